This is an optimization exercise on Yosys and OpenROAD, whose aim is small area, not a production implementation.
Where RTL was checked, it was by simulation tests only, not by an equivalence proof against the original.
The runs stand in the order in which they began. Some may have run side by side, so a run need not build on the results above it, and the first need not be the original design.
The series may have gaps, and a smaller design here may also do less where the tests do not look.
Only the layout flow was run in runs 1 and 3; the RTL was not checked for function there.
Power figures rest on the tool's default switching activity, not on a simulated workload.

## design/flow/config.mk

```make
export PLATFORM = sky130hd
export DESIGN_NAME = VGA_Display
export DESIGN_NICKNAME = VGA_Display
export VERILOG_FILES = /design/flow/design.v
export SDC_FILE = /design/flow/constraint.sdc
export NUM_CORES = 4
export LEC_CHECK = 0
export CAP_MARGIN = 20
export CORE_MARGIN = 2
export CORE_UTILIZATION = 40
export SLEW_MARGIN = 20
```

## design/flow/constraint.sdc

```tcl
create_clock -name core_clock -period 10.0 [get_ports {clk}]
set_input_delay 2.0000 -clock core_clock [delete_from_list [all_inputs] [get_ports {clk}]]
set_output_delay 2.0000 -clock core_clock [all_outputs]
set_load 0.01 [all_outputs]
```

## design/flow/design.v

```verilog
`timescale 1ns / 1ps
module Sync_Controller(
    input clk,
    input rst,
    output vga_out_hsync,
    output vga_out_vsync,
    output [9:0] X_Pixel,
    output [9:0] Y_Pixel,
	 output active
    );
localparam HActive = 10'd630;
localparam HBack = 10'd48;		 
localparam HFront = 10'd16;
localparam HSync = 10'd96;		 
localparam VActive = 10'd480;
localparam VBack = 10'd31;
localparam VFront = 10'd11;
localparam VSync = 10'd2;		 
reg [9:0] Count_X;
reg [9:0] Count_Y;
wire H_MAX = (Count_X == (HActive + HBack + HFront + HSync - 1'b1) );
wire V_MAX = (Count_Y == (VActive + VBack + VFront + VSync - 1'b1) );
always @ (posedge clk or posedge rst)	begin
	if (rst)
		Count_X <= 10'b0; 
	else if (H_MAX)
		Count_X <= 10'b0;
	else
		Count_X <= Count_X + 1'b1;
end
always @ (posedge clk or posedge rst) begin
	if (rst)
		Count_Y <= 10'b0;
	else if (V_MAX && H_MAX)
		Count_Y <= 10'b0;
	else if (H_MAX)
		Count_Y <= Count_Y + 1'b1;
	else
		Count_Y <= Count_Y; 
end
assign vga_out_hsync = ~(Count_X < HActive + HFront + HSync && Count_X >= HActive + HFront);
assign vga_out_vsync = ~(Count_Y <= (VActive + VFront + VSync) && Count_Y >= (VActive + VFront) );
assign X_Pixel = Count_X;
assign Y_Pixel = Count_Y;
wire ActiveH = (Count_X < HActive);
wire ActiveV = (Count_Y < VActive);
assign active = ActiveH && ActiveV;
endmodule
`timescale 1ns / 1ps
module blocks_generator(
	 input clk,
	 input rst,
	 input [24:0] collision_ball,
	 output [9:0] b1,
	 output [9:0] b2,
	 output [9:0] b3,
	 output [9:0] b4,
	 output [9:0] b5,
	 output [9:0] b6,
	 output [9:0] b7,
	 output [9:0] b8,
	 output [9:0] b9,
	 output [9:0] b10,
	 output [9:0] b11,
	 output [9:0] b12,
	 output [9:0] b13,
	 output [9:0] b14,
	 output [9:0] b15,
	 output [9:0] b16,
	 output [9:0] b17,
	 output [9:0] b18,
	 output [9:0] b19,
	 output [9:0] b20,
	 output [9:0] r1,
	 output [9:0] r2,
	 output [9:0] r3,
	 output [9:0] r4,
	 output [9:0] r5,
	 output [9:0] G1_Y,
	 output [9:0] G2_Y,
	 output [9:0] G3_Y,
	 output [9:0] G4_Y,
	 output [9:0] G5_Y,
	 output [9:0] G6_Y,
	 output [9:0] block_width,
	 output [9:0] rock_width,
	 output [9:0] rock2_width
    );
assign b1 = (collision_ball[0]) ? 10'd640 : 10'd30;
assign b2 = (collision_ball[1]) ? 10'd640 : 10'd100;
assign b3 = (collision_ball[2]) ? 10'd640 : 10'd30;
assign b4 = (collision_ball[3]) ? 10'd640 : 10'd100;
assign b5 = (collision_ball[4]) ? 10'd640 : 10'd30;
assign b6 = (collision_ball[5]) ? 10'd640 : 10'd100;
assign b7 = (collision_ball[6]) ? 10'd640 : 10'd30;
assign b8 = (collision_ball[7]) ? 10'd640 : 10'd100;
assign b9 = (collision_ball[8]) ? 10'd640 : 10'd220;
assign b10 = (collision_ball[9]) ? 10'd640 : 10'd305;
assign b11 = (collision_ball[10]) ? 10'd640 : 10'd220;
assign b12 = (collision_ball[11]) ? 10'd640 : 10'd305;
assign b13 = (collision_ball[12]) ? 10'd640 : 10'd450;	
assign b14 = (collision_ball[13]) ? 10'd640 : 10'd520;
assign b15 = (collision_ball[14]) ? 10'd640 : 10'd450;
assign b16 = (collision_ball[15]) ? 10'd640 : 10'd520;
assign b17 = (collision_ball[16]) ? 10'd640 : 10'd450;
assign b18 = (collision_ball[17]) ? 10'd640 : 10'd520;
assign b19 = (collision_ball[18]) ? 10'd640 : 10'd450;
assign b20 = (collision_ball[19]) ? 10'd640 : 10'd520;
assign r1 = (collision_ball[20]) ? 10'd640 : 10'd170;
assign r2 = (collision_ball[21]) ? 10'd640 : 10'd400;
assign r3 = (collision_ball[22]) ? 10'd640 : 10'd220;
assign r4 = (collision_ball[23]) ? 10'd640 : 10'd170;
assign r5 = (collision_ball[24]) ? 10'd640 : 10'd400;
assign G1_Y = 10'd40;
assign G2_Y = 10'd100;
assign G3_Y = 10'd130;
assign G4_Y = 10'd180;
assign G5_Y = 10'd230;
assign G6_Y = 10'd290;
assign block_width = 10'd60;
assign rock_width = 10'd30;
assign rock2_width = 10'd170;
endmodule
`timescale 1ns / 1ps
module BCD7segment(
    input [3:0] IN,
    output reg [6:0] OUT
    );
always @ (IN)
begin
	case (IN)
0: OUT = 7'b0000001;
1: OUT = 7'b1001111;
2: OUT = 7'b0010010;
3: OUT = 7'b0000110;
4: OUT = 7'b1001100;
5: OUT = 7'b0100100;
6: OUT = 7'b0100000;
7: OUT = 7'b0001111;
8: OUT = 7'b0000000;
9: OUT = 7'b0000100;
10: OUT = 7'b0001000;
11: OUT = 7'b0000000;
12: OUT = 7'b0110001;
13: OUT = 7'b0000001;
14: OUT = 7'b0110000;
15: OUT = 7'b0111000;
endcase
end
endmodule
`timescale 1ns / 1ps
module moduloNcounter(
	 input clk,
	 input tick,
    input rst,
    output [3:0] Q,
    input EN,
    input [4:0] N
    );
reg [3:0] Q1;
always @ (posedge clk or posedge rst)
begin
if (rst)
	Q1 <= 4'b0;
else if (!tick)
	Q1 <= Q1;
else if( (Q1 == N) & EN)
	Q1 <= 4'b0;
else if(EN)
		Q1 <= Q1+1'b1;
else
		Q1 <= Q1;
end
assign Q = Q1;
endmodule
`timescale 1ns / 1ps
module Counter(
	 input clk,
	 input Score,
	 input rst,
    output [3:0] out0,
    output [3:0] out1
    );
reg Score_d;
always @ (posedge clk or posedge rst)
if (rst)
	Score_d <= 1'b0;
else
	Score_d <= Score;
wire fall = Score_d & ~Score;
moduloNcounter first(.clk(clk), .tick(fall), .rst(rst), .Q(out0), .EN(1'b1), .N(5'd9));
moduloNcounter second(.clk(clk), .tick(fall), .rst(rst), .Q(out1), .EN(out0 == 4'd9), .N(5'd9));
endmodule
`timescale 1ns / 1ps
module CounterSequence(
	 input clk,
	 input Score_update,			 
    input rst,
    output reg [3:0] Q,
    input EN,
    input [4:0] N
    );
always @ (posedge clk or posedge rst)
begin
if (rst)
	Q <= 0;
else if (!Score_update)
	Q <= Q;
else if(Q == N & EN)
	Q <= 0;
else
	if(EN)
		Q<= Q+1'b1;
	else
		Q <= Q;
end
endmodule
`timescale 1ns / 1ps
module ScoreCounter(
    input clk,
    input tick,				 
	 input Score_P1_update,
	 input Score_P2_update,
    input rst,
    output reg [6:0] OUT,
    output reg [3:0] EN
    );
wire [3:0] out0, out2;
wire [3:0] out1, out3;
wire [6:0] bcd0, bcd1, bcd2, bcd3;
wire [3:0] sel_MUX;
Counter	P1(.clk(clk), .Score(Score_P1_update), .rst(rst), .out0(out0), .out1(out1));
Counter	P2(.clk(clk), .Score(Score_P2_update), .rst(rst), .out0(out2), .out1(out3));
BCD7segment		BCD0(out0, bcd0);
BCD7segment		BCD1(out1, bcd1);
BCD7segment		BCD2(out2, bcd2);
BCD7segment		BCD3(out3, bcd3);
CounterSequence cont(.clk(clk), .Score_update(tick),.rst(rst), .Q(sel_MUX), .EN(1'b1), .N(5'd3));
always @ (posedge clk or posedge rst)		 
begin
	if (rst)
		EN <= 4'b1111;
	else if (tick)
	case(sel_MUX)
	0: EN <= 4'b0111;
	1: EN <= 4'b1011;
	2: EN <= 4'b1101;
	3: EN <= 4'b1110;
	default: EN <= EN;
	endcase
end
always @ (posedge clk or posedge rst)		 
begin
	if (rst)
		OUT <= 7'b1111111;
	else if (tick)
	case(sel_MUX)
	0: OUT <= bcd3;
	1: OUT <= bcd2;
	2: OUT <= bcd1;
	3: OUT <= bcd0;
	default: OUT <= OUT;
	endcase
end
endmodule
`timescale 1ns / 1ps
module Game_Clock_Divider(
    input clk,
    input rst,
    input fast,				 
    output out_clk
    );
reg [31:0] counter;
wire [31:0] limit = fast ? 32'd63 : 32'd33750;
always @ (posedge clk or posedge rst)
if (rst)
	counter <= 32'd0;
else if (counter >= limit)
	counter <= 32'd0;
else
	counter <= counter + 1;
assign out_clk = (counter >= limit);
endmodule
`timescale 1ns / 1ps
module paddle_clock(
    input clk,
    input rst,
    input fast,				 
    output out_clk
    );
reg [31:0] counter;
wire [31:0] limit = fast ? 32'd79 : 32'd43750;
always @ (posedge clk or posedge rst)
if (rst)
	counter <= 32'd0;
else if (counter >= limit)
	counter <= 32'd0;
else
	counter <= counter + 1;
assign out_clk = (counter >= limit);
endmodule
`timescale 1ns / 1ps
module Paddle(
    input clk,
    input rst,
    input en,					 
    input [1:0] controls,		 
	 input [6:0] paddle_width,
    output reg [9:0] paddle_x
    );
always @ (posedge clk or posedge rst)
if (rst)
	paddle_x <= 10'd295;  
else if (!en)
	paddle_x <= paddle_x;
else if((controls == 2'd1) && (paddle_x - paddle_width > 20))
	paddle_x <= paddle_x - 2'b10;		 
else if ((controls == 2'd2) && (paddle_x + paddle_width < 610))
	paddle_x <= paddle_x + 2'b10;
else
	paddle_x <= paddle_x;
endmodule
`timescale 1ns / 1ps
module Ball(
    input clk,
    input rst,
    input en,				 
    output [9:0] ball_x,
    output [9:0] ball_y,
    input [3:0] collision	 
    );
reg [9:0] Vx, Vy;
reg [9:0] Bx, By;
always @ (posedge clk or posedge rst)
	if(rst)	begin
		Bx <= 10'd295;
		By <= 10'd240;
		Vx <= 10'd1;
		Vy <= 10'b1111111111;
	end
	else if (!en) begin
		Bx <= Bx;
		By <= By;
	end
	else if (collision == 4'd0)	begin
		Bx <= 10'd295;
		By <= 10'd240;
		Vx <= 10'd1;
		Vy <= 10'b1111111111;
	end
	else if(collision == 4'd1) begin	 
		Vy <= 10'd2;
		if(Vx == 10'd2 || Vx == 10'd3)
			Vx <= 10'd2;
		else
			Vx <= 10'b1111111110;
	end
	else if (collision == 4'd2) begin 
		Vy <= 10'd1;
		if(Vx == 10'd2 || Vx == 10'd3)
			Vx <= 10'd3;
		else
			Vx <= 10'b1111111101;
	end
	else if (collision == 4'd3) begin	 
		Vy <= 10'b1111111110;
		if(Vx == 10'd2 || Vx == 10'd3)
			Vx <= 10'd2;
		else
			Vx <=10'b1111111110;
	end	
	else if (collision == 4'd4) begin	 
		Vy <= 10'b1111111111;
		if(Vx == 10'd2 || Vx == 10'd3)
			Vx <=10'd3;
		else
			Vx <= 10'b1111111101;
	end
	else if (collision == 4'd5) 	 
		if (Vx == 10'b1111111101)
			Vx <= 10'd3;
		else
			Vx <= 10'd2;
	else if (collision == 4'd6)	 
		if(Vx == 10'd3)
			Vx <= 10'b1111111101;
		else
			Vx <= 10'b1111111110;
	else if (collision == 4'd7)begin
		Bx <= Bx + Vx;
		By <= By + Vy;
	end
	else begin
		Bx <= Bx;
		By <= By;
	end
assign ball_x = Bx;
assign ball_y = By;
endmodule
`timescale 1ns / 1ps
module ClkDiv_66_67kHz(
    CLK,
    RST,
    CLKOUT,
    RISE,
    FALL
    );
	input CLK;
	input RST;
	output CLKOUT;
	output RISE;
	output FALL;
	reg CLKOUT;
	parameter cntEndVal = 10'd187;
	reg [9:0] clkCount;
	assign RISE = (clkCount == cntEndVal) & ~CLKOUT;
	assign FALL = (clkCount == cntEndVal) & CLKOUT;
	always @(posedge CLK or posedge RST) begin
			if(RST == 1'b1) begin
					CLKOUT <= 1'b0;
					clkCount <= 10'b0000000000;
			end
			else begin
					if(clkCount == cntEndVal) begin
							CLKOUT <= ~CLKOUT;
							clkCount <= 10'b0000000000;
					end
					else begin
							clkCount <= clkCount + 1'b1;
					end
			end
	end
endmodule
`timescale 1ns / 1ps
module ClkDiv_5Hz(
    CLK,
    RST,
    CLKOUT
    );
	input CLK;
	input RST;
	output CLKOUT;
	reg CLKOUT;
	parameter cntEndVal = 24'd49999;
	reg [23:0] clkCount;
	always @(posedge CLK or posedge RST) begin
			if(RST == 1'b1) begin
					CLKOUT <= 1'b0;
					clkCount <= 24'h000000;
			end
			else begin
					if(clkCount == cntEndVal) begin
							CLKOUT <= ~CLKOUT;
							clkCount <= 24'h000000;
					end
					else begin
							clkCount <= clkCount + 1'b1;
					end
			end
	end
endmodule
`timescale 1ns / 1ps
module spiCtrl(
			CLK,
			FALL,
			RST,
			sndRec,
			BUSY,
			DIN,
			RxData,
			SS,
			getByte,
			sndData,
			DOUT
    );
			input CLK;
			input FALL;						 
			input RST;						 
			input sndRec;					 
			input BUSY;						 
			input [7:0] DIN;				 
			input [7:0] RxData;			 
			output SS;						 
			output getByte;				 
			output [7:0] sndData;		 
			output [39:0] DOUT;			 
			reg SS;
			reg getByte;
			reg [7:0] sndData;
			reg [39:0] DOUT;
			parameter [2:0] Idle = 3'd0,
								 Init = 3'd1,
								 Wait = 3'd2,
								 Check = 3'd3,
								 Done = 3'd4;
			reg [2:0] pState;
			reg [2:0] byteCnt;					 
			parameter byteEndVal = 3'd5;				 
			reg [39:0] tmpSR;		 
	always @(posedge CLK or posedge RST) begin
			if(RST == 1'b1) begin
					SS <= 1'b1;
					getByte <= 1'b0;
					sndData <= 8'h00;
					tmpSR <= 40'h0000000000;
					DOUT <= 40'h0000000000;
					byteCnt <= 3'd0;
					pState <= Idle;
			end
			else if(FALL) begin
					case(pState)
								Idle : begin
										SS <= 1'b1;								 
										getByte <= 1'b0;						 
										sndData <= 8'h00;						 
										tmpSR <= 40'h0000000000;			 
										DOUT <= DOUT;							 
										byteCnt <= 3'd0;						 
										if(sndRec == 1'b1) begin
											pState <= Init;
										end
										else begin
											pState <= Idle;
										end
								end
								Init : begin
										SS <= 1'b0;								 
										getByte <= 1'b1;						 
										sndData <= DIN;						 
										tmpSR <= tmpSR;						 
										DOUT <= DOUT;							 
										if(BUSY == 1'b1) begin
												pState <= Wait;
												byteCnt <= byteCnt + 1'b1;	 
										end
										else begin
												pState <= Init;
										end
								end
								Wait : begin
										SS <= 1'b0;								 
										getByte <= 1'b0;						 
										sndData <= sndData;					 
										tmpSR <= tmpSR;						 
										DOUT <= DOUT;							 
										byteCnt <= byteCnt;					 
										if(BUSY == 1'b0) begin
												pState <= Check;
										end
										else begin
												pState <= Wait;
										end
								end
								Check : begin
										SS <= 1'b0;								 
										getByte <= 1'b0;						 
										sndData <= sndData;					 
										tmpSR <= {tmpSR[31:0], RxData};	 
										DOUT <= DOUT;							 
										byteCnt <= byteCnt;					 
										if(byteCnt == 3'd5) begin
												pState <= Done;
										end
										else begin
												pState <= Init;
										end
								end
								Done : begin
										SS <= 1'b1;							 
										getByte <= 1'b0;					 
										sndData <= 8'h00;					 
										tmpSR <= tmpSR;					 
										DOUT[39:0] <= tmpSR[39:0];		 
										byteCnt <= byteCnt;				 
										if(sndRec == 1'b0) begin
												pState <= Idle;
										end
										else begin
												pState <= Done;
										end
								end
								default : pState <= Idle;
						endcase
			end
	end
endmodule
`timescale 1ns / 1ps
module spiMode0(
    CLK,
    SCK,
    RISE,
    FALL,
    RST,
    sndRec,
    DIN,
    MISO,
    MOSI,
    SCLK,
	 BUSY,
    DOUT
    );
			input CLK;
			input SCK;						 
			input RISE;						 
			input FALL;						 
			input RST;						 
			input sndRec;					 
			input [7:0] DIN;				 
			input MISO;						 
			output MOSI;					 
			output SCLK;					 
			output BUSY;					 
			output [7:0] DOUT;			 
			wire MOSI;
			wire SCLK;
			wire [7:0] DOUT;
			reg BUSY;
			parameter [1:0] Idle = 2'd0,
								 Init = 2'd1,
								 RxTx = 2'd2,
								 Done = 2'd3;
			reg [4:0] bitCount;							 
			reg [7:0] rSR;						 
			reg [7:0] wSR;						 
			reg [1:0] pState;					 
			reg CE;										 
			assign SCLK = (CE == 1'b1) ? SCK : 1'b0;
			assign MOSI = wSR[7];
			assign DOUT = rSR;
			always @(posedge CLK or posedge RST) begin
					if(RST == 1'b1) begin
							wSR <= 8'h00;
					end
					else if(FALL) begin
							case(pState)
									Idle : begin
											wSR <= DIN;
									end
									Init : begin
											wSR <= wSR;
									end
									RxTx : begin
											if(CE == 1'b1) begin
													wSR <= {wSR[6:0], 1'b0};
											end
									end
									Done : begin
											wSR <= wSR;
									end
							endcase
					end
			end
			always @(posedge CLK or posedge RST) begin
					if(RST == 1'b1) begin
							rSR <= 8'h00;
					end
					else if(RISE) begin
							case(pState)
									Idle : begin
											rSR <= rSR;
									end
									Init : begin
											rSR <= rSR;
									end
									RxTx : begin
											if(CE == 1'b1) begin
													rSR <= {rSR[6:0], MISO};
											end
									end
									Done : begin
											rSR <= rSR;
									end
							endcase
					end
			end
			always @(posedge CLK or posedge RST) begin
					if(RST == 1'b1) begin
							CE <= 1'b0;				 
							BUSY <= 1'b0;			 
							bitCount <= 4'h0;		 
							pState <= Idle;		 
					end
					else if(FALL) begin
							case (pState)
								Idle : begin
										CE <= 1'b0;				 
										BUSY <= 1'b0;			 
										bitCount <= 4'd0;		 
										if(sndRec == 1'b1) begin
											pState <= Init;
										end
										else begin
											pState <= Idle;
										end
								end
								Init : begin
										BUSY <= 1'b1;			 
										bitCount <= 4'h0;		 
										CE <= 1'b0;				 
										pState <= RxTx;		 
								end
								RxTx : begin
										BUSY <= 1'b1;						 
										bitCount <= bitCount + 1'b1;	 
										if(bitCount >= 4'd8) begin
												CE <= 1'b0;
										end
										else begin
												CE <= 1'b1;
										end
										if(bitCount == 4'd8) begin
												pState <= Done;
										end
										else begin
												pState <= RxTx;
										end
								end
								Done : begin
										CE <= 1'b0;			 
										BUSY <= 1'b1;		 
										bitCount <= 4'd0;	 
										pState <= Idle;
								end
								default : pState <= Idle;
							endcase
					end
			end
endmodule
`timescale 1ns / 1ps
module PmodJSTK(
			CLK,
			RST,
			sndRec,
			DIN,
			MISO,
			SS,
			SCLK,
			MOSI,
			DOUT
    );
			input CLK;						 
			input RST;						 
			input sndRec;					 
			input [7:0] DIN;				 
			input MISO;						 
			output SS;						 
			output SCLK;					 
			output MOSI;					 
			output [39:0] DOUT;			 
			wire SS;
			wire SCLK;
			wire MOSI;
			wire [39:0] DOUT;
			wire getByte;									 
			wire [7:0] sndData;							 
			wire [7:0] RxData;							 
			wire BUSY;										 
			wire iSCLK;
			wire sRise, sFall;										 
			spiCtrl SPI_Ctrl(
					.CLK(CLK),
					.FALL(sFall),
					.RST(RST),
					.sndRec(sndRec),
					.BUSY(BUSY),
					.DIN(DIN),
					.RxData(RxData),
					.SS(SS),
					.getByte(getByte),
					.sndData(sndData),
					.DOUT(DOUT)
			);
			spiMode0 SPI_Int(
					.CLK(CLK),
					.SCK(iSCLK),
					.RISE(sRise),
					.FALL(sFall),
					.RST(RST),
					.sndRec(getByte),
					.DIN(sndData),
					.MISO(MISO),
					.MOSI(MOSI),
					.SCLK(SCLK),
					.BUSY(BUSY),
					.DOUT(RxData)
			);
			ClkDiv_66_67kHz SerialClock(
					.CLK(CLK),
					.RST(RST),
					.CLKOUT(iSCLK),
					.RISE(sRise),
					.FALL(sFall)
			);
endmodule
`timescale 1ns / 1ps
module VGA_Display(input clk, input left, input left_2, input rst, input switch, input AI_switch,
						 output [2:0] R, output [2:0] G, output [1:0] B, output vga_out_vsync, output vga_out_hsync,
						 output reg flag, output [6:0] OUT, output[3:0] EN,
						 input MISO, output SS, output MOSI, output SCLK, 
						 input MISO_P2, output SS_P2, output MOSI_P2, output SCLK_P2 ,output test,
						 input fast);
wire pixel_clk = clk;
wire game_clk;
wire temp_clk;
wire ball_clk = (switch) ? temp_clk : game_clk;
wire [9:0] X_Pixel;
wire [9:0] Y_Pixel;
wire active;
wire [9:0] paddle_x_P1;		 
wire [9:0] paddle_x_P2;
parameter [6:0] paddle_width = 7'd60;
wire [9:0] ball_x;
wire [9:0] ball_y;
wire [5:0] collision_ball;
wire [4:0] ball_size;
assign ball_size = 5'd20;
wire RightBorder = (X_Pixel >= 610 && X_Pixel <= 630);
wire LeftBorder = (X_Pixel >= 0 && X_Pixel <= 20);
wire TopBorder = (Y_Pixel >= 0 && Y_Pixel <= 20);
wire border_Rico = (RightBorder | LeftBorder | TopBorder);
wire border = (RightBorder | LeftBorder);
wire paddle_P1 = ( (X_Pixel <= paddle_x_P1 + paddle_width) && (X_Pixel >= paddle_x_P1 - paddle_width) ) && (Y_Pixel >= 460 && Y_Pixel < 480);
wire paddle_P2 = ( (X_Pixel <= paddle_x_P2 + paddle_width) && (X_Pixel >= paddle_x_P2 - paddle_width) ) && (Y_Pixel >= 0 && Y_Pixel < 20);
wire paddle_P1_left = (X_Pixel >= paddle_x_P1 - paddle_width && X_Pixel <= paddle_x_P1 - paddle_width + 40);
wire paddle_P1_right = (X_Pixel <= paddle_x_P1 + paddle_width && X_Pixel >= paddle_x_P1 + paddle_width - 40);
wire paddle_P2_left = (X_Pixel >= paddle_x_P2 - paddle_width && X_Pixel <= paddle_x_P2 - paddle_width + 40);
wire paddle_P2_right = (X_Pixel <= paddle_x_P2 + paddle_width && X_Pixel >= paddle_x_P2 + paddle_width - 40);
wire ball = (X_Pixel >= ball_x && X_Pixel <= ball_x + ball_size && Y_Pixel >= ball_y && Y_Pixel <= ball_y + ball_size);
wire ball_reset = (ball_y > 530);
wire [9:0] b1;
wire [9:0] b2;
wire [9:0] b3;
wire [9:0] b4;
wire [9:0] b5;
wire [9:0] b6;
wire [9:0] b7;
wire [9:0] b8;
wire [9:0] b9;
wire [9:0] b10;
wire [9:0] b11;
wire [9:0] b12;
wire [9:0] b13;
wire [9:0] b14;
wire [9:0] b15;
wire [9:0] b16;
wire [9:0] b17;
wire [9:0] b18;
wire [9:0] b19;
wire [9:0] b20;
wire [9:0] r1;
wire [9:0] r2;
wire [9:0] r3;
wire [9:0] r4;
wire [9:0] r5;
wire [9:0] G1_Y;
wire [9:0] G2_Y;
wire [9:0] G3_Y;
wire [9:0] G4_Y;
wire [9:0] G5_Y;
wire [9:0] G6_Y;
wire [24:0] collision_blocks;
wire [9:0] block_width;
wire [9:0] rock_width;
wire [9:0] rock2_width;
wire [9:0] s = 10'd30;
wire Block1 = (X_Pixel >= b1 && X_Pixel <= b1 + block_width && Y_Pixel >= G1_Y + 20 - s && Y_Pixel <= G3_Y - 10 - s); 																										
wire Block2 = (X_Pixel >= b2 && X_Pixel <= b2 + block_width && Y_Pixel >= G1_Y + 20 - s && Y_Pixel <= G3_Y - 10 - s);							
wire Block3 = (X_Pixel >= b3 && X_Pixel <= b3 + block_width && Y_Pixel >= G3_Y - s && Y_Pixel <= G3_Y + 50 - s);																		
wire Block4 = (X_Pixel >= b4 && X_Pixel <= b4 + block_width && Y_Pixel >= G3_Y - s && Y_Pixel <= G3_Y + 50 - s);																
wire Block5 = (X_Pixel >= b5 && X_Pixel <= b5 + block_width && Y_Pixel >= G5_Y - s && Y_Pixel <= G6_Y - 10 - s);
wire Block6 = (X_Pixel >= b6 && X_Pixel <= b6 + block_width && Y_Pixel >= G5_Y - s && Y_Pixel <= G6_Y - 10 - s);
wire Block7 = (X_Pixel >= b7 && X_Pixel <= b7 + block_width && Y_Pixel >= G6_Y - s && Y_Pixel <= G6_Y + 50 - s);
wire Block8 = (X_Pixel >= b8 && X_Pixel <= b8 + block_width && Y_Pixel >= G6_Y - s && Y_Pixel <= G6_Y + 50 - s);														
wire Block9 = (X_Pixel >= b9 && X_Pixel <= b10 - 20 && Y_Pixel >= G1_Y + 20 - s && Y_Pixel <= G3_Y - 10 - s);		
wire Block10 = (X_Pixel >= b10 && X_Pixel <= r2 - 20 && Y_Pixel >= G1_Y + 20 - s && Y_Pixel <= G3_Y - 10 - s);		
wire Block11 = (X_Pixel >= b11 && X_Pixel <= b12 - 20 && Y_Pixel >= G3_Y - s && Y_Pixel <= G3_Y + 50 - s);		
wire Block12 = (X_Pixel >= b12 && X_Pixel <= r2 - 20 && Y_Pixel >= G3_Y - s && Y_Pixel <= G3_Y + 50 - s);		
wire Block13 = (X_Pixel >= b13 && X_Pixel <= b14 - 10 && Y_Pixel >= G1_Y + 20 - s && Y_Pixel <= G3_Y - 10 - s);		
wire Block14 = (X_Pixel >= b14 && X_Pixel <= b14 + 60 && Y_Pixel >= G1_Y + 20 - s && Y_Pixel <= G3_Y - 10 - s);		
wire Block15 = (X_Pixel >= b15 && X_Pixel <= b16 - 10 && Y_Pixel >= G3_Y - s && Y_Pixel <= G3_Y + 50 - s);		
wire Block16 = (X_Pixel >= b16 && X_Pixel <= b16 + 60 && Y_Pixel >= G3_Y - s && Y_Pixel <= G3_Y + 50 - s);		
wire Block17 = (X_Pixel >= b17 && X_Pixel <= b18 - 10 && Y_Pixel >= G5_Y - s && Y_Pixel <= G6_Y - 10 - s);		
wire Block18 = (X_Pixel >= b18 && X_Pixel <= b18 + 60 && Y_Pixel >= G5_Y - s && Y_Pixel <= G6_Y - 10 - s);		
wire Block19 = (X_Pixel >= b19 && X_Pixel <= b20 - 10 && Y_Pixel >= G6_Y - s && Y_Pixel <= G6_Y + 50 - s);		
wire Block20 = (X_Pixel >= b20 && X_Pixel <= b20 + 60&& Y_Pixel >= G6_Y - s && Y_Pixel <= G6_Y + 50 - s);		
wire Rock1 = (X_Pixel >= r1 && X_Pixel <= r1 + rock_width && Y_Pixel >= G1_Y + 20 - s && Y_Pixel <= G3_Y + 50 - s);		
wire Rock2 = (X_Pixel >= r2 && X_Pixel <= r2 + rock_width && Y_Pixel >= G1_Y + 20 - s && Y_Pixel <= G3_Y + 50 - s);		
wire Rock4 = (X_Pixel >= r4 && X_Pixel <= r4 + rock_width && Y_Pixel >= G5_Y - s && Y_Pixel <= G5_Y + 110 - s);		
wire Rock5 = (X_Pixel >= r5 && X_Pixel <= r5 + rock_width && Y_Pixel >= G5_Y - s && Y_Pixel <= G5_Y + 110 - s);
wire Rocks = (Rock1 || Rock2 || Rock5 || Rock4);
wire Blocks = (Block1 || Block2 || Block3 || Block4 || Block5 || Block6 || Block7 || 
					Block8 || Block9 || Block10 || Block11 || Block12 || Block13 || Block14 ||
					Block15|| Block16 || Block17 || Block18 || Block19 || Block20);																
wire ball_top = (X_Pixel == ball_x + (ball_size)/2 && Y_Pixel <= ball_y - 8 && Y_Pixel >= ball_y  - 13);
wire ball_bot = (X_Pixel == ball_x + (ball_size)/2 && Y_Pixel >= ball_y + ball_size + 8 && Y_Pixel <= ball_y  + ball_size + 13);
wire ball_right = (X_Pixel >= ball_x + ball_size + 8 && X_Pixel <= ball_x + ball_size + 13 && Y_Pixel == ball_y + (ball_size)/2);
wire ball_left = (X_Pixel <= ball_x - 8 && X_Pixel >= ball_x - 13 && Y_Pixel == ball_y + (ball_size)/2);
wire ball_top_2 = (X_Pixel == ball_x + (ball_size)/2 && Y_Pixel == ball_y - 5);
wire ball_bot_2 = (X_Pixel == ball_x + (ball_size)/2 && Y_Pixel == ball_y + ball_size + 5);
wire ball_right_2 = (X_Pixel == ball_x + ball_size + 5 && Y_Pixel == ball_y + (ball_size)/2);
wire ball_left_2 = (X_Pixel == ball_x - 5 && Y_Pixel == ball_y + (ball_size)/2);
wire ball_all_2 = (ball_top_2 || ball_left_2 || ball_right_2 || ball_bot_2);
wire ball_all = (ball_top || ball_left || ball_right || ball_bot);
wire ANYTHING = (switch) ?  (paddle_P1 || border_Rico || Rocks) : (paddle_P1 || border || paddle_P2);
wire CLK = clk;
wire RST = rst;
wire [7:0] sndData;
wire [7:0] sndData_P2;
wire sndRec;
wire sndRec_P2;
wire [39:0] jstkData;
wire [39:0] jstkData_P2;
wire [9:0] posData;
wire [9:0] posData_P2;
PmodJSTK PmodJSTK_Int(
					.CLK(CLK),
					.RST(RST),
					.sndRec(sndRec),
					.DIN(sndData),
					.MISO(MISO),
					.SS(SS),
					.SCLK(SCLK),
					.MOSI(MOSI),
					.DOUT(jstkData) );
PmodJSTK PmodJSTK_Int2(
					.CLK(CLK),
					.RST(RST),
					.sndRec(sndRec),
					.DIN(sndData_P2),
					.MISO(MISO_P2),
					.SS(SS_P2),
					.SCLK(SCLK_P2),
					.MOSI(MOSI_P2),
					.DOUT(jstkData_P2) );
ClkDiv_5Hz genSndRec(
					.CLK(CLK),
					.RST(RST),
					.CLKOUT(sndRec)
			);
assign posData = {jstkData[25:24], jstkData[39:32]};
assign posData_P2 = {jstkData_P2[25:24], jstkData_P2[39:32]};
assign sndData = {10'b10000010};
assign sndData_P2 = {10'b10000001};
assign test = (posData > 480) && (posData < 490);
ScoreCounter SCounter (clk, ball_clk, (ball_y >= 1'b1 && ball_y <= 2), (ball_y >= 480 && ball_y <= 482), rst, OUT, EN);
Game_Clock_Divider game_divider (clk, rst, fast, game_clk);	 
paddle_clock ball_p (clk, rst, fast, temp_clk);					 
Sync_Controller controller(.clk(pixel_clk), .rst(rst), .vga_out_vsync(vga_out_vsync), .vga_out_hsync(vga_out_hsync), .X_Pixel(X_Pixel), .Y_Pixel(Y_Pixel), .active(active));
wire [1:0] left_P2 = (posData_P2 > 550) ? 2 : (posData_P2 < 400) ? 1 : 0;
wire [1:0] left_ai = (paddle_x_P2 > ball_x && ball_y < 300) ? 1'b1 : (paddle_x_P2 < ball_x && ball_y < 300) ? 2'd2 : 2'd0;
wire [1:0] controls_P1 = (posData > 550) ? 2 : (posData < 400) ? 1 : 0;
wire [1:0] controls_P2 = (AI_switch) ? left_ai : left_P2;
Paddle P1 (clk, rst, game_clk, controls_P1, paddle_width, paddle_x_P1);
Paddle P2 (clk, rst, game_clk, controls_P2, paddle_width, paddle_x_P2);
Ball ball_module (clk, rst, ball_clk, ball_x, ball_y, collision_ball);	 
blocks_generator Blocks_Gen (pixel_clk, rst, collision_blocks, b1, b2, b3, b4, b5, b6, b7, b8, b9, b10, b11, b12, b13, b14, b15, b16, b17, b18, b19, b20,
 r1, r2, r3, r4, r5, G1_Y, G2_Y, G3_Y, G4_Y, G5_Y, G6_Y, block_width, rock_width, rock2_width);
reg [3:0] CBall;
always @ (posedge pixel_clk or posedge rst) begin		 
	if (rst) begin
		CBall <= 4'd7;
		flag <= 0;
		end
	else if(game_clk)begin
		CBall <= 4'd7;
		flag <= 0;
	end
	else if (ANYTHING && ball_top_2 && !flag && !border) begin
		flag <= 1;
		if(paddle_P1_left || paddle_P1_right)
			CBall <= 4'd2;
		else
			CBall <= 4'd1;
		end
	else if (ANYTHING && ball_bot_2 && !flag && !border) begin
		flag <= 1;
		if(paddle_P2_left || paddle_P2_right) 
			CBall <= 4'd4;
		else
			CBall <= 4'd3;
		end
	else if (ANYTHING && ball_left_2 && !flag && !paddle_P1 && !paddle_P2) begin
		CBall <= 4'd5;
		flag <= 1;
		end
	else if (ANYTHING && ball_right_2 && !flag && !paddle_P1 && !paddle_P2) begin
		CBall <= 4'd6;
		flag <= 1;
		end
	else if (ball_reset) begin
		CBall <= 4'd0;
	end	
end
reg [24:0] CBlocks;
reg flag_block;
wire detect = (CBall[0] || CBall[1] || CBall[2] || CBall[3]);
always @ (posedge pixel_clk or posedge rst) begin
	if (rst) begin
		CBlocks <= 20'b0;
		flag_block <= 0;
		end
	else if (ball_all_2 && Block1) 
		CBlocks <= CBlocks | (20'd1);
	else if (ball_all_2 && Block2) 
		CBlocks <= CBlocks | (20'd2);
	else if (ball_all_2 && Block3)
		CBlocks <= CBlocks | (20'd4);
	else if (ball_all_2 && Block4) 
		CBlocks <= CBlocks | (20'd8);
	else if (ball_all_2 && Block5) 
		CBlocks <= CBlocks | (20'd16);
	else if (ball_all_2 && Block6) 
		CBlocks <= CBlocks | (20'd32);
	else if (ball_all_2 && Block7) 
		CBlocks <= CBlocks | (20'd64);
	else if (ball_all_2 && Block8) 
		CBlocks <= CBlocks | (20'd128);
	else if (ball_all_2 && Block9) 
		CBlocks <= CBlocks | (20'd256);
	else if (ball_all_2 && Block10) 
		CBlocks <= CBlocks | (20'd512);
	else if (ball_all_2 && Block11) 
		CBlocks <= CBlocks | (1024);
	else if (ball_all_2 && Block12) 
		CBlocks <= CBlocks | (20'd2048);
	else if (ball_all_2 && Block13) 
		CBlocks <= CBlocks | (20'd4096);
	else if (ball_all_2 && Block14) 
		CBlocks <= CBlocks | (20'd8192);
	else if (ball_all_2 && Block15) 
		CBlocks <= CBlocks | (20'd16384);
	else if (ball_all_2 && Block16) 
		CBlocks <= CBlocks | (20'd32768);
	else if (ball_all_2 && Block17) 
		CBlocks <= CBlocks | (20'd65536);
	else if (ball_all_2 && Block18) 
		CBlocks <= CBlocks | (20'd131072);
	else if (ball_all_2 && Block19) 
		CBlocks <= CBlocks | (20'd262144);
	else if (ball_all_2 && Block20) 
		CBlocks <= CBlocks | (20'd524288);
	else if (ball_reset) begin
		CBlocks <= 20'b0;
		flag_block <= 0;
		end
end
wire pong = border || paddle_P1 || paddle_P2 || ball;
wire ricochet = border_Rico || paddle_P1 || ball || Blocks;
wire R_temp = (switch) ? (ricochet ^ border_Rico ^ Blocks) & active : (pong ^ paddle_P1) & active;
wire B_temp = (switch) ? (ricochet ^ Blocks ^ ball ^ Rocks) & active : (pong ^ paddle_P2 ^ ball) & active;
wire G_temp = (switch) ? (ricochet ^ border_Rico ^ ball ^ Rocks) & active : (pong ^ ball) & active;
assign R = (R_temp) ? 3'b111 : 3'b000;
assign G = (G_temp) ? 3'b111 : 3'b000;
assign B = (B_temp) ? 2'b11 : 2'b00;
assign collision_ball = CBall;
assign collision_blocks = CBlocks;
endmodule
```

## design/flow/run.sh

```bash
#!/bin/bash
# synth_recipe.tcl (not shown) runs the flow's synth.tcl, then flattens the netlist and writes it again
# the make line also repeats each setting of config.mk as NAME=value (left out here)
make -C /OpenROAD-flow-scripts/flow DESIGN_CONFIG=/design/flow/config.mk WORK_HOME=/design/flow/orfs CLKGATE_MAP_FILE= SYNTH_SCRIPT=/design/flow/synth_recipe.tcl finish
```

==> results of run 1 <==
==> layout by cell type, fill, tap and decap left out, types with 20 or more instances in the layout <==
cell type | Yosys | final
a211oi_1 | 22 | 22
a21o_1 | 50 | 50
a21oi_1 | 166 | 166
a22o_1 | 95 | 95
a31oi_1 | 30 | 30
and3_1 | 34 | 34
buf_4 | 10 | 30
clkbuf_16 | 0 | 48
clkdlybuf4s50_1 | 0 | 35
conb_1 | 1 | 30
dfrtp_1 | 362 | 355
dfstp_2 | 37 | 37
ha_1 | 404 | 404
inv_1 | 175 | 174
mux2_2 | 49 | 49
nand2_1 | 240 | 240
nand2b_1 | 39 | 39
nand3_1 | 118 | 118
nand4_1 | 56 | 56
nor2_1 | 234 | 232
nor2b_1 | 50 | 50
nor3_1 | 83 | 83
nor4_1 | 44 | 42
o211ai_1 | 20 | 20
o21ai_0 | 209 | 209
o22ai_1 | 26 | 26
xnor2_1 | 126 | 126
xor2_1 | 84 | 84
==> worst max-delay path: stages, from the launching register on <==
cell	delay, ns
dfrtp_2	0.58
buf_4	0.55
inv_2	0.23
nor3b_1	0.46
o211ai_1	0.16
a21o_1	0.18
o211ai_1	0.12
nand4_1	0.18
or4b_1	0.71
or4_4	0.64
mux2_1	0.33
a21oi_1	0.35
clkdlybuf4s50_1	0.61
==> stage by stage <==
| step | hold WS [ns] | setup WS (ns) | power, mW | util, % |
|---|---|---|---|---|
| after floorplan | 0.443 | 2.66 | 3.98 | - |
| after global placement | 0.463 | 2.96 | 4.51 | 42.3 |
| after detailed placement | 0.464 | 2.98 | 4.54 | 42.3 |
| after CTS | 0.477 | 2.34 | 6.56 | 44.7 |
| after global routing | 0.485 | 2.00 | 7.04 | 44.7 |
| final | 0.477 | 2.29 | 6.50 | 44.7 |
==> final cells by class <==
class	count	area (um^2)
multi-input combinational	2552	18400
sequential	399	10000
timing repair buffer	66	596
inverter	178	672
clock inverter	26	435
tap	959	1200
clock buffer	62	1360
fill	7065	40500
==> state kept, by name, summed over array words and instances, names as in the netlist, 5 cells and up <==
register / cells
game_divider.counter: 32
PmodJSTK_Int.SPI_Int.rSR: 8
controller.Count_Y: 10
P1.paddle_x: 9
Blocks_Gen.collision_ball: 20
ball_module.By: 10
genSndRec.clkCount: 24
P2.paddle_x: 9
PmodJSTK_Int2.SPI_Int.wSR: 8
PmodJSTK_Int2.SPI_Int.bitCount: 5
PmodJSTK_Int.SPI_Int.wSR: 7
PmodJSTK_Int.SPI_Ctrl.tmpSR: 40
PmodJSTK_Int2.SerialClock.clkCount: 10
PmodJSTK_Int.SPI_Ctrl.DOUT: 10
PmodJSTK_Int2.SPI_Int.rSR: 8
PmodJSTK_Int2.SPI_Ctrl.DOUT: 10
PmodJSTK_Int.SPI_Int.bitCount: 5
ball_module.Bx: 10
ball_p.counter: 32
SCounter.OUT: 7
PmodJSTK_Int2.SPI_Ctrl.tmpSR: 40
PmodJSTK_Int.SerialClock.clkCount: 10
controller.Count_X: 10
==> cells by family after synthesis <==
family / count (synthesis) / share of synthesized area (%)
AOI/OAI and AO/OA: 810 / 18.2
buffers and inverters: 326 / 4.38
adders and majority gates: 409 / 17.4
other: 1 / 0.0127
DFF: 399 / 33.9
and+or+nand+nor: 1030 / 17.6
muxes: 63 / 2.42
xor gates and xnor gates: 210 / 6.21
==> metal layers <==
metal	up-vias	GRT usage [%]	wire length [um]
met5	-	0	0
met4	0	4.13	1290
met3	89	2.24	2570
met2	372	29.0	31300
met1	11352	26.4	34800
li1	11776	-	-
==> report_power, final <==
| group | switching, mW | internal [mW] | total, mW |
|---|---|---|---|
| logic | 1.45 | 1.11 | 2.56 |
| registers | 0.252 | 1.73 | 1.98 |
| clock network | 0.733 | 1.22 | 1.96 |
==> cells in the mapped netlist (11+ instances only) <==
cell | number | area, um^2
a31oi_1 | 30 | 188
nor4b_1 | 15 | 131
mux2i_1 | 11 | 110
a21oi_1 | 166 | 831
nor2b_1 | 50 | 313
buf_2 | 12 | 60.1
and2_1 | 19 | 119
and3_1 | 34 | 213
o21ai_0 | 209 | 1050
nand2b_1 | 39 | 244
dfstp_2 | 37 | 972
xor2_1 | 84 | 736
nand4_1 | 56 | 350
o31ai_1 | 15 | 113
o211ai_1 | 20 | 150
xnor2_1 | 126 | 1100
or3_1 | 18 | 113
ha_1 | 404 | 5050
nor4_1 | 44 | 275
a211oi_1 | 22 | 165
or4_1 | 13 | 97.6
nand2_1 | 240 | 901
o22ai_1 | 26 | 163
a2111oi_0 | 14 | 123
nand4b_1 | 15 | 131
a22oi_1 | 17 | 128
nor3_1 | 83 | 415
buf_1 | 15 | 56.3
dfrtp_1 | 362 | 9060
inv_1 | 175 | 657
nor2_1 | 234 | 878
nand3_1 | 118 | 591
o2111ai_1 | 12 | 105
mux2_2 | 49 | 552
a22o_1 | 95 | 832
a21o_1 | 50 | 375
clkbuf_1 | 108 | 405
o21a_1 | 18 | 135
==> final timing paths <==
check | depth (start not counted) | to | slack [ns]
min in group asynchronous | 2 | PmodJSTK_Int.SPI_Ctrl.tmpSR[18] | 1.83
hold / removal | 1 | PmodJSTK_Int.SerialClock.clkCount[9] | 0.48
max in group asynchronous | 4 | ball_module.Vy[8] | 6.54
setup reg to reg | 12 | Blocks_Gen.collision_ball[17] | 5.02
hold reg to reg | 1 | PmodJSTK_Int.SerialClock.clkCount[9] | 0.48
setup / recovery | 12 | G[1] | 2.29
==> results.sh, run 1 <==
export IMPL_status="timing/DRC/antenna clean"
export IMPL_antenna_cells=0
export IMPL_drtPass1Iterations=5
export IMPL_syn_area_um2=29600
export IMPL_synth_warnings=16
export IMPL_dieWidth_um=276
export IMPL_async_flop_share_pct=100
export IMPL_clk_pin_slew_worst_paths_ns=0.06
export IMPL_worstMarginPinSlew_ns=0.970
export IMPL_drive_above_1_share_pct=7.55
export IMPL_drv_cap=0
export IMPL_r2r_start="ball_module.By[3]"
export IMPL_cts_buffers=47
export IMPL_startpoint="controller.Count_X[7]"
export IMPL_cts_tree="done"
export IMPL_synth_cell_types=97
export IMPL_yosys_register_bits=399
export IMPL_hold_start="PmodJSTK_Int.SerialClock.clkCount[9]"
export IMPL_worstPathArrival_ns=5.71
export IMPL_fin_crit_ns=7.71
export IMPL_finalSetupTns_ns=0
export IMPL_power_density_nw_per_um2=198
export IMPL_placed_cells=4154
export IMPL_slew_viol_final=0
export IMPL_grt_first_pass_wirelength_mm=118
export IMPL_grt_ovfl_total=0
export IMPL_final_hold_viol_count=0
export IMPL_worst_hold_path_type="flip-flop to flip-flop"
export IMPL_drt_iter0_drc=1522
export IMPL_finalCritPeriodShare_pct=77.1
export IMPL_rsz0062_at_grt="false"
export IMPL_rows=99
export IMPL_cts_resized=0
export IMPL_syn_to_final_growth_pct=10.5
export IMPL_worstPathMaxFanout=33
export IMPL_grt_pass1_vias=22533
export IMPL_io_pins=38
export IMPL_antenna_found_initial=0
export IMPL_design_area_um2=32700
export IMPL_cts_max_path_buffers=3
export IMPL_cts_max_level=2
export IMPL_detail_route_wl_per_cell_um=16.5
export IMPL_synthFlopType="dfrtp_1"
export IMPL_die_area_um2=76300
export IMPL_critPathLaunchType="flip-flop"
export IMPL_seq_area_frac_synth_pct=33.9
export IMPL_placed_area_um2=30900
export IMPL_grt_use_total_pct=18.2
export IMPL_critical_path_endpoint_type="output pin"
export IMPL_fin_nets=3661
export IMPL_viasPerCell=5.56
export IMPL_syn_area_per_cell_um2=9.12
export IMPL_synth_edf_count=0
export IMPL_core_area_um2=73200
export IMPL_ant_nets=0
export IMPL_routed_wl_mm=70.0
export IMPL_p_leak_nw=14.7
export IMPL_hpwl_mm=48.2
export IMPL_start_util_pct=40.5
export IMPL_port_buffer_count=35
export IMPL_die_h_um=276
export IMPL_relSlewSlack_pct=35.1
export IMPL_critPathRequiredTime_ns=8.00
export IMPL_drcViolationCount=0
export IMPL_skew_ns=0.0205
export IMPL_setup_viol=0
export IMPL_ir_drop_v=0.000150
export IMPL_clkSinkCount=399
export IMPL_vias=23589
export IMPL_cts_hold_buf=0
export IMPL_syn_inst=3248
export IMPL_fin_cells=4242
export IMPL_worstSetupPathType="flip-flop to output pin"
export IMPL_clock_root_buffer="clkbuf_16"
export IMPL_grt_max_degree=163
export IMPL_clkLatencyLatePin_ns=0.60
export IMPL_postCtsSetupRepairBufs=0
export IMPL_clock_fmax_ghz=0.130
export IMPL_routabilityCongestion=0.872
==> inputs of run 2 (changes only) <==
==> design/flow/design.v (replaced) <==
`timescale 1ns / 1ps
module VGA_pixel(
	input [9:0] X, input [9:0] Y,           
	input [9:0] Bx, input [9:0] By,         
	input [8:0] p1h, input [8:0] p2h,       
	input [19:0] CBlocks,                   
	input [2:0] CBall, input flag,
	input switch, input game_clk,
	output R_temp, output G_temp, output B_temp,
	output reg [2:0] CBall_n, output reg flag_n,
	output reg [19:0] CBlocks_n,
	output [1:0] ai_ctl
	);
wire [9:0] paddle_x_P1 = {p1h, 1'b1};
wire [9:0] paddle_x_P2 = {p2h, 1'b1};
wire active = (X < 10'd630) && (Y < 10'd480);
wire [10:0] dP1 = {1'b0, X} - {1'b0, paddle_x_P1};
wire [10:0] dP2 = {1'b0, X} - {1'b0, paddle_x_P2};
wire [10:0] dBX = {1'b0, X} - {1'b0, Bx};
wire [10:0] dBY = {1'b0, Y} - {1'b0, By};
wire signed [10:0] sP1 = dP1, sP2 = dP2, sBX = dBX, sBY = dBY;
wire RightBorder = (X >= 10'd610 && X <= 10'd630);
wire LeftBorder = (X <= 10'd20);
wire TopBorder = (Y <= 10'd20);
wire border_Rico = RightBorder | LeftBorder | TopBorder;
wire border = RightBorder | LeftBorder;
wire paddle_P1 = (sP1 >= -11'sd60) && (sP1 <= 11'sd60) && (Y >= 10'd460 && Y < 10'd480);
wire paddle_P2 = (sP2 >= -11'sd60) && (sP2 <= 11'sd60) && (Y < 10'd20);
wire paddle_P1_left  = (sP1 >= -11'sd60) && (sP1 <= -11'sd20);
wire paddle_P1_right = (sP1 >= 11'sd20) && (sP1 <= 11'sd60);
wire paddle_P2_left  = (sP2 >= -11'sd60) && (sP2 <= -11'sd20);
wire paddle_P2_right = (sP2 >= 11'sd20) && (sP2 <= 11'sd60);
wire ball = (sBX >= 11'sd0) && (sBX <= 11'sd20) && (sBY >= 11'sd0) && (sBY <= 11'sd20);
wire ball_reset = (By > 10'd530);
wire xMid = (sBX == 11'sd10);          
wire yMid = (sBY == 11'sd10);          
wire ball_top_2 = xMid && (sBY == -11'sd5);
wire ball_bot_2 = xMid && (sBY == 11'sd25);
wire ball_right_2 = (sBX == 11'sd25) && yMid;
wire ball_left_2 = (sBX == -11'sd5) && yMid;
wire ball_all_2 = ball_top_2 | ball_left_2 | ball_right_2 | ball_bot_2;
wire yb1 = (Y >= 10'd30) && (Y <= 10'd90);
wire yb3 = (Y >= 10'd100) && (Y <= 10'd150);
wire yb5 = (Y >= 10'd200) && (Y <= 10'd250);
wire yb6 = (Y >= 10'd260) && (Y <= 10'd310);
wire xOff = (X >= 10'd640) && (X <= 10'd700);
wire xA = (X >= 10'd30) && (X <= 10'd90);
wire xB = (X >= 10'd100) && (X <= 10'd160);
wire xC = (X >= 10'd520) && (X <= 10'd580);
wire x220 = (X >= 10'd220), x305 = (X >= 10'd305), x450 = (X >= 10'd450);
wire le285 = (X <= 10'd285), le620 = (X <= 10'd620), le380 = (X <= 10'd380);
wire le510 = (X <= 10'd510), le630 = (X <= 10'd630);
wire [19:0] bx;
assign bx[0]  = ~CBlocks[0] & xA;
assign bx[1]  = ~CBlocks[1] & xB;
assign bx[2]  = ~CBlocks[2] & xA;
assign bx[3]  = ~CBlocks[3] & xB;
assign bx[4]  = ~CBlocks[4] & xA;
assign bx[5]  = ~CBlocks[5] & xB;
assign bx[6]  = ~CBlocks[6] & xA;
assign bx[7]  = ~CBlocks[7] & xB;
assign bx[8]  = ~CBlocks[8] & x220 & (CBlocks[9] ? le620 : le285);
assign bx[9]  = ~CBlocks[9] & x305 & le380;
assign bx[10] = ~CBlocks[10] & x220 & (CBlocks[11] ? le620 : le285);
assign bx[11] = ~CBlocks[11] & x305 & le380;
assign bx[12] = ~CBlocks[12] & x450 & (CBlocks[13] ? le630 : le510);
assign bx[13] = ~CBlocks[13] & xC;
assign bx[14] = ~CBlocks[14] & x450 & (CBlocks[15] ? le630 : le510);
assign bx[15] = ~CBlocks[15] & xC;
assign bx[16] = ~CBlocks[16] & x450 & (CBlocks[17] ? le630 : le510);
assign bx[17] = ~CBlocks[17] & xC;
assign bx[18] = ~CBlocks[18] & x450 & (CBlocks[19] ? le630 : le510);
assign bx[19] = ~CBlocks[19] & xC;
wire [19:0] yb = {yb6, yb6, yb5, yb5, yb3, yb3, yb1, yb1, yb3, yb3, yb1, yb1, yb6, yb6, yb5, yb5, yb3, yb3, yb1, yb1};
wire [19:0] blk = bx & yb;
wire Blocks = |blk;
wire offBlk = xOff & ((yb1 & (CBlocks[0] | CBlocks[1] | CBlocks[13])) |
                      (yb3 & (CBlocks[2] | CBlocks[3] | CBlocks[15])) |
                      (yb5 & (CBlocks[4] | CBlocks[5] | CBlocks[17])) |
                      (yb6 & (CBlocks[6] | CBlocks[7] | CBlocks[19])));
wire Rocks = ((Y >= 10'd30 && Y <= 10'd150) || (Y >= 10'd200 && Y <= 10'd310)) &&
             ((X >= 10'd170 && X <= 10'd200) || (X >= 10'd400 && X <= 10'd430));
wire ANYTHING = switch ? (paddle_P1 | border_Rico | Rocks) : (paddle_P1 | border | paddle_P2);
assign ai_ctl = (By < 10'd300) ? ((paddle_x_P2 > Bx) ? 2'd1 : (paddle_x_P2 < Bx) ? 2'd2 : 2'd0) : 2'd0;
always @(*) begin
	CBall_n = CBall; flag_n = flag;
	if (game_clk) begin CBall_n = 3'd7; flag_n = 1'b0; end
	else if (ANYTHING && ball_top_2 && !flag && !border) begin
		flag_n = 1'b1;
		CBall_n = (paddle_P1_left || paddle_P1_right) ? 3'd2 : 3'd1;
	end
	else if (ANYTHING && ball_bot_2 && !flag && !border) begin
		flag_n = 1'b1;
		CBall_n = (paddle_P2_left || paddle_P2_right) ? 3'd4 : 3'd3;
	end
	else if (ANYTHING && ball_left_2 && !flag && !paddle_P1 && !paddle_P2) begin
		CBall_n = 3'd5; flag_n = 1'b1;
	end
	else if (ANYTHING && ball_right_2 && !flag && !paddle_P1 && !paddle_P2) begin
		CBall_n = 3'd6; flag_n = 1'b1;
	end
	else if (ball_reset) CBall_n = 3'd0;
end
wire [19:0] hit = blk & {20{ball_all_2}};
wire [19:0] first_hit = hit & ~(hit - 1'b1);
always @(*) begin
	CBlocks_n = CBlocks;
	if (ball_all_2 & Blocks) CBlocks_n = CBlocks | first_hit;
	else if (ball_reset & ~(ball_all_2 & offBlk)) CBlocks_n = 20'd0;
end
wire pong = border | paddle_P1 | paddle_P2 | ball;
wire ricochet = border_Rico | paddle_P1 | ball | Blocks;
assign R_temp = switch ? (ricochet ^ border_Rico ^ Blocks) & active : (pong ^ paddle_P1) & active;
assign B_temp = switch ? (ricochet ^ Blocks ^ ball ^ Rocks) & active : (pong ^ paddle_P2 ^ ball) & active;
assign G_temp = switch ? (ricochet ^ border_Rico ^ ball ^ Rocks) & active : (pong ^ ball) & active;
endmodule
`timescale 1ns / 1ps
module VGA_Display(input clk, input left, input left_2, input rst, input switch, input AI_switch,
						 output [2:0] R, output [2:0] G, output [1:0] B, output vga_out_vsync, output vga_out_hsync,
						 output reg flag, output [6:0] OUT, output[3:0] EN,
						 input MISO, output SS, output MOSI, output SCLK,
						 input MISO_P2, output SS_P2, output MOSI_P2, output SCLK_P2 ,output test,
						 input fast);
reg [9:0] X, Y;
wire H_MAX = X[9] & X[8] & X[4] & X[2] & X[0];   
wire V_MAX = Y[9] & Y[3] & Y[1] & Y[0];          
always @(posedge clk or posedge rst)
	if (rst) X <= 10'd0;
	else if (H_MAX) X <= 10'd0;
	else X <= X + 1'b1;
always @(posedge clk or posedge rst)
	if (rst) Y <= 10'd0;
	else if (H_MAX) Y <= V_MAX ? 10'd0 : Y + 1'b1;
assign vga_out_hsync = ~(X >= 10'd646 && X < 10'd742);
assign vga_out_vsync = ~(Y >= 10'd491 && Y <= 10'd493);
wire active = (X < 10'd630) && (Y < 10'd480);
reg [5:0] gl;
reg [9:0] gh;
wire game_clk = fast ? ((|gh) | (&gl))
                     : ((gh == 10'd400) & gl[4] & gl[2] & gl[1]);
always @(posedge clk or posedge rst)
	if (rst) begin gl <= 6'd0; gh <= 10'd0; end
	else if (game_clk) begin gl <= 6'd0; gh <= 10'd0; end
	else begin
		gl <= gl + 1'b1;
		if (&gl) gh <= {gh[8:0], ~(gh[9] ^ gh[6])};
	end
reg [6:0] pl;
reg [8:0] ph;
wire temp_clk = fast ? ((|ph) | (pl[6] & (pl[5] | pl[4] | (&pl[3:0]))))
                     : ((ph == 9'd380) & pl[6] & pl[5] & pl[2] & pl[1]);
always @(posedge clk or posedge rst)
	if (rst) begin pl <= 7'd0; ph <= 9'd0; end
	else if (temp_clk) begin pl <= 7'd0; ph <= 9'd0; end
	else begin
		pl <= pl + 1'b1;
		if (&pl) ph <= {ph[7:0], ~(ph[8] ^ ph[4])};
	end
wire ball_clk = switch ? temp_clk : game_clk;
reg [15:0] rcnt;
reg sndRec;
wire rc_end = (rcnt == 16'd38023);
always @(posedge clk or posedge rst)
	if (rst) begin rcnt <= 16'd0; sndRec <= 1'b0; end
	else if (rc_end) begin rcnt <= 16'd0; sndRec <= ~sndRec; end
	else rcnt <= {rcnt[14:0], ~(rcnt[15] ^ rcnt[14] ^ rcnt[12] ^ rcnt[3])};
reg [7:0] scnt;
reg SCK;
wire sc_end = (scnt == 8'd76);
wire sRise = sc_end & ~SCK;
wire sFall = sc_end & SCK;
always @(posedge clk or posedge rst)
	if (rst) begin scnt <= 8'd0; SCK <= 1'b0; end
	else if (sc_end) begin scnt <= 8'd0; SCK <= ~SCK; end
	else scnt <= {scnt[6:0], ~(scnt[7] ^ scnt[5] ^ scnt[4] ^ scnt[3])};
localparam M_IDLE = 2'd0, M_INIT = 2'd1, M_RXTX = 2'd2, M_DONE = 2'd3;
reg [1:0] mState;
reg [3:0] bitCount;
reg CE, BUSY;
reg mosiL;             
localparam C_IDLE = 3'd0, C_INIT = 3'd1, C_WAIT = 3'd2, C_CHECK = 3'd3, C_DONE = 3'd4;
reg [2:0] cState;
reg [2:0] byteCnt;
reg getByte, SSr, sndNZ;
always @(posedge clk or posedge rst)
	if (rst) begin
		CE <= 1'b0; BUSY <= 1'b0; bitCount <= 4'd0; mState <= M_IDLE; mosiL <= 1'b0;
	end
	else if (sFall) begin
		case (mState)
			M_IDLE: begin
				CE <= 1'b0; BUSY <= 1'b0; bitCount <= 4'd0; mosiL <= sndNZ;
				mState <= getByte ? M_INIT : M_IDLE;
			end
			M_INIT: begin
				BUSY <= 1'b1; bitCount <= 4'd0; CE <= 1'b0; mState <= M_RXTX;
			end
			M_RXTX: begin
				BUSY <= 1'b1; bitCount <= bitCount + 1'b1;
				CE <= (bitCount >= 4'd8) ? 1'b0 : 1'b1;
				mState <= (bitCount == 4'd8) ? M_DONE : M_RXTX;
			end
			M_DONE: begin
				CE <= 1'b0; BUSY <= 1'b1; bitCount <= 4'd0; mState <= M_IDLE; mosiL <= 1'b0;
			end
		endcase
	end
always @(posedge clk or posedge rst)
	if (rst) begin
		SSr <= 1'b1; getByte <= 1'b0; sndNZ <= 1'b0; byteCnt <= 3'd0; cState <= C_IDLE;
	end
	else if (sFall) begin
		case (cState)
			C_IDLE: begin
				SSr <= 1'b1; getByte <= 1'b0; sndNZ <= 1'b0; byteCnt <= 3'd0;
				cState <= sndRec ? C_INIT : C_IDLE;
			end
			C_INIT: begin
				SSr <= 1'b0; getByte <= 1'b1; sndNZ <= 1'b1;
				if (BUSY) begin cState <= C_WAIT; byteCnt <= byteCnt + 1'b1; end
			end
			C_WAIT: begin
				SSr <= 1'b0; getByte <= 1'b0;
				if (!BUSY) cState <= C_CHECK;
			end
			C_CHECK: begin
				SSr <= 1'b0; getByte <= 1'b0;
				cState <= (byteCnt == 3'd5) ? C_DONE : C_INIT;
			end
			C_DONE: begin
				SSr <= 1'b1; getByte <= 1'b0; sndNZ <= 1'b0;
				if (!sndRec) cState <= C_IDLE;
			end
			default: cState <= C_IDLE;
		endcase
	end
assign SS = SSr;
assign SS_P2 = SSr;
assign SCLK = CE & SCK;
assign SCLK_P2 = CE & SCK;
wire m_first = (mState == M_IDLE) | (mState == M_INIT) |
               ((mState == M_RXTX) & (bitCount[3:1] == 3'd0));
wire m_rx = (mState == M_RXTX);
assign MOSI    = mosiL & (m_first | (m_rx & (bitCount == 4'd7)));
assign MOSI_P2 = mosiL & (m_first | (m_rx & (bitCount == 4'd8)));
	function [2:0] jstk1_next;
	  input [3:0] k;    
	  input [2:0] s;
	  input m;
	  begin
	    jstk1_next = 3'd0;
	    case (k)
	      4'd1: case (m)
	          1'b0: jstk1_next = 3'd1;
	          1'b1: jstk1_next = 3'd0;
	          default: jstk1_next = 3'd0;
	        endcase
	      4'd2: case ({s, m})
	          {3'd0, 1'b0}: jstk1_next = 3'd1;
	          {3'd0, 1'b1}: jstk1_next = 3'd3;
	          {3'd1, 1'b0}: jstk1_next = 3'd2;
	          {3'd1, 1'b1}: jstk1_next = 3'd0;
	          default: jstk1_next = 3'd0;
	        endcase
	      4'd3: case ({s, m})
	          {3'd0, 1'b0}: jstk1_next = 3'd0;
	          {3'd0, 1'b1}: jstk1_next = 3'd0;
	          {3'd1, 1'b0}: jstk1_next = 3'd1;
	          {3'd1, 1'b1}: jstk1_next = 3'd4;
	          {3'd2, 1'b0}: jstk1_next = 3'd3;
	          {3'd2, 1'b1}: jstk1_next = 3'd2;
	          {3'd3, 1'b0}: jstk1_next = 3'd4;
	          {3'd3, 1'b1}: jstk1_next = 3'd5;
	          default: jstk1_next = 3'd0;
	        endcase
	      4'd4: case ({s, m})
	          {3'd0, 1'b0}: jstk1_next = 3'd0;
	          {3'd0, 1'b1}: jstk1_next = 3'd0;
	          {3'd1, 1'b0}: jstk1_next = 3'd0;
	          {3'd1, 1'b1}: jstk1_next = 3'd3;
	          {3'd2, 1'b0}: jstk1_next = 3'd1;
	          {3'd2, 1'b1}: jstk1_next = 3'd0;
	          {3'd3, 1'b0}: jstk1_next = 3'd2;
	          {3'd3, 1'b1}: jstk1_next = 3'd2;
	          {3'd4, 1'b0}: jstk1_next = 3'd3;
	          {3'd4, 1'b1}: jstk1_next = 3'd3;
	          {3'd5, 1'b0}: jstk1_next = 3'd4;
	          {3'd5, 1'b1}: jstk1_next = 3'd3;
	          default: jstk1_next = 3'd0;
	        endcase
	      4'd5: case ({s, m})
	          {3'd0, 1'b0}: jstk1_next = 3'd0;
	          {3'd0, 1'b1}: jstk1_next = 3'd0;
	          {3'd1, 1'b0}: jstk1_next = 3'd1;
	          {3'd1, 1'b1}: jstk1_next = 3'd0;
	          {3'd2, 1'b0}: jstk1_next = 3'd2;
	          {3'd2, 1'b1}: jstk1_next = 3'd2;
	          {3'd3, 1'b0}: jstk1_next = 3'd3;
	          {3'd3, 1'b1}: jstk1_next = 3'd3;
	          {3'd4, 1'b0}: jstk1_next = 3'd4;
	          {3'd4, 1'b1}: jstk1_next = 3'd5;
	          default: jstk1_next = 3'd0;
	        endcase
	      4'd6: case ({s, m})
	          {3'd0, 1'b0}: jstk1_next = 3'd0;
	          {3'd0, 1'b1}: jstk1_next = 3'd0;
	          {3'd1, 1'b0}: jstk1_next = 3'd2;
	          {3'd1, 1'b1}: jstk1_next = 3'd1;
	          {3'd2, 1'b0}: jstk1_next = 3'd2;
	          {3'd2, 1'b1}: jstk1_next = 3'd2;
	          {3'd3, 1'b0}: jstk1_next = 3'd3;
	          {3'd3, 1'b1}: jstk1_next = 3'd3;
	          {3'd4, 1'b0}: jstk1_next = 3'd4;
	          {3'd4, 1'b1}: jstk1_next = 3'd6;
	          {3'd5, 1'b0}: jstk1_next = 3'd5;
	          {3'd5, 1'b1}: jstk1_next = 3'd3;
	          default: jstk1_next = 3'd0;
	        endcase
	      4'd7: case ({s, m})
	          {3'd0, 1'b0}: jstk1_next = 3'd0;
	          {3'd0, 1'b1}: jstk1_next = 3'd0;
	          {3'd1, 1'b0}: jstk1_next = 3'd2;
	          {3'd1, 1'b1}: jstk1_next = 3'd1;
	          {3'd2, 1'b0}: jstk1_next = 3'd2;
	          {3'd2, 1'b1}: jstk1_next = 3'd2;
	          {3'd3, 1'b0}: jstk1_next = 3'd3;
	          {3'd3, 1'b1}: jstk1_next = 3'd3;
	          {3'd4, 1'b0}: jstk1_next = 3'd4;
	          {3'd4, 1'b1}: jstk1_next = 3'd5;
	          {3'd5, 1'b0}: jstk1_next = 3'd5;
	          {3'd5, 1'b1}: jstk1_next = 3'd3;
	          {3'd6, 1'b0}: jstk1_next = 3'd5;
	          {3'd6, 1'b1}: jstk1_next = 3'd5;
	          default: jstk1_next = 3'd0;
	        endcase
	      4'd8: case ({s, m})
	          {3'd0, 1'b0}: jstk1_next = 3'd0;
	          {3'd0, 1'b1}: jstk1_next = 3'd0;
	          {3'd1, 1'b0}: jstk1_next = 3'd1;
	          {3'd1, 1'b1}: jstk1_next = 3'd0;
	          {3'd2, 1'b0}: jstk1_next = 3'd1;
	          {3'd2, 1'b1}: jstk1_next = 3'd1;
	          {3'd3, 1'b0}: jstk1_next = 3'd2;
	          {3'd3, 1'b1}: jstk1_next = 3'd2;
	          {3'd4, 1'b0}: jstk1_next = 3'd2;
	          {3'd4, 1'b1}: jstk1_next = 3'd3;
	          {3'd5, 1'b0}: jstk1_next = 3'd3;
	          {3'd5, 1'b1}: jstk1_next = 3'd3;
	          default: jstk1_next = 3'd0;
	        endcase
	      4'd9: case ({s, m})
	          {3'd0, 1'b0}: jstk1_next = 3'd1;
	          {3'd0, 1'b1}: jstk1_next = 3'd0;
	          {3'd1, 1'b0}: jstk1_next = 3'd1;
	          {3'd1, 1'b1}: jstk1_next = 3'd4;
	          {3'd2, 1'b0}: jstk1_next = 3'd2;
	          {3'd2, 1'b1}: jstk1_next = 3'd0;
	          {3'd3, 1'b0}: jstk1_next = 3'd3;
	          {3'd3, 1'b1}: jstk1_next = 3'd0;
	          default: jstk1_next = 3'd0;
	        endcase
	      4'd10: case ({s, m})
	          {3'd0, 1'b0}: jstk1_next = 3'd2;
	          {3'd0, 1'b1}: jstk1_next = 3'd2;
	          {3'd1, 1'b0}: jstk1_next = 3'd1;
	          {3'd1, 1'b1}: jstk1_next = 3'd1;
	          {3'd2, 1'b0}: jstk1_next = 3'd1;
	          {3'd2, 1'b1}: jstk1_next = 3'd0;
	          {3'd3, 1'b0}: jstk1_next = 3'd1;
	          {3'd3, 1'b1}: jstk1_next = 3'd3;
	          {3'd4, 1'b0}: jstk1_next = 3'd0;
	          {3'd4, 1'b1}: jstk1_next = 3'd2;
	          default: jstk1_next = 3'd0;
	        endcase
	      default: jstk1_next = s;
	    endcase
	  end
	endfunction
	function [2:0] jstk2_next;
	  input [3:0] k;    
	  input [2:0] s;
	  input m;
	  begin
	    jstk2_next = 3'd0;
	    case (k)
	      4'd1: case (m)
	          1'b0: jstk2_next = 3'd1;
	          1'b1: jstk2_next = 3'd0;
	          default: jstk2_next = 3'd0;
	        endcase
	      4'd2: case ({s, m})
	          {3'd0, 1'b0}: jstk2_next = 3'd1;
	          {3'd0, 1'b1}: jstk2_next = 3'd3;
	          {3'd1, 1'b0}: jstk2_next = 3'd2;
	          {3'd1, 1'b1}: jstk2_next = 3'd0;
	          default: jstk2_next = 3'd0;
	        endcase
	      4'd3: case ({s, m})
	          {3'd0, 1'b0}: jstk2_next = 3'd0;
	          {3'd0, 1'b1}: jstk2_next = 3'd0;
	          {3'd1, 1'b0}: jstk2_next = 3'd1;
	          {3'd1, 1'b1}: jstk2_next = 3'd4;
	          {3'd2, 1'b0}: jstk2_next = 3'd3;
	          {3'd2, 1'b1}: jstk2_next = 3'd2;
	          {3'd3, 1'b0}: jstk2_next = 3'd4;
	          {3'd3, 1'b1}: jstk2_next = 3'd4;
	          default: jstk2_next = 3'd0;
	        endcase
	      4'd4: case ({s, m})
	          {3'd0, 1'b0}: jstk2_next = 3'd0;
	          {3'd0, 1'b1}: jstk2_next = 3'd0;
	          {3'd1, 1'b0}: jstk2_next = 3'd0;
	          {3'd1, 1'b1}: jstk2_next = 3'd3;
	          {3'd2, 1'b0}: jstk2_next = 3'd1;
	          {3'd2, 1'b1}: jstk2_next = 3'd0;
	          {3'd3, 1'b0}: jstk2_next = 3'd2;
	          {3'd3, 1'b1}: jstk2_next = 3'd2;
	          {3'd4, 1'b0}: jstk2_next = 3'd3;
	          {3'd4, 1'b1}: jstk2_next = 3'd3;
	          default: jstk2_next = 3'd0;
	        endcase
	      4'd5: case ({s, m})
	          {3'd0, 1'b0}: jstk2_next = 3'd0;
	          {3'd0, 1'b1}: jstk2_next = 3'd0;
	          {3'd1, 1'b0}: jstk2_next = 3'd1;
	          {3'd1, 1'b1}: jstk2_next = 3'd0;
	          {3'd2, 1'b0}: jstk2_next = 3'd2;
	          {3'd2, 1'b1}: jstk2_next = 3'd2;
	          {3'd3, 1'b0}: jstk2_next = 3'd3;
	          {3'd3, 1'b1}: jstk2_next = 3'd3;
	          default: jstk2_next = 3'd0;
	        endcase
	      4'd6: case ({s, m})
	          {3'd0, 1'b0}: jstk2_next = 3'd0;
	          {3'd0, 1'b1}: jstk2_next = 3'd0;
	          {3'd1, 1'b0}: jstk2_next = 3'd2;
	          {3'd1, 1'b1}: jstk2_next = 3'd1;
	          {3'd2, 1'b0}: jstk2_next = 3'd2;
	          {3'd2, 1'b1}: jstk2_next = 3'd2;
	          {3'd3, 1'b0}: jstk2_next = 3'd3;
	          {3'd3, 1'b1}: jstk2_next = 3'd3;
	          default: jstk2_next = 3'd0;
	        endcase
	      4'd7: case ({s, m})
	          {3'd0, 1'b0}: jstk2_next = 3'd0;
	          {3'd0, 1'b1}: jstk2_next = 3'd0;
	          {3'd1, 1'b0}: jstk2_next = 3'd2;
	          {3'd1, 1'b1}: jstk2_next = 3'd1;
	          {3'd2, 1'b0}: jstk2_next = 3'd2;
	          {3'd2, 1'b1}: jstk2_next = 3'd2;
	          {3'd3, 1'b0}: jstk2_next = 3'd3;
	          {3'd3, 1'b1}: jstk2_next = 3'd3;
	          default: jstk2_next = 3'd0;
	        endcase
	      4'd8: case ({s, m})
	          {3'd0, 1'b0}: jstk2_next = 3'd0;
	          {3'd0, 1'b1}: jstk2_next = 3'd0;
	          {3'd1, 1'b0}: jstk2_next = 3'd1;
	          {3'd1, 1'b1}: jstk2_next = 3'd0;
	          {3'd2, 1'b0}: jstk2_next = 3'd1;
	          {3'd2, 1'b1}: jstk2_next = 3'd1;
	          {3'd3, 1'b0}: jstk2_next = 3'd2;
	          {3'd3, 1'b1}: jstk2_next = 3'd2;
	          default: jstk2_next = 3'd0;
	        endcase
	      4'd9: case ({s, m})
	          {3'd0, 1'b0}: jstk2_next = 3'd1;
	          {3'd0, 1'b1}: jstk2_next = 3'd0;
	          {3'd1, 1'b0}: jstk2_next = 3'd1;
	          {3'd1, 1'b1}: jstk2_next = 3'd3;
	          {3'd2, 1'b0}: jstk2_next = 3'd2;
	          {3'd2, 1'b1}: jstk2_next = 3'd0;
	          default: jstk2_next = 3'd0;
	        endcase
	      4'd10: case ({s, m})
	          {3'd0, 1'b0}: jstk2_next = 3'd2;
	          {3'd0, 1'b1}: jstk2_next = 3'd2;
	          {3'd1, 1'b0}: jstk2_next = 3'd1;
	          {3'd1, 1'b1}: jstk2_next = 3'd1;
	          {3'd2, 1'b0}: jstk2_next = 3'd1;
	          {3'd2, 1'b1}: jstk2_next = 3'd0;
	          {3'd3, 1'b0}: jstk2_next = 3'd0;
	          {3'd3, 1'b1}: jstk2_next = 3'd2;
	          default: jstk2_next = 3'd0;
	        endcase
	      default: jstk2_next = s;
	    endcase
	  end
	endfunction
wire shiftIn = sRise & m_rx & CE;
wire jUpd = shiftIn & ((byteCnt == 3'd1) | ((byteCnt == 3'd2) & (bitCount[3] | (bitCount == 4'd7))));
wire [3:0] jStep = (byteCnt == 3'd1) ? bitCount : {2'b10, bitCount[3], ~bitCount[3]};    
reg [2:0] j1s, j2s;       
reg [1:0] j1c, j2c;       
always @(posedge clk or posedge rst)
	if (rst) begin j1s <= 3'd0; j2s <= 3'd0; end
	else if (jUpd) begin
		j1s <= jstk1_next(jStep, j1s, MISO);
		j2s <= jstk2_next(jStep, j2s, MISO_P2);
	end
always @(posedge clk or posedge rst)
	if (rst) begin j1c <= 2'd1; j2c <= 2'd1; end
	else if (sFall & (cState == C_DONE)) begin j1c <= j1s[1:0]; j2c <= j2s[1:0]; end
assign test = (j1c == 2'd3);
wire [1:0] controls_P1 = (j1c == 2'd3) ? 2'd0 : j1c;
wire [1:0] left_P2 = j2c;
reg [8:0] p1h, p2h;
reg [9:0] Bx, By;
reg vxOne, vxNeg, vxThree;    
reg vyNeg, vyTwo;             
reg [2:0] CBall;
wire [1:0] ai_ctl;
wire [1:0] controls_P2 = AI_switch ? ai_ctl : left_P2;
always @(posedge clk or posedge rst)
	if (rst) begin p1h <= 9'd147; p2h <= 9'd147; end
	else if (game_clk) begin
		if (controls_P1 == 2'd1 && p1h >= 9'd40) p1h <= p1h - 1'b1;
		else if (controls_P1 == 2'd2 && p1h <= 9'd274) p1h <= p1h + 1'b1;
		if (controls_P2 == 2'd1 && p2h >= 9'd40) p2h <= p2h - 1'b1;
		else if (controls_P2 == 2'd2 && p2h <= 9'd274) p2h <= p2h + 1'b1;
	end
wire vx23 = ~vxOne & ~vxNeg;    
wire [9:0] Vx10 = {{8{vxNeg}}, vxOne ? 2'b01 : (vxNeg ? (vxThree ? 2'b01 : 2'b10) : (vxThree ? 2'b11 : 2'b10))};
wire [9:0] Vy10 = {{8{vyNeg}}, vyTwo | vyNeg, ~vyTwo};
always @(posedge clk or posedge rst)
	if (rst) begin
		Bx <= 10'd295; By <= 10'd240;
		vxOne <= 1'b1; vxNeg <= 1'b0; vxThree <= 1'b0; vyNeg <= 1'b1; vyTwo <= 1'b0;
	end
	else if (ball_clk) begin
		case (CBall)
			3'd0: begin
				Bx <= 10'd295; By <= 10'd240;
				vxOne <= 1'b1; vxNeg <= 1'b0; vxThree <= 1'b0; vyNeg <= 1'b1; vyTwo <= 1'b0;
			end
			3'd1, 3'd2, 3'd3, 3'd4: begin
				vyNeg <= CBall[1] & CBall[0] | CBall[2];
				vyTwo <= CBall[0];
				vxOne <= 1'b0; vxNeg <= ~vx23; vxThree <= ~CBall[0];
			end
			3'd5: begin    
				vxThree <= vxNeg & vxThree; vxNeg <= 1'b0; vxOne <= 1'b0;
			end
			3'd6: begin    
				vxThree <= ~vxNeg & vxThree & ~vxOne; vxNeg <= 1'b1; vxOne <= 1'b0;
			end
			3'd7: begin
				Bx <= Bx + Vx10; By <= By + Vy10;
			end
		endcase
	end
reg [19:0] CBlocks;
wire R_temp, G_temp, B_temp;
wire [2:0] CBall_n;
wire flag_n;
wire [19:0] CBlocks_n;
VGA_pixel pix(.X(X), .Y(Y), .Bx(Bx), .By(By), .p1h(p1h), .p2h(p2h), .CBlocks(CBlocks),
	.CBall(CBall), .flag(flag), .switch(switch), .game_clk(game_clk),
	.R_temp(R_temp), .G_temp(G_temp), .B_temp(B_temp),
	.CBall_n(CBall_n), .flag_n(flag_n), .CBlocks_n(CBlocks_n), .ai_ctl(ai_ctl));
always @(posedge clk or posedge rst)
	if (rst) begin CBall <= 3'd7; flag <= 1'b0; CBlocks <= 20'd0; end
	else begin CBall <= CBall_n; flag <= flag_n; CBlocks <= CBlocks_n; end
assign R = {3{R_temp}};
assign G = {3{G_temp}};
assign B = {2{B_temp}};
wire sc1 = (By >= 10'd1) && (By <= 10'd2);
wire sc2 = (By >= 10'd480) && (By <= 10'd482);
reg sc1_d, sc2_d;
reg [3:0] d0, d1, d2, d3;
wire f1 = sc1_d & ~sc1;
wire f2 = sc2_d & ~sc2;
always @(posedge clk or posedge rst)
	if (rst) begin sc1_d <= 1'b0; sc2_d <= 1'b0; d0 <= 4'd0; d1 <= 4'd0; d2 <= 4'd0; d3 <= 4'd0; end
	else begin
		sc1_d <= sc1; sc2_d <= sc2;
		if (f1) begin
			d0 <= (d0 == 4'd9) ? 4'd0 : d0 + 1'b1;
			if (d0 == 4'd9) d1 <= (d1 == 4'd9) ? 4'd0 : d1 + 1'b1;
		end
		if (f2) begin
			d2 <= (d2 == 4'd9) ? 4'd0 : d2 + 1'b1;
			if (d2 == 4'd9) d3 <= (d3 == 4'd9) ? 4'd0 : d3 + 1'b1;
		end
	end
reg [1:0] shown;
reg [3:0] dsp;
wire [1:0] sel = shown + 1'b1;
always @(posedge clk or posedge rst)
	if (rst) begin shown <= 2'd3; dsp <= 4'd15; end
	else if (ball_clk) begin
		shown <= sel;
		case (sel)
			2'd0: dsp <= d3;
			2'd1: dsp <= d2;
			2'd2: dsp <= d1;
			2'd3: dsp <= d0;
		endcase
	end
wire blank = &dsp;
assign EN = blank ? 4'b1111 : ~(4'b1000 >> shown);
reg [6:0] seg;
always @(*)
	case (dsp)
		4'd0: seg = 7'b0000001;
		4'd1: seg = 7'b1001111;
		4'd2: seg = 7'b0010010;
		4'd3: seg = 7'b0000110;
		4'd4: seg = 7'b1001100;
		4'd5: seg = 7'b0100100;
		4'd6: seg = 7'b0100000;
		4'd7: seg = 7'b0001111;
		4'd8: seg = 7'b0000000;
		4'd9: seg = 7'b0000100;
		default: seg = 7'b1111111;
	endcase
assign OUT = seg;
endmodule
==> run 2 against run 1 <==
Effect of this change:
- worst setup slack better by 0.19 ns
- final cell count shrank 46%
- sequential cell count decreased by 202
- area after synthesis shrank 48%
- highest routed layer unchanged
- utilization fell by 1.2 points
- global-route usage is 0.72 points higher
==> results.sh, run 2 <==
export IMPL_crit_buf_inv=2
export IMPL_holdWs_ns=0.377
export IMPL_layout_commonest_cell="dfrtp_1"
export IMPL_vias=13205
export IMPL_netlist_top_cells_count="dfrtp_1, nor2_1, nand2_1"
export IMPL_routed_wl_mm=37.4
export IMPL_layout_common_cells="dfrtp_1, nor2_1, nand2_1"
export IMPL_crit_cells=13
export IMPL_dieWidth_um=201
export IMPL_crit_family="compound AO/OA/AOI/OAI gates"
export IMPL_ant_nets=0
export IMPL_core_area_um2=38400
export IMPL_io_pins=38
export IMPL_status="timing/DRC/antenna clean"
export IMPL_syn_inst=1800
export IMPL_final_hold_viol_count=0
export IMPL_grt_ovfl_total=0
export IMPL_synth_warnings=2
export IMPL_drtPass1Iterations=5
export IMPL_r2r_start="X[0]"
export IMPL_clock_power_share_pct=21.4
export IMPL_synthFlopType="dfrtp_1"
export IMPL_async_flop_share_pct=100
export IMPL_p_leak_nw=7.30
export IMPL_grt_pass1_vias=12697
export IMPL_grt_max_degree=127
export IMPL_drv_cap=0
export IMPL_fin_crit_ns=7.51
export IMPL_cts_max_level=4
export IMPL_path_cells="inv_1 > fa_1 > nor2b_1 > o21a_1 > o311ai_0 > a311o_1 > nor4_1 > o21ai_0 > a21boi_0 > xnor2_1 > nand3_1 > a31oi_1 > clkdlybuf4s50_1"
export IMPL_cts_hold_buf=0
export IMPL_critPathLaunchType="flip-flop"
export IMPL_p_switching_mw=1.38
export IMPL_p_sw_share_pct=40.9
export IMPL_power_density_nw_per_um2=201
export IMPL_top_regs="CBlocks (20), rcnt (16)"
export IMPL_clock_root_buffer="clkbuf_16"
export IMPL_largest_register="CBlocks"
export IMPL_finalCritPeriodShare_pct=75.1
export IMPL_yosysMostFrequentCell="dfrtp_1"
export IMPL_synth_edf_count=0
export IMPL_worstMarginPinSlew_ns=0.962
export IMPL_yosys_area_top_type="dfrtp_1"
export IMPL_seq_area_frac_synth_pct=32.1
export IMPL_drcViolationCount=0
export IMPL_worst_hold_path_type="flip-flop to flip-flop"
export IMPL_worstPathArrival_ns=5.51
export IMPL_setup_viol=0
export IMPL_relSlewSlack_pct=35.4
export IMPL_finalSetupTns_ns=0
export IMPL_viasPerCell=5.74
export IMPL_critPathSlowestCell="dfrtp_1"
export IMPL_die_area_um2=40300
export IMPL_antenna_found_initial=0
export IMPL_syn_area_um2=15500
export IMPL_rsz0062_at_grt="false"
export IMPL_port_buffer_count=35
export IMPL_clkLatencyLatePin_ns=0.47
export IMPL_skew_ns=0.0173
export IMPL_startpoint="X[1]"
export IMPL_drive_above_1_share_pct=6.62
export IMPL_max_stage_delay_ns=0.77
export IMPL_clock_fmax_ghz=0.133
export IMPL_grt_first_pass_wirelength_mm=63.8
export IMPL_clkSinkCount=197
export IMPL_start_util_pct=40.3
export IMPL_syn_area_per_cell_um2=8.59
export IMPL_cts_tree="done"
export IMPL_die_h_um=201
export IMPL_routabilityCongestion=0.886
export IMPL_detail_route_wl_per_cell_um=16.2
export IMPL_cts_resized=0
export IMPL_worstPathMaxFanout=18
export IMPL_power_frac_seq_pct=32.1
export IMPL_synth_top_area_share_pct=26.9
export IMPL_synth_area_leaders="dfrtp_1, ha_1, dfstp_2"
export IMPL_whs_path_depth=0
export IMPL_combPwrFrac_pct=46.5
export IMPL_critical_path_endpoint_type="output pin"
export IMPL_postCtsSetupRepairBufs=0
export IMPL_largest_reg_flops=20
export IMPL_drt_iter0_drc=813
export IMPL_antenna_cells=0
export IMPL_p_int_mw=1.99
export IMPL_syn_to_final_growth_pct=8.07
export IMPL_fin_nets=1904
export IMPL_cts_buffers=17
export IMPL_worstSetupPathType="flip-flop to output pin"
export IMPL_rows=72
export IMPL_synth_cell_types=100
export IMPL_slew_viol_final=0
export IMPL_clk_pin_slew_worst_paths_ns=0.08
export IMPL_r2r_cells=13
export IMPL_cts_max_path_buffers=2
export IMPL_ir_drop_v=0.000144
export IMPL_fill_cells=3838
export IMPL_critPathRequiredTime_ns=8.00
export IMPL_grt_use_total_pct=18.9
export IMPL_hpwl_mm=27.2
export IMPL_hold_start="scnt[1]"
export IMPL_yosys_register_bits=197
==> run 2: changes by cell type in the layout (fill, tap and decap cells not counted), sizes merged, moves of 56 or more <==
cell | before | now
nand3 | 119 | 51
dfrtp | 362 | 166
o21ai | 215 | 124
nor2 | 234 | 148
a21oi | 166 | 110
ha | 404 | 117
nand2 | 240 | 142
xnor2 | 126 | 55
a22o | 95 | 14
==> run 2: power groups by stage <==
stage          Sequential, mW  Clock, mW  Combinational [mW]
6_report                 1.08      0.721                1.56
5_1_grt                  1.11      0.775                1.77
4_1_cts                  1.08      0.745                1.57
3_5_place_dp             1.10          0                1.56
3_3_place_gp             1.09          0                1.51
2_1_floorplan            1.03          0                1.25
==> run 2: worst paths after layout <==
check	endpoint	slack [ns]
hold reg to reg	scnt[2]	0.38
min in group asynchronous	pl[0]	2.10
setup / recovery	G[1]	2.49
setup reg to reg	CBlocks[8]	5.51
hold / removal	scnt[2]	0.38
max in group asynchronous	CBlocks[15]	6.42
==> run 2: per-layer routing <==
metal	global-route usage (%)	vias up	wire, um
met2	30.9	244	17300
met5	0	-	0
met4	4.74	0	515
met1	26.2	6414	18100
li1	-	6514	-
met3	3.15	33	1440
==> run 2: final cells by class <==
cell class / count / area (um^2) / share of cell area (%)
clock buffer: 19 / 443 / 2.65
clock inverter: 13 / 160 / 0.958
timing repair buffer: 41 / 395 / 2.37
tap: 518 / 648 / 3.88
multi-input combinational: 1393 / 9640 / 57.7
inverter: 120 / 458 / 2.74
sequential: 197 / 4970 / 29.7
==> run 2: per-stage QoR <==
| stage | setup WS (ns) | instance area (um^2) | power (mW) | util [%] | cells |
|---|---|---|---|---|---|
| floorplan | 2.68 | 15500 | 2.28 | - | 1800 |
| global placement | 3.24 | 16100 | 2.60 | 41.9 | 2267 |
| detailed placement | 3.12 | 16100 | 2.65 | 42.0 | 2268 |
| CTS | 2.58 | 16700 | 3.39 | 43.5 | 2300 |
| global route | 2.16 | 16700 | 3.65 | 43.5 | 2301 |
| finish | 2.49 | 16700 | 3.37 | 43.5 | 2301 |
==> run 2: logic make-up after synthesis <==
kind of cell / synth area share, %
mux: 2.76
xor+xnor: 4.93
flops: 32.1
simple gates: 20.1
compound gates: 24.0
fa+ha+maj: 10.5
buf+inv: 5.57
==> inputs of run 3 (changes only) <==
==> design/flow/design.v (replaced) <==
`timescale 1ns / 1ps
module VGA_pixel(
	input [9:0] X, input [9:0] Y,           
	input [9:0] Bx, input [9:0] By,         
	input [8:0] p1h, input [8:0] p2h,       
	input [19:0] CBlocks,                   
	input [2:0] CBall, input flag,
	input switch, input game_clk,
	output R_temp, output G_temp, output B_temp,
	output reg [2:0] CBall_n, output reg flag_n,
	output reg [19:0] CBlocks_n,
	output [1:0] ai_ctl
	);
function [10:0] sub11;
	input [9:0] a, b;
	reg c; integer i;
	begin
		c = 1'b1;
		for (i = 0; i < 10; i = i + 1) begin
			sub11[i] = a[i] ^ ~b[i] ^ c;
			c = (a[i] & ~b[i]) | (a[i] & c) | (~b[i] & c);
		end
		sub11[10] = ~c;
	end
endfunction
function geC;                     
	input [10:0] x, k;
	integer i;
	begin
		geC = 1'b1;
		for (i = 0; i < 11; i = i + 1)
			geC = k[i] ? (x[i] & geC) : (x[i] | geC);
	end
endfunction
function leC;                     
	input [10:0] x, k;
	integer i;
	begin
		leC = 1'b1;
		for (i = 0; i < 11; i = i + 1)
			leC = k[i] ? (~x[i] | leC) : (~x[i] & leC);
	end
endfunction
function inS;                     
	input [10:0] d, lo, hi;
	inS = geC(d ^ 11'h400, lo ^ 11'h400) & leC(d ^ 11'h400, hi ^ 11'h400);
endfunction
wire [9:0] paddle_x_P1 = {p1h, 1'b1};
wire [9:0] paddle_x_P2 = {p2h, 1'b1};
wire active = (leC({1'b0, X}, 11'd629)) && (leC({1'b0, Y}, 11'd479));
wire [10:0] dP1 = sub11(X, paddle_x_P1);
wire [10:0] dP2 = sub11(X, paddle_x_P2);
wire [10:0] dBX = sub11(X, Bx);
wire [10:0] dBY = sub11(Y, By);
wire signed [10:0] sP1 = dP1, sP2 = dP2, sBX = dBX, sBY = dBY;
wire RightBorder = (geC({1'b0, X}, 11'd610) && leC({1'b0, X}, 11'd630));
wire LeftBorder = (leC({1'b0, X}, 11'd20));
wire TopBorder = (leC({1'b0, Y}, 11'd20));
wire border_Rico = RightBorder | LeftBorder | TopBorder;
wire border = RightBorder | LeftBorder;
wire paddle_P1 = inS(dP1, -11'sd60, 11'sd60) && (geC({1'b0, Y}, 11'd460) && leC({1'b0, Y}, 11'd479));
wire paddle_P2 = inS(dP2, -11'sd60, 11'sd60) && (leC({1'b0, Y}, 11'd19));
wire paddle_P1_left  = inS(dP1, -11'sd60, -11'sd20);
wire paddle_P1_right = inS(dP1, 11'sd20, 11'sd60);
wire paddle_P2_left  = inS(dP2, -11'sd60, -11'sd20);
wire paddle_P2_right = inS(dP2, 11'sd20, 11'sd60);
wire ball = inS(dBX, 11'sd0, 11'sd20) && inS(dBY, 11'sd0, 11'sd20);
wire ball_reset = (geC({1'b0, By}, 11'd531));
wire xMid = (sBX == 11'sd10);          
wire yMid = (sBY == 11'sd10);          
wire ball_top_2 = xMid && (sBY == -11'sd5);
wire ball_bot_2 = xMid && (sBY == 11'sd25);
wire ball_right_2 = (sBX == 11'sd25) && yMid;
wire ball_left_2 = (sBX == -11'sd5) && yMid;
wire ball_all_2 = ball_top_2 | ball_left_2 | ball_right_2 | ball_bot_2;
wire yb1 = (geC({1'b0, Y}, 11'd30)) && (leC({1'b0, Y}, 11'd90));
wire yb3 = (geC({1'b0, Y}, 11'd100)) && (leC({1'b0, Y}, 11'd150));
wire yb5 = (geC({1'b0, Y}, 11'd200)) && (leC({1'b0, Y}, 11'd250));
wire yb6 = (geC({1'b0, Y}, 11'd260)) && (leC({1'b0, Y}, 11'd310));
wire xOff = (geC({1'b0, X}, 11'd640)) && (leC({1'b0, X}, 11'd700));
wire xA = (geC({1'b0, X}, 11'd30)) && (leC({1'b0, X}, 11'd90));
wire xB = (geC({1'b0, X}, 11'd100)) && (leC({1'b0, X}, 11'd160));
wire xC = (geC({1'b0, X}, 11'd520)) && (leC({1'b0, X}, 11'd580));
wire x220 = (geC({1'b0, X}, 11'd220)), x305 = (geC({1'b0, X}, 11'd305)), x450 = (geC({1'b0, X}, 11'd450));
wire le285 = (leC({1'b0, X}, 11'd285)), le620 = (leC({1'b0, X}, 11'd620)), le380 = (leC({1'b0, X}, 11'd380));
wire le510 = (leC({1'b0, X}, 11'd510)), le630 = (leC({1'b0, X}, 11'd630));
wire [19:0] bx;
assign bx[0]  = ~CBlocks[0] & xA;
assign bx[1]  = ~CBlocks[1] & xB;
assign bx[2]  = ~CBlocks[2] & xA;
assign bx[3]  = ~CBlocks[3] & xB;
assign bx[4]  = ~CBlocks[4] & xA;
assign bx[5]  = ~CBlocks[5] & xB;
assign bx[6]  = ~CBlocks[6] & xA;
assign bx[7]  = ~CBlocks[7] & xB;
assign bx[8]  = ~CBlocks[8] & x220 & (CBlocks[9] ? le620 : le285);
assign bx[9]  = ~CBlocks[9] & x305 & le380;
assign bx[10] = ~CBlocks[10] & x220 & (CBlocks[11] ? le620 : le285);
assign bx[11] = ~CBlocks[11] & x305 & le380;
assign bx[12] = ~CBlocks[12] & x450 & (CBlocks[13] ? le630 : le510);
assign bx[13] = ~CBlocks[13] & xC;
assign bx[14] = ~CBlocks[14] & x450 & (CBlocks[15] ? le630 : le510);
assign bx[15] = ~CBlocks[15] & xC;
assign bx[16] = ~CBlocks[16] & x450 & (CBlocks[17] ? le630 : le510);
assign bx[17] = ~CBlocks[17] & xC;
assign bx[18] = ~CBlocks[18] & x450 & (CBlocks[19] ? le630 : le510);
assign bx[19] = ~CBlocks[19] & xC;
wire [19:0] yb = {yb6, yb6, yb5, yb5, yb3, yb3, yb1, yb1, yb3, yb3, yb1, yb1, yb6, yb6, yb5, yb5, yb3, yb3, yb1, yb1};
wire [19:0] blk = bx & yb;
wire Blocks = |blk;
wire offBlk = xOff & ((yb1 & (CBlocks[0] | CBlocks[1] | CBlocks[13])) |
                      (yb3 & (CBlocks[2] | CBlocks[3] | CBlocks[15])) |
                      (yb5 & (CBlocks[4] | CBlocks[5] | CBlocks[17])) |
                      (yb6 & (CBlocks[6] | CBlocks[7] | CBlocks[19])));
wire Rocks = ((geC({1'b0, Y}, 11'd30) && leC({1'b0, Y}, 11'd150)) || (geC({1'b0, Y}, 11'd200) && leC({1'b0, Y}, 11'd310))) &&
             ((geC({1'b0, X}, 11'd170) && leC({1'b0, X}, 11'd200)) || (geC({1'b0, X}, 11'd400) && leC({1'b0, X}, 11'd430)));
wire ANYTHING = switch ? (paddle_P1 | border_Rico | Rocks) : (paddle_P1 | border | paddle_P2);
wire [10:0] dPB = sub11(paddle_x_P2, Bx);
assign ai_ctl = leC({1'b0, By}, 11'd299) ? {dPB[10], ~dPB[10] & (|dPB[9:0])} : 2'd0;
always @(*) begin
	CBall_n = CBall; flag_n = flag;
	if (game_clk) begin CBall_n = 3'd7; flag_n = 1'b0; end
	else if (ANYTHING && ball_top_2 && !flag && !border) begin
		flag_n = 1'b1;
		CBall_n = (paddle_P1_left || paddle_P1_right) ? 3'd2 : 3'd1;
	end
	else if (ANYTHING && ball_bot_2 && !flag && !border) begin
		flag_n = 1'b1;
		CBall_n = (paddle_P2_left || paddle_P2_right) ? 3'd4 : 3'd3;
	end
	else if (ANYTHING && ball_left_2 && !flag && !paddle_P1 && !paddle_P2) begin
		CBall_n = 3'd5; flag_n = 1'b1;
	end
	else if (ANYTHING && ball_right_2 && !flag && !paddle_P1 && !paddle_P2) begin
		CBall_n = 3'd6; flag_n = 1'b1;
	end
	else if (ball_reset) CBall_n = 3'd0;
end
wire [19:0] hit = blk & {20{ball_all_2}};
reg [19:0] first_hit;
reg seen;
integer fi;
always @(*) begin
	seen = 1'b0;
	for (fi = 0; fi < 20; fi = fi + 1) begin
		first_hit[fi] = hit[fi] & ~seen;
		seen = seen | hit[fi];
	end
end
always @(*) begin
	CBlocks_n = CBlocks;
	if (ball_all_2 & Blocks) CBlocks_n = CBlocks | first_hit;
	else if (ball_reset & ~(ball_all_2 & offBlk)) CBlocks_n = 20'd0;
end
wire pong = border | paddle_P1 | paddle_P2 | ball;
wire ricochet = border_Rico | paddle_P1 | ball | Blocks;
assign R_temp = switch ? (ricochet ^ border_Rico ^ Blocks) & active : (pong ^ paddle_P1) & active;
assign B_temp = switch ? (ricochet ^ Blocks ^ ball ^ Rocks) & active : (pong ^ paddle_P2 ^ ball) & active;
assign G_temp = switch ? (ricochet ^ border_Rico ^ ball ^ Rocks) & active : (pong ^ ball) & active;
endmodule
`timescale 1ns / 1ps
module jstk1_class(input b2, input [3:0] bc, input [2:0] s, input m, output reg [2:0] n);
wire p = s[2];
wire [1:0] xy = s[1:0];
wire [7:0] c39 = 8'b00100111, c144 = 8'b10010000, c225 = 8'b11100001, c233 = 8'b11101001;
wire [2:0] ix = 3'd0 - bc[2:0];    
reg c;
always @(*)
	case (xy)
		2'd0: c = c39[ix];
		2'd1: c = c144[ix];
		2'd2: c = c225[ix];
		default: c = c233[ix];
	endcase
wire above = m & ~c;
reg [1:0] dcls;
always @(*)
	case (xy)
		2'd0: dcls = above ? 2'd1 : 2'd0;
		2'd1: dcls = above ? 2'd2 : 2'd1;
		2'd2: dcls = (above & (bc != 4'd4)) ? 2'd3 : 2'd2;
		default: dcls = above ? 2'd2 : 2'd3;
	endcase
wire [1:0] cls = p ? ((xy == 2'd0) ? 2'd1 : (xy == 2'd1) ? 2'd2 : 2'd3) : xy;
always @(*) begin
	n = s;
	if (!b2) begin
		if (bc == 4'd1) n = {1'b1, m, 1'b0};
		else if (p & (bc == 4'd2) & (xy == 2'd2)) n = {1'b1, m, ~m};
		else if (p & (bc == 4'd5) & (xy == 2'd2)) n = {1'b1, 1'b1, m};
		else if (p & (m != c)) n = {1'b0, dcls};
	end
	else if (!bc[3]) n = m ? {2'b10, cls != 2'd0} : {1'b0, cls[1] & cls[0], ~cls[1] | cls[0]};
	else n = s[2] ? {1'b0, m | s[0], 1'b0} : (m ? {1'b0, s[1:0]} : 3'b001);
end
endmodule
module jstk2_class(input b2, input [3:0] bc, input [2:0] s, input m, output reg [2:0] n);
wire [7:0] c39 = 8'b00100111, c144 = 8'b10010000;
wire c = s[1] ? c144[4'd8 - bc] : c39[4'd8 - bc];
wire u = s[2], g = s[1], e = s[0];
wire A = ~g | (~e & ~u);
wire B = g | e;
always @(*) begin
  if (!b2) begin
    if (bc == 4'd1) n = {1'b0, m, 1'b1};
    else n = {u | (e & g & m & ~c), g | (e & ~g & m & ~c), e & ~(m ^ c)};
  end else if (!bc[3]) n = {1'b0, m, m ? B : A};
  else n = {1'b0, g & (m | e), ~g & (~m | e)};
end
endmodule
`timescale 1ns / 1ps
module VGA_Display(input clk, input left, input left_2, input rst, input switch, input AI_switch,
						 output [2:0] R, output [2:0] G, output [1:0] B, output vga_out_vsync, output vga_out_hsync,
						 output reg flag, output [6:0] OUT, output[3:0] EN,
						 input MISO, output SS, output MOSI, output SCLK,
						 input MISO_P2, output SS_P2, output MOSI_P2, output SCLK_P2 ,output test,
						 input fast);
function [15:0] inc16;            
	input [15:0] x;
	reg c; integer i;
	begin
		c = 1'b1;
		for (i = 0; i < 16; i = i + 1) begin
			inc16[i] = x[i] ^ c;
			c = x[i] & c;
		end
	end
endfunction
function [9:0] add10;             
	input [9:0] a, b;
	reg c; integer i;
	begin
		c = 1'b0;
		for (i = 0; i < 10; i = i + 1) begin
			add10[i] = a[i] ^ b[i] ^ c;
			c = (a[i] & b[i]) | (a[i] & c) | (b[i] & c);
		end
	end
endfunction
function geC;                     
	input [9:0] x, k;
	integer i;
	begin
		geC = 1'b1;
		for (i = 0; i < 10; i = i + 1)
			geC = k[i] ? (x[i] & geC) : (x[i] | geC);
	end
endfunction
function leC;                     
	input [9:0] x, k;
	integer i;
	begin
		leC = 1'b1;
		for (i = 0; i < 10; i = i + 1)
			leC = k[i] ? (~x[i] | leC) : (~x[i] & leC);
	end
endfunction
reg [9:0] X, Y;
wire H_MAX = X[9] & X[8] & X[4] & X[2] & X[0];   
wire V_MAX = Y[9] & Y[3] & Y[1] & Y[0];          
always @(posedge clk or posedge rst)
	if (rst) X <= 10'd0;
	else if (H_MAX) X <= 10'd0;
	else X <= inc16({6'd0, X});
always @(posedge clk or posedge rst)
	if (rst) Y <= 10'd0;
	else if (H_MAX) Y <= V_MAX ? 10'd0 : inc16({6'd0, Y});
assign vga_out_hsync = ~(geC(X, 10'd646) && leC(X, 10'd741));
assign vga_out_vsync = ~(geC(Y, 10'd491) && leC(Y, 10'd493));
reg [5:0] gl;
reg [9:0] gh;
wire game_clk = fast ? ((|gh) | (&gl))
                     : ((gh == 10'd400) & gl[4] & gl[2] & gl[1]);
always @(posedge clk or posedge rst)
	if (rst) begin gl <= 6'd0; gh <= 10'd0; end
	else if (game_clk) begin gl <= 6'd0; gh <= 10'd0; end
	else begin
		gl <= inc16({10'd0, gl});
		if (&gl) gh <= {gh[8:0], ~(gh[9] ^ gh[6])};
	end
reg [6:0] pl;
reg [8:0] ph;
wire temp_clk = fast ? ((|ph) | (pl[6] & (pl[5] | pl[4] | (&pl[3:0]))))
                     : ((ph == 9'd380) & pl[6] & pl[5] & pl[2] & pl[1]);
always @(posedge clk or posedge rst)
	if (rst) begin pl <= 7'd0; ph <= 9'd0; end
	else if (temp_clk) begin pl <= 7'd0; ph <= 9'd0; end
	else begin
		pl <= inc16({9'd0, pl});
		if (&pl) ph <= {ph[7:0], ~(ph[8] ^ ph[4])};
	end
wire ball_clk = switch ? temp_clk : game_clk;
reg [15:0] rcnt;
reg sndRec;
wire rc_end = (rcnt == 16'd38023);
always @(posedge clk or posedge rst)
	if (rst) begin rcnt <= 16'd0; sndRec <= 1'b0; end
	else if (rc_end) begin rcnt <= 16'd0; sndRec <= ~sndRec; end
	else rcnt <= {rcnt[14:0], ~(rcnt[15] ^ rcnt[14] ^ rcnt[12] ^ rcnt[3])};
reg [7:0] scnt;
reg SCK;
wire sc_end = (scnt == 8'd76);
wire sRise = sc_end & ~SCK;
wire sFall = sc_end & SCK;
always @(posedge clk or posedge rst)
	if (rst) begin scnt <= 8'd0; SCK <= 1'b0; end
	else if (sc_end) begin scnt <= 8'd0; SCK <= ~SCK; end
	else scnt <= {scnt[6:0], ~(scnt[7] ^ scnt[5] ^ scnt[4] ^ scnt[3])};
localparam M_IDLE = 2'd0, M_INIT = 2'd1, M_RXTX = 2'd2, M_DONE = 2'd3;
reg [1:0] mState;
reg [3:0] bitCount;
reg CE, BUSY;
reg mosiL;             
localparam C_IDLE = 3'd0, C_INIT = 3'd1, C_WAIT = 3'd2, C_CHECK = 3'd3, C_DONE = 3'd4;
reg [2:0] cState;
reg [2:0] byteCnt;
reg getByte, SSr, sndNZ;
always @(posedge clk or posedge rst)
	if (rst) begin
		CE <= 1'b0; BUSY <= 1'b0; bitCount <= 4'd0; mState <= M_IDLE; mosiL <= 1'b0;
	end
	else if (sFall) begin
		case (mState)
			M_IDLE: begin
				CE <= 1'b0; BUSY <= 1'b0; bitCount <= 4'd0; mosiL <= sndNZ;
				mState <= getByte ? M_INIT : M_IDLE;
			end
			M_INIT: begin
				BUSY <= 1'b1; bitCount <= 4'd0; CE <= 1'b0; mState <= M_RXTX;
			end
			M_RXTX: begin
				BUSY <= 1'b1; bitCount <= inc16({12'd0, bitCount});
				CE <= (bitCount >= 4'd8) ? 1'b0 : 1'b1;
				mState <= (bitCount == 4'd8) ? M_DONE : M_RXTX;
			end
			M_DONE: begin
				CE <= 1'b0; BUSY <= 1'b1; bitCount <= 4'd0; mState <= M_IDLE; mosiL <= 1'b0;
			end
		endcase
	end
always @(posedge clk or posedge rst)
	if (rst) begin
		SSr <= 1'b1; getByte <= 1'b0; sndNZ <= 1'b0; byteCnt <= 3'd0; cState <= C_IDLE;
	end
	else if (sFall) begin
		case (cState)
			C_IDLE: begin
				SSr <= 1'b1; getByte <= 1'b0; sndNZ <= 1'b0; byteCnt <= 3'd0;
				cState <= sndRec ? C_INIT : C_IDLE;
			end
			C_INIT: begin
				SSr <= 1'b0; getByte <= 1'b1; sndNZ <= 1'b1;
				if (BUSY) begin cState <= C_WAIT; byteCnt <= inc16({13'd0, byteCnt}); end
			end
			C_WAIT: begin
				SSr <= 1'b0; getByte <= 1'b0;
				if (!BUSY) cState <= C_CHECK;
			end
			C_CHECK: begin
				SSr <= 1'b0; getByte <= 1'b0;
				cState <= (byteCnt == 3'd5) ? C_DONE : C_INIT;
			end
			C_DONE: begin
				SSr <= 1'b1; getByte <= 1'b0; sndNZ <= 1'b0;
				if (!sndRec) cState <= C_IDLE;
			end
			default: cState <= C_IDLE;
		endcase
	end
assign SS = SSr;
assign SS_P2 = SSr;
assign SCLK = CE & SCK;
assign SCLK_P2 = CE & SCK;
wire m_first = (mState == M_IDLE) | (mState == M_INIT) |
               ((mState == M_RXTX) & (bitCount[3:1] == 3'd0));
wire m_rx = (mState == M_RXTX);
assign MOSI    = mosiL & (m_first | (m_rx & (bitCount == 4'd7)));
assign MOSI_P2 = mosiL & (m_first | (m_rx & (bitCount == 4'd8)));
wire shiftIn = sRise & m_rx & CE;
wire jUpd = shiftIn & ((byteCnt == 3'd1) | ((byteCnt == 3'd2) & (bitCount[3] | (bitCount == 4'd7))));
reg [2:0] j1s, j2s;       
wire [2:0] j1n, j2n;
jstk1_class jc1(.b2(byteCnt[1]), .bc(bitCount), .s(j1s), .m(MISO), .n(j1n));
jstk2_class jc2(.b2(byteCnt[1]), .bc(bitCount), .s(j2s), .m(MISO_P2), .n(j2n));
reg [1:0] j1c, j2c;       
always @(posedge clk or posedge rst)
	if (rst) begin j1s <= 3'd0; j2s <= 3'd0; end
	else if (jUpd) begin
		j1s <= j1n;
		j2s <= j2n;
	end
always @(posedge clk or posedge rst)
	if (rst) begin j1c <= 2'd1; j2c <= 2'd1; end
	else if (sFall & (cState == C_DONE)) begin j1c <= j1s[1:0]; j2c <= j2s[1:0]; end
assign test = (j1c == 2'd3);
wire [1:0] controls_P1 = (j1c == 2'd3) ? 2'd0 : j1c;
wire [1:0] left_P2 = j2c;
reg [8:0] p1h, p2h;
reg [9:0] Bx, By;
reg vxOne, vxNeg, vxThree;    
reg vyNeg, vyTwo;             
reg [2:0] CBall;
wire [1:0] ai_ctl;
wire [1:0] controls_P2 = AI_switch ? ai_ctl : left_P2;
wire p1mv = controls_P1[0] ? geC({1'b0, p1h}, 10'd40) : (controls_P1[1] & leC({1'b0, p1h}, 10'd274));
wire p2mv = controls_P2[0] ? geC({1'b0, p2h}, 10'd40) : (controls_P2[1] & leC({1'b0, p2h}, 10'd274));
wire [9:0] p1nx = add10({1'b0, p1h}, {{9{controls_P1[0]}}, 1'b1});
wire [9:0] p2nx = add10({1'b0, p2h}, {{9{controls_P2[0]}}, 1'b1});
always @(posedge clk or posedge rst)
	if (rst) begin p1h <= 9'd147; p2h <= 9'd147; end
	else if (game_clk) begin
		if (p1mv) p1h <= p1nx[8:0];
		if (p2mv) p2h <= p2nx[8:0];
	end
wire vx23 = ~vxOne & ~vxNeg;    
wire [9:0] Vx10 = {{8{vxNeg}}, vxOne ? 2'b01 : (vxNeg ? (vxThree ? 2'b01 : 2'b10) : (vxThree ? 2'b11 : 2'b10))};
wire [9:0] Vy10 = {{8{vyNeg}}, vyTwo | vyNeg, ~vyTwo};
always @(posedge clk or posedge rst)
	if (rst) begin
		Bx <= 10'd295; By <= 10'd240;
		vxOne <= 1'b1; vxNeg <= 1'b0; vxThree <= 1'b0; vyNeg <= 1'b1; vyTwo <= 1'b0;
	end
	else if (ball_clk) begin
		case (CBall)
			3'd0: begin
				Bx <= 10'd295; By <= 10'd240;
				vxOne <= 1'b1; vxNeg <= 1'b0; vxThree <= 1'b0; vyNeg <= 1'b1; vyTwo <= 1'b0;
			end
			3'd1, 3'd2, 3'd3, 3'd4: begin
				vyNeg <= CBall[1] & CBall[0] | CBall[2];
				vyTwo <= CBall[0];
				vxOne <= 1'b0; vxNeg <= ~vx23; vxThree <= ~CBall[0];
			end
			3'd5: begin    
				vxThree <= vxNeg & vxThree; vxNeg <= 1'b0; vxOne <= 1'b0;
			end
			3'd6: begin    
				vxThree <= ~vxNeg & vxThree & ~vxOne; vxNeg <= 1'b1; vxOne <= 1'b0;
			end
			3'd7: begin
				Bx <= add10(Bx, Vx10); By <= add10(By, Vy10);
			end
		endcase
	end
reg [19:0] CBlocks;
wire R_temp, G_temp, B_temp;
wire [2:0] CBall_n;
wire flag_n;
wire [19:0] CBlocks_n;
VGA_pixel pix(.X(X), .Y(Y), .Bx(Bx), .By(By), .p1h(p1h), .p2h(p2h), .CBlocks(CBlocks),
	.CBall(CBall), .flag(flag), .switch(switch), .game_clk(game_clk),
	.R_temp(R_temp), .G_temp(G_temp), .B_temp(B_temp),
	.CBall_n(CBall_n), .flag_n(flag_n), .CBlocks_n(CBlocks_n), .ai_ctl(ai_ctl));
always @(posedge clk or posedge rst)
	if (rst) begin CBall <= 3'd7; flag <= 1'b0; CBlocks <= 20'd0; end
	else begin CBall <= CBall_n; flag <= flag_n; CBlocks <= CBlocks_n; end
assign R = {3{R_temp}};
assign G = {3{G_temp}};
assign B = {2{B_temp}};
wire sc1 = geC(By, 10'd1) && leC(By, 10'd2);
wire sc2 = geC(By, 10'd480) && leC(By, 10'd482);
reg sc1_d, sc2_d;
reg [3:0] d0, d1, d2, d3;
wire f1 = sc1_d & ~sc1;
wire f2 = sc2_d & ~sc2;
always @(posedge clk or posedge rst)
	if (rst) begin sc1_d <= 1'b0; sc2_d <= 1'b0; d0 <= 4'd0; d1 <= 4'd0; d2 <= 4'd0; d3 <= 4'd0; end
	else begin
		sc1_d <= sc1; sc2_d <= sc2;
		if (f1) begin
			d0 <= (d0 == 4'd9) ? 4'd0 : inc16({12'd0, d0});
			if (d0 == 4'd9) d1 <= (d1 == 4'd9) ? 4'd0 : inc16({12'd0, d1});
		end
		if (f2) begin
			d2 <= (d2 == 4'd9) ? 4'd0 : inc16({12'd0, d2});
			if (d2 == 4'd9) d3 <= (d3 == 4'd9) ? 4'd0 : inc16({12'd0, d3});
		end
	end
reg [1:0] shown;
reg [3:0] dsp;
wire [1:0] sel = {shown[1] ^ shown[0], ~shown[0]};
always @(posedge clk or posedge rst)
	if (rst) begin shown <= 2'd3; dsp <= 4'd15; end
	else if (ball_clk) begin
		shown <= sel;
		case (sel)
			2'd0: dsp <= d3;
			2'd1: dsp <= d2;
			2'd2: dsp <= d1;
			2'd3: dsp <= d0;
		endcase
	end
wire blank = &dsp;
assign EN = blank ? 4'b1111 : ~(4'b1000 >> shown);
reg [6:0] seg;
always @(*)
	case (dsp)
		4'd0: seg = 7'b0000001;
		4'd1: seg = 7'b1001111;
		4'd2: seg = 7'b0010010;
		4'd3: seg = 7'b0000110;
		4'd4: seg = 7'b1001100;
		4'd5: seg = 7'b0100100;
		4'd6: seg = 7'b0100000;
		4'd7: seg = 7'b0001111;
		4'd8: seg = 7'b0000000;
		4'd9: seg = 7'b0000100;
		default: seg = 7'b1111111;
	endcase
assign OUT = seg;
endmodule
==> run 3 against run 2 <==
Effect of this change:
- still clean on timing, DRC and antenna
- clock skew fell by 0.0054 ns
- non-clock buffer count grew 1
- sequential power about the same
- critical path depth increased by 7
- maximum frequency decreased by 21%
- count of clock-buffer cells in the layout shrank 1
- sequential share of layout area rose by 4.6 points
- sequential cell count is the same
- area after synthesis decreased by 14%
- first-iteration DRC count decreased by 18%
- synthesized cell count is 24% lower
- critical path type unchanged
- critical endpoint is now B[1]
- largest power group is now sequential cells
- highest routed layer unchanged
==> results.sh, run 3 <==
export IMPL_grt_pass1_vias=9548
export IMPL_setup_ws_ns=0.542
export IMPL_seq_area_frac_synth_pct=37.5
export IMPL_netlist_top_cells_count="dfrtp_1, inv_1, nand2_1"
export IMPL_pre_cts_ws_ns=0.926
export IMPL_layout_commonest_cell="dfrtp_1"
export IMPL_synth_top_area_share_pct=31.3
export IMPL_io_pins=38
export IMPL_clkSinkCount=197
export IMPL_max_stage_delay_ns=0.69
export IMPL_relSlewSlack_pct=22.3
export IMPL_rsz0062_at_grt="false"
export IMPL_p_leak_nw=6.22
export IMPL_hpwl_mm=20.2
export IMPL_synth_cell_types=86
export IMPL_syn_area_per_cell_um2=9.65
export IMPL_postCtsSetupRepairBufs=0
export IMPL_antenna_cells=0
export IMPL_skew_ns=0.0119
export IMPL_clock_fmax_ghz=0.106
export IMPL_grt_max_degree=140
export IMPL_synthFlopType="dfrtp_1"
export IMPL_fill_cells=3110
export IMPL_fin_util_pct=44.4
export IMPL_synth_edf_count=0
export IMPL_slew_viol_final=0
export IMPL_whs_path_depth=0
export IMPL_worstPathArrival_ns=7.46
export IMPL_cts_tree="done"
export IMPL_ir_drop_v=0.000172
export IMPL_top_regs="CBlocks (20), rcnt (16)"
export IMPL_setup_viol=0
export IMPL_r2r_start="p2h[0]"
export IMPL_syn_inst=1374
export IMPL_detail_route_wl_per_cell_um=15.5
export IMPL_drv_cap=0
export IMPL_drcViolationCount=0
export IMPL_port_buffer_count=35
export IMPL_finalSetupTns_ns=0
export IMPL_rrSetupSlack_ns=1.75
export IMPL_syn_area_um2=13300
export IMPL_worstMarginPinSlew_ns=1.15
export IMPL_yosys_register_bits=197
export IMPL_vias=9746
export IMPL_cp_common_cell="fa_1"
export IMPL_finalCritPeriodShare_pct=94.6
export IMPL_largest_register="CBlocks"
export IMPL_synth_area_leaders="dfrtp_1, fa_1, ha_1"
export IMPL_fin_crit_ns=9.46
export IMPL_rows=66
export IMPL_layout_common_cells="dfrtp_1, inv_1, nand2_1"
export IMPL_fin_nets=1513
export IMPL_worst_hold_path_type="flip-flop to flip-flop"
export IMPL_critPathRequiredTime_ns=8.00
export IMPL_yosysMostFrequentCell="dfrtp_1"
export IMPL_critical_path_endpoint_type="output pin"
export IMPL_drt_iter0_drc=669
export IMPL_cts_max_level=4
export IMPL_reg2reg_to="p2h[8]"
export IMPL_critPathLaunchType="flip-flop"
export IMPL_cts_resized=0
export IMPL_clkLatencyLatePin_ns=0.46
export IMPL_syn_to_final_growth_pct=9.19
export IMPL_antenna_found_initial=0
export IMPL_viasPerCell=5.37
export IMPL_path_cells="inv_1 > ha_1 > a211oi_1 > fa_1 > inv_1 > fa_1 > fa_1 > fa_1 > fa_1 > fa_1 > fa_1 > fa_1 > and4b_1 > o311ai_0 > a2111oi_4 > nor2_1 > a211oi_1 > o21ai_0 > nor3_1 > clkdlybuf4s50_1"
export IMPL_drtPass1Iterations=5
export IMPL_synth_warnings=4
export IMPL_cts_hold_buf=0
export IMPL_yosys_area_top_type="dfrtp_1"
export IMPL_critPathSlowestCell="a2111oi_4"
export IMPL_core_area_um2=32600
export IMPL_routabilityCongestion=0.830
export IMPL_grt_first_pass_wirelength_mm=48.6
export IMPL_cts_buffers=17
export IMPL_clk_pin_slew_worst_paths_ns=0.08
export IMPL_hold_start="rcnt[5]"
export IMPL_largest_reg_flops=20
export IMPL_die_area_um2=34600
export IMPL_dieWidth_um=186
export IMPL_worstSetupPathType="flip-flop to output pin"
export IMPL_r2r_cells=24
export IMPL_final_hold_viol_count=0
export IMPL_cts_max_path_buffers=2
export IMPL_start_util_pct=40.6
export IMPL_grt_ovfl_total=0
export IMPL_die_h_um=186
export IMPL_crit_buf_inv=3
export IMPL_clock_root_buffer="clkbuf_16"
export IMPL_grt_use_total_pct=17.5
export IMPL_routed_wl_mm=28.2
export IMPL_crit_family="adder cells"
export IMPL_worstPathMaxFanout=8
export IMPL_power_density_nw_per_um2=193
export IMPL_status="timing/DRC/antenna clean"
export IMPL_async_flop_share_pct=100
export IMPL_min_to="rcnt[6]"
export IMPL_crit_cells=20
export IMPL_ant_nets=0
export IMPL_drive_above_1_share_pct=8.08
==> run 3: per-layer routing <==
metal  GRT usage, %  part of all wire, %
met5              0                    0
met3           2.93                  3.3
met4           4.50                  1.3
met1           25.0                   50
met2           27.8                   45
==> run 3: where the power goes <==
group	leakage (nW)	internal [mW]	switching, mW
clock network	0.275	0.332	0.351
logic	3.44	0.456	0.575
registers	2.50	0.936	0.139
total	6.22	1.72	1.07
==> run 3: final cells by class <==
cell class | count | area (um^2) | area share, %
Clock buffer | 18 | 429 | 2.97
Clock inverter | 14 | 141 | 0.977
Inverter | 124 | 473 | 3.27
Sequential cell | 197 | 4970 | 34.3
Tap cell | 442 | 553 | 3.82
Multi-Input combinational cell | 979 | 7510 | 51.9
Timing Repair Buffer | 42 | 403 | 2.78
==> run 3: per-stage QoR <==
step | instance area, um^2 | total power, mW | hold slack, ns | cells
2_1_floorplan | 13300 | 1.83 | 0.410 | 1374
3_3_place_gp | 13900 | 2.08 | 0.358 | 1784
3_5_place_dp | 13900 | 2.12 | 0.357 | 1784
4_1_cts | 14500 | 2.82 | 0.375 | 1816
5_1_grt | 14500 | 3.03 | 0.392 | 1816
6_report | 14500 | 2.79 | 0.372 | 1816
==> run 3: worst reg2reg max path, cell delays in order (launching register included) <==
cell,delay [ns]
dfstp_2,0.52
inv_1,0.14
ha_1,0.26
fa_1,0.38
fa_1,0.41
fa_1,0.41
fa_1,0.39
fa_1,0.39
fa_1,0.39
fa_1,0.39
fa_1,0.49
nand4_1,0.08
nor3_1,0.17
nor2_1,0.07
a31oi_1,0.45
inv_1,0.33
fa_1,0.48
fa_1,0.39
fa_1,0.41
fa_1,0.39
fa_1,0.39
fa_1,0.39
xnor2_1,0.18
nand2_1,0.10
xnor2_1,0.15
==> run 3: how the worst max path moves through the flow <==
stage | startpoint | to
floorplan | p1h[0] | B[0]
global placement | p1h[0] | B[1]
detailed placement | p1h[0] | B[1]
CTS | p1h[0] | B[1]
global route | p1h[0] | B[1]
finish | p1h[0] | B[1]
==> run 3: logic make-up after synthesis <==
family,Yosys count,synth area share (%)
simple gates,461,18.2
compound gates,301,15.1
buf+inv,198,6.09
flops,197,37.5
fa+ha+maj,144,17.7
mux,42,3.45
xor+xnor,31,2.05
==> inputs of run 4 (changes only) <==
--- a/design/flow/design.v
+++ b/design/flow/design.v
@@ -138,19 +138,7 @@
 end
 wire [19:0] hit = blk & {20{ball_all_2}};
-reg [19:0] first_hit;
-reg seen;
-integer fi;
-always @(*) begin
-	seen = 1'b0;
-	for (fi = 0; fi < 20; fi = fi + 1) begin
-		first_hit[fi] = hit[fi] & ~seen;
-		seen = seen | hit[fi];
-	end
-end
-always @(*) begin
-	CBlocks_n = CBlocks;
-	if (ball_all_2 & Blocks) CBlocks_n = CBlocks | first_hit;
-	else if (ball_reset & ~(ball_all_2 & offBlk)) CBlocks_n = 20'd0;
-end
+wire [19:0] first_hit = hit & ~{4'b0, hit[10], hit[10], hit[8], hit[8], 12'b0};
+wire clr = ball_reset & ~(ball_all_2 & (Blocks | offBlk));
+always @(*) CBlocks_n = {20{~clr}} & (CBlocks | first_hit);
 wire pong = border | paddle_P1 | paddle_P2 | ball;
 wire ricochet = border_Rico | paddle_P1 | ball | Blocks;
@@ -310,30 +298,31 @@
 reg [1:0] mState;
 reg [3:0] bitCount;
-reg CE, BUSY;
 reg mosiL;             
+wire CE = (mState == M_RXTX) & (|bitCount);
+wire BUSY = mState[1] | ((mState == M_IDLE) & bitCount[3]);
 localparam C_IDLE = 3'd0, C_INIT = 3'd1, C_WAIT = 3'd2, C_CHECK = 3'd3, C_DONE = 3'd4;
 reg [2:0] cState;
-reg [2:0] byteCnt;
-reg getByte, SSr, sndNZ;
+reg [2:0] byteCnt;     
+reg getByte, SSr;
+wire sndNZ = ~SSr;
 always @(posedge clk or posedge rst)
 	if (rst) begin
-		CE <= 1'b0; BUSY <= 1'b0; bitCount <= 4'd0; mState <= M_IDLE; mosiL <= 1'b0;
+		bitCount <= 4'd0; mState <= M_IDLE; mosiL <= 1'b0;
 	end
 	else if (sFall) begin
 		case (mState)
 			M_IDLE: begin
-				CE <= 1'b0; BUSY <= 1'b0; bitCount <= 4'd0; mosiL <= sndNZ;
+				bitCount <= 4'd0; mosiL <= sndNZ;
 				mState <= getByte ? M_INIT : M_IDLE;
 			end
 			M_INIT: begin
-				BUSY <= 1'b1; bitCount <= 4'd0; CE <= 1'b0; mState <= M_RXTX;
+				bitCount <= 4'd0; mState <= M_RXTX;
 			end
 			M_RXTX: begin
-				BUSY <= 1'b1; bitCount <= inc16({12'd0, bitCount});
-				CE <= (bitCount >= 4'd8) ? 1'b0 : 1'b1;
+				bitCount <= inc16({12'd0, bitCount});
 				mState <= (bitCount == 4'd8) ? M_DONE : M_RXTX;
 			end
 			M_DONE: begin
-				CE <= 1'b0; BUSY <= 1'b1; bitCount <= 4'd0; mState <= M_IDLE; mosiL <= 1'b0;
+				bitCount <= 4'd8; mState <= M_IDLE; mosiL <= 1'b0;
 			end
 		endcase
@@ -341,15 +330,15 @@
 always @(posedge clk or posedge rst)
 	if (rst) begin
-		SSr <= 1'b1; getByte <= 1'b0; sndNZ <= 1'b0; byteCnt <= 3'd0; cState <= C_IDLE;
+		SSr <= 1'b1; getByte <= 1'b0; cState <= C_IDLE;
 	end
 	else if (sFall) begin
 		case (cState)
 			C_IDLE: begin
-				SSr <= 1'b1; getByte <= 1'b0; sndNZ <= 1'b0; byteCnt <= 3'd0;
+				SSr <= 1'b1; getByte <= 1'b0;
 				cState <= sndRec ? C_INIT : C_IDLE;
 			end
 			C_INIT: begin
-				SSr <= 1'b0; getByte <= 1'b1; sndNZ <= 1'b1;
-				if (BUSY) begin cState <= C_WAIT; byteCnt <= inc16({13'd0, byteCnt}); end
+				SSr <= 1'b0; getByte <= 1'b1;
+				if (BUSY) cState <= C_WAIT;
 			end
 			C_WAIT: begin
@@ -362,5 +351,5 @@
 			end
 			C_DONE: begin
-				SSr <= 1'b1; getByte <= 1'b0; sndNZ <= 1'b0;
+				SSr <= 1'b1; getByte <= 1'b0;
 				if (!sndRec) cState <= C_IDLE;
 			end
@@ -368,4 +357,9 @@
 		endcase
 	end
+always @(posedge clk)
+	if (sFall) begin
+		if (cState == C_IDLE) byteCnt <= 3'd0;
+		else if ((cState == C_INIT) & BUSY) byteCnt <= inc16({13'd0, byteCnt});
+	end
 assign SS = SSr;
 assign SS_P2 = SSr;
@@ -384,7 +378,6 @@
 jstk2_class jc2(.b2(byteCnt[1]), .bc(bitCount), .s(j2s), .m(MISO_P2), .n(j2n));
 reg [1:0] j1c, j2c;       
-always @(posedge clk or posedge rst)
-	if (rst) begin j1s <= 3'd0; j2s <= 3'd0; end
-	else if (jUpd) begin
+always @(posedge clk)       
+	if (jUpd) begin
 		j1s <= j1n;
 		j2s <= j2n;
==> design/flow/flow/run.sh (new file) <==
#!/bin/bash
# Layout flow: the standard ORFS flow, with two changes that only affect
# cell choice:
#  - ABC maps the logic with an area-oriented script (flow/abc_area.script)
#    instead of ORFS's delay-oriented one (registers are mapped before ABC
#    and are untouched by it);
#  - the input/output port buffers are buf_1 cells.
# Each tool's output goes to a log file in this folder.
set -euo pipefail
WORK=$(pwd)
rm -rf "$WORK/scripts_local"
cp -r "$FLOW_HOME/scripts" "$WORK/scripts_local"
cp "$WORK/flow/abc_area.script" "$WORK/scripts_local/abc_speed.script"
bash "$WORK/standard.sh" SCRIPTS_DIR="$WORK/scripts_local" \
	BUFFER_PORTS_ARGS="-buffer_cell sky130_fd_sc_hd__buf_1" finish > "$WORK/flow_make.log" 2>&1
==> design/flow/flow/abc_area.script (new file) <==
strash
&get -n
&fraig -x
&put
scorr
dc2
strash
&get -n
&syn2
&dch -f
&nf -R 1000 -p
&put
strash
dch -f
&get -n
&nf -R 1000 -p
&put
==> design/flow/standard.sh (new file) <==
#!/bin/bash
# synth_recipe.tcl (not shown) runs the flow's synth.tcl, then flattens the netlist and writes it again
# the make line also repeats each setting of config.mk as NAME=value (left out here)
make -C /OpenROAD-flow-scripts/flow DESIGN_CONFIG=/design/flow/config.mk WORK_HOME=/design/flow/orfs CLKGATE_MAP_FILE= SYNTH_SCRIPT=/design/flow/synth_recipe.tcl "${@:-finish}"
removed: design/flow/run.sh
==> run 4 against run 3 <==
Effect of this change:
- final cell count shrank 5.7%
- clock power is essentially flat
- via count shrank 4.4%
- critical path type unchanged
- final area shrank 6.0%
- non-clock buffer count grew 1
- die area shrank 6.0%
- area after synthesis shrank 6.1%
- maximum frequency grew 6.0%
- count of clock-buffer cells in the layout grew 1
==> results.sh, run 4 <==
export IMPL_detail_route_wl_per_cell_um=15.4
export IMPL_io_pins=38
export IMPL_yosys_register_bits=194
export IMPL_layout_commonest_cell="dfrtp_1"
export IMPL_drtPass1Iterations=5
export IMPL_synth_warnings=4
export IMPL_worstPathMaxFanout=5
export IMPL_drive_above_1_share_pct=5.55
export IMPL_netlist_top_cells_count="dfrtp_1, nor2_1, clkinv_1"
export IMPL_synth_cell_types=70
export IMPL_synth_edf_count=9
export IMPL_clkLatencyLatePin_ns=0.45
export IMPL_cts_hold_buf=0
export IMPL_seq_area_frac_synth_pct=39.7
export IMPL_routed_wl_mm=26.4
export IMPL_layout_common_cells="dfrtp_1, nor2_1, clkinv_1"
export IMPL_synthFlopType="dfrtp_1"
export IMPL_clock_root_buffer="clkbuf_16"
export IMPL_vias=9314
export IMPL_power_mw=2.67
export IMPL_relSlewSlack_pct=31.0
export IMPL_worstSetupPathType="flip-flop to output pin"
export IMPL_antenna_cells=0
export IMPL_start_util_pct=40.7
export IMPL_rsz0062_at_grt="false"
export IMPL_critical_path_endpoint_type="output pin"
export IMPL_port_buffer_count=35
export IMPL_clk_pin_slew_worst_paths_ns=0.08
export IMPL_skew_ns=0.0140
export IMPL_fin_util_pct=44.5
export IMPL_viasPerCell=5.44
export IMPL_worst_hold_path_type="flip-flop to flip-flop"
export IMPL_yosysMostFrequentCell="dfrtp_1"
export IMPL_syn_to_final_growth_pct=9.35
export IMPL_routabilityCongestion=0.807
export IMPL_clkSinkCount=194
export IMPL_cts_resized=0
export IMPL_yosys_area_top_type="dfrtp_1"
export IMPL_die_area_um2=32500
export IMPL_fin_crit_ns=8.92
export IMPL_cts_tree="done"
export IMPL_drcViolationCount=0
export IMPL_status="timing/DRC/antenna clean"
export IMPL_antenna_found_initial=0
export IMPL_clock_fmax_ghz=0.112
export IMPL_postCtsSetupRepairBufs=0
export IMPL_ir_drop_v=0.000137
export IMPL_drt_iter0_drc=592
export IMPL_dieWidth_um=180
export IMPL_cts_max_level=4
export IMPL_hpwl_mm=19.5
export IMPL_die_h_um=180
export IMPL_synth_area_leaders="dfrtp_1, fa_1, ha_1"
export IMPL_setup_viol=0
export IMPL_grt_ovfl_total=0
export IMPL_syn_inst=1263
export IMPL_syn_area_per_cell_um2=9.86
export IMPL_top_regs="CBlocks (20), rcnt (16)"
export IMPL_finalSetupTns_ns=0
export IMPL_grt_first_pass_wirelength_mm=45.9
export IMPL_power_density_nw_per_um2=196
export IMPL_drv_cap=0
export IMPL_finalCritPeriodShare_pct=89.2
export IMPL_ant_nets=0
export IMPL_fin_nets=1454
export IMPL_worstMarginPinSlew_ns=1.03
export IMPL_p_leak_nw=5.65
export IMPL_cts_buffers=17
export IMPL_rows=64
export IMPL_grt_use_total_pct=17.0
export IMPL_async_flop_share_pct=95.4
export IMPL_synth_top_area_share_pct=31.0
export IMPL_critPathLaunchType="flip-flop"
export IMPL_critPathRequiredTime_ns=8.00
export IMPL_core_area_um2=30600
export IMPL_cts_max_path_buffers=2
export IMPL_grt_pass1_vias=9241
export IMPL_largest_register="CBlocks"
export IMPL_largest_reg_flops=20
export IMPL_worstPathArrival_ns=6.92
export IMPL_grt_max_degree=87
export IMPL_slew_viol_final=0
export IMPL_syn_area_um2=12400
export IMPL_final_hold_viol_count=0
## run 4: power by group
group,total (mW),internal [mW],switching [mW]
clock network,0.681,0.340,0.341
registers,1.06,0.928,0.132
logic,0.924,0.393,0.531
total,2.67,1.66,1.00
## run 4: cell families after synthesis
family | count (synthesis) | synth area share (%)
buf+inv | 136 | 4.40
mux | 39 | 3.30
compound gates | 272 | 13.9
simple gates | 451 | 18.1
xor+xnor | 29 | 2.04
fa+ha+maj | 142 | 18.6
flops | 194 | 39.7
## run 4: final cells by class
class,count,area [um^2]
Fill cell,2939,17000
Multi-Input combinational cell,933,6970
Sequential cell,194,4940
Tap cell,396,495
Clock buffer,19,443
Inverter,114,435
Timing Repair Buffer,43,191
Clock inverter,13,140
## run 4: per-stage QoR
step	hold WS (ns)	instances	instance area [um^2]	setup WS (ns)
after global placement	0.359	1680	13000	1.50
final	0.372	1712	13600	1.08
after detailed placement	0.364	1680	13000	1.41
after global routing	0.394	1712	13600	0.595
after CTS	0.377	1712	13600	1.05
after floorplan	0.410	1263	12400	1.98
## run 4: layer usage
metal / vias to the layer above / routed length (um) / part of all wire, % / global-route usage [%]
met5: - / 0 / 0 / 0
met4: 0 / 343 / 1.3 / 4.39
met3: 20 / 1000 / 3.8 / 3.13
met2: 164 / 12400 / 47 / 27.4
met1: 4600 / 12700 / 48 / 23.7
li1: 4530 / - / - / -
## run 4: worst paths after layout
path / slack, ns / start / endpoint / depth (start not counted)
worst max-delay path: 1.08 / p2h[0] / B[1] / 21
worst min-delay path: 0.37 / rcnt[11] / rcnt[12] / 0
worst max register to register: 1.43 / p2h[0] / p2h[8] / 24
worst min register to register: 0.37 / rcnt[11] / rcnt[12] / 0
max in group asynchronous: 7.24 / rst / d1[3] / 3
min in group asynchronous: 1.60 / rst / mState[0] / 2
## run 4: critical path: stages (launching register included)
cell	delay (ns)
dfstp_2	0.56
clkinv_1	0.20
ha_1	0.25
a211oi_1	0.26
fa_1	0.22
clkinv_1	0.07
fa_1	0.38
fa_1	0.39
fa_1	0.39
fa_1	0.39
fa_1	0.39
fa_1	0.40
fa_1	0.52
nand3_1	0.08
nor4b_1	0.43
o21a_1	0.29
nand2b_1	0.13
or2_0	0.19
nor3b_1	0.21
a211oi_1	0.08
a311oi_1	0.44
buf_1	0.20
==> inputs of run 5 (changes only) <==
==> design/flow/run.sh (new file) <==
#!/bin/bash
# synth_recipe.tcl (not shown) runs the flow's synth.tcl, then flattens the netlist and writes it again
# the make line also repeats each setting of config.mk as NAME=value (left out here)
make -C /OpenROAD-flow-scripts/flow DESIGN_CONFIG=/design/flow/config.mk WORK_HOME=/design/flow/orfs CLKGATE_MAP_FILE= SYNTH_SCRIPT=/design/flow/synth_recipe.tcl finish
--- a/design/flow/config.mk
+++ b/design/flow/config.mk
@@ -9,3 +9,4 @@
 export CORE_MARGIN = 2
 export CORE_UTILIZATION = 40
+export CTS_BUF_LIST = sky130_fd_sc_hd__clkbuf_8
 export SLEW_MARGIN = 20
removed: design/flow/flow/run.sh
removed: design/flow/flow/abc_area.script
removed: design/flow/standard.sh
==> run 5 against run 4 <==
Effect of this change:
- area after synthesis rose by 4.4%
- still clean
- sequential power barely moved
- synthesized cell count rose by 6.2%
- clock skew is 0.0051 ns higher
- global-route usage is 0.53 points higher
- final area is 3.0% higher
- highest routed layer unchanged
- largest cell class unchanged
==> results.sh, run 5 <==
export IMPL_status="timing/DRC/antenna clean"
export IMPL_core_area_um2=31800
export IMPL_skew_ns=0.0191
export IMPL_grt_pass1_vias=9515
export IMPL_grt_use_total_pct=17.5
export IMPL_postCtsSetupRepairBufs=0
export IMPL_drive_above_1_share_pct=8.77
export IMPL_worstPathMaxFanout=9
export IMPL_power_density_nw_per_um2=190
export IMPL_io_pins=38
export IMPL_routed_wl_mm=27.5
export IMPL_synth_warnings=4
export IMPL_synth_simple_area_share_pct=18.4
export IMPL_final_hold_viol_count=0
export IMPL_cts_buffers=17
export IMPL_rrSetupSlack_ns=2.18
export IMPL_drv_cap=0
export IMPL_clk_pin_slew_worst_paths_ns=0.12
export IMPL_drtPass1Iterations=5
export IMPL_drt_iter0_drc=538
export IMPL_drcViolationCount=0
export IMPL_power_mw=2.67
export IMPL_die_h_um=184
export IMPL_cts_max_level=4
export IMPL_clkLatencyLatePin_ns=0.51
export IMPL_hold_start="scnt[1]"
export IMPL_max_stage_delay_ns=0.64
export IMPL_worstPathArrival_ns=7.15
export IMPL_yosys_register_bits=194
export IMPL_layout_commonest_cell="dfrtp_1"
export IMPL_synth_cell_types=86
export IMPL_start_util_pct=40.9
export IMPL_yosys_area_top_type="dfrtp_1"
export IMPL_syn_area_per_cell_um2=9.69
export IMPL_worst_hold_path_type="flip-flop to flip-flop"
export IMPL_syn_area_um2=13000
export IMPL_yosysMostFrequentCell="dfrtp_1"
export IMPL_vias=9486
export IMPL_die_area_um2=33900
export IMPL_syn_inst=1341
export IMPL_ir_drop_v=0.000127
export IMPL_critPathRequiredTime_ns=8.00
export IMPL_synthAdderAreaFrac_pct=17.9
export IMPL_synthFlopType="dfrtp_1"
export IMPL_crit_family="adder cells"
export IMPL_largest_reg_flops=20
export IMPL_dieWidth_um=184
export IMPL_routabilityCongestion=0.864
export IMPL_synth_top_area_share_pct=29.7
export IMPL_cts_hold_buf=0
export IMPL_fin_nets=1484
export IMPL_synth_compound_area_share_pct=14.4
export IMPL_top_regs="CBlocks (20), rcnt (16)"
export IMPL_finalSetupTns_ns=0
export IMPL_ant_nets=0
export IMPL_r2r_cells=27
export IMPL_rsz0062_at_grt="false"
export IMPL_path_cells="inv_1 > ha_1 > inv_1 > fa_1 > inv_1 > fa_1 > inv_1 > fa_1 > fa_1 > fa_1 > fa_1 > fa_1 > fa_1 > fa_1 > nor4b_1 > nand4_1 > and3b_1 > a21o_1 > o21ai_0 > a211oi_1 > clkdlybuf4s50_1"
export IMPL_grt_first_pass_wirelength_mm=48.1
export IMPL_antenna_cells=0
export IMPL_clkSinkCount=194
export IMPL_synth_mux_area_fraction_pct=2.92
export IMPL_cp_common_cell="fa_1"
export IMPL_p_leak_nw=6.06
export IMPL_synth_top_family_by_area="simple AND/OR/NAND/NOR gates"
export IMPL_largest_register="CBlocks"
export IMPL_viasPerCell=5.33
export IMPL_rows=65
export IMPL_relSlewSlack_pct=34.9
export IMPL_seq_area_frac_synth_pct=38.0
export IMPL_netlist_top_cells_count="dfrtp_1, inv_1, nor2_1"
export IMPL_slew_viol_final=0
export IMPL_grt_ovfl_total=0
export IMPL_hpwl_mm=19.5
export IMPL_grt_max_degree=111
export IMPL_detail_route_wl_per_cell_um=15.4
export IMPL_finalCritPeriodShare_pct=91.5
export IMPL_clock_fmax_ghz=0.109
export IMPL_syn_to_final_growth_pct=7.92
export IMPL_clock_root_buffer="clkbuf_8"
export IMPL_synth_edf_count=9
export IMPL_crit_buf_inv=5
export IMPL_layout_common_cells="dfrtp_1, nor2_1, inv_1"
export IMPL_whs_path_depth=0
export IMPL_worstSetupPathType="flip-flop to output pin"
export IMPL_async_flop_share_pct=95.4
export IMPL_synth_area_leaders="dfrtp_1, fa_1, ha_1"
export IMPL_critical_path_endpoint_type="output pin"
export IMPL_multi_input_area_um2=7270
export IMPL_regArea_um2=4940
export IMPL_min_to="scnt[2]"
export IMPL_worstMarginPinSlew_ns=0.977
export IMPL_synth_xor_area_share_pct=2.16
export IMPL_cts_max_path_buffers=2
export IMPL_port_buffer_count=35
export IMPL_reg2reg_to="p2h[8]"
export IMPL_cts_resized=0
export IMPL_critPathSlowestCell="clkdlybuf4s50_1"
export IMPL_critPathLaunchType="flip-flop"
export IMPL_antenna_found_initial=0
export IMPL_cts_tree="done"
export IMPL_fill_cells=3043
export IMPL_setup_viol=0
export IMPL_r2r_start="p2h[0]"
export IMPL_fin_crit_ns=9.15
run 5: cell types whose count changed after synthesis, sizes merged, moves of 9 or more:
cell,change
and2,+9
clkbuf,+48
clkinv,-114
inv,+118
mux2i,-11
nor2,-19
nor2b,-14
nor3,+27
o21ai,+11
or4,-11
run 5: final cells by class:
| cell class | instances | area share, % |
|---|---|---|
| Inverter | 118 | 3.21 |
| Sequential cell | 194 | 35.2 |
| Timing Repair Buffer | 42 | 2.93 |
| Multi-Input combinational cell | 960 | 51.9 |
| Tap cell | 435 | 3.88 |
| Clock inverter | 14 | 1.12 |
| Clock buffer | 18 | 1.77 |
run 5: logic make-up after synthesis:
logic type,Yosys count
simple gates,461
compound gates,289
mux,35
buf+inv,187
flops,194
xor+xnor,32
fa+ha+maj,143
run 5: worst max path at each step:
stage | from | endpoint | slack, ns | cells after the start
6_report | Y[0] | B[1] | 0.85 | 21
5_1_grt | Y[0] | B[1] | 0.48 | 21
4_1_cts | Y[0] | B[1] | 0.78 | 21
3_5_place_dp | Y[0] | B[1] | 1.32 | 21
3_3_place_gp | Y[0] | B[1] | 1.42 | 21
2_1_floorplan | Y[0] | R[0] | 2.37 | 22
run 5: where the power goes:
| part | leakage (nW) | switching (mW) | internal (mW) |
|---|---|---|---|
| clock | 0.210 | 0.328 | 0.217 |
| sequential | 2.41 | 0.144 | 0.932 |
| combinational | 3.44 | 0.593 | 0.456 |
run 5: through the flow:
stage	worst slack [ns]	cell area, um^2	hold slack [ns]	instances	utilization, %
3_3_place_gp	1.42	13600	0.352	1747	42.7
3_5_place_dp	1.32	13600	0.362	1747	42.8
4_1_cts	0.782	14000	0.388	1779	44.0
5_1_grt	0.482	14000	0.411	1781	44.1
2_1_floorplan	2.37	13000	0.410	1341	-
6_report	0.849	14000	0.371	1781	44.1
run 5: per-layer routing:
| layer | vias to the layer above | GRT usage (%) | share of wire [%] |
|---|---|---|---|
| met1 | 4653 | 25.0 | 50 |
| met2 | 166 | 27.2 | 45 |
| met4 | 0 | 5.34 | 1.6 |
| li1 | 4639 | - | - |
| met5 | - | 0 | 0 |
| met3 | 28 | 3.14 | 3.3 |
==> inputs of run 6 (changes only) <==
==> design/flow/flow/run.sh (new file) <==
#!/bin/bash
# Layout flow: the standard ORFS flow, with two changes that only affect
# cell choice:
#  - ABC maps the logic with an area-oriented script (flow/abc_area.script)
#    instead of ORFS's delay-oriented one (registers are mapped before ABC
#    and are untouched by it);
#  - the input/output port buffers are buf_1 cells;
#  - clock tree synthesis uses clkbuf_8 and adds no dummy loads.
# Each tool's output goes to a log file in this folder.
set -euo pipefail
WORK=$(pwd)
rm -rf "$WORK/scripts_local"
cp -r "$FLOW_HOME/scripts" "$WORK/scripts_local"
cp "$WORK/flow/abc_area.script" "$WORK/scripts_local/abc_speed.script"
bash "$WORK/standard.sh" SCRIPTS_DIR="$WORK/scripts_local" \
	BUFFER_PORTS_ARGS="-buffer_cell sky130_fd_sc_hd__buf_1" \
	CTS_ARGS="-sink_clustering_enable -repair_clock_nets -dont_use_dummy_load -buf_list sky130_fd_sc_hd__clkbuf_8 -sink_clustering_size 10" finish > "$WORK/flow_make.log" 2>&1
==> design/flow/flow/abc_area.script (new file) <==
strash
&get -n
&fraig -x
&put
scorr
dc2
strash
&get -n
&syn2
&dch -f
&nf -R 1000 -p
&put
strash
dch -f
&get -n
&nf -R 1000 -p
&put
==> design/flow/standard.sh (new file) <==
#!/bin/bash
# synth_recipe.tcl (not shown) runs the flow's synth.tcl, then flattens the netlist and writes it again
# the make line also repeats each setting of config.mk as NAME=value (left out here)
make -C /OpenROAD-flow-scripts/flow DESIGN_CONFIG=/design/flow/config.mk WORK_HOME=/design/flow/orfs CLKGATE_MAP_FILE= SYNTH_SCRIPT=/design/flow/synth_recipe.tcl "${@:-finish}"
--- a/design/flow/config.mk
+++ b/design/flow/config.mk
@@ -9,4 +9,3 @@
 export CORE_MARGIN = 2
 export CORE_UTILIZATION = 40
-export CTS_BUF_LIST = sky130_fd_sc_hd__clkbuf_8
 export SLEW_MARGIN = 20
removed: design/flow/run.sh
==> run 6 against run 5 <==
Effect of this change:
- clock power shrank 27%
- hold slack got worse by 0.0067 ns
- final cell count is 4.7% lower
- non-clock buffer count up 1
- total power down 11%
- maximum frequency increased by 2.2%
- combinational power fell by 12%
- sequential power about the same
- sequential share of layout area up 2.0 points
- highest routed layer unchanged
- largest power group unchanged
- critical path depth is the same
- sequential cell count unchanged
- utilization is 0.73 points lower
==> results.sh, run 6 <==
export IMPL_status="timing/DRC/antenna clean"
export IMPL_p_switching_uw=912
export IMPL_grt_first_pass_wirelength_mm=45.4
export IMPL_die_area_um2=32500
export IMPL_vias=9250
export IMPL_finalSetupTns_ns=0
export IMPL_port_buffer_count=35
export IMPL_yosys_area_top_type="dfrtp_1"
export IMPL_cts_max_path_buffers=2
export IMPL_drv_cap=0
export IMPL_synthFlopType="dfrtp_1"
export IMPL_drt_iter0_drc=570
export IMPL_io_pins=38
export IMPL_top_regs="CBlocks (20), rcnt (16)"
export IMPL_grt_ovfl_total=0
export IMPL_postCtsSetupRepairBufs=0
export IMPL_crit_cells=21
export IMPL_drcViolationCount=0
export IMPL_power_frac_seq_pct=44.5
export IMPL_synth_cell_types=70
export IMPL_syn_area_per_cell_um2=9.86
export IMPL_ir_drop_v=0.0000963
export IMPL_drtPass1Iterations=5
export IMPL_syn_area_um2=12400
export IMPL_worstSetupPathType="flip-flop to output pin"
export IMPL_worstPathArrival_ns=6.95
export IMPL_startpoint="p2h[0]"
export IMPL_p_int_mw=1.47
export IMPL_whs_path_depth=0
export IMPL_final_hold_viol_count=0
export IMPL_grt_use_total_pct=16.8
export IMPL_pre_cts_ws_ns=1.41
export IMPL_finalCritPeriodShare_pct=89.5
export IMPL_clock_fmax_ghz=0.112
export IMPL_hpwl_mm=19.5
export IMPL_routabilityCongestion=0.807
export IMPL_power_density_nw_per_um2=180
export IMPL_clkLatencyLatePin_ns=0.50
export IMPL_async_flop_share_pct=95.4
export IMPL_critical_path_endpoint_type="output pin"
export IMPL_cts_resized=0
export IMPL_largest_reg_flops=20
export IMPL_fin_nets=1454
export IMPL_p_leak_nw=5.49
export IMPL_synth_area_leaders="dfrtp_1, fa_1, ha_1"
export IMPL_crit_family="adder cells"
export IMPL_layout_commonest_cell="dfrtp_1"
export IMPL_route_met2_wl_mm=12.4
export IMPL_worst_hold_path_type="flip-flop to flip-flop"
export IMPL_antenna_found_initial=0
export IMPL_rows=64
export IMPL_synth_top_area_share_pct=31.0
export IMPL_clk_pin_slew_worst_paths_ns=0.11
export IMPL_cts_buffers=17
export IMPL_cts_max_level=4
export IMPL_setup_ws_ns=1.05
export IMPL_slew_viol_final=0
export IMPL_grt_max_degree=87
export IMPL_netlist_top_cells_count="dfrtp_1, nor2_1, clkinv_1"
export IMPL_ant_nets=0
export IMPL_reg2reg_to="p2h[8]"
export IMPL_fin_crit_ns=8.95
export IMPL_cp_common_cell="fa_1"
export IMPL_die_h_um=180
export IMPL_skew_ns=0.0456
export IMPL_max_stage_delay_ns=0.56
export IMPL_cts_tree="done"
export IMPL_p_sw_share_pct=38.3
export IMPL_clock_power_share_pct=16.8
export IMPL_yosys_register_bits=194
export IMPL_worstMarginPinSlew_ns=1.03
export IMPL_met1Wirelength_mm=12.7
export IMPL_holdWs_ns=0.365
export IMPL_worstPathMaxFanout=5
export IMPL_grt_pass1_vias=9139
export IMPL_setup_viol=0
export IMPL_crit_path_end="B[1]"
export IMPL_syn_to_final_growth_pct=6.54
export IMPL_yosysMostFrequentCell="dfrtp_1"
export IMPL_rrSetupSlack_ns=1.44
export IMPL_critPathRequiredTime_ns=8.00
export IMPL_layout_common_cells="dfrtp_1, nor2_1, clkinv_1"
export IMPL_relSlewSlack_pct=31.4
export IMPL_clock_root_buffer="clkbuf_8"
export IMPL_r2r_cells=24
export IMPL_viasPerCell=5.45
export IMPL_core_area_um2=30600
export IMPL_dieWidth_um=180
export IMPL_seq_area_frac_synth_pct=39.7
export IMPL_critPathLaunchType="flip-flop"
export IMPL_routed_wl_mm=26.2
export IMPL_synth_warnings=4
export IMPL_synth_edf_count=9
export IMPL_start_util_pct=40.7
export IMPL_cts_hold_buf=0
export IMPL_wl_met3_um=982
export IMPL_syn_inst=1263
export IMPL_path_cells="clkinv_1 > ha_1 > a211oi_1 > fa_1 > clkinv_1 > fa_1 > fa_1 > fa_1 > fa_1 > fa_1 > fa_1 > fa_1 > nand3_1 > nor4b_1 > o21a_1 > nand2b_1 > or2_0 > nor3b_1 > a211oi_1 > a311oi_1 > buf_1"
export IMPL_drive_above_1_share_pct=4.53
export IMPL_largest_register="CBlocks"
export IMPL_critPathSlowestCell="dfstp_2"
export IMPL_rsz0062_at_grt="false"
export IMPL_clkSinkCount=194
export IMPL_crit_buf_inv=3
export IMPL_detail_route_wl_per_cell_um=15.5
export IMPL_r2r_start="p2h[0]"
export IMPL_antenna_cells=0
export IMPL_highest_layer="met4"
export IMPL_combPwrFrac_pct=38.7
## run 6: power groups by stage
stage	logic, mW	clock network, mW	registers, mW
2_1_floorplan	0.712	0	1.04
3_3_place_gp	0.889	0	1.08
3_5_place_dp	0.927	0	1.08
4_1_cts	0.934	0.420	1.06
5_1_grt	1.07	0.451	1.09
6_report	0.923	0.399	1.06
## run 6: area by class of cell
class	instances	area (um^2)
fillers	2969	17300
multi-input cells	933	6970
flip-flops and latches	194	4940
well taps	396	495
inverters	114	435
clock buffers	17	234
repair buffers	43	191
## run 6: through the flow
| stage | utilization, % | cell area, um^2 | cells | total power, mW |
|---|---|---|---|---|
| floorplan | - | 12400 | 1263 | 1.75 |
| global placement | 42.6 | 13000 | 1680 | 1.97 |
| detailed placement | 42.6 | 13000 | 1680 | 2.00 |
| CTS | 43.4 | 13300 | 1697 | 2.42 |
| global route | 43.4 | 13300 | 1697 | 2.61 |
| finish | 43.4 | 13300 | 1697 | 2.38 |
## run 6: worst min-delay path by stage
stage | endpoint | from | slack [ns]
detailed placement | scnt[1] | scnt[0] | 0.36
global placement | scnt[1] | scnt[0] | 0.36
floorplan | gl[0] | gl[0] | 0.41
finish | rcnt[12] | rcnt[11] | 0.36
global route | rcnt[12] | rcnt[11] | 0.39
CTS | rcnt[12] | rcnt[11] | 0.37
## run 6: cell families after synthesis
kind of cell	after synthesis	synth area share, %
AO/OA/AOI/OAI	272	13.9
adder cells (fa/ha/maj)	142	18.6
flip-flops	194	39.7
AND/OR/NAND/NOR	451	18.1
buffers and inverters	136	4.40
multiplexers	39	3.30
XOR/XNOR	29	2.04
## run 6: metal layers
metal  global-route usage (%)  vias to the layer above
met5                        0                        -
li1                         -                     4508
met4                     3.81                        0
met2                     27.4                      162
met3                     2.91                       15
met1                     23.5                     4565
==> inputs of run 7 (changes only) <==
--- a/design/flow/flow/run.sh
+++ b/design/flow/flow/run.sh
@@ -15,3 +15,3 @@
 bash "$WORK/standard.sh" SCRIPTS_DIR="$WORK/scripts_local" \
 	BUFFER_PORTS_ARGS="-buffer_cell sky130_fd_sc_hd__buf_1" \
-	CTS_ARGS="-sink_clustering_enable -repair_clock_nets -dont_use_dummy_load -buf_list sky130_fd_sc_hd__clkbuf_8 -sink_clustering_size 10" finish > "$WORK/flow_make.log" 2>&1
+	CTS_ARGS="-sink_clustering_enable -repair_clock_nets -dont_use_dummy_load -buf_list sky130_fd_sc_hd__clkbuf_8" finish > "$WORK/flow_make.log" 2>&1
==> run 7 against run 6 <==
Effect of this change:
- non-clock buffer count did not move
- clock skew did not move
- maximum frequency did not move
- final cell count did not move
- hold slack did not move
- sequential cell count did not move
- total power did not move
- register-to-register slack barely moved
- routed wire length did not move
- worst setup slack did not move
- clock power barely moved
- critical path type unchanged
==> results.sh, run 7 <==
export IMPL_routed_wl_mm=26.2
export IMPL_max_stage_delay_ns=0.56
export IMPL_skew_ns=0.0456
export IMPL_power_frac_seq_pct=44.5
export IMPL_rsz0062_at_grt="false"
export IMPL_drtPass1Iterations=5
export IMPL_drcViolationCount=0
export IMPL_holdWs_ns=0.365
export IMPL_critPathLaunchType="flip-flop"
export IMPL_start_util_pct=40.7
export IMPL_highest_layer="met4"
export IMPL_critical_path_endpoint_type="output pin"
export IMPL_crit_buf_inv=3
export IMPL_wl_met3_um=982
export IMPL_yosysMostFrequentCell="dfrtp_1"
export IMPL_synth_area_leaders="dfrtp_1, fa_1, ha_1"
export IMPL_core_area_um2=30600
export IMPL_clkLatencyLatePin_ns=0.50
export IMPL_largest_reg_flops=20
export IMPL_fin_crit_ns=8.95
export IMPL_relSlewSlack_pct=31.4
export IMPL_yosys_area_top_type="dfrtp_1"
export IMPL_die_area_um2=32500
export IMPL_p_switching_uw=912
export IMPL_syn_inst=1263
export IMPL_worstPathMaxFanout=5
export IMPL_synth_edf_count=9
export IMPL_synth_cell_types=70
export IMPL_cts_hold_buf=0
export IMPL_slew_viol_final=0
export IMPL_syn_area_um2=12400
export IMPL_cts_buffers=17
export IMPL_seq_area_frac_synth_pct=39.7
export IMPL_rrSetupSlack_ns=1.44
export IMPL_rows=64
export IMPL_clkSinkCount=194
export IMPL_clock_fmax_ghz=0.112
export IMPL_clock_power_share_pct=16.8
export IMPL_min_to="rcnt[12]"
export IMPL_synth_top_area_share_pct=31.0
export IMPL_met1Wirelength_mm=12.7
export IMPL_combPwrFrac_pct=38.7
export IMPL_r2r_cells=24
export IMPL_largest_register="CBlocks"
export IMPL_grt_first_pass_wirelength_mm=45.4
export IMPL_cts_tree="done"
export IMPL_r2r_start="p2h[0]"
export IMPL_syn_area_per_cell_um2=9.86
export IMPL_layout_common_cells="dfrtp_1, nor2_1, clkinv_1"
export IMPL_critPathRequiredTime_ns=8.00
export IMPL_drive_above_1_share_pct=4.53
export IMPL_worstPathArrival_ns=6.95
export IMPL_worstSetupPathType="flip-flop to output pin"
export IMPL_worst_hold_path_type="flip-flop to flip-flop"
export IMPL_clk_pin_slew_worst_paths_ns=0.11
export IMPL_detail_route_wl_per_cell_um=15.5
export IMPL_layout_commonest_cell="dfrtp_1"
export IMPL_ir_drop_v=0.0000963
export IMPL_route_met2_wl_mm=12.4
export IMPL_reg2reg_to="p2h[8]"
export IMPL_netlist_top_cells_count="dfrtp_1, nor2_1, clkinv_1"
export IMPL_crit_family="adder cells"
export IMPL_dieWidth_um=180
export IMPL_antenna_found_initial=0
export IMPL_synthFlopType="dfrtp_1"
export IMPL_setup_viol=0
export IMPL_drt_iter0_drc=570
export IMPL_cts_max_path_buffers=2
export IMPL_whs_path_depth=0
export IMPL_routabilityCongestion=0.807
export IMPL_cts_resized=0
export IMPL_grt_ovfl_total=0
export IMPL_syn_to_final_growth_pct=6.54
export IMPL_finalSetupTns_ns=0
export IMPL_status="timing/DRC/antenna clean"
export IMPL_final_hold_viol_count=0
export IMPL_port_buffer_count=35
export IMPL_async_flop_share_pct=95.4
export IMPL_cp_common_cell="fa_1"
export IMPL_grt_use_total_pct=16.8
export IMPL_p_int_mw=1.47
export IMPL_antenna_cells=0
export IMPL_path_cells="clkinv_1 > ha_1 > a211oi_1 > fa_1 > clkinv_1 > fa_1 > fa_1 > fa_1 > fa_1 > fa_1 > fa_1 > fa_1 > nand3_1 > nor4b_1 > o21a_1 > nand2b_1 > or2_0 > nor3b_1 > a211oi_1 > a311oi_1 > buf_1"
export IMPL_yosys_register_bits=194
export IMPL_critPathSlowestCell="dfstp_2"
export IMPL_postCtsSetupRepairBufs=0
export IMPL_top_regs="CBlocks (20), rcnt (16)"
export IMPL_ant_nets=0
export IMPL_worstMarginPinSlew_ns=1.03
export IMPL_io_pins=38
export IMPL_cts_max_level=4
export IMPL_grt_pass1_vias=9139
export IMPL_grt_max_degree=87
export IMPL_clock_root_buffer="clkbuf_8"
export IMPL_power_density_nw_per_um2=180
export IMPL_p_leak_nw=5.49
export IMPL_viasPerCell=5.45
export IMPL_drv_cap=0
export IMPL_hpwl_mm=19.5
export IMPL_finalCritPeriodShare_pct=89.5
export IMPL_p_sw_share_pct=38.3
export IMPL_vias=9250
export IMPL_synth_warnings=4
export IMPL_hold_start="rcnt[11]"
export IMPL_fin_nets=1454
export IMPL_die_h_um=180
-- run 7: worst max-delay path by stage --
| stage | start | to | slack (ns) | cells after the start |
|---|---|---|---|---|
| floorplan | p2h[0] | p2h[8] | 1.98 | 24 |
| global placement | p2h[0] | p2h[8] | 1.50 | 24 |
| detailed placement | p2h[0] | p2h[8] | 1.41 | 24 |
| CTS | p2h[0] | B[1] | 1.03 | 21 |
| global route | p2h[0] | B[1] | 0.57 | 21 |
| finish | p2h[0] | B[1] | 1.05 | 21 |
-- run 7: worst register-to-register path: stages (launching register included) --
cell      delay [ns]
dfstp_2         0.56
clkinv_1        0.20
ha_1            0.28
fa_1            0.38
fa_1            0.39
fa_1            0.39
fa_1            0.38
fa_1            0.39
fa_1            0.39
fa_1            0.39
fa_1            0.43
nand2_1         0.07
nor3_1          0.05
or4b_1          0.47
o21ai_0         0.27
clkinv_1        0.50
fa_1            0.53
fa_1            0.39
fa_1            0.39
fa_1            0.39
fa_1            0.39
fa_1            0.40
xnor2_1         0.16
nand2_1         0.09
xnor2_1         0.17
-- run 7: cell type report --
cell class | instances | area [um^2]
flip-flops and latches | 194 | 4940
inverters | 114 | 435
repair buffers | 43 | 191
well taps | 396 | 495
clock buffers | 17 | 234
fillers | 2969 | 17300
multi-input cells | 933 | 6970
-- run 7: power by group through the flow --
| stage | Clock, mW | Sequential [mW] | Combinational [mW] |
|---|---|---|---|
| floorplan | 0 | 1.04 | 0.712 |
| global placement | 0 | 1.08 | 0.889 |
| detailed placement | 0 | 1.08 | 0.927 |
| CTS | 0.420 | 1.06 | 0.934 |
| global route | 0.451 | 1.09 | 1.07 |
| finish | 0.399 | 1.06 | 0.923 |
-- run 7: cell families after synthesis --
| group | Yosys count | share of synthesized area, % |
|---|---|---|
| and+or+nand+nor | 451 | 18.1 |
| AOI/OAI and AO/OA | 272 | 13.9 |
| DFF | 194 | 39.7 |
| xor gates and xnor gates | 29 | 2.04 |
| muxes | 39 | 3.30 |
| adders and majority gates | 142 | 18.6 |
| buffers and inverters | 136 | 4.40 |
-- run 7: metrics by stage --
stage	area [um^2]	total power, mW	utilization [%]	cells	setup WS [ns]
floorplan	12400	1.75	-	1263	1.98
global placement	13000	1.97	42.6	1680	1.50
detailed placement	13000	2.00	42.6	1680	1.41
CTS	13300	2.42	43.4	1697	1.03
global route	13300	2.61	43.4	1697	0.575
finish	13300	2.38	43.4	1697	1.05
-- run 7: metal layers --
| layer | up-vias | global-route usage (%) |
|---|---|---|
| li1 | 4508 | - |
| met1 | 4565 | 23.5 |
| met2 | 162 | 27.4 |
| met3 | 15 | 2.91 |
| met4 | 0 | 3.81 |
| met5 | - | 0 |
==> inputs of run 8 (changes only) <==
--- a/design/flow/design.v
+++ b/design/flow/design.v
@@ -2,6 +2,6 @@
 module VGA_pixel(
 	input [9:0] X, input [9:0] Y,           
-	input [9:0] Bx, input [9:0] By,         
-	input [8:0] p1h, input [8:0] p2h,       
+	input [9:0] nBx, input [9:0] nBy,       
+	input [8:0] nP1, input [8:0] nP2,       
 	input [19:0] CBlocks,                   
 	input [2:0] CBall, input flag,
@@ -12,14 +12,23 @@
 	output [1:0] ai_ctl
 	);
-function [10:0] sub11;
-	input [9:0] a, b;
+function [10:0] sub11n;
+	input [9:0] a, nb;
 	reg c; integer i;
 	begin
 		c = 1'b1;
 		for (i = 0; i < 10; i = i + 1) begin
-			sub11[i] = a[i] ^ ~b[i] ^ c;
-			c = (a[i] & ~b[i]) | (a[i] & c) | (~b[i] & c);
+			sub11n[i] = a[i] ^ nb[i] ^ c;
+			c = (a[i] & nb[i]) | (a[i] & c) | (nb[i] & c);
 		end
-		sub11[10] = ~c;
+		sub11n[10] = ~c;
+	end
+endfunction
+function ltU;                     
+	input [9:0] a, b;
+	integer i;
+	begin
+		ltU = 1'b0;
+		for (i = 0; i < 10; i = i + 1)
+			ltU = (~a[i] & b[i]) | (~(a[i] ^ b[i]) & ltU);
 	end
 endfunction
@@ -46,11 +55,11 @@
 	inS = geC(d ^ 11'h400, lo ^ 11'h400) & leC(d ^ 11'h400, hi ^ 11'h400);
 endfunction
-wire [9:0] paddle_x_P1 = {p1h, 1'b1};
-wire [9:0] paddle_x_P2 = {p2h, 1'b1};
+wire [9:0] nPx1 = {nP1, 1'b0};          
+wire [9:0] nPx2 = {nP2, 1'b0};
 wire active = (leC({1'b0, X}, 11'd629)) && (leC({1'b0, Y}, 11'd479));
-wire [10:0] dP1 = sub11(X, paddle_x_P1);
-wire [10:0] dP2 = sub11(X, paddle_x_P2);
-wire [10:0] dBX = sub11(X, Bx);
-wire [10:0] dBY = sub11(Y, By);
+wire [10:0] dP1 = sub11n(X, nPx1);
+wire [10:0] dP2 = sub11n(X, nPx2);
+wire [10:0] dBX = sub11n(X, nBx);
+wire [10:0] dBY = sub11n(Y, nBy);
 wire signed [10:0] sP1 = dP1, sP2 = dP2, sBX = dBX, sBY = dBY;
 wire RightBorder = (geC({1'b0, X}, 11'd610) && leC({1'b0, X}, 11'd630));
@@ -66,5 +75,5 @@
 wire paddle_P2_right = inS(dP2, 11'sd20, 11'sd60);
 wire ball = inS(dBX, 11'sd0, 11'sd20) && inS(dBY, 11'sd0, 11'sd20);
-wire ball_reset = (geC({1'b0, By}, 11'd531));
+wire ball_reset = leC({1'b0, nBy}, 11'd492);      
 wire xMid = (sBX == 11'sd10);          
 wire yMid = (sBY == 11'sd10);          
@@ -116,6 +125,5 @@
              ((geC({1'b0, X}, 11'd170) && leC({1'b0, X}, 11'd200)) || (geC({1'b0, X}, 11'd400) && leC({1'b0, X}, 11'd430)));
 wire ANYTHING = switch ? (paddle_P1 | border_Rico | Rocks) : (paddle_P1 | border | paddle_P2);
-wire [10:0] dPB = sub11(paddle_x_P2, Bx);
-assign ai_ctl = leC({1'b0, By}, 11'd299) ? {dPB[10], ~dPB[10] & (|dPB[9:0])} : 2'd0;
+assign ai_ctl = geC({1'b0, nBy}, 11'd724) ? {ltU(nBx, nPx2), ltU(nPx2, nBx)} : 2'd0;
 always @(*) begin
 	CBall_n = CBall; flag_n = flag;
@@ -389,6 +397,6 @@
 wire [1:0] controls_P1 = (j1c == 2'd3) ? 2'd0 : j1c;
 wire [1:0] left_P2 = j2c;
-reg [8:0] p1h, p2h;
-reg [9:0] Bx, By;
+reg [8:0] nP1, nP2;
+reg [9:0] nBx, nBy;
 reg vxOne, vxNeg, vxThree;    
 reg vyNeg, vyTwo;             
@@ -396,20 +404,20 @@
 wire [1:0] ai_ctl;
 wire [1:0] controls_P2 = AI_switch ? ai_ctl : left_P2;
-wire p1mv = controls_P1[0] ? geC({1'b0, p1h}, 10'd40) : (controls_P1[1] & leC({1'b0, p1h}, 10'd274));
-wire p2mv = controls_P2[0] ? geC({1'b0, p2h}, 10'd40) : (controls_P2[1] & leC({1'b0, p2h}, 10'd274));
-wire [9:0] p1nx = add10({1'b0, p1h}, {{9{controls_P1[0]}}, 1'b1});
-wire [9:0] p2nx = add10({1'b0, p2h}, {{9{controls_P2[0]}}, 1'b1});
+wire p1mv = controls_P1[0] ? leC({1'b0, nP1}, 10'd471) : (controls_P1[1] & geC({1'b0, nP1}, 10'd237));
+wire p2mv = controls_P2[0] ? leC({1'b0, nP2}, 10'd471) : (controls_P2[1] & geC({1'b0, nP2}, 10'd237));
+wire [9:0] p1nx = add10({1'b0, nP1}, {{9{~controls_P1[0]}}, 1'b1});
+wire [9:0] p2nx = add10({1'b0, nP2}, {{9{~controls_P2[0]}}, 1'b1});
 always @(posedge clk or posedge rst)
-	if (rst) begin p1h <= 9'd147; p2h <= 9'd147; end
+	if (rst) begin nP1 <= ~9'd147; nP2 <= ~9'd147; end
 	else if (game_clk) begin
-		if (p1mv) p1h <= p1nx[8:0];
-		if (p2mv) p2h <= p2nx[8:0];
+		if (p1mv) nP1 <= p1nx[8:0];
+		if (p2mv) nP2 <= p2nx[8:0];
 	end
 wire vx23 = ~vxOne & ~vxNeg;    
-wire [9:0] Vx10 = {{8{vxNeg}}, vxOne ? 2'b01 : (vxNeg ? (vxThree ? 2'b01 : 2'b10) : (vxThree ? 2'b11 : 2'b10))};
-wire [9:0] Vy10 = {{8{vyNeg}}, vyTwo | vyNeg, ~vyTwo};
+wire [9:0] nVx10 = {{8{~vxNeg}}, vxOne ? 2'b11 : (vxNeg ? (vxThree ? 2'b11 : 2'b10) : (vxThree ? 2'b01 : 2'b10))};
+wire [9:0] nVy10 = {{8{~vyNeg}}, vyTwo | ~vyNeg, ~vyTwo};
 always @(posedge clk or posedge rst)
 	if (rst) begin
-		Bx <= 10'd295; By <= 10'd240;
+		nBx <= ~10'd295; nBy <= ~10'd240;
 		vxOne <= 1'b1; vxNeg <= 1'b0; vxThree <= 1'b0; vyNeg <= 1'b1; vyTwo <= 1'b0;
 	end
@@ -417,5 +425,5 @@
 		case (CBall)
 			3'd0: begin
-				Bx <= 10'd295; By <= 10'd240;
+				nBx <= ~10'd295; nBy <= ~10'd240;
 				vxOne <= 1'b1; vxNeg <= 1'b0; vxThree <= 1'b0; vyNeg <= 1'b1; vyTwo <= 1'b0;
 			end
@@ -432,5 +440,5 @@
 			end
 			3'd7: begin
-				Bx <= add10(Bx, Vx10); By <= add10(By, Vy10);
+				nBx <= add10(nBx, nVx10); nBy <= add10(nBy, nVy10);
 			end
 		endcase
@@ -441,5 +449,5 @@
 wire flag_n;
 wire [19:0] CBlocks_n;
-VGA_pixel pix(.X(X), .Y(Y), .Bx(Bx), .By(By), .p1h(p1h), .p2h(p2h), .CBlocks(CBlocks),
+VGA_pixel pix(.X(X), .Y(Y), .nBx(nBx), .nBy(nBy), .nP1(nP1), .nP2(nP2), .CBlocks(CBlocks),
 	.CBall(CBall), .flag(flag), .switch(switch), .game_clk(game_clk),
 	.R_temp(R_temp), .G_temp(G_temp), .B_temp(B_temp),
@@ -451,6 +459,6 @@
 assign G = {3{G_temp}};
 assign B = {2{B_temp}};
-wire sc1 = geC(By, 10'd1) && leC(By, 10'd2);
-wire sc2 = geC(By, 10'd480) && leC(By, 10'd482);
+wire sc1 = geC(nBy, 10'd1021) && leC(nBy, 10'd1022);    
+wire sc2 = geC(nBy, 10'd541) && leC(nBy, 10'd543);      
 reg sc1_d, sc2_d;
 reg [3:0] d0, d1, d2, d3;
==> design/flow/flow/run.sh (replaced) <==
#!/bin/bash
# Layout flow: the standard ORFS flow, with changes that only affect
# cell choice:
#  - ABC maps the logic with an area-oriented script (flow/abc_area.script)
#    instead of ORFS's delay-oriented one (registers are mapped before ABC
#    and are untouched by it);
#  - adders are left to ABC (no full/half-adder cell extraction before it);
#  - the input/output port buffers are buf_1 cells;
#  - clock tree synthesis uses clkbuf_8 and adds no dummy loads.
# Each tool's output goes to a log file in this folder.
set -euo pipefail
WORK=$(pwd)
rm -rf "$WORK/scripts_local"
cp -r "$FLOW_HOME/scripts" "$WORK/scripts_local"
cp "$WORK/flow/abc_area.script" "$WORK/scripts_local/abc_speed.script"
bash "$WORK/standard.sh" SCRIPTS_DIR="$WORK/scripts_local" ADDER_MAP_FILE= \
	BUFFER_PORTS_ARGS="-buffer_cell sky130_fd_sc_hd__buf_1" \
	CTS_ARGS="-sink_clustering_enable -repair_clock_nets -dont_use_dummy_load -buf_list sky130_fd_sc_hd__clkbuf_8" finish > "$WORK/flow_make.log" 2>&1
==> run 8 against run 7 <==
Effect of this change:
- via count rose by 15%
- combinational power fell by 33%
- routed wire length up 9.9%
- global-route usage is 2.4 points higher
- non-clock buffer count rose by 3
- highest routed layer unchanged
- critical path type unchanged
- largest cell class unchanged
- area after synthesis down 4.9%
- total power decreased by 11%
- final area fell by 4.6%
- synthesized cell count up 14%
- sequential share of layout area rose by 1.8 points
==> results.sh, run 8 <==
export IMPL_yosys_register_bits=194
export IMPL_power_density_nw_per_um2=168
export IMPL_netlist_top_cells_count="nor2_1, nand2_1, dfrtp_1"
export IMPL_clk_pin_slew_worst_paths_ns=0.11
export IMPL_slew_viol_final=0
export IMPL_critPathLaunchType="flip-flop"
export IMPL_core_area_um2=28900
export IMPL_worstMarginPinSlew_ns=0.998
export IMPL_viasPerCell=5.69
export IMPL_grt_first_pass_wirelength_mm=49.0
export IMPL_status="timing/DRC/antenna clean"
export IMPL_grt_use_total_pct=19.2
export IMPL_synth_edf_count=9
export IMPL_relSlewSlack_pct=31.7
export IMPL_io_pins=38
export IMPL_drcViolationCount=0
export IMPL_dieWidth_um=176
export IMPL_rsz0062_at_grt="false"
export IMPL_path_cells="or2_0 > nand2_1 > nand2_1 > a21oi_1 > nor2_1 > a21o_1 > o21ai_0 > a21oi_1 > o21ai_0 > nand2_1 > o21ai_0 > a31oi_1 > maj3_1 > or2_0 > a21oi_1 > a2111oi_0 > clkinv_1 > a221oi_1 > nor2_1 > and2_0 > a21oi_1 > nor2_1 > a311oi_1 > buf_1"
export IMPL_clock_root_buffer="clkbuf_8"
export IMPL_hpwl_mm=20.3
export IMPL_cts_resized=0
export IMPL_ir_drop_v=0.0000930
export IMPL_routabilityCongestion=0.851
export IMPL_critPathSlowestCell="a221oi_1"
export IMPL_finalCritPeriodShare_pct=82.6
export IMPL_critPathRequiredTime_ns=8.00
export IMPL_antenna_found_initial=0
export IMPL_synthFlopType="dfrtp_1"
export IMPL_drv_cap=0
export IMPL_detail_route_wl_per_cell_um=15.5
export IMPL_vias=10600
export IMPL_cts_buffers=17
export IMPL_port_buffer_count=35
export IMPL_syn_area_um2=11800
export IMPL_cts_tree="done"
export IMPL_synth_top_area_share_pct=31.7
export IMPL_drtPass1Iterations=5
export IMPL_synth_warnings=4
export IMPL_cts_hold_buf=0
export IMPL_clock_fmax_ghz=0.121
export IMPL_skew_ns=0.0418
export IMPL_final_hold_viol_count=0
export IMPL_worstPathArrival_ns=6.26
export IMPL_antenna_cells=0
export IMPL_worst_hold_path_type="flip-flop to flip-flop"
export IMPL_grt_ovfl_total=0
export IMPL_max_stage_delay_ns=0.66
export IMPL_yosysMostFrequentCell="nor2_1"
export IMPL_top_regs="CBlocks (20), rcnt (16)"
export IMPL_layout_common_cells="nor2_1, nand2_1, dfrtp_1"
export IMPL_crit_family="compound AO/OA/AOI/OAI gates"
export IMPL_cts_max_path_buffers=2
export IMPL_fin_util_pct=43.7
export IMPL_drt_iter0_drc=784
export IMPL_layout_commonest_cell="nor2_1"
export IMPL_die_area_um2=31000
export IMPL_cts_max_level=4
export IMPL_ant_nets=0
export IMPL_fin_nets=1489
export IMPL_clkLatencyLatePin_ns=0.49
export IMPL_grt_max_degree=107
export IMPL_yosys_area_top_type="dfrtp_1"
export IMPL_p_leak_nw=4.98
export IMPL_finalSetupTns_ns=0
export IMPL_crit_buf_inv=2
export IMPL_start_util_pct=40.9
export IMPL_syn_area_per_cell_um2=8.23
export IMPL_seq_area_frac_synth_pct=41.8
export IMPL_routed_wl_mm=28.8
export IMPL_synth_area_leaders="dfrtp_1, dfstp_2, nor2_1"
export IMPL_grt_pass1_vias=9777
export IMPL_rows=62
export IMPL_cp_common_cell="a21oi_1"
export IMPL_die_h_um=176
export IMPL_fin_crit_ns=8.26
export IMPL_async_flop_share_pct=95.4
export IMPL_synth_cell_types=70
export IMPL_syn_inst=1438
export IMPL_largest_register="CBlocks"
export IMPL_setup_viol=0
export IMPL_syn_to_final_growth_pct=6.96
export IMPL_largest_reg_flops=20
export IMPL_critical_path_endpoint_type="output pin"
export IMPL_worstPathMaxFanout=13
export IMPL_postCtsSetupRepairBufs=0
export IMPL_drive_above_1_share_pct=4.40
export IMPL_worstSetupPathType="flip-flop to output pin"
export IMPL_clkSinkCount=194
run 8: worst reg2reg max path, cell delays in order (launching register included):
cell and delay, ns:
dfrtp_1 0.61, or2_0 0.46, nand2_1 0.10, nand2_1 0.15, a21oi_1 0.11, nor2_1 0.22
a21o_1 0.11, o21ai_0 0.12, a21oi_1 0.23, o21ai_0 0.10, nand2_1 0.18, o21ai_0 0.14
a31oi_1 0.32, maj3_1 0.27, or2_0 0.17, a21oi_1 0.08, a2111oi_0 0.40, clkinv_1 0.27
a221oi_1 0.66, nor2_1 0.16, a311oi_1 0.50, and3_1 0.28, nand2_1 0.10, a221oi_1 0.37
a21oi_1 0.11, a211o_1 0.29
run 8: path summary, 6_finish.rpt:
check                      startpoint        to  slack [ns]  depth (start not counted)
max                              X[1]      R[2]        1.74                         24
min                           rcnt[4]   rcnt[5]        0.39                          0
max reg2reg                      X[1]  CBall[2]        3.42                         25
min reg2reg                   rcnt[4]   rcnt[5]        0.39                          0
max in group asynchronous         rst     d0[1]        7.11                          3
min in group asynchronous         rst     gl[4]        1.67                          2
run 8: cells by family after synthesis:
family                   Yosys count  share of synthesized area (%)
AND/OR/NAND/NOR                  694                           28.5
AO/OA/AOI/OAI                    390                           19.9
flip-flops                       194                           41.8
XOR/XNOR                          74                           5.48
buffers and inverters             62                           2.28
multiplexers                      18                           1.61
adder cells (fa/ha/maj)            6                          0.508
run 8: layout make-up:
type                    instances  area, um^2
multi-input cells            1182        6630
flip-flops and latches        194        4940
inverters                      39         154
well taps                     384         480
clock buffers                  17         234
repair buffers                 46         218
fillers                      2886       16300
run 8: power breakdown:
group / internal, mW / switching [mW] / total [mW] / leakage (nW)
clock: 0.151 / 0.254 / 0.405 / 0.122
sequential: 0.916 / 0.191 / 1.11 / 2.41
combinational: 0.263 / 0.353 / 0.616 / 2.45
run 8: stage by stage:
stage	hold WS [ns]	cell area [um^2]	power, mW	std cells	worst slack, ns
6_report	0.385	12700	2.13	1862	1.74
3_5_place_dp	0.360	12400	1.73	1845	2.32
4_1_cts	0.385	12700	2.15	1862	1.78
3_3_place_gp	0.357	12400	1.72	1845	2.47
5_1_grt	0.396	12700	2.29	1862	0.817
2_1_floorplan	0.429	11800	1.55	1438	2.93
run 8: layer usage:
metal  GRT usage, %  up-vias  share of wire (%)
li1               -     5282                  -
met1           27.3     5071                 49
met2           30.9      223                 46
met3           2.89       24                3.8
met4           4.82        0                1.2
met5              0        -                  0
==> inputs of run 9 (changes only) <==
--- a/design/flow/flow/run.sh
+++ b/design/flow/flow/run.sh
@@ -2,5 +2,6 @@
 # Layout flow: the standard ORFS flow, with changes that only affect
 # cell choice:
-#  - ABC maps the logic with an area-oriented script (flow/abc_area.script)
+#  - ABC restructures the logic for fewer nodes (&deepsyn, 2 minutes) and
+#    maps it with an area-oriented script (flow/abc_area.script)
 #    instead of ORFS's delay-oriented one (registers are mapped before ABC
 #    and are untouched by it);
@@ -16,3 +17,3 @@
 bash "$WORK/standard.sh" SCRIPTS_DIR="$WORK/scripts_local" ADDER_MAP_FILE= \
 	BUFFER_PORTS_ARGS="-buffer_cell sky130_fd_sc_hd__buf_1" \
-	CTS_ARGS="-sink_clustering_enable -repair_clock_nets -dont_use_dummy_load -buf_list sky130_fd_sc_hd__clkbuf_8" finish > "$WORK/flow_make.log" 2>&1
+	CTS_ARGS="-sink_clustering_enable -repair_clock_nets -dont_use_dummy_load -buf_list \"sky130_fd_sc_hd__clkbuf_8 sky130_fd_sc_hd__clkbuf_16\"" finish > "$WORK/flow_make.log" 2>&1
==> design/flow/flow/abc_area.script (replaced) <==
strash
&get -n
&fraig -x
&put
scorr
dc2
strash
&get -n
&deepsyn -T 120
&put
strash
&get -n
&dch -f
&nf -R 1000 -p
&put
==> run 9 against run 8 <==
Effect of this change:
- the flow now stops in clock tree synthesis
- synthesized cell count shrank 11%
- area after synthesis decreased by 5.2%
==> results.sh, run 9 <==
export IMPL_io_pins=38
export IMPL_syn_area_um2=11200
export IMPL_die_h_um=171
export IMPL_dieWidth_um=171
export IMPL_synth_area_leaders="dfrtp_1, dfstp_2, nor2_1"
export IMPL_stop_stage="clock tree synthesis"
export IMPL_yosysMostFrequentCell="nor2_1"
export IMPL_hpwl_mm=18.3
export IMPL_error="[ERROR STA-0564] clock_tree_synthesis positional arguments not supported."
export IMPL_synth_simple_area_share_pct=24.2
export IMPL_placed_area_um2=11800
export IMPL_synth_compound_area_share_pct=20.9
export IMPL_synth_xor_area_share_pct=6.56
export IMPL_port_buffer_count=35
export IMPL_yosys_area_top_type="dfrtp_1"
export IMPL_status="aborted with a tool error"
export IMPL_synthAdderAreaFrac_pct=0
export IMPL_synth_top_family_by_area="simple AND/OR/NAND/NOR gates"
export IMPL_syn_inst=1278
export IMPL_synthFlopType="dfrtp_1"
export IMPL_rows=61
export IMPL_syn_area_per_cell_um2=8.78
export IMPL_routabilityCongestion=0.859
export IMPL_netlist_top_cells_count="nor2_1, dfrtp_1, nand2_1"
export IMPL_start_util_pct=40.5
export IMPL_synth_top_area_share_pct=33.5
export IMPL_seq_area_frac_synth_pct=44.1
export IMPL_synth_edf_count=9
export IMPL_async_flop_share_pct=95.4
export IMPL_synth_warnings=4
export IMPL_pre_cts_ws_ns=3.57
export IMPL_yosys_register_bits=194
export IMPL_synth_cell_types=70
export IMPL_synth_mux_area_fraction_pct=2.05
-- run 9: cell types whose count changed after synthesis, moves of 7 or more --
cell / change
nand2_1: -27
a22o_1: +23
clkinv_1: -7
a311oi_1: -7
xor2_1: +7
nor2_1: -52
nor2b_1: -10
nor3_1: -21
a21oi_1: -39
-- run 9: cell families after synthesis --
group / count (synthesis)
flip-flops: 194
multiplexers: 17
buffers and inverters: 55
AO/OA/AOI/OAI: 374
AND/OR/NAND/NOR: 554
XOR/XNOR: 84
-- run 9: how the worst max path moves through the flow --
stage | from | end | slack (ns) | depth (start not counted)
detailed placement | X[2] | G[2] | 3.57 | 18
global placement | X[2] | G[1] | 3.67 | 18
floorplan | X[4] | G[0] | 4.34 | 18
-- run 9: stage by stage --
| stage | utilization (%) | hold WS [ns] | cells |
|---|---|---|---|
| 3_5_place_dp | 42.4 | 0.364 | 1674 |
| 3_3_place_gp | 42.4 | 0.359 | 1674 |
| 2_1_floorplan | - | 0.423 | 1278 |
-- run 9: power groups by stage --
| stage | sequential [mW] | combinational (mW) | clock, mW |
|---|---|---|---|
| 2_1_floorplan | 0.995 | 0.369 | 0 |
| 3_3_place_gp | 1.03 | 0.453 | 0 |
| 3_5_place_dp | 1.04 | 0.464 | 0 |
==> inputs of run 10 (changes only) <==
--- a/design/flow/flow/run.sh
+++ b/design/flow/flow/run.sh
@@ -17,3 +17,3 @@
 bash "$WORK/standard.sh" SCRIPTS_DIR="$WORK/scripts_local" ADDER_MAP_FILE= \
 	BUFFER_PORTS_ARGS="-buffer_cell sky130_fd_sc_hd__buf_1" \
-	CTS_ARGS="-sink_clustering_enable -repair_clock_nets -dont_use_dummy_load -buf_list \"sky130_fd_sc_hd__clkbuf_8 sky130_fd_sc_hd__clkbuf_16\"" finish > "$WORK/flow_make.log" 2>&1
+	CTS_ARGS="-sink_clustering_enable -repair_clock_nets -dont_use_dummy_load -buf_list {sky130_fd_sc_hd__clkbuf_8 sky130_fd_sc_hd__clkbuf_16}" finish > "$WORK/flow_make.log" 2>&1
==> run 10 against run 9 <==
Effect of this change:
- the run now finishes clean
- synthesized cell count is the same
- area after synthesis unchanged
==> results.sh, run 10 <==
export IMPL_cts_tree="done"
export IMPL_finalSetupTns_ns=0
export IMPL_cts_max_level=4
export IMPL_clkLatencyLatePin_ns=0.44
export IMPL_grt_first_pass_wirelength_mm=44.4
export IMPL_slew_viol_final=0
export IMPL_async_flop_share_pct=95.4
export IMPL_largest_register="CBlocks"
export IMPL_drv_cap=0
export IMPL_syn_area_per_cell_um2=8.78
export IMPL_seq_area_frac_synth_pct=44.1
export IMPL_synth_edf_count=9
export IMPL_ir_drop_v=0.000124
export IMPL_critPathRequiredTime_ns=8.00
export IMPL_grt_max_degree=115
export IMPL_setup_ws_ns=3.04
export IMPL_hold_start="rcnt[9]"
export IMPL_clock_root_buffer="clkbuf_16"
export IMPL_critPathLaunchType="flip-flop"
export IMPL_antenna_found_initial=0
export IMPL_core_area_um2=27700
export IMPL_top_regs="CBlocks (20), rcnt (16)"
export IMPL_worstSetupPathType="flip-flop to output pin"
export IMPL_clk_pin_slew_worst_paths_ns=0.07
export IMPL_hpwl_mm=18.3
export IMPL_synth_warnings=4
export IMPL_design_area_um2=12200
export IMPL_netlist_top_cells_count="nor2_1, dfrtp_1, nand2_1"
export IMPL_yosys_area_top_type="dfrtp_1"
export IMPL_grt_use_total_pct=18.6
export IMPL_worstPathMaxFanout=25
export IMPL_cts_max_path_buffers=2
export IMPL_power_density_nw_per_um2=168
export IMPL_startpoint="X[2]"
export IMPL_ant_nets=0
export IMPL_fin_nets=1324
export IMPL_die_area_um2=29400
export IMPL_cts_hold_buf=0
export IMPL_final_hold_viol_count=0
export IMPL_syn_area_um2=11200
export IMPL_fin_cells=1691
export IMPL_routed_wl_mm=25.9
export IMPL_postCtsSetupRepairBufs=0
export IMPL_grt_ovfl_total=0
export IMPL_rsz0062_at_grt="false"
export IMPL_critical_path_endpoint_type="output pin"
export IMPL_placed_area_um2=11800
export IMPL_synth_top_area_share_pct=33.5
export IMPL_clock_fmax_ghz=0.144
export IMPL_drcViolationCount=0
export IMPL_synth_cell_types=70
export IMPL_synthFlopType="dfrtp_1"
export IMPL_fin_util_pct=44.0
export IMPL_holdWs_ns=0.361
export IMPL_worstPathArrival_ns=4.96
export IMPL_pre_cts_ws_ns=3.57
export IMPL_clkSinkCount=194
export IMPL_layout_common_cells="nor2_1, dfrtp_1, nand2_1"
export IMPL_detail_route_wl_per_cell_um=15.3
export IMPL_drtPass1Iterations=4
export IMPL_port_buffer_count=35
export IMPL_setup_viol=0
export IMPL_cts_buffers=17
export IMPL_synth_area_leaders="dfrtp_1, dfstp_2, nor2_1"
export IMPL_drive_above_1_share_pct=4.87
export IMPL_relSlewSlack_pct=27.8
export IMPL_fin_crit_ns=6.96
export IMPL_yosysMostFrequentCell="nor2_1"
export IMPL_start_util_pct=40.5
export IMPL_yosys_register_bits=194
export IMPL_viasPerCell=5.64
export IMPL_finalCritPeriodShare_pct=69.6
export IMPL_worstMarginPinSlew_ns=1.08
export IMPL_grt_pass1_vias=8840
export IMPL_io_pins=38
export IMPL_p_leak_nw=4.80
export IMPL_syn_to_final_growth_pct=8.60
export IMPL_status="timing/DRC/antenna clean"
export IMPL_drt_iter0_drc=711
export IMPL_dieWidth_um=171
export IMPL_routabilityCongestion=0.859
export IMPL_largest_reg_flops=20
export IMPL_placed_cells=1674
export IMPL_power_mw=2.05
export IMPL_antenna_cells=0
export IMPL_layout_commonest_cell="nor2_1"
export IMPL_die_h_um=171
export IMPL_worst_hold_path_type="flip-flop to flip-flop"
export IMPL_fill_cells=2703
export IMPL_r2r_start="X[1]"
export IMPL_cts_resized=0
export IMPL_vias=9538
export IMPL_syn_inst=1278
export IMPL_skew_ns=0.0291
export IMPL_rows=61
run 10: cell counts after synthesis:
No cell type changed its count.
run 10: cells by family (layout without fill, tap and decap cells):
kind of cell              count (synthesis)  after routing  share of synthesized area, %
muxes                                    17             17                          2.05
buffers and inverters                    55             90                          2.18
xor gates and xnor gates                 84             84                          6.56
AOI/OAI and AO/OA                       374            374                          20.9
DFF                                     194            194                          44.1
and+or+nand+nor                         554            554                          24.2
run 10: path summary, 6_finish.rpt:
check / endpoint / slack (ns) / cells after the start
min: rcnt[10] / 0.36 / 0
min reg2reg: rcnt[10] / 0.36 / 0
max reg2reg: CBall[2] / 4.95 / 20
max in group asynchronous: d3[3] / 6.87 / 3
max: G[1] / 3.04 / 18
min in group asynchronous: bitCount[1] / 1.74 / 2
run 10: metal layers:
| metal | track usage [%] | share of wire [%] | up-vias |
|---|---|---|---|
| met1 | 26.2 | 49 | 4615 |
| met3 | 2.90 | 3.2 | 23 |
| li1 | - | - | 4746 |
| met4 | 5.34 | 1.5 | 0 |
| met5 | 0 | 0 | - |
| met2 | 29.4 | 46 | 154 |
run 10: where the power goes:
group	internal (mW)	leakage [nW]	switching, mW
sequential	0.889	2.41	0.133
clock	0.297	0.209	0.266
combinational	0.195	2.18	0.269
run 10: critical path, cell delays in order, from the launching register on:
cell,delay [ns]
dfrtp_1,0.85
nor2_1,0.20
o221ai_1,0.23
o21ai_0,0.31
nand3_1,0.17
o21ai_0,0.12
a31oi_1,0.21
o21ai_0,0.15
a21oi_1,0.16
o21ai_0,0.14
xnor2_1,0.25
nand4_1,0.24
a211oi_1,0.48
clkinv_1,0.17
a31oi_1,0.22
nor2b_1,0.20
a211oi_1,0.07
nor2_1,0.19
buf_1,0.18
run 10: area by class of cell:
| class | instances | area (um^2) | area share (%) |
|---|---|---|---|
| Inverter | 32 | 128 | 1.05 |
| Sequential cell | 194 | 4940 | 40.6 |
| Multi-Input combinational cell | 1029 | 6030 | 49.5 |
| Tap cell | 378 | 473 | 3.88 |
| Timing Repair Buffer | 41 | 176 | 1.45 |
| Clock buffer | 17 | 425 | 3.49 |
==> inputs of run 11 (changes only) <==
--- a/design/flow/flow/run.sh
+++ b/design/flow/flow/run.sh
@@ -17,3 +17,3 @@
 bash "$WORK/standard.sh" SCRIPTS_DIR="$WORK/scripts_local" ADDER_MAP_FILE= \
 	BUFFER_PORTS_ARGS="-buffer_cell sky130_fd_sc_hd__buf_1" \
-	CTS_ARGS="-sink_clustering_enable -repair_clock_nets -dont_use_dummy_load -buf_list {sky130_fd_sc_hd__clkbuf_8 sky130_fd_sc_hd__clkbuf_16}" finish > "$WORK/flow_make.log" 2>&1
+	CTS_ARGS="-sink_clustering_enable -repair_clock_nets -dont_use_dummy_load -buf_list sky130_fd_sc_hd__clkbuf_8" finish > "$WORK/flow_make.log" 2>&1
--- a/design/flow/config.mk
+++ b/design/flow/config.mk
@@ -8,4 +8,4 @@
 export CAP_MARGIN = 20
 export CORE_MARGIN = 2
-export CORE_UTILIZATION = 40
+export CORE_UTILIZATION = 60
 export SLEW_MARGIN = 20
==> run 11 against run 10 <==
Effect of this change:
- synthesized cell count down 0.16%
- clock skew is essentially flat
- total power fell by 1.6%
- critical path type unchanged
- critical endpoint unchanged
==> results.sh, run 11 <==
export IMPL_skew_ns=0.0293
export IMPL_r2r_cells=22
export IMPL_clock_fmax_ghz=0.142
export IMPL_vias=9457
export IMPL_layout_common_cells="nor2_1, dfrtp_1, nand2_1"
export IMPL_antenna_cells=0
export IMPL_grt_max_degree=129
export IMPL_fill_cells=1554
export IMPL_status="timing/DRC/antenna clean"
export IMPL_grt_first_pass_wirelength_mm=41.9
export IMPL_synth_cell_types=68
export IMPL_power_density_nw_per_um2=171
export IMPL_core_area_um2=18100
export IMPL_hold_start="scnt[1]"
export IMPL_largest_register="CBlocks"
export IMPL_slew_viol_final=0
export IMPL_worstMarginPinSlew_ns=0.981
export IMPL_grt_ovfl_total=0
export IMPL_start_util_pct=61.7
export IMPL_syn_area_per_cell_um2=8.77
export IMPL_layout_commonest_cell="nor2_1"
export IMPL_clock_root_buffer="clkbuf_8"
export IMPL_cts_resized=0
export IMPL_postCtsSetupRepairBufs=0
export IMPL_drt_iter0_drc=735
export IMPL_final_hold_viol_count=0
export IMPL_detail_route_wl_per_cell_um=15.9
export IMPL_fin_crit_ns=7.04
export IMPL_largest_reg_flops=20
export IMPL_drv_cap=0
export IMPL_min_to="scnt[2]"
export IMPL_rrSetupSlack_ns=4.51
export IMPL_ir_drop_v=0.000109
export IMPL_synth_area_leaders="dfrtp_1, dfstp_2, xnor2_1"
export IMPL_yosys_area_top_type="dfrtp_1"
export IMPL_finalSetupTns_ns=0
export IMPL_p_leak_nw=4.75
export IMPL_synth_edf_count=9
export IMPL_drtPass1Iterations=5
export IMPL_syn_inst=1276
export IMPL_clkLatencyLatePin_ns=0.47
export IMPL_worstPathMaxFanout=13
export IMPL_drcViolationCount=0
export IMPL_io_pins=38
export IMPL_rsz0062_at_grt="false"
export IMPL_finalCritPeriodShare_pct=70.4
export IMPL_cts_tree="done"
export IMPL_antenna_found_initial=0
export IMPL_whs_path_depth=0
export IMPL_wl_met3_mm=1.03
export IMPL_relSlewSlack_pct=34.1
export IMPL_r2r_start="X[1]"
export IMPL_async_flop_share_pct=95.4
export IMPL_synth_warnings=4
export IMPL_routed_wl_mm=24.5
export IMPL_route_met2_wl_mm=11.3
export IMPL_fin_nets=1323
export IMPL_viasPerCell=6.14
export IMPL_met1Wirelength_mm=11.7
export IMPL_syn_area_um2=11200
export IMPL_cts_max_path_buffers=2
export IMPL_critPathLaunchType="flip-flop"
export IMPL_clkSinkCount=194
export IMPL_synthFlopType="dfrtp_1"
export IMPL_path_cells="and2_0 > o21a_1 > nand3_1 > nand2_1 > o21ai_0 > nand2_1 > nand2_1 > nand2_1 > and3_1 > nor2_1 > a211oi_1 > nor2_1 > a2111oi_0 > nor2_1 > nor2_1 > or2_0 > nor3_1 > nor2_1 > o21ai_0 > a21oi_1 > buf_1"
export IMPL_syn_to_final_growth_pct=5.31
export IMPL_yosysMostFrequentCell="nor2_1"
export IMPL_cts_hold_buf=0
export IMPL_drive_above_1_share_pct=4.95
export IMPL_reg2reg_to="CBall[2]"
export IMPL_yosys_register_bits=194
export IMPL_critical_path_endpoint_type="output pin"
export IMPL_port_buffer_count=35
export IMPL_ant_nets=0
export IMPL_cts_max_level=4
export IMPL_critPathSlowestCell="dfrtp_1"
export IMPL_rows=49
export IMPL_cts_buffers=17
export IMPL_dieWidth_um=141
export IMPL_setup_viol=0
export IMPL_cp_common_cell="nor2_1"
export IMPL_worstPathArrival_ns=5.04
export IMPL_grt_use_total_pct=25.8
export IMPL_clk_pin_slew_worst_paths_ns=0.10
export IMPL_worstSetupPathType="flip-flop to output pin"
export IMPL_worst_hold_path_type="flip-flop to flip-flop"
export IMPL_critPathRequiredTime_ns=8.00
export IMPL_routabilityCongestion=0.912
export IMPL_die_h_um=141
export IMPL_seq_area_frac_synth_pct=44.2
export IMPL_top_regs="CBlocks (20), rcnt (16)"
export IMPL_holdWs_ns=0.373
export IMPL_netlist_top_cells_count="nor2_1, dfrtp_1, nand2_1"
export IMPL_synth_top_area_share_pct=33.5
export IMPL_hpwl_mm=17.4
export IMPL_die_area_um2=19800
export IMPL_grt_pass1_vias=8738
export IMPL_highest_layer="met4"
export IMPL_max_stage_delay_ns=0.60
run 11: cell count changes after synthesis, sizes merged, moves of 7 or more:
cell / previous run / this run
a21oi: 105 / 84
nand3: 40 / 32
o21a: 9 / 17
xnor2: 59 / 67
o31ai: 13 / 6
or3: 9 / 16
nand2: 128 / 142
run 11: cell type report:
cell class                      count  area, um^2  area share, %
Multi-Input combinational cell   1024        6000           50.9
Sequential cell                   194        4940           41.9
Tap cell                          229         287           2.43
Clock buffer                       17         234           1.98
Timing Repair Buffer               42         184           1.56
Inverter                           35         139           1.18
run 11: where the power goes:
group	total [mW]	internal, mW	leakage, nW	switching (mW)
combinational	0.542	0.241	2.21	0.301
clock	0.393	0.151	0.122	0.243
sequential	1.08	0.914	2.41	0.167
total	2.02	1.31	4.75	0.710
run 11: metal layers:
layer / vias up / track usage [%]
met1: 4493 / 36.8
met3: 31 / 4.14
met5: - / 0
met2: 205 / 40.7
li1: 4728 / -
met4: 0 / 8.42
run 11: worst max-delay path: cells and delay by family (launching register included):
family / cells / cell delay [ns]
AO/OA/AOI/OAI: 6 / 1.56
flip-flops: 1 / 0.60
AND/OR/NAND/NOR: 14 / 2.26
buffers and inverters: 1 / 0.19
run 11: logic make-up after synthesis:
| family | after synthesis | share of synthesized area, % |
|---|---|---|
| adder cells (fa/ha/maj) | 1 | 0.0894 |
| AO/OA/AOI/OAI | 358 | 20.5 |
| multiplexers | 15 | 1.82 |
| flip-flops | 194 | 44.2 |
| XOR/XNOR | 96 | 7.51 |
| buffers and inverters | 58 | 2.28 |
| AND/OR/NAND/NOR | 554 | 23.7 |
run 11: worst max-delay path by stage:
stage / from / end / slack (ns) / depth (start not counted)
CTS: X[1] / G[1] / 2.96 / 21
finish: X[1] / G[1] / 2.96 / 21
floorplan: X[1] / G[0] / 4.33 / 21
global placement: X[1] / G[2] / 3.53 / 21
global route: X[1] / G[0] / 2.39 / 21
detailed placement: X[1] / G[1] / 3.48 / 21
run 11: through the flow:
| step | area [um^2] | util (%) | total power [mW] | setup slack [ns] | cells |
|---|---|---|---|---|---|
| global placement | 11600 | 63.7 | 1.62 | 3.53 | 1524 |
| floorplan | 11200 | - | 1.48 | 4.33 | 1276 |
| global route | 11800 | 65.0 | 2.15 | 2.39 | 1541 |
| CTS | 11800 | 65.0 | 2.03 | 2.96 | 1541 |
| finish | 11800 | 65.0 | 2.02 | 2.96 | 1541 |
| detailed placement | 11600 | 63.7 | 1.63 | 3.48 | 1524 |
==> inputs of run 12 (changes only) <==
--- a/design/flow/config.mk
+++ b/design/flow/config.mk
@@ -8,4 +8,4 @@
 export CAP_MARGIN = 20
 export CORE_MARGIN = 2
-export CORE_UTILIZATION = 60
+export CORE_UTILIZATION = 75
 export SLEW_MARGIN = 20
==> run 12 against run 11 <==
Effect of this change:
- via count increased by 4.6%
- area after synthesis is the same
- die area fell by 19%
- highest routed layer unchanged
- critical endpoint is now G[2]
- still clean on timing, DRC and antenna
- sequential cell count did not move
- sequential share of layout area rose by 0.18 points
- sequential power about the same
==> results.sh, run 12 <==
export IMPL_port_buffer_count=35
export IMPL_critPathLaunchType="flip-flop"
export IMPL_drive_above_1_share_pct=5.03
export IMPL_ant_nets=0
export IMPL_power_density_nw_per_um2=171
export IMPL_syn_inst=1276
export IMPL_fin_crit_ns=7.08
export IMPL_worstPathMaxFanout=13
export IMPL_skew_ns=0.0371
export IMPL_fin_cells=1497
export IMPL_top_regs="CBlocks (20), rcnt (16)"
export IMPL_routabilityCongestion=0.936
export IMPL_cts_max_level=4
export IMPL_grt_use_total_pct=32.0
export IMPL_highest_layer="met4"
export IMPL_drv_cap=0
export IMPL_cts_tree="done"
export IMPL_worstPathArrival_ns=5.08
export IMPL_grt_pass1_vias=9186
export IMPL_critical_path_endpoint_type="output pin"
export IMPL_syn_to_final_growth_pct=4.85
export IMPL_route_met2_wl_mm=11.7
export IMPL_postCtsSetupRepairBufs=0
export IMPL_yosys_register_bits=194
export IMPL_finalSetupTns_ns=0
export IMPL_grt_first_pass_wirelength_mm=42.2
export IMPL_hpwl_mm=17.5
export IMPL_rows=44
export IMPL_synth_area_leaders="dfrtp_1, dfstp_2, xnor2_1"
export IMPL_clkLatencyLatePin_ns=0.47
export IMPL_cts_max_path_buffers=2
export IMPL_setup_viol=0
export IMPL_worst_hold_path_type="flip-flop to flip-flop"
export IMPL_antenna_cells=0
export IMPL_routed_wl_mm=24.8
export IMPL_met1Wirelength_mm=10.8
export IMPL_largest_register="CBlocks"
export IMPL_layout_common_cells="nor2_1, dfrtp_1, nand2_1"
export IMPL_placed_cells=1480
export IMPL_die_area_um2=15900
export IMPL_setup_ws_ns=2.92
export IMPL_drt_iter0_drc=943
export IMPL_detail_route_wl_per_cell_um=16.6
export IMPL_relSlewSlack_pct=38.2
export IMPL_rsz0062_at_grt="false"
export IMPL_synth_cell_types=68
export IMPL_clk_pin_slew_worst_paths_ns=0.09
export IMPL_cts_buffers=17
export IMPL_slew_viol_final=0
export IMPL_fin_util_pct=80.8
export IMPL_pre_cts_ws_ns=3.56
export IMPL_ir_drop_v=0.000135
export IMPL_core_area_um2=14500
export IMPL_die_h_um=126
export IMPL_cts_resized=0
export IMPL_dieWidth_um=126
export IMPL_antenna_found_initial=0
export IMPL_fill_cells=979
export IMPL_netlist_top_cells_count="nor2_1, dfrtp_1, nand2_1"
export IMPL_cts_hold_buf=0
export IMPL_synthFlopType="dfrtp_1"
export IMPL_status="timing/DRC/antenna clean"
export IMPL_grt_ovfl_total=0
export IMPL_syn_area_um2=11200
export IMPL_drcViolationCount=0
export IMPL_drtPass1Iterations=7
export IMPL_yosys_area_top_type="dfrtp_1"
export IMPL_fin_nets=1324
export IMPL_yosysMostFrequentCell="nor2_1"
export IMPL_finalCritPeriodShare_pct=70.8
export IMPL_io_pins=38
export IMPL_clock_root_buffer="clkbuf_8"
export IMPL_seq_area_frac_synth_pct=44.2
export IMPL_p_leak_nw=4.75
export IMPL_synth_warnings=4
export IMPL_critPathRequiredTime_ns=8.00
export IMPL_holdWs_ns=0.363
export IMPL_synth_top_area_share_pct=33.5
export IMPL_syn_area_per_cell_um2=8.77
export IMPL_start_util_pct=77.0
export IMPL_final_hold_viol_count=0
export IMPL_vias=9896
export IMPL_grt_max_degree=71
export IMPL_clock_fmax_ghz=0.141
export IMPL_wl_met3_mm=1.65
export IMPL_synth_edf_count=9
export IMPL_worstSetupPathType="flip-flop to output pin"
export IMPL_largest_reg_flops=20
export IMPL_worstMarginPinSlew_ns=0.920
export IMPL_rrSetupSlack_ns=4.42
export IMPL_clkSinkCount=194
export IMPL_layout_commonest_cell="nor2_1"
export IMPL_viasPerCell=6.61
export IMPL_async_flop_share_pct=95.4
run 12: logic make-up (layout without fill, tap and decap cells):
group	count (synthesis)	in the layout	synth area share, %
adders and majority gates	1	1	0.0894
AOI/OAI and AO/OA	358	358	20.5
DFF	194	194	44.2
muxes	15	15	1.82
and+or+nand+nor	554	554	23.7
xor gates and xnor gates	96	96	7.51
buffers and inverters	58	95	2.28
run 12: metrics by stage:
| stage | cell area [um^2] | power, mW |
|---|---|---|
| floorplan | 11200 | 1.48 |
| detailed placement | 11500 | 1.63 |
| global route | 11700 | 2.13 |
| CTS | 11700 | 2.01 |
| finish | 11700 | 2.01 |
| global placement | 11500 | 1.60 |
run 12: power by group:
group	switching (mW)	internal, mW
Sequential	0.170	0.914
Clock	0.238	0.151
Combinational	0.299	0.241
Total	0.707	1.31
run 12: cell type report:
| type | count | area, um^2 | share of cell area (%) |
|---|---|---|---|
| Tap cell | 184 | 230 | 1.96 |
| Timing Repair Buffer | 43 | 191 | 1.63 |
| Inverter | 35 | 136 | 1.16 |
| Sequential cell | 194 | 4940 | 42.1 |
| Multi-Input combinational cell | 1024 | 6000 | 51.1 |
| Clock buffer | 17 | 234 | 1.99 |
run 12: worst max-delay path: stages, from the launching register on:
cell and delay (ns):
dfrtp_1 0.60, and2_0 0.43, o21a_1 0.20, nand3_1 0.10, nand2_1 0.17, o21ai_0 0.10, nand2_1 0.16, nand2_1 0.10
nand2_1 0.15, and3_1 0.18, nor2_1 0.07, a211oi_1 0.38, nor2_1 0.10, a2111oi_0 0.55, nor2_1 0.13, nor2_1 0.23
or2_0 0.17, nor3_1 0.07, nor2_1 0.17, o21ai_0 0.10, a21oi_1 0.28, buf_1 0.19
run 12: routing by layer:
metal,track usage (%),up-vias
li1,-,4714
met1,44.1,4714
met2,51.5,409
met3,5.95,59
met4,11.0,0
met5,0,-
run 12: final timing paths:
path                             to  startpoint  cells after the start
setup / recovery               G[2]        X[1]                     21
hold / removal             rcnt[14]    rcnt[13]                      0
setup reg to reg           CBall[2]        X[1]                     22
hold reg to reg            rcnt[14]    rcnt[13]                      0
max in group asynchronous    nP1[7]         rst                      3
min in group asynchronous   scnt[3]         rst                      2
==> inputs of run 13 (changes only) <==
--- a/design/flow/flow/run.sh
+++ b/design/flow/flow/run.sh
@@ -17,3 +17,3 @@
 bash "$WORK/standard.sh" SCRIPTS_DIR="$WORK/scripts_local" ADDER_MAP_FILE= \
 	BUFFER_PORTS_ARGS="-buffer_cell sky130_fd_sc_hd__buf_1" \
-	CTS_ARGS="-sink_clustering_enable -repair_clock_nets -dont_use_dummy_load -buf_list sky130_fd_sc_hd__clkbuf_8" finish > "$WORK/flow_make.log" 2>&1
+	CTS_ARGS="-sink_clustering_enable -repair_clock_nets -dont_use_dummy_load -buf_list {sky130_fd_sc_hd__clkbuf_4 sky130_fd_sc_hd__clkbuf_8} -sink_clustering_buffer sky130_fd_sc_hd__clkbuf_4 -sink_clustering_size 6 -sink_clustering_max_diameter 60" finish > "$WORK/flow_make.log" 2>&1
--- a/design/flow/config.mk
+++ b/design/flow/config.mk
@@ -8,4 +8,4 @@
 export CAP_MARGIN = 20
 export CORE_MARGIN = 2
-export CORE_UTILIZATION = 75
+export CORE_UTILIZATION = 60
 export SLEW_MARGIN = 20
==> run 13 against run 12 <==
Effect of this change:
- register-to-register slack got worse by 0.20 ns
- worst setup slack got worse by 0.32 ns
- final cell count increased by 2.1%
- maximum frequency decreased by 4.3%
- count of clock-buffer cells in the layout unchanged
- critical path type unchanged
- hold slack improved by 0.015 ns
- clock skew decreased by 0.0029 ns
- largest power group unchanged
- synthesized cell count decreased by 0.86%
- largest cell class unchanged
- utilization decreased by 16 points
==> results.sh, run 13 <==
export IMPL_cts_resized=0
export IMPL_max_stage_delay_ns=0.80
export IMPL_grt_pass1_vias=8739
export IMPL_met3_usage_pct=4.68
export IMPL_top_regs="CBlocks (20), rcnt (16)"
export IMPL_async_flop_share_pct=95.4
export IMPL_worst_hold_path_type="flip-flop to flip-flop"
export IMPL_startpoint="X[3]"
export IMPL_drt_iter0_drc=573
export IMPL_syn_area_um2=11200
export IMPL_detail_route_wl_per_cell_um=16.1
export IMPL_setup_viol=0
export IMPL_synth_top_area_share_pct=33.6
export IMPL_fin_util_pct=64.9
export IMPL_largest_register="CBlocks"
export IMPL_core_area_um2=18100
export IMPL_clock_root_buffer="clkbuf_8"
export IMPL_use_met2_pct=41.2
export IMPL_io_pins=38
export IMPL_antenna_cells=0
export IMPL_dieWidth_um=141
export IMPL_critPathSlowestCell="dfrtp_1"
export IMPL_yosysMostFrequentCell="dfrtp_1"
export IMPL_p_leak_nw=4.61
export IMPL_cts_tree="done"
export IMPL_die_h_um=141
export IMPL_critical_path_endpoint_type="output pin"
export IMPL_r2r_start="X[3]"
export IMPL_power_density_nw_per_um2=175
export IMPL_seq_area_frac_synth_pct=44.2
export IMPL_drv_cap=0
export IMPL_grt_ovfl_total=0
export IMPL_worstSetupPathType="flip-flop to output pin"
export IMPL_multi_input_area_um2=5990
export IMPL_ir_drop_v=0.000104
export IMPL_hold_start="scnt[0]"
export IMPL_synth_warnings=4
export IMPL_crit_buf_inv=1
export IMPL_yosys_area_top_type="dfrtp_1"
export IMPL_antenna_found_initial=0
export IMPL_pre_cts_ws_ns=3.12
export IMPL_synth_compound_area_share_pct=20.7
export IMPL_routabilityCongestion=0.871
export IMPL_syn_to_final_growth_pct=5.25
export IMPL_path_cells="xnor2_1 > nor2_1 > a21o_1 > maj3_1 > maj3_1 > maj3_1 > and2_0 > a221oi_1 > nand3_1 > o21ai_0 > nand3b_1 > a2111o_1 > a31oi_1 > and2_0 > a31oi_1 > xnor2_1 > buf_1"
export IMPL_clkLatencyLatePin_ns=0.48
export IMPL_fill_cells=1560
export IMPL_grt_first_pass_wirelength_mm=41.8
export IMPL_hpwl_mm=17.4
export IMPL_viasPerCell=6.19
export IMPL_routed_wl_mm=24.6
export IMPL_cts_hold_buf=0
export IMPL_met1_usage_pct=36.3
export IMPL_syn_inst=1265
export IMPL_layout_common_cells="dfrtp_1, nand2_1, nor2_1"
export IMPL_start_util_pct=61.6
export IMPL_clock_fmax_ghz=0.135
export IMPL_rsz0062_at_grt="false"
export IMPL_die_area_um2=19700
export IMPL_setup_ws_ns=2.60
export IMPL_worstMarginPinSlew_ns=1.03
export IMPL_largest_reg_flops=20
export IMPL_holdWs_ns=0.379
export IMPL_clkSinkCount=194
export IMPL_regArea_um2=4940
export IMPL_ant_nets=0
export IMPL_netlist_top_cells_count="dfrtp_1, nand2_1, nor2_1"
export IMPL_cts_max_path_buffers=2
export IMPL_yosys_register_bits=194
export IMPL_synth_xor_area_share_pct=6.81
export IMPL_fin_nets=1311
export IMPL_cp_common_cell="maj3_1"
export IMPL_cts_max_level=4
export IMPL_synthAdderAreaFrac_pct=0.537
export IMPL_drive_above_1_share_pct=4.92
export IMPL_critPathRequiredTime_ns=8.00
export IMPL_skew_ns=0.0342
export IMPL_synth_simple_area_share_pct=23.5
export IMPL_final_hold_viol_count=0
export IMPL_status="timing/DRC/antenna clean"
export IMPL_syn_area_per_cell_um2=8.84
export IMPL_grt_max_degree=110
export IMPL_cts_buffers=17
export IMPL_power_mw=2.06
export IMPL_clk_pin_slew_worst_paths_ns=0.09
export IMPL_drtPass1Iterations=5
export IMPL_synth_mux_area_fraction_pct=2.00
export IMPL_synth_area_leaders="dfrtp_1, dfstp_2, a21oi_1"
export IMPL_fin_crit_ns=7.40
export IMPL_grt_busiest_layer="met2"
export IMPL_port_buffer_count=35
export IMPL_layout_commonest_cell="dfrtp_1"
export IMPL_drcViolationCount=0
export IMPL_synth_cell_types=65
export IMPL_synthFlopType="dfrtp_1"
export IMPL_slew_viol_final=0
export IMPL_worstPathMaxFanout=22
export IMPL_synth_edf_count=9
export IMPL_vias=9470
export IMPL_critPathLaunchType="flip-flop"
export IMPL_postCtsSetupRepairBufs=0
export IMPL_synth_top_family_by_area="simple AND/OR/NAND/NOR gates"
export IMPL_grt_use_total_pct=25.7
export IMPL_finalSetupTns_ns=0
export IMPL_relSlewSlack_pct=29.3
export IMPL_finalCritPeriodShare_pct=74.0
export IMPL_crit_family="compound AO/OA/AOI/OAI gates"
export IMPL_rows=49
export IMPL_worstPathArrival_ns=5.40
[run 13: layer usage]
layer | vias to the layer above | routed length [um]
met2 | 213 | 11100
met4 | 0 | 481
li1 | 4689 | -
met3 | 30 | 1050
met1 | 4538 | 12000
met5 | - | 0
[run 13: power breakdown]
| group | leakage (nW) | internal (mW) | total, mW | switching [mW] |
|---|---|---|---|---|
| Sequential | 2.40 | 0.919 | 1.08 | 0.165 |
| Clock | 0.122 | 0.151 | 0.391 | 0.240 |
| Combinational | 2.09 | 0.255 | 0.588 | 0.333 |
| Total | 4.61 | 1.32 | 2.06 | 0.737 |
[run 13: worst paths after layout]
check	to	slack (ns)	depth (start not counted)
worst min-delay path	scnt[1]	0.38	0
worst max-delay path	R[0]	2.60	17
worst max register to register	CBall[2]	4.22	19
min in group asynchronous	sndRec	1.66	2
worst min register to register	scnt[1]	0.38	0
max in group asynchronous	Y[3]	6.90	3
[run 13: layout make-up]
| cell class | instances | share of cell area, % |
|---|---|---|
| Clock buffer | 17 | 1.99 |
| Inverter | 34 | 1.15 |
| Multi-Input combinational cell | 1014 | 50.9 |
| Sequential cell | 194 | 42.0 |
| Tap cell | 229 | 2.43 |
| Timing Repair Buffer | 41 | 1.50 |
[run 13: cells by family (layout without fill, tap and decap cells)]
logic type               after synthesis  after routing
AND/OR/NAND/NOR                      530            530
AO/OA/AOI/OAI                        374            374
flip-flops                           194            194
XOR/XNOR                              87             87
buffers and inverters                 57             92
multiplexers                          17             17
adder cells (fa/ha/maj)                6              6
[run 13: per-stage QoR]
step / instances / area (um^2)
after CTS: 1529 / 11800
after global placement: 1512 / 11500
after detailed placement: 1512 / 11500
after global routing: 1529 / 11800
after floorplan: 1265 / 11200
final: 1529 / 11800
==> inputs of run 14 (changes only) <==
--- a/design/flow/design.v
+++ b/design/flow/design.v
@@ -74,12 +74,14 @@
 wire paddle_P2_left  = inS(dP2, -11'sd60, -11'sd20);
 wire paddle_P2_right = inS(dP2, 11'sd20, 11'sd60);
-wire ball = inS(dBX, 11'sd0, 11'sd20) && inS(dBY, 11'sd0, 11'sd20);
+wire bxZ = ~|dBX[10:5], bxO = &dBX[10:5];
+wire byZ = ~|dBY[10:5], byO = &dBY[10:5];
+wire ball = bxZ && (dBX[4:0] <= 5'd20) && byZ && (dBY[4:0] <= 5'd20);
 wire ball_reset = leC({1'b0, nBy}, 11'd492);      
-wire xMid = (sBX == 11'sd10);          
-wire yMid = (sBY == 11'sd10);          
-wire ball_top_2 = xMid && (sBY == -11'sd5);
-wire ball_bot_2 = xMid && (sBY == 11'sd25);
-wire ball_right_2 = (sBX == 11'sd25) && yMid;
-wire ball_left_2 = (sBX == -11'sd5) && yMid;
+wire xMid = bxZ & (dBX[4:0] == 5'd10);    
+wire yMid = byZ & (dBY[4:0] == 5'd10);    
+wire ball_top_2 = xMid && byO && (dBY[4:0] == 5'd27);     
+wire ball_bot_2 = xMid && byZ && (dBY[4:0] == 5'd25);
+wire ball_right_2 = bxZ && (dBX[4:0] == 5'd25) && yMid;
+wire ball_left_2 = bxO && (dBX[4:0] == 5'd27) && yMid;
 wire ball_all_2 = ball_top_2 | ball_left_2 | ball_right_2 | ball_bot_2;
 wire yb1 = (geC({1'b0, Y}, 11'd30)) && (leC({1'b0, Y}, 11'd90));
@@ -385,5 +387,6 @@
 jstk1_class jc1(.b2(byteCnt[1]), .bc(bitCount), .s(j1s), .m(MISO), .n(j1n));
 jstk2_class jc2(.b2(byteCnt[1]), .bc(bitCount), .s(j2s), .m(MISO_P2), .n(j2n));
-reg [1:0] j1c, j2c;       
+reg [1:0] j1c_x, j2c_x;   
+wire [1:0] j1c = j1c_x ^ 2'd1, j2c = j2c_x ^ 2'd1;
 always @(posedge clk)       
 	if (jUpd) begin
@@ -392,14 +395,19 @@
 	end
 always @(posedge clk or posedge rst)
-	if (rst) begin j1c <= 2'd1; j2c <= 2'd1; end
-	else if (sFall & (cState == C_DONE)) begin j1c <= j1s[1:0]; j2c <= j2s[1:0]; end
+	if (rst) begin j1c_x <= (2'd1) ^ 2'd1; j2c_x <= (2'd1) ^ 2'd1; end
+	else if (sFall & (cState == C_DONE)) begin j1c_x <= (j1s[1:0]) ^ 2'd1; j2c_x <= (j2s[1:0]) ^ 2'd1; end
 assign test = (j1c == 2'd3);
 wire [1:0] controls_P1 = (j1c == 2'd3) ? 2'd0 : j1c;
 wire [1:0] left_P2 = j2c;
-reg [8:0] nP1, nP2;
-reg [9:0] nBx, nBy;
-reg vxOne, vxNeg, vxThree;    
-reg vyNeg, vyTwo;             
-reg [2:0] CBall;
+reg [8:0] nP1_x, nP2_x;    
+wire [8:0] nP1 = nP1_x ^ ~9'd147, nP2 = nP2_x ^ ~9'd147;
+reg [9:0] nBx_x, nBy_x;    
+wire [9:0] nBx = nBx_x ^ ~10'd295, nBy = nBy_x ^ ~10'd240;
+reg vxOne_x, vxNeg, vxThree;
+wire vxOne = ~vxOne_x;    
+reg vyNeg_x, vyTwo;
+wire vyNeg = ~vyNeg_x;             
+reg [2:0] CBall_x;           
+wire [2:0] CBall = ~CBall_x;
 wire [1:0] ai_ctl;
 wire [1:0] controls_P2 = AI_switch ? ai_ctl : left_P2;
@@ -409,8 +417,8 @@
 wire [9:0] p2nx = add10({1'b0, nP2}, {{9{~controls_P2[0]}}, 1'b1});
 always @(posedge clk or posedge rst)
-	if (rst) begin nP1 <= ~9'd147; nP2 <= ~9'd147; end
+	if (rst) begin nP1_x <= (~9'd147) ^ ~9'd147; nP2_x <= (~9'd147) ^ ~9'd147; end
 	else if (game_clk) begin
-		if (p1mv) nP1 <= p1nx[8:0];
-		if (p2mv) nP2 <= p2nx[8:0];
+		if (p1mv) nP1_x <= (p1nx[8:0]) ^ ~9'd147;
+		if (p2mv) nP2_x <= (p2nx[8:0]) ^ ~9'd147;
 	end
 wire vx23 = ~vxOne & ~vxNeg;    
@@ -419,26 +427,26 @@
 always @(posedge clk or posedge rst)
 	if (rst) begin
-		nBx <= ~10'd295; nBy <= ~10'd240;
-		vxOne <= 1'b1; vxNeg <= 1'b0; vxThree <= 1'b0; vyNeg <= 1'b1; vyTwo <= 1'b0;
+		nBx_x <= (~10'd295) ^ ~10'd295; nBy_x <= (~10'd240) ^ ~10'd240;
+		vxOne_x <= (1'b1) ^ 1'b1; vxNeg <= 1'b0; vxThree <= 1'b0; vyNeg_x <= (1'b1) ^ 1'b1; vyTwo <= 1'b0;
 	end
 	else if (ball_clk) begin
 		case (CBall)
 			3'd0: begin
-				nBx <= ~10'd295; nBy <= ~10'd240;
-				vxOne <= 1'b1; vxNeg <= 1'b0; vxThree <= 1'b0; vyNeg <= 1'b1; vyTwo <= 1'b0;
+				nBx_x <= (~10'd295) ^ ~10'd295; nBy_x <= (~10'd240) ^ ~10'd240;
+				vxOne_x <= (1'b1) ^ 1'b1; vxNeg <= 1'b0; vxThree <= 1'b0; vyNeg_x <= (1'b1) ^ 1'b1; vyTwo <= 1'b0;
 			end
 			3'd1, 3'd2, 3'd3, 3'd4: begin
-				vyNeg <= CBall[1] & CBall[0] | CBall[2];
+				vyNeg_x <= (CBall[1] & CBall[0] | CBall[2]) ^ 1'b1;
 				vyTwo <= CBall[0];
-				vxOne <= 1'b0; vxNeg <= ~vx23; vxThree <= ~CBall[0];
+				vxOne_x <= (1'b0) ^ 1'b1; vxNeg <= ~vx23; vxThree <= ~CBall[0];
 			end
 			3'd5: begin    
-				vxThree <= vxNeg & vxThree; vxNeg <= 1'b0; vxOne <= 1'b0;
+				vxThree <= vxNeg & vxThree; vxNeg <= 1'b0; vxOne_x <= (1'b0) ^ 1'b1;
 			end
 			3'd6: begin    
-				vxThree <= ~vxNeg & vxThree & ~vxOne; vxNeg <= 1'b1; vxOne <= 1'b0;
+				vxThree <= ~vxNeg & vxThree & ~vxOne; vxNeg <= 1'b1; vxOne_x <= (1'b0) ^ 1'b1;
 			end
 			3'd7: begin
-				nBx <= add10(nBx, nVx10); nBy <= add10(nBy, nVy10);
+				nBx_x <= (add10(nBx, nVx10)) ^ ~10'd295; nBy_x <= (add10(nBy, nVy10)) ^ ~10'd240;
 			end
 		endcase
@@ -454,6 +462,6 @@
 	.CBall_n(CBall_n), .flag_n(flag_n), .CBlocks_n(CBlocks_n), .ai_ctl(ai_ctl));
 always @(posedge clk or posedge rst)
-	if (rst) begin CBall <= 3'd7; flag <= 1'b0; CBlocks <= 20'd0; end
-	else begin CBall <= CBall_n; flag <= flag_n; CBlocks <= CBlocks_n; end
+	if (rst) begin CBall_x <= (3'd7) ^ 3'd7; flag <= 1'b0; CBlocks <= 20'd0; end
+	else begin CBall_x <= (CBall_n) ^ 3'd7; flag <= flag_n; CBlocks <= CBlocks_n; end
 assign R = {3{R_temp}};
 assign G = {3{G_temp}};
@@ -478,16 +486,18 @@
 		end
 	end
-reg [1:0] shown;
-reg [3:0] dsp;
+reg [1:0] shown_x;           
+wire [1:0] shown = ~shown_x;
+reg [3:0] dsp_x;             
+wire [3:0] dsp = ~dsp_x;
 wire [1:0] sel = {shown[1] ^ shown[0], ~shown[0]};
 always @(posedge clk or posedge rst)
-	if (rst) begin shown <= 2'd3; dsp <= 4'd15; end
+	if (rst) begin shown_x <= (2'd3) ^ 2'd3; dsp_x <= (4'd15) ^ 4'd15; end
 	else if (ball_clk) begin
-		shown <= sel;
+		shown_x <= (sel) ^ 2'd3;
 		case (sel)
-			2'd0: dsp <= d3;
-			2'd1: dsp <= d2;
-			2'd2: dsp <= d1;
-			2'd3: dsp <= d0;
+			2'd0: dsp_x <= (d3) ^ 4'd15;
+			2'd1: dsp_x <= (d2) ^ 4'd15;
+			2'd2: dsp_x <= (d1) ^ 4'd15;
+			2'd3: dsp_x <= (d0) ^ 4'd15;
 		endcase
 	end
--- a/design/flow/flow/run.sh
+++ b/design/flow/flow/run.sh
@@ -2,5 +2,6 @@
 # Layout flow: the standard ORFS flow, with changes that only affect
 # cell choice:
-#  - ABC restructures the logic for fewer nodes (&deepsyn, 2 minutes) and
+#  - ABC restructures the logic for fewer nodes (two rounds of &deepsyn,
+#    2 + 1 minutes) and
 #    maps it with an area-oriented script (flow/abc_area.script)
 #    instead of ORFS's delay-oriented one (registers are mapped before ABC
@@ -17,3 +18,3 @@
 bash "$WORK/standard.sh" SCRIPTS_DIR="$WORK/scripts_local" ADDER_MAP_FILE= \
 	BUFFER_PORTS_ARGS="-buffer_cell sky130_fd_sc_hd__buf_1" \
-	CTS_ARGS="-sink_clustering_enable -repair_clock_nets -dont_use_dummy_load -buf_list {sky130_fd_sc_hd__clkbuf_4 sky130_fd_sc_hd__clkbuf_8} -sink_clustering_buffer sky130_fd_sc_hd__clkbuf_4 -sink_clustering_size 6 -sink_clustering_max_diameter 60" finish > "$WORK/flow_make.log" 2>&1
+	CTS_ARGS="-sink_clustering_enable -repair_clock_nets -dont_use_dummy_load -buf_list sky130_fd_sc_hd__clkbuf_8" finish > "$WORK/flow_make.log" 2>&1
==> design/flow/flow/abc_area.script (replaced) <==
strash
&get -n
&fraig -x
&put
scorr
dc2
strash
&get -n
&deepsyn -T 120
&put
strash
&get -n
&dch -f
&nf -R 1000 -p
&put
strash
&get -n
&deepsyn -T 60
&put
strash
&get -n
&dch -f
&nf -R 1000 -p
&put
==> run 14 against run 13 <==
Effect of this change:
- critical path depth decreased by 1
- via count about the same
- clock power about the same
- final cell count increased by 1.4%
- utilization decreased by 0.098 points
- largest cell class unchanged
- still clean on timing, DRC and antenna
==> results.sh, run 14 <==
export IMPL_layout_commonest_cell="dfrtp_1"
export IMPL_fin_cells=1550
export IMPL_worstSetupPathType="flip-flop to output pin"
export IMPL_die_area_um2=19700
export IMPL_worstPathArrival_ns=4.61
export IMPL_async_flop_share_pct=95.4
export IMPL_placed_area_um2=11500
export IMPL_drv_cap=0
export IMPL_critPathRequiredTime_ns=8.00
export IMPL_detail_route_wl_per_cell_um=15.9
export IMPL_relSlewSlack_pct=34.7
export IMPL_fin_util_pct=64.8
export IMPL_drt_iter0_drc=520
export IMPL_syn_area_per_cell_um2=8.65
export IMPL_worstMarginPinSlew_ns=0.979
export IMPL_skew_ns=0.0439
export IMPL_yosysMostFrequentCell="dfrtp_1"
export IMPL_seq_area_frac_synth_pct=44.0
export IMPL_synthFlopType="dfrtp_1"
export IMPL_die_h_um=140
export IMPL_synth_edf_count=9
export IMPL_finalSetupTns_ns=0
export IMPL_crit_path_end="B[0]"
export IMPL_fill_cells=1514
export IMPL_routabilityCongestion=0.931
export IMPL_slew_viol_final=0
export IMPL_worst_hold_path_type="flip-flop to flip-flop"
export IMPL_drtPass1Iterations=5
export IMPL_clkSinkCount=194
export IMPL_cts_resized=0
export IMPL_fin_crit_ns=6.61
export IMPL_yosys_register_bits=194
export IMPL_cts_max_level=4
export IMPL_yosys_area_top_type="dfrtp_1"
export IMPL_ir_drop_v=0.000104
export IMPL_antenna_found_initial=0
export IMPL_syn_inst=1288
export IMPL_placed_cells=1533
export IMPL_r2r_start="X[3]"
export IMPL_top_regs="CBlocks (20), rcnt (16)"
export IMPL_core_area_um2=18100
export IMPL_synth_top_area_share_pct=41.3
export IMPL_grt_ovfl_total=0
export IMPL_routed_wl_mm=24.7
export IMPL_clk_pin_slew_worst_paths_ns=0.12
export IMPL_fin_nets=1332
export IMPL_cts_max_path_buffers=2
export IMPL_drcViolationCount=0
export IMPL_vias=9478
export IMPL_hpwl_mm=17.3
export IMPL_largest_reg_flops=20
export IMPL_postCtsSetupRepairBufs=0
export IMPL_startpoint="X[3]"
export IMPL_grt_use_total_pct=25.6
export IMPL_rsz0062_at_grt="false"
export IMPL_final_hold_viol_count=0
export IMPL_p_leak_nw=4.73
export IMPL_layout_common_cells="dfrtp_1, nor2_1, nand2_1"
export IMPL_setup_viol=0
export IMPL_clkLatencyLatePin_ns=0.47
export IMPL_critPathLaunchType="flip-flop"
export IMPL_largest_register="CBlocks"
export IMPL_highest_layer="met4"
export IMPL_rows=49
export IMPL_clock_root_buffer="clkbuf_8"
export IMPL_dieWidth_um=140
export IMPL_power_density_nw_per_um2=193
export IMPL_worstPathMaxFanout=20
export IMPL_port_buffer_count=35
export IMPL_r2r_cells=19
export IMPL_grt_first_pass_wirelength_mm=41.5
export IMPL_grt_max_degree=110
export IMPL_cts_tree="done"
export IMPL_io_pins=38
export IMPL_cts_buffers=17
export IMPL_finalCritPeriodShare_pct=66.1
export IMPL_critical_path_endpoint_type="output pin"
export IMPL_netlist_top_cells_count="dfrtp_1, nor2_1, nand2_1"
export IMPL_grt_pass1_vias=8704
export IMPL_viasPerCell=6.11
export IMPL_synth_area_leaders="dfrtp_1, o21ai_0, xnor2_1"
export IMPL_cts_hold_buf=0
export IMPL_synth_cell_types=63
export IMPL_reg2reg_to="CBall_x[0]"
export IMPL_wl_met3_um=950
export IMPL_drive_above_1_share_pct=2.04
export IMPL_syn_to_final_growth_pct=5.07
export IMPL_ant_nets=0
export IMPL_design_area_um2=11700
export IMPL_syn_area_um2=11100
export IMPL_route_met2_wl_mm=11.5
export IMPL_start_util_pct=61.6
export IMPL_status="timing/DRC/antenna clean"
export IMPL_antenna_cells=0
export IMPL_clock_fmax_ghz=0.151
export IMPL_rrSetupSlack_ns=5.27
export IMPL_synth_warnings=4
export IMPL_met1Wirelength_mm=11.8
## run 14: cell count changes after synthesis, sizes merged, moves of 8 or more
cell	change
a22o	+8
clkinv	+16
dfrtp	+34
dfstp	-34
nand2	+10
nand3	-19
nor2	+19
o21a	-8
o21ai	+15
## run 14: area by class of cell
| type | instances | area, um^2 | share of cell area [%] |
|---|---|---|---|
| clock buffers | 17 | 234 | 2.00 |
| inverters | 50 | 195 | 1.67 |
| multi-input cells | 1021 | 5930 | 50.7 |
| flip-flops and latches | 194 | 4900 | 41.8 |
| well taps | 229 | 287 | 2.45 |
| repair buffers | 39 | 161 | 1.38 |
## run 14: critical path: stages, from the launching register on
cell	delay, ns
dfrtp_1	0.76
xnor2_1	0.21
nand2_1	0.10
o21ai_0	0.12
nand2_1	0.08
o21ai_0	0.13
maj3_1	0.45
o21ai_0	0.27
a21oi_1	0.09
a21oi_1	0.18
xnor2_1	0.11
or4_1	0.55
a21oi_1	0.30
nand2b_1	0.23
o21ai_0	0.14
o22ai_1	0.28
buf_1	0.18
## run 14: worst min path at each step
stage              from        to  slack [ns]  cells past startpoint
4_1_cts         rcnt[4]   rcnt[5]        0.37                      0
3_3_place_gp    rcnt[4]   rcnt[5]        0.36                      0
3_5_place_dp   rcnt[11]  rcnt[12]        0.36                      0
2_1_floorplan   scnt[0]   scnt[1]        0.43                      1
6_report        rcnt[4]   rcnt[5]        0.36                      0
5_1_grt         rcnt[4]   rcnt[5]        0.37                      0
## run 14: routing by layer
| metal | GRT usage, % | up-vias |
|---|---|---|
| li1 | - | 4715 |
| met1 | 35.9 | 4516 |
| met2 | 41.4 | 208 |
| met3 | 3.90 | 39 |
| met4 | 8.24 | 0 |
| met5 | 0 | - |
## run 14: per-stage QoR
step | setup slack, ns | total power [mW] | hold WS, ns
4_1_cts | 3.38 | 2.27 | 0.368
6_report | 3.39 | 2.26 | 0.363
3_3_place_gp | 3.92 | 1.86 | 0.358
5_1_grt | 2.97 | 2.43 | 0.372
3_5_place_dp | 3.87 | 1.88 | 0.361
2_1_floorplan | 4.52 | 1.70 | 0.430
## run 14: cell families after synthesis
| logic type | Yosys count | share of synthesized area [%] |
|---|---|---|
| AOI/OAI and AO/OA | 385 | 21.3 |
| xor gates and xnor gates | 92 | 7.23 |
| adders and majority gates | 2 | 0.180 |
| buffers and inverters | 73 | 2.80 |
| DFF | 194 | 44.0 |
| muxes | 12 | 1.58 |
| and+or+nand+nor | 530 | 22.9 |
## run 14: power by group
group | switching [mW] | total, mW | internal (mW)
clock network | 0.243 | 0.394 | 0.151
logic | 0.443 | 0.785 | 0.342
registers | 0.191 | 1.08 | 0.891
total | 0.877 | 2.26 | 1.38

what the ideal ports hide:
How much do the figures lean on ideal ports? The routed layouts below were timed once more, with nothing changed but the port constraints.
Step 1 sets driving cells, clkbuf_16 on the clock port and buf_2 on the other inputs (assumed; they add their load-dependent delay and slew).
Step 2, shift: input delay + t, output delay - t, t = (earliest + latest rising clock arrival at the registers) / 2. This alone moves slack from input paths to output paths.
Three values: no drivers, after step 1, after step 2; two values: the first two.
run	shift t [ns]	slack for setup (ns)	clock arrival spread, ns	slew at the worst register clock pin (ns)	pins driven straight from the clock port
run 1	0.641	2.292 / 2.238 / 2.879	0.023 / 0.023	0.07 / 0.07	1
run 2	0.514	2.486 / 2.432 / 2.946	0.017 / 0.017	0.08 / 0.08	1
run 3	0.498	0.542 / 0.495 / 0.993	0.012 / 0.012	0.08 / 0.08	1
run 4	0.496	1.081 / 1.032 / 1.434	0.015 / 0.015	0.08 / 0.08	1
run 5	0.547	0.849 / 0.803 / 1.350	0.020 / 0.020	0.12 / 0.12	1
run 6	0.520	1.050 / 1.006 / 1.444	0.046 / 0.046	0.11 / 0.11	1
run 7	0.520	1.050 / 1.006 / 1.444	0.046 / 0.046	0.11 / 0.11	1
run 8	0.514	1.745 / 1.698 / 2.212	0.043 / 0.043	0.11 / 0.11	1
run 10	0.472	3.040 / 2.991 / 3.463	0.037 / 0.037	0.09 / 0.09	1
run 11	0.500	2.964 / 2.922 / 3.422	0.034 / 0.034	0.10 / 0.10	1
run 12	0.496	2.917 / 2.875 / 3.371	0.040 / 0.040	0.12 / 0.12	1
run 13	0.510	2.598 / 2.553 / 3.063	0.037 / 0.037	0.11 / 0.11	1
run 14	0.495	3.388 / 3.344 / 3.839	0.047 / 0.048	0.12 / 0.12	1
After both steps setup and hold are still met in every run listed.
